From an optimization exercise on the open Yosys and OpenROAD flow, aimed at small area; shortcuts taken in it are not production practice. The RTL was checked by simulation tests, not by an equivalence proof against the original design. The runs stand in the order in which they began. Some may have run side by side, so a run need not build on the results above it, and the first need not be the original design. Some runs may be left out. An edit can pass the tests and still lose a function that they never use.

==> flow/design.v <==
module reflet_sr_latch #(
    parameter default_value = 1'b0
    )(
    input clk,
    input reset,
    input set,
    output reg out
    );
    always @ (posedge clk)
        if(reset)
            out <= 0;
        else
            if(set)
                out <= 1;
endmodule
module reflet_short (
    input clk,
    input reset,
    input in,
    output out
    );
    reg mem1, mem2;
    always @ (posedge clk)
        if(!reset)
        begin
            mem1 <= 0;
            mem2 <= 0;
        end
        else
        begin
            mem1 <= in;
            mem2 <= mem1;
        end
    assign out = mem1 & !mem2;
endmodule
module reflet_rw_register #(
    parameter addr_size = 16,
    reg_addr = 0,
    default_value = 0
    )(
    input clk,
    input reset,
    input enable,
    input [addr_size-1:0] addr,
    input write_en,
    input [7:0] data_in,
    output [7:0] data_out,
    output reg [7:0] data
    );
    wire wr_en = enable && write_en && reg_addr == addr;
    wire read_en = enable && reg_addr == addr;
    always @ (posedge clk)
        if(!reset)
        begin
            data <= default_value;
        end
        else
        begin
            if(wr_en)
                data <= data_in;
        end
    assign data_out = ( read_en ? data : 0 );
endmodule
module reflet_rwe_register #(
    parameter addr_size = 16,
    reg_addr = 0,
    default_value = 0
    )(
    input clk,
    input reset,
    input enable,
    input [addr_size-1:0] addr,
    input write_en,
    input [7:0] data_in,
    output [7:0] data_out,
    input [7:0] data_override,
    input override,
    output reg [7:0] data
    );
    wire wr_en = enable && write_en && reg_addr == addr;
    wire read_en = enable && reg_addr == addr;
    always @ (posedge clk)
        if(!reset)
        begin
            data <= default_value;
        end
        else
        begin
            if(override)
                data <= data_override;
            else
            begin
                if(wr_en)
                    data <= data_in;
            end
        end
    assign data_out = ( read_en ? data : 0 );
endmodule
module reflet_ro_register #(
    parameter addr_size = 16,
    reg_addr = 0
    )(
    input enable,
    input [addr_size-1:0] addr,
    output [7:0] data_out,
    input [7:0] data
    );
    wire read_en = enable && reg_addr == addr;
    assign data_out = ( read_en ? data : 0 );
endmodule
module reflet_counter #(
    parameter size = 32
    )(
    input clk,
    input reset,
    input enable,
    input [size-1:0] max,
    output out
    );
    reg [size-1:0] counter;
    reg reached_max;
    reg reached_max_ark;
    always @ (posedge clk)
        if(!reset)
        begin
            counter <= 0;
            reached_max <= 0;    
            reached_max_ark <= 0;
        end
        else
        begin 
            if(enable)  
            begin
                if(counter == max - 1)
                begin
                    counter <= 0;
                    reached_max <= 1;
                end
                else
                begin
                    counter <= counter + 1;
                    reached_max <= 0;
                end
            end
            reached_max_ark <= reached_max;
        end
        assign out = ( max == 0 ? 0 :
                        ( max == 1 ? enable :
                           reached_max & !reached_max_ark));
endmodule
module reflet_hardware_info #(
    parameter wordsize = 16,
    base_addr_size = 16,
    base_addr = 16'hFF00,
    enable_interrupt_mux = 1,
    enable_gpio = 1,
    enable_timer = 1,
    enable_timer2 = 1,
    enable_uart = 1,
    enable_pwm = 1,
    enable_segments = 1,
    enable_power_manager = 1,
    enable_synth = 1,
    enable_ext_io = 1,
    clk_freq=1000000
    )(
    input enable,
    input [base_addr_size-1:0] addr,
    output [7:0] data_out
    );
    wire using_hwi = enable && addr >= base_addr && addr < base_addr + 4;
    wire [1:0] offset = addr - base_addr;
    localparam integer clk_freq_MHz = clk_freq/1000000;
    wire [7:0] clk_freq_lsb = clk_freq_MHz & 32'h000000FF;
    wire [7:0] clk_freq_msb = (clk_freq_MHz & 32'h0000FF00) >> 8;
    wire [2:0] wordsize_info = ( wordsize == 8 ? 1 :
                               ( wordsize == 16 ? 2 : 
                               ( wordsize == 32 ? 3 :
                               ( wordsize == 64 ? 4 :
                               ( wordsize == 128 ? 5 :
                               0)))));
    wire [7:0] dout_clk1;
    wire [7:0] dout_clk2;
    wire [7:0] dout_info1;
    wire [7:0] dout_info2;
    assign data_out = dout_clk1 | dout_clk2 | dout_info1 | dout_info2;
    reflet_ro_register #(.addr_size(2), .reg_addr(0)) reg_clk_lsb (
       .enable(using_hwi),
       .addr(offset),
       .data_out(dout_clk1),
       .data(clk_freq_lsb));
   reflet_ro_register #(.addr_size(2), .reg_addr(1)) reg_clk_msb (
       .enable(using_hwi),
       .addr(offset),
       .data_out(dout_clk2),
       .data(clk_freq_msb));
   reflet_ro_register #(.addr_size(2), .reg_addr(2)) reg_info1 (
       .enable(using_hwi),
       .addr(offset),
       .data_out(dout_info1),
       .data({|enable_uart, |enable_timer2, |enable_timer, |enable_gpio, |enable_interrupt_mux, wordsize_info }));
   reflet_ro_register #(.addr_size(2), .reg_addr(3)) reg_info2 (
       .enable(using_hwi),
       .addr(offset),
       .data_out(dout_info2),
       .data({3'h0, |enable_ext_io, |enable_synth, |enable_power_manager, |enable_segments, |enable_pwm}));
endmodule
module reflet_interrupt_mux #(
    parameter base_addr_size = 16,
    base_addr = 16'hFF04
    )(
    input clk,
    input reset,
    input enable,
    input [base_addr_size-1:0] addr,
    input write_en,
    input [7:0] data_in,
    output [7:0] data_out,
    output [3:0] cpu_int,
    input gpio_int_in,
    input uart_int_in,
    input timer_int_in,
    input timer_2_int_in
    );
    wire using_interrupt_mux = enable && addr >= base_addr && addr < base_addr + 4;
    wire [1:0] offset = addr - base_addr;
    wire gpio_int, uart_int, timer_int, timer_2_int;
    wire gpio_int_en;
    wire [1:0] gpio_int_level;
    wire [3:0] gpio_int_interrupt_mux;
    reflet_int_mapper gpio_mapper(.enable(gpio_int_en & gpio_int), .level(gpio_int_level), .out(gpio_int_interrupt_mux));
    wire uart_int_en;
    wire [1:0] uart_int_level;
    wire [3:0] uart_int_interrupt_mux;
    reflet_int_mapper uart_mapper(.enable(uart_int_en & uart_int), .level(uart_int_level), .out(uart_int_interrupt_mux));
    wire timer_int_en;
    wire [1:0] timer_int_level;
    wire [3:0] timer_int_interrupt_mux;
    reflet_int_mapper timer_mapper(.enable(timer_int_en & timer_int), .level(timer_int_level), .out(timer_int_interrupt_mux));
    wire [1:0] timer_2_int_level;
    wire [3:0] timer_2_int_interrupt_mux;
    wire timer_2_int_en;
    reflet_int_mapper timer_2_mapper(.enable(timer_2_int_en & timer_2_int), .level(timer_2_int_level), .out(timer_2_int_interrupt_mux));
    assign cpu_int = gpio_int_interrupt_mux | uart_int_interrupt_mux | timer_int_interrupt_mux | timer_2_int_interrupt_mux;
    wire [7:0] int_list = {4'h0, timer_2_int_in & timer_2_int_en, timer_int_in & timer_int_en, uart_int_in & uart_int_en, gpio_int_in & gpio_int_en};
    wire int_updating = |int_list;
    wire [7:0] status_register;
    assign gpio_int = status_register[0];
    assign uart_int = status_register[1];
    assign timer_int = status_register[2];
    assign timer_2_int = status_register[3];
    wire [7:0] dout_enable;
    wire [7:0] dout_level;
    wire [7:0] dout_reserved;
    wire [7:0] dout_status;
    wire [7:0] int_en;
    wire [7:0] int_level;
    assign data_out = dout_enable | dout_status | dout_reserved | dout_level;
    reflet_rw_register #(.addr_size(2), .reg_addr(0), .default_value(0)) reg_en(
        .clk(clk),
        .reset(reset),
        .enable(using_interrupt_mux),
        .addr(offset),
        .write_en(write_en),
        .data_in(data_in[7:0]),
        .data_out(dout_enable),
        .data(int_en));
    reflet_rw_register #(.addr_size(2), .reg_addr(1), .default_value(0)) reg_level(
        .clk(clk),
        .reset(reset),
        .enable(using_interrupt_mux),
        .addr(offset),
        .write_en(write_en),
        .data_in(data_in[7:0]),
        .data_out(dout_level),
        .data(int_level));
    reflet_ro_register #(.addr_size(2), .reg_addr(2)) reg_reserved (
        .enable(using_interrupt_mux),
        .addr(offset),
        .data_out(dout_reserved),
        .data(8'h0));
    reflet_rwe_register #(.addr_size(2), .reg_addr(3), .default_value(0)) reg_status(
        .clk(clk),
        .reset(reset),
        .enable(using_interrupt_mux),
        .addr(offset),
        .write_en(write_en),
        .data_in(data_in[7:0]),
        .data_out(dout_status),
        .data(status_register),
        .data_override(status_register | int_list),
        .override(int_updating));
    assign gpio_int_en = int_en[0];
    assign gpio_int_level = int_level[1:0];
    assign uart_int_en = int_en[1];
    assign uart_int_level = int_level[3:2];
    assign timer_int_en = int_en[2];
    assign timer_int_level = int_level[5:4];
    assign timer_2_int_en = int_en[3];
    assign timer_2_int_level = int_level[7:6];
endmodule
module reflet_int_mapper(
    input enable,
    input [1:0] level,
    output [3:0] out
    );
    wire [3:0] map = ( level == 0 ? 4'b0001 :
                ( level == 1 ? 4'b0010 :
                 ( level == 2 ? 4'b0100 :
                  4'b1000 )));
    assign out = ( enable ? map : 4'b0000 );
endmodule
module reflet_gpio #(
    parameter base_addr_size = 16,
    base_addr = 16'hFF08
    )(
    input clk,
    input reset,
    input enable,
    output interrupt,
    input [base_addr_size-1:0] addr,
    input write_en,
    input [7:0] data_in,
    output [7:0] data_out,
    input [15:0] gpi,
    output [15:0] gpo
    );
    wire using_gpio = enable && addr >= base_addr && addr < base_addr + 8;
    wire [2:0] offset = addr - base_addr;
    wire [15:0] intmap_rising;
    wire [15:0] intmap_falling;
    reg [15:0] prev_gpi;
    wire [15:0] rising_edge_gpi = gpi & ~prev_gpi;
    wire [15:0] falling_edge_gpi = ~gpi & prev_gpi;
    assign interrupt = |(rising_edge_gpi & intmap_rising) | |(falling_edge_gpi & intmap_falling);
    always @ (posedge clk)
        if(!reset)
            prev_gpi <= 0;
        else
            prev_gpi <= gpi;
    wire [7:0] dout_gpo1;
    wire [7:0] dout_gpo2;
    wire [7:0] dout_gpi1;
    wire [7:0] dout_gpi2;
    wire [7:0] dout_intmap_r1;
    wire [7:0] dout_intmap_r2;
    wire [7:0] dout_intmap_f1;
    wire [7:0] dout_intmap_f2;
    reflet_rw_register #(.addr_size(3), .reg_addr(0), .default_value(0)) reg_pgo1(
        .clk(clk),
        .reset(reset),
        .enable(using_gpio),
        .addr(offset),
        .write_en(write_en),
        .data_in(data_in[7:0]),
        .data_out(dout_gpo1),
        .data(gpo[7:0]));
    reflet_rw_register #(.addr_size(3), .reg_addr(1), .default_value(0)) reg_pgo2(
        .clk(clk),
        .reset(reset),
        .enable(using_gpio),
        .addr(offset),
        .write_en(write_en),
        .data_in(data_in[7:0]),
        .data_out(dout_gpo2),
        .data(gpo[15:8]));
    reflet_ro_register #(.addr_size(3), .reg_addr(2)) reg_pgi1(
        .enable(using_gpio),
        .addr(offset),
        .data_out(dout_gpi1),
        .data(gpi[7:0]));
    reflet_ro_register #(.addr_size(3), .reg_addr(3)) reg_pgi2(
        .enable(using_gpio),
        .addr(offset),
        .data_out(dout_gpi2),
        .data(gpi[15:8]));
    reflet_rw_register #(.addr_size(3), .reg_addr(4), .default_value(0)) reg_intmap_r1(
        .clk(clk),
        .reset(reset),
        .enable(using_gpio),
        .addr(offset),
        .write_en(write_en),
        .data_in(data_in[7:0]),
        .data_out(dout_intmap_r1),
        .data(intmap_rising[7:0]));
    reflet_rw_register #(.addr_size(3), .reg_addr(5), .default_value(0)) reg_intmap_r2(
        .clk(clk),
        .reset(reset),
        .enable(using_gpio),
        .addr(offset),
        .write_en(write_en),
        .data_in(data_in[7:0]),
        .data_out(dout_intmap_r2),
        .data(intmap_rising[15:8]));
    reflet_rw_register #(.addr_size(3), .reg_addr(6), .default_value(0)) reg_intmap_f1(
        .clk(clk),
        .reset(reset),
        .enable(using_gpio),
        .addr(offset),
        .write_en(write_en),
        .data_in(data_in[7:0]),
        .data_out(dout_intmap_f1),
        .data(intmap_falling[7:0]));
    reflet_rw_register #(.addr_size(3), .reg_addr(7), .default_value(0)) reg_intmap_f2(
        .clk(clk),
        .reset(reset),
        .enable(using_gpio),
        .addr(offset),
        .write_en(write_en),
        .data_in(data_in[7:0]),
        .data_out(dout_intmap_f2),
        .data(intmap_falling[15:8]));
    assign data_out = dout_gpi1 | dout_gpi2 | dout_gpo1 | dout_gpo2 | dout_intmap_r1 | dout_intmap_r2 | dout_intmap_f1 | dout_intmap_f2;
endmodule
module reflet_timer #(
    parameter base_addr_size = 16,
    base_addr = 16'hFF10
    )(
    input clk,
    input reset,
    input enable,
    output interrupt,
    input [base_addr_size-1:0] addr,
    input write_en,
    input [7:0] data_in,
    output [7:0] data_out
    );
    wire using_timer = enable && addr >= base_addr && addr < base_addr + 3;
    wire [1:0] offset = addr - base_addr;
    wire [7:0] dout_pre1;
    wire [7:0] dout_pre2;
    wire [7:0] dout_mcnt;
    assign data_out = dout_mcnt | dout_pre1 | dout_pre2;
    wire [7:0] pre1;
    wire [7:0] pre2;
    wire [7:0] mcnt;
    reflet_rw_register #(.addr_size(2), .reg_addr(0), .default_value(0)) reg_pre1(
        .clk(clk),
        .reset(reset),
        .enable(using_timer),
        .addr(offset),
        .write_en(write_en),
        .data_in(data_in),
        .data_out(dout_pre1),
        .data(pre1));
    reflet_rw_register #(.addr_size(2), .reg_addr(1), .default_value(0)) reg_pre2(
        .clk(clk),
        .reset(reset),
        .enable(using_timer),
        .addr(offset),
        .write_en(write_en),
        .data_in(data_in),
        .data_out(dout_pre2),
        .data(pre2));
    reflet_rw_register #(.addr_size(2), .reg_addr(2), .default_value(0)) reg_mcnt(
        .clk(clk),
        .reset(reset),
        .enable(using_timer),
        .addr(offset),
        .write_en(write_en),
        .data_in(data_in),
        .data_out(dout_mcnt),
        .data(mcnt));
    wire timer_active = mcnt != 8'h0;
    wire [8:0] pre1_max = pre1+1;
    wire [8:0] pre2_max = pre2+1;
    wire [7:0] mcnt_max = mcnt;
    wire pre1_out, pre2_out;
    reflet_counter #(.size(9)) pre1_cnt(
        .clk(clk),
        .reset(reset & timer_active),
        .enable(1'b1),
        .max(pre1_max),
        .out(pre1_out));
    reflet_counter #(.size(9)) pre2_cnt(
        .clk(clk),
        .reset(reset & timer_active),
        .enable(pre1_out),
        .max(pre2_max),
        .out(pre2_out));
    reflet_counter #(.size(8)) mcnt_cnt(
        .clk(clk),
        .reset(reset & timer_active),
        .enable(pre2_out),
        .max(mcnt_max),
        .out(interrupt));
endmodule
module reflet_timer_2 #(
    parameter base_addr_size = 16,
    base_addr = 16'hFF13
    )(
    input clk,
    input reset,
    input enable,
    output interrupt,
    input [base_addr_size-1:0] addr,
    input write_en,
    input [7:0] data_in,
    output [7:0] data_out,
    input timer_input
    );
    wire using_timer = enable && addr >= base_addr && addr < base_addr + 3;
    wire [1:0] offset = addr - base_addr;
    wire [7:0] dout_pre1;
    wire [7:0] dout_pre2;
    wire [7:0] dout_mcnt;
    assign data_out = dout_mcnt | dout_pre1 | dout_pre2;
    wire using_external_input;
    wire [6:0] pre1;
    wire [7:0] pre2;
    wire [7:0] mcnt;
    reflet_rw_register #(.addr_size(2), .reg_addr(0), .default_value(0)) reg_pre1(
        .clk(clk),
        .reset(reset),
        .enable(using_timer),
        .addr(offset),
        .write_en(write_en),
        .data_in(data_in),
        .data_out(dout_pre1),
        .data({pre1, using_external_input}));
    reflet_rw_register #(.addr_size(2), .reg_addr(1), .default_value(0)) reg_pre2(
        .clk(clk),
        .reset(reset),
        .enable(using_timer),
        .addr(offset),
        .write_en(write_en),
        .data_in(data_in),
        .data_out(dout_pre2),
        .data(pre2));
    reflet_rw_register #(.addr_size(2), .reg_addr(2), .default_value(0)) reg_mcnt(
        .clk(clk),
        .reset(reset),
        .enable(using_timer),
        .addr(offset),
        .write_en(write_en),
        .data_in(data_in),
        .data_out(dout_mcnt),
        .data(mcnt));
    wire timer_active = mcnt != 8'h0;
    wire [7:0] pre1_max = pre1+1;
    wire [8:0] pre2_max = pre2+1;
    wire [7:0] mcnt_max = mcnt;
    wire pre1_out, pre2_out;
    reflet_counter #(.size(8)) pre1_cnt(
        .clk(clk),
        .reset(reset & timer_active),
        .enable(using_external_input ? timer_input : 1'b1),
        .max(pre1_max),
        .out(pre1_out));
    reflet_counter #(.size(9)) pre2_cnt(
        .clk(clk),
        .reset(reset & timer_active),
        .enable(pre1_out),
        .max(pre2_max),
        .out(pre2_out));
    reflet_counter #(.size(8)) mcnt_cnt(
        .clk(clk),
        .reset(reset & timer_active),
        .enable(pre2_out),
        .max(mcnt_max),
        .out(interrupt));
endmodule
module reflet_uart #(
    parameter base_addr_size = 16,
    base_addr = 16'hFF16,
    clk_freq = 1000000
    )(
    input clk,
    input reset,
    input enable,
    output interrupt,
    input [base_addr_size-1:0] addr,
    input write_en,
    input [7:0] data_in,
    output [7:0] data_out,
    input rx,
    output tx
    );
    wire using_uart = enable && addr >= base_addr && addr < base_addr + 4;
    wire [1:0] offset = addr - base_addr;
    wire receive_done, end_transmit;
    wire [7:0] dout_tx_cmd;
    wire [7:0] dout_tx_data;
    wire [7:0] dout_rx_cmd;
    wire [7:0] dout_rx_data;
    wire [7:0] tx_cmd;
    wire [7:0] tx_data;
    wire [7:0] rx_cmd;
    wire [7:0] rx_data;
    reflet_rw_register #(.addr_size(2), .reg_addr(0), .default_value(1)) reg_tx_cmd(
        .clk(clk),
        .reset(reset & !end_transmit),
        .enable(using_uart),
        .addr(offset),
        .write_en(write_en),
        .data_in(data_in[7:0]),
        .data_out(dout_tx_cmd),
        .data(tx_cmd));
    reflet_rw_register #(.addr_size(2), .reg_addr(1), .default_value(0)) reg_tx_data(
        .clk(clk),
        .reset(reset),
        .enable(using_uart),
        .addr(offset),
        .write_en(write_en),
        .data_in(data_in[7:0]),
        .data_out(dout_tx_data),
        .data(tx_data));
    reflet_rwe_register #(.addr_size(2), .reg_addr(2), .default_value(1)) reg_rx_cmd(
        .clk(clk),
        .reset(reset),
        .enable(using_uart),
        .data_override(8'h0),
        .override(receive_done),
        .addr(offset),
        .write_en(write_en),
        .data_in(data_in[7:0]),
        .data_out(dout_rx_cmd),
        .data(rx_cmd));
    reflet_ro_register #(.addr_size(2), .reg_addr(3)) reg_rx_data(
        .enable(using_uart),
        .addr(offset),
        .data_out(dout_rx_data),
        .data(rx_data));
    assign data_out = dout_rx_cmd | dout_tx_cmd | dout_rx_data | dout_tx_data;
    reflet_uart_uart #(.clk_freq(clk_freq)) uart(
        .clk(clk),
        .reset(reset),
        .rx(rx),
        .tx(tx),
        .data_tx(tx_data),
        .data_rx(rx_data),
        .receive_done(receive_done),
        .start_transmit(!(|tx_cmd)),
        .end_transmit(end_transmit));
    reg save_receive;
    assign interrupt = receive_done & !save_receive;
    always @ (posedge clk)
        if(!reset)
            save_receive <= 0;
        else
            save_receive <= receive_done;
endmodule
module reflet_uart_uart #(
    parameter clk_freq = 1000000,
    baud_rate = 9600 
    )(
    input clk,
    input reset,
    input rx,
    output tx,
    input [7:0] data_tx,           
    output [7:0] data_rx,          
    output receive_done,           
    input start_transmit,          
    output end_transmit            
    );
    localparam integer mult = clk_freq / (baud_rate * 4);
    wire uart_en;
    reflet_counter #(.size(32)) uart_counter (
        .clk(clk), 
        .reset(reset), 
        .enable(1'b1), 
        .max(mult), 
        .out(uart_en));
    wire start_transmit_latched, end_transmit_long, receive_done_long;
    reflet_sr_latch tx_cmd_latch (  
        .clk(clk),
        .reset(!reset | end_transmit),
        .set(start_transmit),
        .out(start_transmit_latched));
    reflet_short end_tx_shortening (  
        .clk(clk),
        .reset(reset),
        .in(end_transmit_long),
        .out(end_transmit));
    reflet_short receive_done_shortening (
        .clk(clk),
        .reset(reset),
        .in(receive_done_long),
        .out(receive_done));
    reflet_uart_tx transmit (
        .clk(clk),
        .enable(uart_en),
        .reset(reset),
        .tx(tx),
        .data_tx(data_tx),
        .start_transmit(start_transmit_latched),
        .end_transmit(end_transmit_long));
    reflet_uart_rx receive (
        .clk(clk),
        .enable(uart_en),
        .reset(reset),
        .rx(rx),
        .data_rx(data_rx),
        .receive_done(receive_done_long));
endmodule
module reflet_uart_tx(
    input clk,
    input enable,  
    input reset,
    output tx,
    input [7:0] data_tx,
    input start_transmit,
    output end_transmit
    );
    reg [4:0] tx_count;
    reg tx_buzy;
    reg tx_r;
    assign tx = tx_r;
    assign end_transmit = tx_count > 7;
    reg [1:0] tx_sync;  
    always @(posedge clk)
        if(!reset)
        begin
            tx_count <= 0;
            tx_buzy <= 0;
            tx_r <= 1;
            tx_sync <= 0;
        end
        else if(enable)
        begin
            if(tx_sync == 0)
            begin
                if(tx_buzy)
                begin
                    if(tx_count > 7)  
                    begin
                        tx_r <= 1;
                        tx_count <= 0;
                        tx_buzy <= 0;
                    end    
                    else  
                    begin
                        tx_r <= data_tx[tx_count];
                        tx_count <= tx_count + 1;
                    end
                end
                else 
                    if(start_transmit)
                    begin
                        tx_buzy <= 1;
                        tx_r <= 0;  
                    end
                    else  
                        tx_r <= 1;
            end
            tx_sync <= tx_sync + 1;
        end
endmodule    
module reflet_uart_rx(
    input clk,
    input enable,  
    input reset,
    input rx,
    output reg [7:0] data_rx,
    output receive_done
    );
    reg [4:0] rx_count;
    reg rx_buzy;
    reg receive_done_r;
    reg [7:0] data_rx_r;
    assign receive_done = receive_done_r;
    reg [1:0] rx_sync;
    reg rx_sync_pass;  
    always @ (posedge clk)
        if(!reset)
        begin
            rx_buzy <= 0;
            rx_count <= 0;
            data_rx_r <= 0;
            receive_done_r <= 0;
            data_rx <= 0;
            rx_sync_pass <= 0;
            rx_sync <= 1;  
        end
        else if(enable)
        begin
            if(rx_buzy)
            begin
                if(rx_sync == 0)
                begin
                    if(rx_count < 8)  
                        data_rx_r[rx_count] <= rx;
                    else
                    begin  
                        receive_done_r <= 1;
                        rx_buzy <= 0;
                        data_rx <= data_rx_r;
                    end    
                    rx_count <= rx_count + 1;
                end
                rx_sync <= rx_sync + 1;
            end
            else
                if(rx)  
                    receive_done_r <= 0;
                else  
                begin
                    if(rx_sync_pass)
                    begin
                        receive_done_r <= 0;
                        rx_count <= 0;
                        rx_buzy <= 1;
                        rx_sync_pass <= 0;
                    end
                    else
                        rx_sync_pass <= 1;
                end
        end
endmodule
module reflet_pwm #(
    parameter base_addr_size = 16,
    base_addr= 16'hFF1A
    )(
    input clk,
    input reset,
    input enable,
    input [base_addr_size-1:0] addr,
    input [7:0] data_in,
    output [7:0] data_out,
    input write_en,
    output out
    );
    wire using_pwm = enable && addr >= base_addr && addr < base_addr + 2;
    wire offset = addr - base_addr;
    wire [7:0] dout_freq;
    wire [7:0] dout_duty;
    wire [7:0] freq;
    wire [7:0] duty;
    assign data_out = dout_duty | dout_freq;
    reflet_rw_register #(.addr_size(1), .reg_addr(0), .default_value(0)) reg_freq (
        .clk(clk),
        .reset(reset),
        .enable(using_pwm),
        .addr(offset),
        .write_en(write_en),
        .data_in(data_in),
        .data_out(dout_freq),
        .data(freq));
    reflet_rw_register #(.addr_size(1), .reg_addr(1), .default_value(0)) reg_duty (
        .clk(clk),
        .reset(reset),
        .enable(using_pwm),
        .addr(offset),
        .write_en(write_en),
        .data_in(data_in),
        .data_out(dout_duty),
        .data(duty));
    reflet_pwm_pwm #(.size(8)) pwm (
        .clk(clk),
        .reset(reset),
        .enable(1'b1),
        .duty_cycle(duty),
        .max(freq),
        .out(out));
endmodule
module reflet_pwm_pwm #(
    parameter size = 8
    )(
    input clk,
    input reset,
    input enable,
    input [size-1:0] duty_cycle,
    input [size-1:0] max,
    output out
    );
    reg out_normal;
    reg enable_later;
    wire update;
    wire using_count_off = duty_cycle > 1 && duty_cycle < max;
    wire using_count_base = using_count_off | duty_cycle == 1;
    wire base_freq, switch_off;
    wire [size-1:0] duty_cycle_late = duty_cycle - 1;  
    reflet_counter #(.size(size)) count_base (
        .clk(clk),
        .reset(reset & !update),
        .enable(using_count_base & enable),
        .max(max),
        .out(base_freq));
    reflet_counter #(.size(size)) count_off (
        .clk(clk),
        .reset(reset & !update & !base_freq),  
        .enable(using_count_off & out_normal & enable),
        .max(duty_cycle_late),  
        .out(switch_off));
    always @ (posedge clk)
        if(!reset)
        begin
            out_normal <= 0;
            enable_later <= 0;
        end
        else
        begin
            enable_later <= enable;
            if (enable_later)
            begin
                if(base_freq | update)
                    out_normal <= 1;
                else if(switch_off)
                    out_normal <= 0;
            end
        end
    reg [2 * size - 1:0] old_values;
    always @ (posedge clk)
        old_values <= {max, duty_cycle};
    assign update = |(old_values ^ {max, duty_cycle});
    assign out = ( duty_cycle == 0 ? 0 :
                    ( duty_cycle == 1 ? base_freq :
                       ( duty_cycle >= max ? 1 :
                          out_normal)));
endmodule
module reflet_seven_segments #(
    parameter base_addr_size = 16,
    base_addr = 16'hFF1C
    )(
    input clk,
    input reset,
    input enable,
    input [base_addr_size-1:0] addr,
    input [7:0] data_in,
    output [7:0] data_out,
    input write_en,
    output [6:0] segments,
    output [3:0] selection,
    output dot,
    output colon
    );
    wire using_segment = enable && addr >= base_addr && addr < base_addr + 3;
    wire [1:0] offset = addr - base_addr;
    wire [7:0] dout_ctrl;
    wire [7:0] dout_num01;
    wire [7:0] dout_num23;
    wire [7:0] ctrl;
    wire [7:0] num01;
    wire [7:0] num23;
    assign data_out = dout_ctrl | dout_num01 | dout_num23;
    reflet_rw_register #(.addr_size(2), .reg_addr(0), .default_value(0)) reg_ctrl(
        .clk(clk),
        .reset(reset),
        .enable(using_segment),
        .addr(offset),
        .write_en(write_en),
        .data_in(data_in[7:0]),
        .data_out(dout_ctrl),
        .data(ctrl));
    reflet_rw_register #(.addr_size(2), .reg_addr(1), .default_value(0)) reg_num01(
        .clk(clk),
        .reset(reset),
        .enable(using_segment),
        .addr(offset),
        .write_en(write_en),
        .data_in(data_in[7:0]),
        .data_out(dout_num01),
        .data(num01));
    reflet_rw_register #(.addr_size(2), .reg_addr(2), .default_value(0)) reg_num23(
        .clk(clk),
        .reset(reset),
        .enable(using_segment),
        .addr(offset),
        .write_en(write_en),
        .data_in(data_in[7:0]),
        .data_out(dout_num23),
        .data(num23));
    reflet_7seg seg7 (
        .clk(clk),
        .reset(reset),
        .enable(ctrl[0]),
        .using_colon(ctrl[1]),
        .dots(ctrl[7:4]),
        .num0(num01[3:0]),
        .num1(num01[7:4]),
        .num2(num23[3:0]),
        .num3(num23[7:4]),
        .segments(segments),
        .selection(selection),
        .dot(dot),
        .colon(colon));
endmodule
module reflet_7seg (
    input clk,
    input reset,
    input enable,
    input using_colon,
    input [3:0] dots,
    input [3:0] num0,
    input [3:0] num1,
    input [3:0] num2,
    input [3:0] num3,
    output [6:0] segments,
    output [3:0] selection,
    output dot,
    output colon
    );
    wire [6:0] num_segments [3:0];
    reflet_number_to_segment seg0(num0, num_segments[0]);
    reflet_number_to_segment seg1(num1, num_segments[1]);
    reflet_number_to_segment seg2(num2, num_segments[2]);
    reflet_number_to_segment seg3(num3, num_segments[3]);
    reg [10:0] cnt_r;
    wire [1:0] cnt = cnt_r[10:9];
    always @ (posedge clk)
        if(!reset)
            cnt_r <= 0;
        else
            cnt_r <= cnt_r + 1;
    assign segments = num_segments[cnt];
    assign selection = 
        ( !enable  ? 4'b0000 :
        ( cnt == 0 ? 4'b0001 :
        ( cnt == 1 ? 4'b0010 :
        ( cnt == 2 ? 4'b0100 :
                 4'b1000))));
    assign colon = !using_colon;
    assign dot = !dots[cnt];
endmodule
module reflet_number_to_segment (
    input [3:0] number,
    output [6:0] segments
    );
    assign segments =
        ( number == 4'h0 ? 7'b1000000 :
        ( number == 4'h1 ? 7'b1111001 :
        ( number == 4'h2 ? 7'b0100100 :
        ( number == 4'h3 ? 7'b0110000 :
        ( number == 4'h4 ? 7'b0011001 :
        ( number == 4'h5 ? 7'b0010010 :
        ( number == 4'h6 ? 7'b0000010 :
        ( number == 4'h7 ? 7'b1111000 :
        ( number == 4'h8 ? 7'b0000000 :
        ( number == 4'h9 ? 7'b0010000 :
        ( number == 4'hA ? 7'b0001000 :
        ( number == 4'hB ? 7'b0000011 :
        ( number == 4'hC ? 7'b1000110 :
        ( number == 4'hD ? 7'b0100001 :
        ( number == 4'hE ? 7'b0000110 :
                   7'b0001110 )))))))))))))));
endmodule
module reflet_power_manager #(
    parameter base_addr_size = 16,
    base_addr = 16'hFF1F
    )(
    input clk,
    input reset,
    input enable,
    input [base_addr_size-1:0] addr,
    input write_en,
    input [7:0] data_in,
    output [7:0] data_out,
    input [3:0] cpu_interrupts,
    output cpu_enable
    );
    wire using_pm = enable && addr >= base_addr && addr < base_addr + 2;
    wire offset = addr - base_addr;
    wire [3:0] awakening_ints;
    wire int_detected = |{awakening_ints & cpu_interrupts};
    wire [7:0] power_value;
    wire pwm_out, using_lowpower, sleeping;
    reflet_pwm_pwm #(.size(9)) power_pwm(
        .clk(clk),
        .reset(reset),
        .enable(1'b1),
        .duty_cycle(power_value + 9'h1),
        .max(9'h100),
        .out(pwm_out));
    assign cpu_enable = (sleeping ? 0 : (using_lowpower ? pwm_out : 1));
    wire [7:0] dout_sleep;
    wire [7:0] dout_lowpower;
    wire [7:0] sleep_value;
    assign data_out = dout_sleep | dout_lowpower;
    reflet_rwe_register #(.addr_size(1), .reg_addr(0), .default_value(0)) sleep_reg (
        .clk(clk),
        .reset(reset),
        .enable(using_pm),
        .addr(offset),
        .write_en(write_en),
        .data_in(data_in),
        .data_out(dout_sleep),
        .data(sleep_value),
        .data_override({sleep_value[7:1], 1'b0}),
        .override(int_detected));
    reflet_rw_register #(.addr_size(1), .reg_addr(1), .default_value(8'hFF)) power_reg (
        .clk(clk),
        .reset(reset),
        .enable(using_pm),
        .addr(offset),
        .write_en(write_en),
        .data_in(data_in),
        .data_out(dout_lowpower),
        .data(power_value));
    assign using_lowpower = sleep_value[1];
    assign sleeping = sleep_value[0];
    assign awakening_ints = sleep_value[7:4];
endmodule    
module reflet_synth #(
    parameter base_addr_size = 16,
    base_addr = 16'hFF21,
    clk_freq = 1000000
    )(
    input clk,
    input reset,
    input enable,
    input [base_addr_size-1:0] addr,
    input write_en,
    input [7:0] data_in,
    output [7:0] data_out,
    output synth_out
    );
    wire using_synth = enable && addr == base_addr;
    wire [1:0] shape;
    wire [5:0] tone;
    reflet_rw_register #(.addr_size(1), .reg_addr(0), .default_value(0)) register (
        .clk(clk),
        .reset(reset),
        .enable(using_synth),
        .addr(1'b0),
        .write_en(write_en),
        .data_in(data_in),
        .data_out(data_out),
        .data({shape, tone}));
    reflet_synth_generator #(.clk_freq(clk_freq)) synth (
        .clk(clk),
        .reset(reset),
        .shape(shape),
        .tone(tone),
        .out(synth_out));
endmodule
module reflet_synth_generator #(
    parameter clk_freq = 1000000
    )(
    input clk,
    input reset,
    input [1:0] shape,
    input [5:0] tone,
    output out
    );
    wire clk_1MHZ;
    localparam clk_freq_MHz = clk_freq / 1000000;
    wire[$clog2(clk_freq_MHz):0] _clk_freq_MHz = clk_freq_MHz;
    reflet_counter #(.size($clog2(clk_freq_MHz)+1)) mhz_gen (
        .clk(clk),
        .reset(reset),
        .enable(1'b1),
        .max(_clk_freq_MHz),
        .out(clk_1MHZ));
    wire [13:0] divisor;
    wire [13:0] duty = (shape == 2'b01 ? {3'b000, divisor[13:3]} :  
                          (shape == 2'b10 ? {2'b00, divisor[13:2]} :  
                              (shape == 2'b11 ? {1'b0, divisor[13:1]} :  
                                 0)));  
    reflet_synth_div_map map(
        .clk(clk),
        .select(tone),
        .out(divisor));
    reflet_pwm_pwm #(.size(14)) pwm (
        .clk(clk),
        .reset(reset),
        .enable(clk_1MHZ),
        .duty_cycle(duty),
        .max(divisor),
        .out(out));
endmodule
module reflet_synth_div_map (
    input clk,
    input [5:0] select,
    output [13:0] out
    );
    reg [13:0] divisor;
    assign out = divisor;
    always @ (posedge clk)
        case(select)
            00 : divisor <= 14431;  
            01 : divisor <= 13621;  
            02 : divisor <= 12856;  
            03 : divisor <= 12135;  
            04 : divisor <= 11454;  
            05 : divisor <= 10811;  
            06 : divisor <= 10204;  
            07 : divisor <= 9631;   
            08 : divisor <= 9091;   
            09 : divisor <= 8581;   
            10 : divisor <= 8099;   
            11 : divisor <= 7645;   
            12 : divisor <= 7215;   
            13 : divisor <= 6810;   
            14 : divisor <= 6428;   
            15 : divisor <= 6067;   
            16 : divisor <= 5727;   
            17 : divisor <= 5405;   
            18 : divisor <= 5102;   
            19 : divisor <= 4816;   
            20 : divisor <= 4545;   
            21 : divisor <= 4290;   
            22 : divisor <= 4050;   
            23 : divisor <= 3822;   
            24 : divisor <= 3608;   
            25 : divisor <= 3405;   
            26 : divisor <= 3214;   
            27 : divisor <= 3034;   
            28 : divisor <= 2863;   
            29 : divisor <= 2703;   
            30 : divisor <= 2551;   
            31 : divisor <= 2408;   
            32 : divisor <= 2273;   
            33 : divisor <= 2145;   
            34 : divisor <= 2025;   
            35 : divisor <= 1911;   
            36 : divisor <= 1804;   
            37 : divisor <= 1703;   
            38 : divisor <= 1607;   
            39 : divisor <= 1517;   
            40 : divisor <= 1432;   
            41 : divisor <= 1351;   
            42 : divisor <= 1276;   
            43 : divisor <= 1204;   
            44 : divisor <= 1136;   
            45 : divisor <= 1073;   
            46 : divisor <= 1012;   
            47 : divisor <= 956;    
            48 : divisor <= 902;    
            49 : divisor <= 851;    
            50 : divisor <= 804;    
            51 : divisor <= 758;    
            52 : divisor <= 716;    
            53 : divisor <= 676;    
            54 : divisor <= 638;    
            55 : divisor <= 602;    
            56 : divisor <= 568;    
            57 : divisor <= 536;    
            58 : divisor <= 506;    
            59 : divisor <= 478;    
            60 : divisor <= 451;    
            61 : divisor <= 426;    
            62 : divisor <= 402;    
            63 : divisor <= 379;    
        endcase
endmodule
module reflet_extended_io #(
    parameter base_addr_size = 16,
    base_addr = 16'hFF22,
    number_of_io = 128
    )(
    input clk,
    input reset,
    input enable,
    input [base_addr_size-1:0] addr,
    input write_en,
    input [7:0] data_in,
    output [7:0] data_out,
    input [number_of_io-1:0] gpi,
    output [number_of_io-1:0] gpo
    );
    wire using_extio = addr >= base_addr && addr < base_addr + 2 && enable;
    wire offset = addr - base_addr;
    wire [7:0] dout_addr;
    wire [7:0] dout_ctrl;
    wire [7:0] io_addr;
    wire [7:0] io_ctrl;
    wire gpi_read, gpo_read, gpo_write, edit_gpo, update_ctrl;
    assign data_out = dout_addr | dout_ctrl;
    reflet_rw_register #(.addr_size(1), .reg_addr(0), .default_value(0)) reg_addr (
        .clk(clk),
        .reset(reset),
        .enable(using_extio),
        .addr(offset),
        .write_en(write_en),
        .data_in(data_in),
        .data_out(dout_addr),
        .data(io_addr));
    reflet_rwe_register #(.addr_size(1), .reg_addr(1), .default_value(0)) reg_ctrl (
        .clk(clk),
        .reset(reset),
        .enable(using_extio),
        .addr(offset),
        .write_en(write_en),
        .data_in(data_in),
        .data_out(dout_ctrl),
        .data(io_ctrl),
        .data_override({5'h0, gpo_write, gpo_read, gpi_read}),
        .override(edit_gpo | update_ctrl));
    assign gpo_write = io_ctrl[2];
    assign edit_gpo = io_ctrl[3];
    reflet_addressable_io #(.number_of_io(number_of_io), .addr_size(8)) io (
        .clk(clk),
        .reset(reset),
        .addr(io_addr),
        .gpi_read(gpi_read),
        .gpo_read(gpo_read),
        .gpo_write(gpo_write),
        .edit_gpo(edit_gpo),
        .gpi(gpi),
        .gpo(gpo));
    reg [7:0] io_addr_old;
    wire update_addr = io_addr_old != io_addr;
    reg update_delay;  
    always @ (posedge clk)
        if(!reset)
        begin
            io_addr_old <= 7'h1;  
            update_delay <= 1;
        end
        else
        begin
            io_addr_old <= io_addr;
            update_delay <= edit_gpo;
        end
    assign update_ctrl = update_addr | update_delay;
endmodule
module reflet_addressable_io #(
    parameter number_of_io = 128,
    addr_size = 8
    )(
    input clk,
    input reset,
    input [addr_size-1:0] addr,
    output gpi_read,
    output gpo_read,
    input gpo_write,
    input edit_gpo,
    input [number_of_io-1:0] gpi,
    output reg [number_of_io-1:0] gpo
    );
    integer i;
    assign gpi_read = gpi[addr];
    assign gpo_read = gpo[addr];
    always @ (posedge clk)
        if(!reset)
            gpo <= 0;
        else
            if(edit_gpo)
                gpo[addr] <= gpo_write;
endmodule
module reflet_peripheral #(
    parameter wordsize = 16,
    base_addr_size = 16,
    base_addr = 16'hFF00,
    clk_freq = 1000000,
    mem_resetable = 0,
    enable_interrupt_mux = 1,
    enable_gpio = 1,
    enable_timer = 1,
    enable_timer2 = 1,
    enable_uart = 1,
    enable_pwm = 1,
    enable_segments = 1,
    enable_power_manager = 1,
    enable_synth = 1,
    enable_ext_io = 1,
    enable_vga = 1,
    ext_io_size = 128
    )(
    input clk,
    input reset,
    input enable,
    output [3:0] interrupt_request,
    output cpu_enable,
    input [base_addr_size-1:0] addr,
    input [7:0] data_in,
    output [7:0] data_out,
    input write_en,
    input [15:0] gpi,
    output [15:0] gpo,
    input rx,
    output tx,
    output pwm,
    output [6:0] segments,
    output [3:0] seg_select,
    output seg_dot,
    output seg_colon,
    output synth_out,
    input [ext_io_size-1:0] ext_io_in,
    output [ext_io_size-1:0] ext_io_out,
    output h_sync,
    output v_sync,
    output [1:0] R_out,
    output [1:0] G_out,
    output [1:0] B_out
    );
    wire [7:0] dout_hwi;
    wire [7:0] dout_interrupt_mux;
    wire [7:0] dout_gpio;
    wire [7:0] dout_timer;
    wire [7:0] dout_timer2;
    wire [7:0] dout_uart;
    wire [7:0] dout_pwm;
    wire [7:0] dout_segments;
    wire [7:0] dout_power;
    wire [7:0] dout_synth;
    wire [7:0] dout_extio;
    wire [7:0] dout_vga;
    assign data_out = dout_hwi | dout_interrupt_mux | dout_gpio | dout_timer | dout_timer2 | dout_uart | dout_pwm | dout_segments | dout_power | dout_synth | dout_extio | dout_vga;
    wire int_gpio, int_timer, int_uart, int_timer2;
    wire using_peripherals = enable && addr >= base_addr && addr < base_addr + (4 + 4 + 8 + 3 + 4 + 2 + 3 + 3 + 2 + 1 + 2 + 5);
    wire [($clog2((4 + 4 + 8 + 3 + 4 + 2 + 3 + 3 + 2 + 1 + 2 + 5)))-1:0] offset = addr - base_addr;
    reflet_hardware_info #(
        .wordsize(wordsize),
        .base_addr_size(($clog2((4 + 4 + 8 + 3 + 4 + 2 + 3 + 3 + 2 + 1 + 2 + 5)))), 
        .base_addr(0), 
        .clk_freq(clk_freq),
        .enable_interrupt_mux(enable_interrupt_mux),
        .enable_gpio(enable_gpio),
        .enable_timer(enable_timer),
        .enable_timer2(enable_timer2),
        .enable_uart(enable_uart),
        .enable_pwm(enable_pwm),
        .enable_segments(enable_segments),
        .enable_power_manager(enable_power_manager),
        .enable_synth(enable_synth),
        .enable_ext_io(enable_ext_io))
    hwi (
        .enable(using_peripherals),
        .addr(offset),
        .data_out(dout_hwi)); 
    generate
        if(enable_interrupt_mux)
            reflet_interrupt_mux #(.base_addr_size(($clog2((4 + 4 + 8 + 3 + 4 + 2 + 3 + 3 + 2 + 1 + 2 + 5)))), .base_addr((0   + 4))) interrupt_mux (
                .clk(clk),
                .reset(reset),
                .enable(using_peripherals),
                .addr(offset),
                .data_in(data_in[7:0]),
                .data_out(dout_interrupt_mux),
                .write_en(write_en),
                .cpu_int(interrupt_request),
                .gpio_int_in(int_gpio),
                .uart_int_in(int_uart),
                .timer_int_in(int_timer),
                .timer_2_int_in(int_timer2));
        else
        begin
            assign dout_interrupt_mux = 0;
            assign interrupt_request = 0;
        end
    endgenerate
    generate
        if(enable_gpio)
            reflet_gpio #(.base_addr_size(($clog2((4 + 4 + 8 + 3 + 4 + 2 + 3 + 3 + 2 + 1 + 2 + 5)))), .base_addr(((0   + 4)  + 4))) gpio (
                .clk(clk),
                .reset(reset),
                .enable(using_peripherals),
                .interrupt(int_gpio),
                .addr(offset),
                .data_in(data_in[7:0]),
                .data_out(dout_gpio),
                .write_en(write_en),
                .gpi(gpi),
                .gpo(gpo));
        else
        begin
            assign dout_gpio = 0;
            assign int_gpio = 0;
            assign gpo = 0;
        end
    endgenerate
    generate
        if(enable_timer)
            reflet_timer #(.base_addr_size(($clog2((4 + 4 + 8 + 3 + 4 + 2 + 3 + 3 + 2 + 1 + 2 + 5)))), .base_addr((((0   + 4)  + 4)  + 8))) timer (
                .clk(clk),
                .reset(reset),
                .enable(using_peripherals),
                .interrupt(int_timer),
                .addr(offset),
                .data_in(data_in[7:0]),
                .data_out(dout_timer),
                .write_en(write_en));
        else
        begin
            assign dout_timer = 0;
            assign int_timer = 0;
        end
    endgenerate
    generate
        if(enable_timer2)
            reflet_timer_2 #(.base_addr_size(($clog2((4 + 4 + 8 + 3 + 4 + 2 + 3 + 3 + 2 + 1 + 2 + 5)))), .base_addr(((((0   + 4)  + 4)  + 8) + 3))) timer2 (
                .clk(clk),
                .reset(reset),
                .enable(using_peripherals),
                .interrupt(int_timer2),
                .addr(offset),
                .data_in(data_in[7:0]),
                .data_out(dout_timer2),
                .write_en(write_en),
                .timer_input(int_timer));
        else
        begin
            assign dout_timer2 = 0;
            assign int_timer2 = 0;
        end
    endgenerate
    generate
        if(enable_uart)
            reflet_uart #(.base_addr_size(($clog2((4 + 4 + 8 + 3 + 4 + 2 + 3 + 3 + 2 + 1 + 2 + 5)))), .base_addr((((((0   + 4)  + 4)  + 8) + 3) + 3)), .clk_freq(clk_freq)) uart (
                .clk(clk),
                .reset(reset),
                .enable(using_peripherals),
                .interrupt(int_uart),
                .addr(offset),
                .data_in(data_in[7:0]),
                .data_out(dout_uart),
                .write_en(write_en),
                .rx(rx),
                .tx(tx));
        else
        begin
            assign dout_uart = 0;
            assign int_uart = 0;
        end
    endgenerate
    generate
        if(enable_pwm)
            reflet_pwm #(.base_addr_size(($clog2((4 + 4 + 8 + 3 + 4 + 2 + 3 + 3 + 2 + 1 + 2 + 5)))), .base_addr(((((((0   + 4)  + 4)  + 8) + 3) + 3)  + 4))) pwm_generator (
                .clk(clk),
                .reset(reset),
                .enable(using_peripherals),
                .addr(offset),
                .data_in(data_in[7:0]),
                .data_out(dout_pwm),
                .write_en(write_en),
                .out(pwm));
        else
        begin
            assign dout_pwm = 0;
            assign pwm = 0;
        end
    endgenerate
    generate
        if(enable_segments)
            reflet_seven_segments #(.base_addr_size(($clog2((4 + 4 + 8 + 3 + 4 + 2 + 3 + 3 + 2 + 1 + 2 + 5)))), .base_addr((((((((0   + 4)  + 4)  + 8) + 3) + 3)  + 4)   + 2))) seg7 (
                .clk(clk),
                .reset(reset),
                .enable(using_peripherals),
                .addr(offset),
                .data_in(data_in[7:0]),
                .data_out(dout_segments),
                .write_en(write_en),
                .segments(segments),
                .selection(seg_select),
                .dot(seg_dot),
                .colon(seg_colon));
        else
        begin
            assign segments = 0;
            assign seg_select = 0;
            assign seg_dot = 0;
            assign seg_colon = 0;
            assign dout_segments = 0;
        end
    endgenerate
    generate
        if(enable_power_manager)
            reflet_power_manager #(.base_addr_size(($clog2((4 + 4 + 8 + 3 + 4 + 2 + 3 + 3 + 2 + 1 + 2 + 5)))), .base_addr(((((((((0   + 4)  + 4)  + 8) + 3) + 3)  + 4)   + 2)   + 3))) power_manager (
                .clk(clk),
                .reset(reset),
                .enable(using_peripherals),
                .addr(offset),
                .data_in(data_in[7:0]),
                .data_out(dout_power),
                .write_en(write_en),
                .cpu_enable(cpu_enable),
                .cpu_interrupts(interrupt_request));
        else
        begin
            assign cpu_enable = 1;
            assign dout_power = 0;
        end
    endgenerate
    generate 
        if(enable_synth)
            reflet_synth #(.base_addr_size(($clog2((4 + 4 + 8 + 3 + 4 + 2 + 3 + 3 + 2 + 1 + 2 + 5)))), .base_addr((((((((((0   + 4)  + 4)  + 8) + 3) + 3)  + 4)   + 2)   + 3) + 2)), .clk_freq(clk_freq)) synth (
                .clk(clk),
                .reset(reset),
                .enable(using_peripherals),
                .addr(offset),
                .write_en(write_en),
                .data_in(data_in[7:0]),
                .data_out(dout_synth),
                .synth_out(synth_out));
        else
        begin
            assign synth_out = 0;
            assign dout_synth = 0;
        end
    endgenerate
    generate
        if(enable_ext_io)
            reflet_extended_io #(.base_addr_size(($clog2((4 + 4 + 8 + 3 + 4 + 2 + 3 + 3 + 2 + 1 + 2 + 5)))), .base_addr(((((((((((0   + 4)  + 4)  + 8) + 3) + 3)  + 4)   + 2)   + 3) + 2) + 1)), .number_of_io(ext_io_size)) ext_io (
                .clk(clk),
                .reset(reset),
                .enable(using_peripherals),
                .addr(offset),
                .data_in(data_in),
                .data_out(dout_extio),
                .write_en(write_en),
                .gpi(ext_io_in),
                .gpo(ext_io_out));
        else
        begin
            assign dout_extio = 0;
            assign ext_io_out = 0;
        end
    endgenerate
    assign h_sync   = 1'b0;
    assign v_sync   = 1'b0;
    assign R_out    = 2'b0;
    assign G_out    = 2'b0;
    assign B_out    = 2'b0;
    assign dout_vga = 8'b0;
endmodule
module reflet_periph16 (
    input clk,
    input reset,
    input enable,
    output [3:0] interrupt_request,
    output cpu_enable,
    input [14:0] addr,
    input [7:0] data_in,
    output [7:0] data_out,
    input write_en,
    input [15:0] gpi,
    output [15:0] gpo,
    input rx,
    output tx,
    output pwm,
    output [6:0] segments,
    output [3:0] seg_select,
    output seg_dot,
    output seg_colon,
    output synth_out,
    input [127:0] ext_io_in,
    output [127:0] ext_io_out
    );
    wire h_sync, v_sync;
    wire [1:0] R_out, G_out, B_out;
    reflet_peripheral #(
        .wordsize(16),
        .base_addr_size(15),
        .base_addr(15'h7F00),
        .clk_freq(1000000),
        .mem_resetable(0),
        .enable_interrupt_mux(1),
        .enable_gpio(1),
        .enable_timer(1),
        .enable_timer2(1),
        .enable_uart(1),
        .enable_pwm(1),
        .enable_segments(1),
        .enable_power_manager(1),
        .enable_synth(1),
        .enable_ext_io(1),
        .enable_vga(0),
        .ext_io_size(128))
    periph (
        .clk(clk),
        .reset(reset),
        .enable(enable),
        .interrupt_request(interrupt_request),
        .cpu_enable(cpu_enable),
        .addr(addr),
        .data_in(data_in),
        .data_out(data_out),
        .write_en(write_en),
        .gpi(gpi),
        .gpo(gpo),
        .rx(rx),
        .tx(tx),
        .pwm(pwm),
        .segments(segments),
        .seg_select(seg_select),
        .seg_dot(seg_dot),
        .seg_colon(seg_colon),
        .synth_out(synth_out),
        .ext_io_in(ext_io_in),
        .ext_io_out(ext_io_out),
        .h_sync(h_sync),
        .v_sync(v_sync),
        .R_out(R_out),
        .G_out(G_out),
        .B_out(B_out));
endmodule
==> flow/run.sh <==
#!/bin/bash
# synth_recipe.tcl (not shown) runs the flow's synth.tcl, then flattens the netlist and writes it again
# the make line also repeats each setting of config.mk as NAME=value (left out here)
make -C /OpenROAD-flow-scripts/flow DESIGN_CONFIG=/design/flow/config.mk WORK_HOME=/design/flow/orfs CLKGATE_MAP_FILE= SYNTH_SCRIPT=/design/flow/synth_recipe.tcl finish
==> flow/config.mk <==
export PLATFORM = sky130hd
export DESIGN_NAME = reflet_periph16
export DESIGN_NICKNAME = reflet_periph16
export VERILOG_FILES = /design/flow/design.v
export SDC_FILE = /design/flow/constraint.sdc
export NUM_CORES = 4
export LEC_CHECK = 0
export CAP_MARGIN = 20
export CORE_MARGIN = 2
export CORE_UTILIZATION = 40
export SLEW_MARGIN = 20
==> flow/constraint.sdc <==
create_clock -name core_clock -period 10.0 [get_ports {clk}]
set_input_delay 2.0000 -clock core_clock [delete_from_list [all_inputs] [get_ports {clk}]]
set_output_delay 2.0000 -clock core_clock [all_outputs]
set_load 0.01 [all_outputs]
==> results of run 1 <==
==> worst reg2reg max path: cells and delay by family (launching register included) <==
kind,cells,cell delay (ps)
simple gates,4,2040
flops,1,710
buf+inv,2,640
compound gates,4,890
mux,2,500
fa+ha+maj,1,350
xor+xnor,1,190
==> per-layer routing <==
metal / up-vias / share of wire, % / global-route usage (%) / wire [um]
li1: 17191 / - / - / -
met1: 17161 / 43 / 34.9 / 56900
met2: 1485 / 45 / 40.9 / 59100
met3: 259 / 8.1 / 5.62 / 10600
met4: 16 / 3.2 / 8.05 / 4170
met5: - / 0.079 / 0 / 104
==> logic make-up after synthesis <==
group / Yosys count
AOI/OAI and AO/OA: 1032
xor gates and xnor gates: 369
adders and majority gates: 91
buffers and inverters: 432
DFF: 670
muxes: 190
and+or+nand+nor: 1972
==> worst paths after layout <==
kind                                                    endpoint                                          start  slack, ps  depth (start not counted)
setup / recovery                                     data_out[6]                                        addr[0]       2060                         10
hold / removal    periph.genblk6.pwm_generator.pwm.old_values[9]  periph.genblk6.pwm_generator.reg_freq.data[1]        400                          0
setup reg to reg                                            flop          periph.genblk9.synth.register.data[6]       4620                         14
hold reg to reg   periph.genblk6.pwm_generator.pwm.old_values[9]  periph.genblk6.pwm_generator.reg_freq.data[1]        400                          0
==> area by class of cell <==
| class | count | area share, % |
|---|---|---|
| Multi-Input combinational cell | 3654 | 51.7 |
| Sequential cell | 670 | 29.9 |
| Timing Repair Buffer | 391 | 8.39 |
| Clock buffer | 115 | 4.96 |
| Tap cell | 1265 | 3.52 |
| Inverter | 115 | 0.977 |
| Clock inverter | 22 | 0.602 |
| Antenna cell | 1 | 0.00557 |
==> synthesized netlist by cell type, types with 10 or more instances <==
library cell / count / area share, %
nand3_1: 314 / 4.1
nand2_1: 660 / 6.5
a21oi_1: 437 / 5.7
nor3_2: 11 / 0.29
mux2_2: 13 / 0.38
a22o_1: 17 / 0.39
xor2_1: 191 / 4.4
or3_1: 21 / 0.34
a22oi_1: 72 / 1.4
or4_1: 19 / 0.37
nor2_1: 416 / 4.1
mux2i_1: 82 / 2.1
and2_1: 55 / 0.90
a211oi_1: 22 / 0.43
nand2b_1: 45 / 0.74
buf_1: 24 / 0.24
or2_2: 17 / 0.28
o21ai_0: 233 / 3.0
nand4_1: 82 / 1.3
and3_1: 64 / 1.0
mux4_2: 94 / 5.5
nor2b_1: 37 / 0.61
nand3b_1: 28 / 0.55
nor4_1: 50 / 0.82
nor3_1: 92 / 1.2
nor3b_1: 14 / 0.27
a222oi_1: 11 / 0.29
clkbuf_1: 274 / 2.7
and4_1: 11 / 0.25
dfxtp_1: 670 / 35
inv_1: 110 / 1.1
a221oi_1: 20 / 0.46
o22ai_1: 21 / 0.34
buf_2: 12 / 0.16
xnor2_1: 178 / 4.1
a31oi_1: 29 / 0.47
o211ai_1: 29 / 0.57
a21o_1: 10 / 0.20
ha_1: 91 / 3.0
==> through the flow <==
step,setup WS (ps),std cells,utilization [%],hold WS [ps]
5_1_grt,1880,6233,47.4,414
6_report,2060,6233,47.4,396
3_3_place_gp,2020,6095,44.7,384
2_1_floorplan,3870,4756,-,326
3_5_place_dp,2040,6095,44.7,388
4_1_cts,2040,6232,47.3,396
==> flow_summary.json, run 1 <==
{
  "synth_compound_area_share_pct": 16.4,
  "final_area_um2": 44900,
  "cp_slowest_stage_delay_ps": 1180,
  "antenna_found_initial": 9,
  "synth_top_flop_cell": "dfxtp_1",
  "min_period_ps": 7940,
  "cts-buffers-inserted": 77,
  "netlist_instances": 4756,
  "cts_hold_buf": 0,
  "grt_pass1_wl_um": 201000,
  "slew_viol_final": 0,
  "fin_crit_sh_pct": 79.4,
  "cp_top_family": "buffers and inverters",
  "path_cells": "clkdlybuf4s50_1, nand2b_1, nand2b_1, nor2_1, buf_4, a222oi_1, nand3_1, nor3_1, nand4_1, clkdlybuf4s50_1",
  "ys_warn_count": 35,
  "ys_async_sr_fraction_pct": 0,
  "via_per_inst": 5.79,
  "avgRoutedWirePerCell_um": 21.0,
  "drive_gt1_share_pct": 7.15,
  "setup_tns_ps": 0,
  "hold_violations": 0,
  "synth_edf_count": 0,
  "io_buffers": 344,
  "drc_errors": 0,
  "clock-skew-final_ps": 33.1,
  "cp_slowest_cell": "clkdlybuf4s50_1",
  "die-width_um": 313,
  "cts-resized-gates": 0,
  "drt_iter0_markers": 3632,
  "final_cell_mix": "dfxtp_1 (666), nand2_1 (660), a21oi_1 (437)",
  "final_nets": 5172,
  "clk_pin_slew_worst_paths_ps": 60,
  "ios": 345,
  "grt_use_total_pct": 25.8,
  "final_common_cell": "dfxtp_1",
  "crit_path_start_kind": "primary input",
  "avgSynthCellArea_um2": 8.04,
  "routed_wl_um": 131000,
  "clock-sinks": 670,
  "dieArea_um2": 98100,
  "cp.required_ps": 8000,
  "grt_max_degree": 189,
  "synth_top_family_by_area": "simple AND/OR/NAND/NOR gates",
  "fill_cells": 9201,
  "seq_area_um2": 13400,
  "first_global_vias": 33418,
  "synth_fa_ha_area_share_pct": 2.98,
  "syn_area_um2": 38300,
  "worstPathMaxFanout": 24,
  "largest_reg_flops": 128,
  "hold_path_class": "reg -> reg",
  "status": "timing/DRC/antenna clean",
  "crit_type": "in -> out",
  "grt_overflow": 0,
  "regMostFlops": "periph.genblk10.ext_io.io.gpo",
  "drt-pass1-iter-count": 9,
  "ant_nets": 0,
  "syn_to_final_growth_pct": 17.4,
  "achievable-frequency_mhz": 126,
  "design.core.area_um2": 94900,
  "worst_pin_slew_ps": 1090,
  "vias": 36112,
  "num_rows": 113,
  "rsz0062_at_grt": "no",
  "synthSimpleGateAreaFrac_pct": 24.6,
  "postCtsSetupRepairBufs": 0,
  "ctsLongestPathBuffers": 3,
  "dp_hpwl_um": 94000,
  "start_util_pct": 40.3,
  "cts_tree": "yes",
  "cp-end-kind": "primary output",
  "reg.largest.list": "periph.genblk10.ext_io.io.gpo x128, periph.genblk5.uart.uart.uart_counter.counter x32, periph.genblk9.synth.synth.pwm.old_values x27",
  "multiInputGateArea_um2": 23200,
  "die_h_um": 313,
  "synth_seq_cells": 670,
  "synth_nets": 5019,
  "synth-seq-area-share_pct": 35.1,
  "synthXorXnorAreaFrac_pct": 8.45,
  "slew_headroom_pct": 27.1,
  "placed_area_um2": 42400,
  "clk_latency_ps": 660,
  "muxShareOfSynthArea_pct": 8.10,
  "gp_congestion": 0.980,
  "crit_buf_inv": 3,
  "clockRootBuffer": "clkbuf_16",
  "arrival_ps": 5940,
  "max-cap-violations": 0,
  "yosysUniqueCellTypes": 99,
  "setup_violations": 0,
  "htree_levels": 3
}
Power of run 1 is not shown: the default activity estimate is doubtful for this run.
==> run 2, diff against run 1 <==
==> flow/design.v (replaced) <==
module reflet_counter #(
    parameter size = 8,
    inc_cmp = 0   
    )(
    input clk,
    input clear,
    input enable,
    input [size-1:0] last,
    output pulse
    );
    reg [size-1:0] counter;
    reg reached_max;
    reg reached_max_ark;
    wire [size:0] counter_inc = {1'b0, counter} + 1'b1;
    wire hit = inc_cmp ? (counter_inc == {1'b0, last}) : (counter == last);
    always @ (posedge clk)
        if(clear)
        begin
            counter <= 0;
            reached_max <= 0;
            reached_max_ark <= 0;
        end
        else
        begin
            if(enable)
            begin
                counter <= hit ? {size{1'b0}} : counter_inc[size-1:0];
                reached_max <= hit;
            end
            reached_max_ark <= reached_max;
        end
    assign pulse = reached_max & !reached_max_ark;
endmodule
module reflet_timer #(
    parameter pre1_size = 8
    )(
    input clk,
    input reset,
    input count_en,             
    input [pre1_size-1:0] pre1,
    input [7:0] pre2,
    input [7:0] mcnt,
    output interrupt
    );
    wire clear = !reset | (mcnt == 8'h0);
    wire p1_pulse, p2_pulse, m_pulse;
    wire pre1_out = (pre1 == 0) ? count_en : p1_pulse;
    wire pre2_out = (pre2 == 0) ? pre1_out : p2_pulse;
    reflet_counter #(.size(pre1_size+1), .inc_cmp(0)) pre1_cnt(
        .clk(clk),
        .clear(clear),
        .enable(count_en),
        .last({1'b0, pre1}),
        .pulse(p1_pulse));
    reflet_counter #(.size(9), .inc_cmp(0)) pre2_cnt(
        .clk(clk),
        .clear(clear),
        .enable(pre1_out),
        .last({1'b0, pre2}),
        .pulse(p2_pulse));
    reflet_counter #(.size(8), .inc_cmp(1)) mcnt_cnt(
        .clk(clk),
        .clear(clear),
        .enable(pre2_out),
        .last(mcnt),
        .pulse(m_pulse));
    assign interrupt = (mcnt == 8'h0) ? 1'b0 :
                       (mcnt == 8'h1) ? pre2_out : m_pulse;
endmodule
module reflet_uart (
    input clk,
    input reset,
    input [7:0] tx_data,
    input start_transmit,       
    output end_transmit,        
    output receive_done,        
    output reg [7:0] rx_data,
    input rx,
    output reg tx
    );
    reg [4:0] div;
    wire uart_en = div == 5'd0;
    always @ (posedge clk)
        if(!reset)
            div <= 5'd26;
        else if(div == 5'd25)
            div <= 5'd0;
        else if(div == 5'd26)
            div <= 5'd1;
        else
            div <= div + 1'b1;
    reg start_latched;
    reg [3:0] tx_state;
    reg [1:0] tx_sync;
    wire tx_end_long = tx_state == 4'd8;
    assign end_transmit = tx_end_long & (tx_sync == 2'd1) & (div == 5'd2);
    always @ (posedge clk)
        if(!reset | end_transmit)
            start_latched <= 0;
        else if(start_transmit)
            start_latched <= 1;
    always @ (posedge clk)
        if(!reset)
        begin
            tx_state <= 4'd9;
            tx <= 1;
            tx_sync <= 0;
        end
        else if(uart_en)
        begin
            if(tx_sync == 0)
            begin
                if(tx_state == 4'd9)
                begin
                    if(start_latched)
                    begin
                        tx_state <= 4'd0;
                        tx <= 0;
                    end
                    else
                        tx <= 1;
                end
                else
                begin
                    tx <= tx_state[3] | tx_data[tx_state[2:0]];
                    tx_state <= tx_state + 1'b1;
                end
            end
            tx_sync <= tx_sync + 1'b1;
        end
    reg [3:0] rx_count;
    reg [1:0] rx_sync;
    reg rx_sync_pass;
    reg [7:0] rx_shift;
    wire rx_busy = !(rx_count[3] & (rx_count[1] | rx_count[0]));
    assign receive_done = (rx_count == 4'd9) & (div == 5'd2);
    always @ (posedge clk)
        if(uart_en & rx_busy & (rx_sync == 0) & !rx_count[3])
            rx_shift <= {rx, rx_shift[7:1]};
    always @ (posedge clk)
        if(!reset)
        begin
            rx_count <= 4'd10;
            rx_data <= 0;
            rx_sync_pass <= 0;
            rx_sync <= 1;
        end
        else if(uart_en)
        begin
            if(rx_busy)
            begin
                if(rx_sync == 0)
                begin
                    if(rx_count[3])
                        rx_data <= rx_shift;
                    rx_count <= rx_count + 1'b1;
                end
                rx_sync <= rx_sync + 1'b1;
            end
            else
            begin
                if(!rx & rx_sync_pass)
                begin
                    rx_count <= 4'd0;
                    rx_sync_pass <= 0;
                end
                else
                begin
                    rx_count <= 4'd10;
                    if(!rx)
                        rx_sync_pass <= 1;
                end
            end
        end
endmodule
module reflet_pwm (
    input clk,
    input reset,
    input update,
    input restart_n,
    input [7:0] duty_cycle,
    input [7:0] max,
    output out
    );
    wire dc_zero = duty_cycle == 8'h0;
    wire dc_one  = duty_cycle == 8'h1;
    wire dc_ge   = duty_cycle >= max;
    wire using_count_off = !dc_zero & !dc_one & !dc_ge;
    wire using_count_base = using_count_off | dc_one;
    reg [7:0] cnt;
    reg reached_max, reached_max_ark;
    wire [8:0] cnt_inc = {1'b0, cnt} + 1'b1;
    wire hit = cnt_inc == {1'b0, max};
    always @ (posedge clk)
    begin
        if(update)
            cnt <= 0;
        else if(using_count_base)
            cnt <= hit ? 8'h0 : cnt_inc[7:0];
        if(!reset | update)
        begin
            reached_max <= 0;
            reached_max_ark <= 0;
        end
        else
        begin
            if(using_count_base)
                reached_max <= hit;
            reached_max_ark <= reached_max;
        end
    end
    wire base_freq = (max == 8'h0) ? 1'b0 :
                     (max == 8'h1) ? using_count_base :
                     reached_max & !reached_max_ark;
    reg out_normal, first;
    wire switch_off = using_count_off & ((duty_cycle == 8'h2) |
        (first ? (cnt_inc[7:0] == duty_cycle) : (cnt == duty_cycle)));
    always @ (posedge clk)
    begin
        if(!reset)
            out_normal <= 0;
        else if(restart_n)
        begin
            if(base_freq | update)
                out_normal <= 1;
            else if(switch_off)
                out_normal <= 0;
        end
        if(update)
            first <= 1;
        else if(base_freq)
            first <= 0;
    end
    assign out = dc_zero ? 1'b0 :
                 (dc_one ? base_freq :
                 (dc_ge ? 1'b1 : out_normal));
endmodule
module reflet_7seg (
    input clk,
    input reset,
    input [7:0] ctrl,
    input [7:0] num01,
    input [7:0] num23,
    output reg [6:0] segments,
    output [3:0] selection,
    output dot,
    output colon
    );
    reg [10:0] cnt_r;
    wire [1:0] cnt = cnt_r[10:9];
    always @ (posedge clk)
        if(!reset)
            cnt_r <= 0;
        else
            cnt_r <= cnt_r + 1'b1;
    wire [3:0] number = cnt[1] ? (cnt[0] ? num23[7:4] : num23[3:0]) :
                                 (cnt[0] ? num01[7:4] : num01[3:0]);
    always @ (*)
        case(number)
            4'h0: segments = 7'b1000000;
            4'h1: segments = 7'b1111001;
            4'h2: segments = 7'b0100100;
            4'h3: segments = 7'b0110000;
            4'h4: segments = 7'b0011001;
            4'h5: segments = 7'b0010010;
            4'h6: segments = 7'b0000010;
            4'h7: segments = 7'b1111000;
            4'h8: segments = 7'b0000000;
            4'h9: segments = 7'b0010000;
            4'hA: segments = 7'b0001000;
            4'hB: segments = 7'b0000011;
            4'hC: segments = 7'b1000110;
            4'hD: segments = 7'b0100001;
            4'hE: segments = 7'b0000110;
            default: segments = 7'b0001110;
        endcase
    assign selection = {4{ctrl[0]}} & (4'b0001 << cnt);
    assign colon = !ctrl[1];
    assign dot = !ctrl[4 + cnt];
endmodule
module reflet_power_pwm (
    input clk,
    input reset,
    input update,
    input restart_n,
    input [7:0] power,
    output out
    );
    wire p_zero = power == 8'h00;
    wire p_full = power == 8'hFF;
    wire using_count_off = !p_zero & !p_full;
    wire using_count_base = !p_full;
    reg [7:0] cnt;
    reg reached_max, reached_max_ark;
    wire hit = cnt == 8'hFF;
    always @ (posedge clk)
    begin
        if(update)
            cnt <= 0;
        else if(using_count_base)
            cnt <= cnt + 1'b1;
        if(!reset | update)
        begin
            reached_max <= 0;
            reached_max_ark <= 0;
        end
        else
        begin
            if(using_count_base)
                reached_max <= hit;
            reached_max_ark <= reached_max;
        end
    end
    wire base_freq = reached_max & !reached_max_ark;
    reg out_normal, first;
    wire switch_off = using_count_off & ((power == 8'h1) |
        (first ? (cnt == power) : (cnt == power + 1'b1)));
    always @ (posedge clk)
    begin
        if(!reset)
            out_normal <= 0;
        else if(restart_n)
        begin
            if(base_freq | update)
                out_normal <= 1;
            else if(switch_off)
                out_normal <= 0;
        end
        if(update)
            first <= 1;
        else if(base_freq)
            first <= 0;
    end
    assign out = p_zero ? base_freq : (p_full ? 1'b1 : out_normal);
endmodule
module reflet_synth (
    input clk,
    input reset,
    input restart_n,
    input [1:0] shape,
    input [5:0] tone,
    input shape_changed,    
    output synth_out
    );
    reg [5:0] tone_late;
    reg tone_changed;
    always @ (posedge clk)
    begin
        tone_late <= tone;
        tone_changed <= tone != tone_late;
    end
    wire update = tone_changed | shape_changed;
    reg [13:0] divisor;
    always @ (*)
        case(tone_late)
            6'd0: divisor = 14'd14431;
            6'd1: divisor = 14'd13621;
            6'd2: divisor = 14'd12856;
            6'd3: divisor = 14'd12135;
            6'd4: divisor = 14'd11454;
            6'd5: divisor = 14'd10811;
            6'd6: divisor = 14'd10204;
            6'd7: divisor = 14'd9631;
            6'd8: divisor = 14'd9091;
            6'd9: divisor = 14'd8581;
            6'd10: divisor = 14'd8099;
            6'd11: divisor = 14'd7645;
            6'd12: divisor = 14'd7215;
            6'd13: divisor = 14'd6810;
            6'd14: divisor = 14'd6428;
            6'd15: divisor = 14'd6067;
            6'd16: divisor = 14'd5727;
            6'd17: divisor = 14'd5405;
            6'd18: divisor = 14'd5102;
            6'd19: divisor = 14'd4816;
            6'd20: divisor = 14'd4545;
            6'd21: divisor = 14'd4290;
            6'd22: divisor = 14'd4050;
            6'd23: divisor = 14'd3822;
            6'd24: divisor = 14'd3608;
            6'd25: divisor = 14'd3405;
            6'd26: divisor = 14'd3214;
            6'd27: divisor = 14'd3034;
            6'd28: divisor = 14'd2863;
            6'd29: divisor = 14'd2703;
            6'd30: divisor = 14'd2551;
            6'd31: divisor = 14'd2408;
            6'd32: divisor = 14'd2273;
            6'd33: divisor = 14'd2145;
            6'd34: divisor = 14'd2025;
            6'd35: divisor = 14'd1911;
            6'd36: divisor = 14'd1804;
            6'd37: divisor = 14'd1703;
            6'd38: divisor = 14'd1607;
            6'd39: divisor = 14'd1517;
            6'd40: divisor = 14'd1432;
            6'd41: divisor = 14'd1351;
            6'd42: divisor = 14'd1276;
            6'd43: divisor = 14'd1204;
            6'd44: divisor = 14'd1136;
            6'd45: divisor = 14'd1073;
            6'd46: divisor = 14'd1012;
            6'd47: divisor = 14'd956;
            6'd48: divisor = 14'd902;
            6'd49: divisor = 14'd851;
            6'd50: divisor = 14'd804;
            6'd51: divisor = 14'd758;
            6'd52: divisor = 14'd716;
            6'd53: divisor = 14'd676;
            6'd54: divisor = 14'd638;
            6'd55: divisor = 14'd602;
            6'd56: divisor = 14'd568;
            6'd57: divisor = 14'd536;
            6'd58: divisor = 14'd506;
            6'd59: divisor = 14'd478;
            6'd60: divisor = 14'd451;
            6'd61: divisor = 14'd426;
            6'd62: divisor = 14'd402;
            default: divisor = 14'd379;  
        endcase
    wire [13:0] duty = (shape == 2'b01 ? {3'b000, divisor[13:3]} :
                       (shape == 2'b10 ? {2'b00, divisor[13:2]} :
                                         {1'b0, divisor[13:1]}));
    wire running = shape != 2'b00;
    reg [13:0] cnt;
    reg reached_max;
    wire [13:0] cnt_inc = cnt + 1'b1;
    wire hit = cnt_inc == divisor;
    always @ (posedge clk)
    begin
        if(update)
            cnt <= 0;
        else if(running)
            cnt <= hit ? 14'h0 : cnt_inc;
        if(!reset | update)
            reached_max <= 0;
        else if(running)
            reached_max <= hit;
    end
    wire base_freq = reached_max;
    reg out_normal, first;
    wire switch_off = running & (first ? (cnt_inc == duty) : (cnt == duty));
    always @ (posedge clk)
    begin
        if(!reset)
            out_normal <= 0;
        else if(restart_n)
        begin
            if(base_freq | update)
                out_normal <= 1;
            else if(switch_off)
                out_normal <= 0;
        end
        if(update)
            first <= 1;
        else if(base_freq)
            first <= 0;
    end
    assign synth_out = running & out_normal;
endmodule
module reflet_extended_io (
    input clk,
    input reset,
    input [6:0] io_addr,
    input edit_gpo,
    input gpo_write,
    output gpi_read,
    output gpo_read,
    input [127:0] gpi,
    output reg [127:0] gpo
    );
    assign gpi_read = gpi[io_addr];
    assign gpo_read = gpo[io_addr];
    wire [7:0] sel_hi;
    wire [15:0] sel_lo;
    genvar i;
    generate
        for(i=0; i<8; i=i+1) begin : g_hi
            assign sel_hi[i] = (edit_gpo & (io_addr[6:4] == i)) | !reset;
        end
        for(i=0; i<16; i=i+1) begin : g_lo
            assign sel_lo[i] = (io_addr[3:0] == i) | !reset;
        end
    endgenerate
    wire wdata = gpo_write & reset;
    generate
        for(i=0; i<128; i=i+1) begin : g_bit
            always @ (posedge clk)
                if(sel_hi[i/16] & sel_lo[i%16])
                    gpo[i] <= wdata;
        end
    endgenerate
endmodule
module reflet_periph16 (
    input clk,
    input reset,
    input enable,
    output [3:0] interrupt_request,
    output cpu_enable,
    input [14:0] addr,
    input [7:0] data_in,
    output [7:0] data_out,
    input write_en,
    input [15:0] gpi,
    output [15:0] gpo,
    input rx,
    output tx,
    output pwm,
    output [6:0] segments,
    output [3:0] seg_select,
    output seg_dot,
    output seg_colon,
    output synth_out,
    input [127:0] ext_io_in,
    output [127:0] ext_io_out
    );
    wire rst = !reset;
    wire bus_sel = enable & (addr[14:6] == 9'b111111100);
    wire [5:0] offset = addr[5:0];
    wire bus_wr = bus_sel & write_en;
    wire [63:0] we = {63'h0, bus_wr} << offset;
    wire [7:0] din0 = data_in & {8{reset}};
    wire [7:0] din1 = {data_in[7:1] & {7{reset}}, data_in[0] | rst};
    reg [7:0] int_en, int_level;
    reg [15:0] gpo_r, rise_mask, fall_mask;
    reg [7:0] t1_pre1, t1_pre2, t1_mcnt;
    reg [7:0] t2_pre1, t2_pre2, t2_mcnt;
    reg [7:0] tx_data;
    reg [7:0] pwm_freq, pwm_duty;
    reg [7:0] seg_ctrl, seg_num01, seg_num23;
    reg [7:0] power;
    reg [7:0] synth_reg;
    reg [6:0] io_addr;
    always @ (posedge clk)
    begin
        if(we[4]  | rst) int_en <= din0;
        if(we[5]  | rst) int_level <= din0;
        if(we[8]  | rst) gpo_r[7:0] <= din0;
        if(we[9]  | rst) gpo_r[15:8] <= din0;
        if(we[12] | rst) rise_mask[7:0] <= din0;
        if(we[13] | rst) rise_mask[15:8] <= din0;
        if(we[14] | rst) fall_mask[7:0] <= din0;
        if(we[15] | rst) fall_mask[15:8] <= din0;
        if(we[16] | rst) t1_pre1 <= din0;
        if(we[17] | rst) t1_pre2 <= din0;
        if(we[18] | rst) t1_mcnt <= din0;
        if(we[19] | rst) t2_pre1 <= din0;
        if(we[20] | rst) t2_pre2 <= din0;
        if(we[21] | rst) t2_mcnt <= din0;
        if(we[23] | rst) tx_data <= din0;
        if(we[26] | rst) pwm_freq <= din0;
        if(we[27] | rst) pwm_duty <= din0;
        if(we[28] | rst) seg_ctrl <= din0;
        if(we[29] | rst) seg_num01 <= din0;
        if(we[30] | rst) seg_num23 <= din0;
        if(we[32] | rst) power <= data_in | {8{rst}};
        if(we[33] | rst) synth_reg <= din0;
        if(we[34] | rst) io_addr <= din0[6:0];
    end
    assign gpo = gpo_r;
    reg restart_n;
    always @ (posedge clk)
        restart_n <= reset;
    reg pwm_update, power_update, shape_changed;
    always @ (posedge clk)
    begin
        pwm_update <= rst ? ((pwm_freq != 8'h0) | (pwm_duty != 8'h0)) :
                      ((we[26] & (data_in != pwm_freq)) | (we[27] & (data_in != pwm_duty)));
        power_update <= rst ? (power != 8'hFF) : (we[32] & (data_in != power));
        shape_changed <= rst ? (synth_reg[7:6] != 2'b00) : (we[33] & (data_in[7:6] != synth_reg[7:6]));
    end
    reg [15:0] prev_gpi;
    always @ (posedge clk)
        prev_gpi <= gpi;
    wire int_gpio = |((gpi & ~prev_gpi & rise_mask) | (~gpi & prev_gpi & fall_mask));
    wire int_timer, int_timer2;
    reflet_timer #(.pre1_size(8)) timer (
        .clk(clk),
        .reset(reset),
        .count_en(1'b1),
        .pre1(t1_pre1),
        .pre2(t1_pre2),
        .mcnt(t1_mcnt),
        .interrupt(int_timer));
    reflet_timer #(.pre1_size(7)) timer2 (
        .clk(clk),
        .reset(reset),
        .count_en(t2_pre1[0] ? int_timer : 1'b1),
        .pre1(t2_pre1[7:1]),
        .pre2(t2_pre2),
        .mcnt(t2_mcnt),
        .interrupt(int_timer2));
    reg [7:0] tx_cmd, rx_cmd;
    wire end_transmit, receive_done;
    wire [7:0] rx_data;
    always @ (posedge clk)
    begin
        if(rst | end_transmit)
            tx_cmd <= 8'h1;
        else if(we[22])
            tx_cmd <= data_in;
        if(rst)
            rx_cmd <= 8'h1;
        else if(receive_done)
            rx_cmd <= 8'h0;
        else if(we[24])
            rx_cmd <= data_in;
    end
    reflet_uart uart (
        .clk(clk),
        .reset(reset),
        .tx_data(tx_data),
        .start_transmit(tx_cmd == 8'h0),
        .end_transmit(end_transmit),
        .receive_done(receive_done),
        .rx_data(rx_data),
        .rx(rx),
        .tx(tx));
    wire int_uart = receive_done;
    reg [7:0] status;
    wire [3:0] int_list = {int_timer2, int_timer, int_uart, int_gpio} & int_en[3:0];
    wire int_updating = |int_list;
    always @ (posedge clk)
        if(rst)
            status <= 0;
        else if(int_updating)
            status <= {status[7:4], status[3:0] | int_list};
        else if(we[7])
            status <= data_in;
    wire [3:0] int_active = status[3:0] & int_en[3:0];
    reg [3:0] cpu_int;
    integer k;
    always @ (*)
    begin
        cpu_int = 4'h0;
        for(k=0; k<4; k=k+1)
            cpu_int = cpu_int | ({3'h0, int_active[k]} << int_level[2*k +: 2]);
    end
    assign interrupt_request = cpu_int;
    reflet_pwm pwm_generator (
        .clk(clk),
        .reset(reset),
        .update(pwm_update),
        .restart_n(restart_n),
        .duty_cycle(pwm_duty),
        .max(pwm_freq),
        .out(pwm));
    reflet_7seg seg7 (
        .clk(clk),
        .reset(reset),
        .ctrl(seg_ctrl),
        .num01(seg_num01),
        .num23(seg_num23),
        .segments(segments),
        .selection(seg_select),
        .dot(seg_dot),
        .colon(seg_colon));
    reg [7:0] sleep;
    wire int_detected = |(sleep[7:4] & cpu_int);
    always @ (posedge clk)
        if(rst)
            sleep <= 0;
        else if(int_detected)
            sleep[0] <= 0;
        else if(we[31])
            sleep <= data_in;
    wire power_pwm_out;
    reflet_power_pwm power_pwm (
        .clk(clk),
        .reset(reset),
        .update(power_update),
        .restart_n(restart_n),
        .power(power),
        .out(power_pwm_out));
    assign cpu_enable = sleep[0] ? 1'b0 : (sleep[1] ? power_pwm_out : 1'b1);
    reflet_synth synth (
        .clk(clk),
        .reset(reset),
        .restart_n(restart_n),
        .shape(synth_reg[7:6]),
        .tone(synth_reg[5:0]),
        .shape_changed(shape_changed),
        .synth_out(synth_out));
    reg [7:0] io_ctrl;
    reg io_update;
    wire gpi_read, gpo_read;
    always @ (posedge clk)
    begin
        if(rst)
            io_ctrl <= 0;
        else if(io_ctrl[3] | io_update)
            io_ctrl <= {5'h0, io_ctrl[2], gpo_read, gpi_read};
        else if(we[35])
            io_ctrl <= data_in;
        io_update <= rst | (we[34] & (data_in[6:0] != io_addr)) | io_ctrl[3];
    end
    reflet_extended_io ext_io (
        .clk(clk),
        .reset(reset),
        .io_addr(io_addr),
        .edit_gpo(io_ctrl[3]),
        .gpo_write(io_ctrl[2]),
        .gpi_read(gpi_read),
        .gpo_read(gpo_read),
        .gpi(ext_io_in),
        .gpo(ext_io_out));
    reg [7:0] rdata;
    always @ (*)
        case(offset)
            6'd0:  rdata = 8'h01;
            6'd2:  rdata = 8'hFA;
            6'd3:  rdata = 8'h1F;
            6'd4:  rdata = int_en;
            6'd5:  rdata = int_level;
            6'd7:  rdata = status;
            6'd8:  rdata = gpo_r[7:0];
            6'd9:  rdata = gpo_r[15:8];
            6'd10: rdata = gpi[7:0];
            6'd11: rdata = gpi[15:8];
            6'd12: rdata = rise_mask[7:0];
            6'd13: rdata = rise_mask[15:8];
            6'd14: rdata = fall_mask[7:0];
            6'd15: rdata = fall_mask[15:8];
            6'd16: rdata = t1_pre1;
            6'd17: rdata = t1_pre2;
            6'd18: rdata = t1_mcnt;
            6'd19: rdata = t2_pre1;
            6'd20: rdata = t2_pre2;
            6'd21: rdata = t2_mcnt;
            6'd22: rdata = tx_cmd;
            6'd23: rdata = tx_data;
            6'd24: rdata = rx_cmd;
            6'd25: rdata = rx_data;
            6'd26: rdata = pwm_freq;
            6'd27: rdata = pwm_duty;
            6'd28: rdata = seg_ctrl;
            6'd29: rdata = seg_num01;
            6'd30: rdata = seg_num23;
            6'd31: rdata = sleep;
            6'd32: rdata = power;
            6'd33: rdata = synth_reg;
            6'd34: rdata = {1'b0, io_addr};
            6'd35: rdata = io_ctrl;
            default: rdata = 8'h00;
        endcase
    assign data_out = rdata & {8{bus_sel}};
endmodule
==> run 2 against run 1 <==
Still clean on timing, DRC and antenna. Worst hold slack improved by 51 ps. Area after synthesis decreased by 25%. Global-route usage rose by 4.8 points. Critical path type unchanged.
==> flow_summary.json, run 2 <==
{
  "status": "timing/DRC/antenna clean",
  "synth_seq_cells": 544,
  "hold_violations": 0,
  "clockRootBuffer": "clkbuf_16",
  "cts_hold_buf": 0,
  "max-cap-violations": 0,
  "htree_levels": 2,
  "critical_path_depth": 9,
  "ant_nets": 0,
  "largest_reg_flops": 128,
  "drt_iter0_markers": 2634,
  "worstPathMaxFanout": 9,
  "avgSynthCellArea_um2": 10.6,
  "ys_async_sr_fraction_pct": 0,
  "path_cells": "clkdlybuf4s50_1, nor2b_1, nand2_1, nor2_1, a22o_1, a221oi_1, and4_1, a21oi_1, clkdlybuf4s50_1",
  "hold_slack_ps": 447,
  "drt-pass1-iter-count": 6,
  "r2r-start": "t1_pre1[0]",
  "cp_slowest_cell": "nor2_1",
  "crit_buf_inv": 2,
  "worst_pin_slew_ps": 1220,
  "cp_slowest_stage_delay_ps": 890,
  "via_per_inst": 6.05,
  "slew_viol_final": 0,
  "antenna_found_initial": 7,
  "synth_nets": 2916,
  "dpl.cell_count": 3896,
  "dieArea_um2": 73600,
  "ios": 345,
  "yosysUniqueCellTypes": 87,
  "cp.required_ps": 8000,
  "avgRoutedWirePerCell_um": 28.8,
  "crit_path_start_kind": "primary input",
  "drive_gt1_share_pct": 9.77,
  "post-synth-top-area-cell": "edfxtp_1",
  "cts-resized-gates": 0,
  "worstHoldStart": "uart.rx_shift[3]",
  "crit_type": "in -> out",
  "cp_top_family": "simple AND/OR/NAND/NOR gates",
  "routed_wl_um": 115000,
  "grt_use_total_pct": 30.5,
  "syn_to_final_growth_pct": 23.5,
  "gp_congestion": 0.972,
  "yosys-top-cells-area": "edfxtp_1 (34%), dfxtp_1 (16%), mux4_2 (7.2%)",
  "yosysTopAreaCellShare_pct": 33.5,
  "reg2reg_slack_ps": 5530,
  "die-width_um": 271,
  "syn_area_um2": 28600,
  "dp_hpwl_um": 87300,
  "min_period_ps": 7580,
  "design.core.area_um2": 71100,
  "cts_tree": "yes",
  "ctsLongestPathBuffers": 3,
  "hold_depth": 0,
  "achievable-frequency_mhz": 132,
  "synth-seq-area-share_pct": 49.3,
  "start_util_pct": 40.2,
  "cp-end-kind": "primary output",
  "clk_latency_ps": 660,
  "setup_tns_ps": 0,
  "clk_pin_slew_worst_paths_ps": 60,
  "ys_warn_count": 10,
  "rsz0062_at_grt": "no",
  "postCtsSetupRepairBufs": 0,
  "hold_end": "uart.rx_shift[2]",
  "first_global_vias": 23601,
  "grt_overflow": 0,
  "r2r-end": "timer2.pre2_cnt.counter[3]",
  "fin_crit_sh_pct": 75.8,
  "regMostFlops": "ext_io.gpo",
  "synth_commonest_cells": "nor2_1 (347), edfxtp_1 (319), nand2_1 (228)",
  "vias": 24271,
  "grt_pass1_wl_um": 165000,
  "io_buffers": 344,
  "hold_path_class": "reg -> reg",
  "synth_edf_count": 319,
  "grt_max_degree": 129,
  "die_h_um": 271,
  "drc_errors": 0,
  "clock-skew-final_ps": 36.0,
  "final_util_pct": 49.6,
  "netlist_instances": 2695,
  "arrival_ps": 5580,
  "final_nets": 3230,
  "stdcell_count": 4012,
  "yosysMostFrequentCell": "nor2_1",
  "slew_headroom_pct": 18.6,
  "num_rows": 98,
  "cts-buffers-inserted": 60,
  "setup_violations": 0,
  "final_cell_mix": "nor2_1 (343), clkdlybuf4s50_1 (343), edfxtp_1 (319)",
  "clock-sinks": 544,
  "synth_top_flop_cell": "edfxtp_1",
  "cp_common_cell": "clkdlybuf4s50_1",
  "reg2regPathDepth": 8
}
run 2: cell types whose count changed after synthesis, sizes merged, moves of 153 or more:
cell    change
nand2     -432
clkbuf    -169
nand3     -228
a21oi     -339
o21ai     -153
dfxtp     -445
edfxtp    +319
run 2: metal layers:
metal,vias to the layer above,track usage (%),part of all wire (%)
met4,4,11.9,4.0
met2,1174,50.8,48
met5,-,0,0.021
met3,204,5.10,7.9
li1,10724,-,-
met1,12165,39.7,40
run 2: how the worst max path moves through the flow:
stage | slack, ps | endpoint | start
CTS | 2410 | data_out[4] | addr[4]
detailed placement | 2400 | data_out[4] | addr[4]
finish | 2420 | data_out[4] | addr[4]
floorplan | 4250 | data_out[5] | addr[1]
global route | 2330 | data_out[0] | addr[4]
global placement | 2410 | data_out[0] | addr[4]
run 2: area by class of cell:
class / count / area, um^2
Timing Repair Buffer: 402 / 3880
Clock buffer: 72 / 1640
Antenna cell: 1 / 2.50
Clock inverter: 42 / 548
Fill cell: 6359 / 35800
Multi-Input combinational cell: 1944 / 13800
Tap cell: 950 / 1190
Sequential cell: 544 / 14100
Inverter: 57 / 214
run 2: through the flow:
| step | area, um^2 | setup slack, ps |
|---|---|---|
| floorplan | 28600 | 4250 |
| global placement | 33100 | 2410 |
| detailed placement | 33100 | 2400 |
| CTS | 35300 | 2410 |
| global route | 35300 | 2330 |
| finish | 35300 | 2420 |
run 2: logic make-up after synthesis:
kind of cell | after synthesis | share of synthesized area (%)
buffers and inverters | 207 | 2.90
xor gates and xnor gates | 209 | 6.46
muxes | 173 | 10.1
and+or+nand+nor | 1023 | 17.4
AOI/OAI and AO/OA | 490 | 11.8
DFF | 544 | 49.3
adders and majority gates | 49 | 2.14
Power of run 2 is not shown: the default activity estimate is doubtful for this run.
==> run 3, diff against run 2 <==
==> flow/flow/run.sh (new file) <==
#!/bin/bash
set -o pipefail
export BUFFER_PORTS_ARGS="-buffer_cell sky130_fd_sc_hd__buf_1"
export CTS_ARGS="-sink_clustering_enable -repair_clock_nets -dont_use_dummy_load"
bash standard.sh > standard.log 2>&1
==> flow/standard.sh (new file) <==
#!/bin/bash
# synth_recipe.tcl (not shown) runs the flow's synth.tcl, then flattens the netlist and writes it again
# the make line also repeats each setting of config.mk as NAME=value (left out here)
make -C /OpenROAD-flow-scripts/flow DESIGN_CONFIG=/design/flow/config.mk WORK_HOME=/design/flow/orfs CLKGATE_MAP_FILE= SYNTH_SCRIPT=/design/flow/synth_recipe.tcl "${@:-finish}"
removed: flow/run.sh
==> run 3 against run 2 <==
Area after synthesis did not move. Maximum frequency rose by 11%. Utilization fell by 4.0 points. Register-to-register slack improved by 630 ps. Wire length fell by 0.98%. First-iteration DRC count fell by 2.2%. Count of clock-buffer cells in the layout fell by 13. Worst hold slack got worse by 11 ps. Critical endpoint is now data_out[7]. Highest routed layer unchanged.
==> flow_summary.json, run 3 <==
{
  "status": "timing/DRC/antenna clean",
  "antenna_found_initial": 5,
  "cp_slowest_cell": "a2111oi_0",
  "final_nets": 3232,
  "final_util_pct": 45.7,
  "netlist_instances": 2695,
  "postCtsSetupRepairBufs": 0,
  "die_h_um": 271,
  "synth_nets": 2916,
  "placed_area_um2": 31000,
  "fin_crit_sh_pct": 68.2,
  "dieArea_um2": 73600,
  "avgRoutedWirePerCell_um": 28.9,
  "hold_violations": 0,
  "start_util_pct": 40.2,
  "die-width_um": 271,
  "cts-resized-gates": 0,
  "crit_type": "in -> out",
  "clockRootBuffer": "clkbuf_16",
  "num_rows": 98,
  "dp_hpwl_um": 85800,
  "io_buffers": 344,
  "clk_pin_slew_worst_paths_ps": 60,
  "cp_slowest_stage_delay_ps": 780,
  "crit_path_start_kind": "primary input",
  "first_global_vias": 23903,
  "largest_reg_flops": 128,
  "path_cells": "buf_1, inv_1, nand2_1, nor2_1, buf_4, a22oi_1, nand4_1, a2111oi_0, a31oi_1, buf_1",
  "slew_viol_final": 0,
  "grt_pass1_wl_um": 164000,
  "slew_headroom_pct": 19.6,
  "grt_max_degree": 100,
  "setup_violations": 0,
  "yosys-top-cells-area": "edfxtp_1 (34%), dfxtp_1 (16%), mux4_2 (7.2%)",
  "regMostFlops": "ext_io.gpo",
  "cts_hold_buf": 0,
  "htree_levels": 2,
  "gp_congestion": 0.995,
  "yosysTopAreaCellShare_pct": 33.5,
  "cts_tree": "yes",
  "synth_commonest_cells": "nor2_1 (347), edfxtp_1 (319), nand2_1 (228)",
  "design.core.area_um2": 71100,
  "clock-sinks": 544,
  "setup_tns_ps": 0,
  "rsz0062_at_grt": "no",
  "grt_overflow": 0,
  "max-cap-violations": 0,
  "avgSynthCellArea_um2": 10.6,
  "worstPathMaxFanout": 10,
  "drc_errors": 0,
  "final_area_um2": 32500,
  "grt_use_total_pct": 30.2,
  "synth_edf_count": 319,
  "clk_latency_ps": 650,
  "yosysMostFrequentCell": "nor2_1",
  "synth-seq-area-share_pct": 49.3,
  "cp.required_ps": 8000,
  "yosysUniqueCellTypes": 87,
  "ios": 345,
  "cp_top_family": "compound AO/OA/AOI/OAI gates",
  "drt_iter0_markers": 2577,
  "worst_pin_slew_ps": 1200,
  "crit_buf_inv": 4,
  "syn_area_um2": 28600,
  "clock-skew-final_ps": 62.1,
  "drt-pass1-iter-count": 8,
  "hold_path_class": "reg -> reg",
  "synth_top_flop_cell": "edfxtp_1",
  "syn_to_final_growth_pct": 13.6,
  "ys_warn_count": 10,
  "ant_nets": 0,
  "drive_gt1_share_pct": 8.67,
  "synth_seq_cells": 544,
  "via_per_inst": 6.18,
  "final_cell_mix": "nor2_1 (343), buf_1 (343), edfxtp_1 (319)",
  "cts-buffers-inserted": 59,
  "min_period_ps": 6820,
  "ys_async_sr_fraction_pct": 0,
  "post-synth-top-area-cell": "edfxtp_1",
  "vias": 24476,
  "achievable-frequency_mhz": 147,
  "arrival_ps": 4820,
  "cp-end-kind": "primary output",
  "cp_common_cell": "buf_1",
  "ctsLongestPathBuffers": 3,
  "routed_wl_um": 114000
}
run 3: cell counts after synthesis:
Identical to the previous run, type by type.
run 3: cell families after synthesis:
| kind of cell | count (synthesis) | synth area share (%) |
|---|---|---|
| compound gates | 490 | 11.8 |
| xor+xnor | 209 | 6.46 |
| mux | 173 | 10.1 |
| buf+inv | 207 | 2.90 |
| simple gates | 1023 | 17.4 |
| fa+ha+maj | 49 | 2.14 |
| flops | 544 | 49.3 |
run 3: stage by stage:
stage	cells	hold WS (ps)	setup slack (ps)
final	3960	435	3180
after global routing	3960	450	3050
after CTS	3959	436	3260
after detailed placement	3900	428	3280
after global placement	3899	427	3180
after floorplan	2695	346	4250
run 3: worst register-to-register path, delay by kind of cell (launching register included):
kind | cells | cell delay [ps]
and+or+nand+nor | 4 | 1360
buffers and inverters | 1 | 220
AOI/OAI and AO/OA | 3 | 1560
DFF | 1 | 540
run 3: area by class of cell:
class,instances,area [um^2]
multi-input combinational,1944,13800
clock buffer,59,1480
inverter,57,214
timing repair buffer,405,1750
tap,950,1190
fill,6718,38600
sequential,544,14100
antenna,1,2.50
run 3: final timing paths:
kind	startpoint	endpoint	slack (ps)	cells past startpoint
worst max-delay path	addr[0]	data_out[7]	3180	10
worst min-delay path	timer.pre1_cnt.reached_max	timer.pre1_cnt.reached_max_ark	440	2
worst max register to register	t1_pre1[4]	timer2.pre2_cnt.counter[2]	6160	8
worst min register to register	timer.pre1_cnt.reached_max	timer.pre1_cnt.reached_max_ark	440	2
run 3: routing by layer:
metal | wire length, um | track usage, % | vias up
li1 | - | - | 10657
met1 | 46000 | 39.3 | 12292
met2 | 54300 | 50.0 | 1306
met3 | 9120 | 5.25 | 215
met4 | 4890 | 12.5 | 6
met5 | 30 | 0 | -
Power of run 3 is not shown: the default activity estimate is doubtful for this run.
==> run 4, diff against run 3 <==
==> flow/flow/run.sh (replaced) <==
#!/bin/bash
set -o pipefail
export BUFFER_PORTS_ARGS="-buffer_cell sky130_fd_sc_hd__buf_1"
export CTS_ARGS="-sink_clustering_enable -repair_clock_nets -dont_use_dummy_load -buf_list sky130_fd_sc_hd__clkbuf_4"
bash standard.sh > standard.log 2>&1
--- a/flow/config.mk
+++ b/flow/config.mk
@@ -6,4 +6,5 @@
 export NUM_CORES = 4
 export LEC_CHECK = 0
+export ABC_AREA = 1
 export CAP_MARGIN = 20
 export CORE_MARGIN = 2
==> run 4 against run 3 <==
Cell area shrank 2.0%. Via count grew 8.8%. Largest cell class unchanged. Still clean. Register-to-register slack gained 710 ps. Non-clock buffer count shrank 19. Critical path depth grew 1.
==> flow_summary.json, run 4 <==
{
  "crit_type": "in -> out",
  "routed_wl_um": 102000,
  "clk_pin_slew_worst_paths_ps": 60,
  "hold_end": "uart.rx_shift[6]",
  "die-width_um": 270,
  "first_global_vias": 24850,
  "slew_headroom_pct": 21.5,
  "synth_seq_cells": 544,
  "worst_pin_slew_ps": 1180,
  "use_met1_pct": 39.0,
  "reg2regPathDepth": 11,
  "path_cells": "buf_1, nor2_1, inv_1, nor3_1, a21oi_1, o2111ai_1, nor4_1, nand2_1, o21ai_0, inv_1, buf_1",
  "vias": 26625,
  "hold_depth": 0,
  "grt_overflow": 0,
  "synth_edf_count": 319,
  "largest_reg_flops": 128,
  "crit_path_start_kind": "primary input",
  "cp_slowest_stage_delay_ps": 620,
  "regMostFlops": "ext_io.gpo",
  "final_nets": 4066,
  "hold_violations": 0,
  "r2r-start": "io_addr[1]",
  "reg2reg_slack_ps": 6870,
  "clk_latency_ps": 1010,
  "yosysTopAreaCellShare_pct": 33.9,
  "drc_errors": 0,
  "avgRoutedWirePerCell_um": 21.2,
  "final_cell_mix": "nand2_1 (648), nor2_1 (461), inv_1 (428)",
  "worstPathMaxFanout": 5,
  "use_met2_pct": 39.5,
  "fin_crit_sh_pct": 66.0,
  "min_period_ps": 6600,
  "drt_iter0_markers": 2699,
  "r2r-end": "io_ctrl[0]",
  "synth_commonest_cells": "nand2_1 (648), nor2_1 (467), inv_1 (431)",
  "io_buffers": 344,
  "synth_nets": 3626,
  "cts_hold_buf": 0,
  "hold_path_class": "reg -> reg",
  "final_common_cell": "nand2_1",
  "fill_cells": 7062,
  "postCtsSetupRepairBufs": 0,
  "htree_levels": 4,
  "avgSynthCellArea_um2": 8.30,
  "clock-sinks": 544,
  "gp_congestion": 0.938,
  "design.core.area_um2": 70000,
  "num_rows": 97,
  "post-synth-top-area-cell": "edfxtp_1",
  "met3_usage_pct": 7.09,
  "yosys-top-cells-area": "edfxtp_1 (34%), dfxtp_1 (16%), nand2_1 (8.6%)",
  "via_per_inst": 5.56,
  "cp.required_ps": 8000,
  "grt_pass1_wl_um": 151000,
  "drt-pass1-iter-count": 6,
  "multiInputGateArea_um2": 12200,
  "ys_warn_count": 10,
  "ant_nets": 0,
  "yosysMostFrequentCell": "nand2_1",
  "dp_hpwl_um": 75100,
  "start_util_pct": 40.3,
  "ys_async_sr_fraction_pct": 0,
  "antenna_found_initial": 5,
  "die_h_um": 270,
  "ios": 345,
  "setup_tns_ps": 0,
  "status": "timing/DRC/antenna clean",
  "syn_to_final_growth_pct": 12.7,
  "cts-resized-gates": 0,
  "rsz0062_at_grt": "no",
  "slew_viol_final": 0,
  "cts-buffers-inserted": 152,
  "seq_area_um2": 14100,
  "worstHoldStart": "uart.rx_shift[7]",
  "setup_violations": 0,
  "top_usage_layer": "met2",
  "grt_use_total_pct": 27.1,
  "yosysUniqueCellTypes": 59,
  "max-cap-violations": 0,
  "grt_max_degree": 129,
  "syn_area_um2": 28300,
  "cp-end-kind": "primary output",
  "achievable-frequency_mhz": 152,
  "clockRootBuffer": "clkbuf_4",
  "synth-seq-area-share_pct": 49.8,
  "arrival_ps": 4600,
  "cts_tree": "yes",
  "dieArea_um2": 72800,
  "netlist_instances": 3405,
  "cp_slowest_cell": "o21ai_0",
  "clock-skew-final_ps": 116,
  "ctsLongestPathBuffers": 3,
  "synth_top_flop_cell": "edfxtp_1",
  "drive_gt1_share_pct": 6.19
}
## run 4: cell types whose count changed after synthesis, moves of 32 or more
cell      delta
a21oi_1     +97
xnor2_1     -84
mux4_2      -91
nand3_1     +61
nor2b_1     -35
nand2b_1    -32
a22oi_1     +82
o22ai_1     +37
o21ai_0     +96
xor2_1      -35
nand2_1    +420
nor2_1     +120
mux2i_1     -71
inv_1      +376
## run 4: worst max path at each step
| stage | from | endpoint | slack (ps) |
|---|---|---|---|
| global route | addr[1] | data_out[4] | 3260 |
| finish | addr[3] | data_out[4] | 3400 |
| detailed placement | addr[3] | data_out[4] | 3560 |
| global placement | addr[1] | data_out[4] | 3600 |
| floorplan | addr[5] | data_out[2] | 4730 |
| CTS | addr[5] | data_out[4] | 3560 |
## run 4: cell families after synthesis
group                    after synthesis  synth area share (%)
adder cells (fa/ha/maj)               49                  2.17
buffers and inverters                539                  7.30
XOR/XNOR                              90                  2.82
AND/OR/NAND/NOR                     1444                  21.5
multiplexers                           1                0.0354
flip-flops                           544                  49.8
AO/OA/AOI/OAI                        738                  16.3
## run 4: area by class of cell
class                           count  area share (%)
Timing Repair Buffer              386            5.06
Multi-Input combinational cell   2322            38.2
Tap cell                          940            3.69
Clock buffer                      152            3.58
Antenna cell                        7          0.0550
Sequential cell                   544            44.2
Inverter                          439            5.17
## run 4: critical path, delay by kind of cell
| family | cells | cell delay (ps) |
|---|---|---|
| and+or+nand+nor | 4 | 720 |
| buffers and inverters | 4 | 640 |
| AOI/OAI and AO/OA | 3 | 1230 |
## run 4: stage by stage
stage | cells | worst slack, ps | hold WS [ps] | utilization, % | area [um^2]
after floorplan | 3405 | 4730 | 346 | - | 28300
after global placement | 4629 | 3600 | 410 | 43.8 | 30600
after detailed placement | 4630 | 3560 | 420 | 43.8 | 30700
after CTS | 4782 | 3560 | 389 | 45.4 | 31800
after global routing | 4789 | 3260 | 395 | 45.5 | 31800
final | 4790 | 3400 | 406 | 45.5 | 31800
## run 4: metal layers
metal / routed length, um / part of all wire [%]
met3: 10800 / 11
met5: 0 / 0
met2: 43400 / 43
met4: 2570 / 2.5
met1: 45000 / 44
Power of run 4 is not shown: the default activity estimate is doubtful for this run.
==> run 5, diff against run 4 <==
==> flow/flow/run.sh (replaced) <==
#!/bin/bash
set -o pipefail
export BUFFER_PORTS_ARGS="-buffer_cell sky130_fd_sc_hd__buf_1"
export CTS_ARGS="-sink_clustering_enable -repair_clock_nets -dont_use_dummy_load -buf_list sky130_fd_sc_hd__clkbuf_2"
bash standard.sh > standard.log 2>&1
==> run 5 against run 4 <==
Critical path type unchanged. Die area did not move. Clock skew increased by 41 ps. Flip-flop and latch count did not move. Still clean. Synthesized cell count is the same.
==> flow_summary.json, run 5 <==
{
  "drc_errors": 0,
  "grt_max_degree": 129,
  "largest_reg_flops": 128,
  "fin_crit_sh_pct": 65.5,
  "syn_area_um2": 28300,
  "synthXorXnorAreaFrac_pct": 2.82,
  "first_global_vias": 24886,
  "dieArea_um2": 72800,
  "fill_cells": 7111,
  "clk_latency_ps": 1340,
  "synth_fa_ha_area_share_pct": 2.17,
  "crit_path_start_kind": "primary input",
  "muxShareOfSynthArea_pct": 0.0354,
  "gp_congestion": 0.938,
  "cp_slowest_cell": "o21ai_0",
  "grt_pass1_wl_um": 152000,
  "netlist_instances": 3405,
  "routed_wl_um": 102000,
  "yosysMostFrequentCell": "nand2_1",
  "io_buffers": 344,
  "worstPathMaxFanout": 8,
  "cts_tree": "yes",
  "ios": 345,
  "synth_nets": 3626,
  "synth_compound_area_share_pct": 16.3,
  "final_cell_mix": "nand2_1 (648), nor2_1 (461), inv_1 (428)",
  "htree_levels": 4,
  "num_rows": 97,
  "clock-sinks": 544,
  "synth_edf_count": 319,
  "design.core.area_um2": 70000,
  "grt_use_total_pct": 27.1,
  "synth_top_family_by_area": "simple AND/OR/NAND/NOR gates",
  "hold_depth": 2,
  "setup_violations": 0,
  "synth-seq-area-share_pct": 49.8,
  "synthSimpleGateAreaFrac_pct": 21.5,
  "arrival_ps": 4550,
  "drt-pass1-iter-count": 6,
  "cts_hold_buf": 0,
  "drt_iter0_markers": 2904,
  "hold_violations": 0,
  "avgRoutedWirePerCell_um": 21.3,
  "crit_type": "in -> out",
  "setup_tns_ps": 0,
  "ys_async_sr_fraction_pct": 0,
  "die-width_um": 270,
  "cp_slowest_stage_delay_ps": 570,
  "ys_warn_count": 10,
  "yosysTopAreaCellShare_pct": 33.9,
  "grt_overflow": 0,
  "final_common_cell": "nand2_1",
  "synth_top_flop_cell": "edfxtp_1",
  "clock-skew-final_ps": 158,
  "slew_headroom_pct": 22.8,
  "yosys-top-cells-area": "edfxtp_1 (34%), dfxtp_1 (16%), nand2_1 (8.6%)",
  "antenna_found_initial": 5,
  "cts-resized-gates": 0,
  "cp.required_ps": 8000,
  "dp_hpwl_um": 75100,
  "post-synth-top-area-cell": "edfxtp_1",
  "min_period_ps": 6550,
  "synth_seq_cells": 544,
  "status": "timing/DRC/antenna clean",
  "postCtsSetupRepairBufs": 0,
  "via_per_inst": 5.55,
  "regMostFlops": "ext_io.gpo",
  "syn_to_final_growth_pct": 11.3,
  "max-cap-violations": 0,
  "synth_commonest_cells": "nand2_1 (648), nor2_1 (467), inv_1 (431)",
  "avgSynthCellArea_um2": 8.30,
  "start_util_pct": 40.3,
  "clockRootBuffer": "clkbuf_2",
  "drive_gt1_share_pct": 6.14,
  "die_h_um": 270,
  "cts-buffers-inserted": 150,
  "vias": 26597,
  "hold_path_class": "reg -> reg",
  "ctsLongestPathBuffers": 3,
  "path_cells": "buf_1, inv_1, nand2_1, inv_1, nand2_1, nor2_1, a22oi_1, o221ai_1, nor4_1, nand2_1, o21ai_0, inv_1, buf_1",
  "ant_nets": 0,
  "achievable-frequency_mhz": 153,
  "final_nets": 4064,
  "clk_pin_slew_worst_paths_ps": 80,
  "cp-end-kind": "primary output",
  "worst_pin_slew_ps": 1160,
  "yosysUniqueCellTypes": 59,
  "reg2regPathDepth": 11,
  "slew_viol_final": 0,
  "rsz0062_at_grt": "no"
}
run 5: cell counts after synthesis:
Identical to the previous run, type by type.
run 5: metrics by stage:
stage	setup WS (ps)	hold slack, ps	area (um^2)	util [%]	instances
2_1_floorplan	4730	346	28300	-	3405
3_3_place_gp	3600	410	30600	43.8	4629
3_5_place_dp	3560	420	30700	43.8	4630
4_1_cts	3560	382	31400	44.9	4780
5_1_grt	3260	401	31500	44.9	4791
6_report	3450	379	31500	44.9	4791
run 5: kinds of logic after synthesis:
kind of cell               after synthesis
adders and majority gates               49
and+or+nand+nor                       1444
buffers and inverters                  539
DFF                                    544
AOI/OAI and AO/OA                      738
muxes                                    1
xor gates and xnor gates                90
run 5: area by class of cell:
cell class                 instances  area, um^2  share of cell area [%]
clock buffer                     150         751                    2.39
inverter                         439        1650                    5.24
timing repair buffer             386        1610                    5.12
sequential                       544       14100                    44.8
multi-input combinational       2322       12200                    38.7
tap                              940        1180                    3.74
antenna                           10        25.0                  0.0795
run 5: path summary, 6_finish.rpt:
path,start,endpoint,slack (ps)
worst max-delay path,addr[2],data_out[4],3450
worst min-delay path,timer.pre2_cnt.reached_max,timer.pre2_cnt.reached_max_ark,380
worst max register to register,io_addr[1],io_ctrl[0],6850
worst min register to register,timer.pre2_cnt.reached_max,timer.pre2_cnt.reached_max_ark,380
run 5: critical path, delay by kind of cell:
family,cells,cell delay [ps]
buffers and inverters,5,600
AOI/OAI and AO/OA,3,1110
and+or+nand+nor,5,840
run 5: routing by layer:
| metal | global-route usage, % | wire [um] | up-vias |
|---|---|---|---|
| li1 | - | - | 12581 |
| met3 | 7.06 | 10800 | 155 |
| met4 | 9.06 | 2490 | 0 |
| met1 | 39.0 | 45000 | 12543 |
| met5 | 0 | 0 | - |
| met2 | 39.5 | 43500 | 1318 |
Power of run 5 is not shown: the default activity estimate is doubtful for this run.
==> run 6, diff against run 5 <==
--- a/flow/design.v
+++ b/flow/design.v
@@ -521,5 +521,5 @@
     wire [63:0] we = {63'h0, bus_wr} << offset;
     wire [7:0] din0 = data_in & {8{reset}};
-    wire [7:0] din1 = {data_in[7:1] & {7{reset}}, data_in[0] | rst};
+    reg [7:0] rdata;
     reg [7:0] int_en, int_level;
     reg [15:0] gpo_r, rise_mask, fall_mask;
@@ -563,10 +563,11 @@
         restart_n <= reset;
     reg pwm_update, power_update, shape_changed;
+    wire [7:0] wr_diff = data_in ^ rdata;
+    wire wr_changes = |wr_diff;
     always @ (posedge clk)
     begin
-        pwm_update <= rst ? ((pwm_freq != 8'h0) | (pwm_duty != 8'h0)) :
-                      ((we[26] & (data_in != pwm_freq)) | (we[27] & (data_in != pwm_duty)));
-        power_update <= rst ? (power != 8'hFF) : (we[32] & (data_in != power));
-        shape_changed <= rst ? (synth_reg[7:6] != 2'b00) : (we[33] & (data_in[7:6] != synth_reg[7:6]));
+        pwm_update <= rst | ((we[26] | we[27]) & wr_changes);
+        power_update <= rst | (we[32] & wr_changes);
+        shape_changed <= rst | (we[33] & (|wr_diff[7:6]));
     end
     reg [15:0] prev_gpi;
@@ -693,5 +694,5 @@
         else if(we[35])
             io_ctrl <= data_in;
-        io_update <= rst | (we[34] & (data_in[6:0] != io_addr)) | io_ctrl[3];
+        io_update <= rst | (we[34] & (|wr_diff[6:0])) | io_ctrl[3];
     end
     reflet_extended_io ext_io (
@@ -705,43 +706,41 @@
         .gpi(ext_io_in),
         .gpo(ext_io_out));
-    reg [7:0] rdata;
+    wire [63:0] rsel = 64'h1 << offset;
     always @ (*)
-        case(offset)
-            6'd0:  rdata = 8'h01;
-            6'd2:  rdata = 8'hFA;
-            6'd3:  rdata = 8'h1F;
-            6'd4:  rdata = int_en;
-            6'd5:  rdata = int_level;
-            6'd7:  rdata = status;
-            6'd8:  rdata = gpo_r[7:0];
-            6'd9:  rdata = gpo_r[15:8];
-            6'd10: rdata = gpi[7:0];
-            6'd11: rdata = gpi[15:8];
-            6'd12: rdata = rise_mask[7:0];
-            6'd13: rdata = rise_mask[15:8];
-            6'd14: rdata = fall_mask[7:0];
-            6'd15: rdata = fall_mask[15:8];
-            6'd16: rdata = t1_pre1;
-            6'd17: rdata = t1_pre2;
-            6'd18: rdata = t1_mcnt;
-            6'd19: rdata = t2_pre1;
-            6'd20: rdata = t2_pre2;
-            6'd21: rdata = t2_mcnt;
-            6'd22: rdata = tx_cmd;
-            6'd23: rdata = tx_data;
-            6'd24: rdata = rx_cmd;
-            6'd25: rdata = rx_data;
-            6'd26: rdata = pwm_freq;
-            6'd27: rdata = pwm_duty;
-            6'd28: rdata = seg_ctrl;
-            6'd29: rdata = seg_num01;
-            6'd30: rdata = seg_num23;
-            6'd31: rdata = sleep;
-            6'd32: rdata = power;
-            6'd33: rdata = synth_reg;
-            6'd34: rdata = {1'b0, io_addr};
-            6'd35: rdata = io_ctrl;
-            default: rdata = 8'h00;
-        endcase
+        rdata =
+            ({8{rsel[0]}} & 8'h01) |
+            ({8{rsel[2]}} & 8'hFA) |
+            ({8{rsel[3]}} & 8'h1F) |
+            ({8{rsel[4]}} & int_en) |
+            ({8{rsel[5]}} & int_level) |
+            ({8{rsel[7]}} & status) |
+            ({8{rsel[8]}} & gpo_r[7:0]) |
+            ({8{rsel[9]}} & gpo_r[15:8]) |
+            ({8{rsel[10]}} & gpi[7:0]) |
+            ({8{rsel[11]}} & gpi[15:8]) |
+            ({8{rsel[12]}} & rise_mask[7:0]) |
+            ({8{rsel[13]}} & rise_mask[15:8]) |
+            ({8{rsel[14]}} & fall_mask[7:0]) |
+            ({8{rsel[15]}} & fall_mask[15:8]) |
+            ({8{rsel[16]}} & t1_pre1) |
+            ({8{rsel[17]}} & t1_pre2) |
+            ({8{rsel[18]}} & t1_mcnt) |
+            ({8{rsel[19]}} & t2_pre1) |
+            ({8{rsel[20]}} & t2_pre2) |
+            ({8{rsel[21]}} & t2_mcnt) |
+            ({8{rsel[22]}} & tx_cmd) |
+            ({8{rsel[23]}} & tx_data) |
+            ({8{rsel[24]}} & rx_cmd) |
+            ({8{rsel[25]}} & rx_data) |
+            ({8{rsel[26]}} & pwm_freq) |
+            ({8{rsel[27]}} & pwm_duty) |
+            ({8{rsel[28]}} & seg_ctrl) |
+            ({8{rsel[29]}} & seg_num01) |
+            ({8{rsel[30]}} & seg_num23) |
+            ({8{rsel[31]}} & sleep) |
+            ({8{rsel[32]}} & power) |
+            ({8{rsel[33]}} & synth_reg) |
+            ({8{rsel[34]}} & {1'b0, io_addr}) |
+            ({8{rsel[35]}} & io_ctrl);
     assign data_out = rdata & {8{bus_sel}};
 endmodule
==> flow/flow/run.sh (replaced) <==
#!/bin/bash
set -o pipefail
export BUFFER_PORTS_ARGS="-buffer_cell sky130_fd_sc_hd__buf_1"
export CTS_ARGS="-sink_clustering_enable -repair_clock_nets -dont_use_dummy_load -buf_list sky130_fd_sc_hd__clkbuf_8 -sink_clustering_size 14 -sink_clustering_max_diameter 70"
bash standard.sh > standard.log 2>&1
==> run 6 against run 5 <==
Still clean on timing, DRC and antenna. Synthesized cell count grew 3.7%. Cell area shrank 0.29%. First-iteration DRC count increased by 8.2%. Global-route usage is 1.2 points higher. Critical path depth is 3 lower. Non-clock buffer count fell by 5. Flip-flop and latch count unchanged. Worst hold slack improved by 46 ps. Wire length up 4.5%.
==> flow_summary.json, run 6 <==
{
  "status": "timing/DRC/antenna clean",
  "synth-seq-area-share_pct": 49.9,
  "worstPathMaxFanout": 13,
  "crit_buf_inv": 2,
  "crit_path_start_kind": "primary input",
  "postCtsSetupRepairBufs": 0,
  "design.core.area_um2": 70000,
  "drt-pass1-iter-count": 6,
  "min_period_ps": 6580,
  "yosysUniqueCellTypes": 54,
  "slew_headroom_pct": 20.4,
  "r2r-end": "status[6]",
  "achievable-frequency_mhz": 152,
  "syn_area_um2": 28200,
  "gp_congestion": 1.01,
  "synth_nets": 3753,
  "post-synth-top-area-cell": "edfxtp_1",
  "setup_ws_ps": 3420,
  "arrival_ps": 4580,
  "dp_hpwl_um": 80200,
  "worst_pin_slew_ps": 1190,
  "cts-resized-gates": 0,
  "htree_levels": 2,
  "clock-sinks": 544,
  "cp.required_ps": 8000,
  "synth_top_flop_cell": "edfxtp_1",
  "synth_seq_cells": 544,
  "r2r-start": "t1_pre1[1]",
  "ctsLongestPathBuffers": 3,
  "regMostFlops": "ext_io.gpo",
  "syn_to_final_growth_pct": 11.1,
  "dieArea_um2": 72800,
  "grt_overflow": 0,
  "cp_slowest_cell": "nor2_1",
  "post-place-ws_ps": 3500,
  "die-width_um": 270,
  "synth_commonest_cells": "nand2_1 (912), nor2_1 (487), inv_1 (368)",
  "cp_top_family": "simple AND/OR/NAND/NOR gates",
  "avgRoutedWirePerCell_um": 22.1,
  "ys_async_sr_fraction_pct": 0,
  "ant_nets": 0,
  "grt_max_degree": 129,
  "hold_end": "timer.pre1_cnt.reached_max_ark",
  "final_nets": 4096,
  "synth_edf_count": 319,
  "reg2regPathDepth": 13,
  "largest_reg_flops": 128,
  "cp_slowest_stage_delay_ps": 760,
  "cp_common_cell": "nor2_1",
  "cts-buffers-inserted": 50,
  "yosysTopAreaCellShare_pct": 33.9,
  "grt_use_total_pct": 28.3,
  "clk_latency_ps": 730,
  "hold_depth": 2,
  "path_cells": "buf_1, nand3_1, nor2_1, nand2_1, o21ai_0, nor2_1, nand2_1, nor2_1, a21oi_1, buf_1",
  "clock-skew-final_ps": 155,
  "rsz0062_at_grt": "no",
  "avgSynthCellArea_um2": 8.00,
  "cts_hold_buf": 0,
  "max-cap-violations": 0,
  "yosys-top-cells-area": "edfxtp_1 (34%), dfxtp_1 (16%), nand2_1 (12%)",
  "io_buffers": 344,
  "netlist_instances": 3532,
  "final_common_cell": "nand2_1",
  "fill_cells": 7209,
  "vias": 26513,
  "ios": 345,
  "setup_violations": 0,
  "setup_tns_ps": 0,
  "drive_gt1_share_pct": 3.38,
  "num_rows": 97,
  "drc_errors": 0,
  "final_cell_mix": "nand2_1 (912), nor2_1 (482), inv_1 (364)",
  "via_per_inst": 5.51,
  "grt_pass1_wl_um": 157000,
  "start_util_pct": 40.3,
  "reg2reg_slack_ps": 6680,
  "worstHoldStart": "timer.pre1_cnt.reached_max",
  "cp-end-kind": "primary output",
  "clk_pin_slew_worst_paths_ps": 90,
  "antenna_found_initial": 2,
  "clockRootBuffer": "clkbuf_8",
  "crit_type": "in -> out",
  "yosysMostFrequentCell": "nand2_1",
  "hold_violations": 0,
  "slew_viol_final": 0,
  "die_h_um": 270,
  "cts_tree": "yes",
  "first_global_vias": 24680,
  "hold_path_class": "reg -> reg",
  "routed_wl_um": 106000,
  "ys_warn_count": 10,
  "drt_iter0_markers": 3142,
  "fin_crit_sh_pct": 65.8
}
-- run 6: worst reg2reg max path: cells and delay by family (launching register included) --
family | cells | cell delay (ps)
and+or+nand+nor | 10 | 1730
DFF | 1 | 540
AOI/OAI and AO/OA | 2 | 850
buffers and inverters | 1 | 150
-- run 6: worst max-delay path by stage --
stage | slack [ps] | depth (start not counted) | end | start
after CTS | 3510 | 10 | data_out[2] | addr[4]
after global placement | 3540 | 10 | data_out[2] | addr[4]
final | 3420 | 10 | data_out[6] | addr[4]
after global routing | 3300 | 10 | data_out[2] | addr[4]
after detailed placement | 3500 | 10 | data_out[2] | addr[4]
after floorplan | 4710 | 10 | data_out[0] | addr[4]
-- run 6: final cells by class --
type / count / area (um^2) / share of cell area (%)
diodes: 1 / 2.50 / 0.00798
repair buffers: 381 / 1590 / 5.07
inverters: 372 / 1400 / 4.45
flip-flops and latches: 544 / 14100 / 44.9
clock buffers: 50 / 688 / 2.19
multi-input cells: 2526 / 12400 / 39.6
well taps: 940 / 1180 / 3.75
-- run 6: per-layer routing --
layer	track usage, %	up-vias	part of all wire, %
met5	0	-	0
met4	8.67	0	3.1
met3	4.36	199	7.9
met2	44.4	1191	44
met1	40.3	12576	44
li1	-	12547	-
-- run 6: metrics by stage --
step | instances | utilization [%] | hold slack (ps) | cell area [um^2]
after floorplan | 3532 | - | 346 | 28200
after detailed placement | 4763 | 43.8 | 414 | 30700
after global placement | 4763 | 43.8 | 413 | 30700
after global routing | 4814 | 44.8 | 435 | 31400
final | 4814 | 44.8 | 425 | 31400
after CTS | 4813 | 44.8 | 427 | 31400
-- run 6: kinds of logic (layout without fill, tap and decap cells) --
group                    Yosys count  after routing  synth area share, %
buffers and inverters            462            803                 6.23
adder cells (fa/ha/maj)           49             49                 2.17
AND/OR/NAND/NOR                 1767           1767                 26.1
flip-flops                       544            544                 49.9
AO/OA/AOI/OAI                    638            638                 13.5
other                              0              1                    0
XOR/XNOR                          72             72                 2.23
Power of run 6 is not shown: the default activity estimate is doubtful for this run.
==> run 7, diff against run 6 <==
==> flow/flow/run.sh (replaced) <==
#!/bin/bash
set -o pipefail
export BUFFER_PORTS_ARGS="-buffer_cell sky130_fd_sc_hd__buf_1"
export CTS_ARGS="-sink_clustering_enable -repair_clock_nets -dont_use_dummy_load -buf_list sky130_fd_sc_hd__clkbuf_4 -sink_clustering_size 8 -sink_clustering_max_diameter 50"
bash standard.sh > standard.log 2>&1
==> run 7 against run 6 <==
Still clean. Die area did not move. Area after synthesis is the same. Worst hold slack about the same. Count of clock-buffer cells in the layout grew 38. Worst setup slack improved by 42 ps. Via count rose by 1.3%. Critical path type unchanged. Critical endpoint is now data_out[2].
==> flow_summary.json, run 7 <==
{
  "grt_use_total_pct": 28.6,
  "cp_slowest_stage_delay_ps": 550,
  "achievable-frequency_mhz": 153,
  "min_period_ps": 6540,
  "cp.required_ps": 8000,
  "r2r-end": "status[5]",
  "hold_path_class": "reg -> reg",
  "fill_cells": 7245,
  "seq_area_um2": 14100,
  "synth_top_flop_cell": "edfxtp_1",
  "grt_max_degree": 129,
  "ys_async_sr_fraction_pct": 0,
  "num_rows": 97,
  "ant_nets": 0,
  "arrival_ps": 4540,
  "final_nets": 4134,
  "fin_crit_sh_pct": 65.4,
  "postCtsSetupRepairBufs": 0,
  "slew_viol_final": 0,
  "multiInputGateArea_um2": 12400,
  "synth_seq_cells": 544,
  "first_global_vias": 25100,
  "reg2reg_slack_ps": 6630,
  "worstPathMaxFanout": 13,
  "cp_slowest_cell": "nand3_1",
  "ios": 345,
  "cp-end-kind": "primary output",
  "cts_tree": "yes",
  "worst_pin_slew_ps": 1150,
  "yosys-top-cells-area": "edfxtp_1 (34%), dfxtp_1 (16%), nand2_1 (12%)",
  "syn_area_um2": 28200,
  "reg2regPathDepth": 13,
  "drt_iter0_markers": 3019,
  "rsz0062_at_grt": "no",
  "final_cell_mix": "nand2_1 (912), nor2_1 (482), inv_1 (364)",
  "design.core.area_um2": 70000,
  "grt_pass1_wl_um": 158000,
  "start_util_pct": 40.3,
  "cts_hold_buf": 0,
  "slew_headroom_pct": 23.2,
  "yosysTopAreaCellShare_pct": 33.9,
  "hold_end": "timer.pre1_cnt.reached_max_ark",
  "synth_commonest_cells": "nand2_1 (912), nor2_1 (487), inv_1 (368)",
  "cp_common_cell": "nor2_1",
  "synth_edf_count": 319,
  "hold_slack_ps": 425,
  "post-synth-top-area-cell": "edfxtp_1",
  "ctsLongestPathBuffers": 3,
  "drc_errors": 0,
  "r2r-start": "t1_pre1[0]",
  "via_per_inst": 5.53,
  "htree_levels": 3,
  "dieArea_um2": 72800,
  "setup_tns_ps": 0,
  "status": "timing/DRC/antenna clean",
  "worstHoldStart": "timer.pre1_cnt.reached_max",
  "largest_reg_flops": 128,
  "synth-seq-area-share_pct": 49.9,
  "grt_overflow": 0,
  "avgRoutedWirePerCell_um": 22.0,
  "cts-buffers-inserted": 88,
  "clockRootBuffer": "clkbuf_4",
  "dp_hpwl_um": 80200,
  "yosysMostFrequentCell": "nand2_1",
  "gp_congestion": 1.01,
  "clock-sinks": 544,
  "clk_pin_slew_worst_paths_ps": 80,
  "die_h_um": 270,
  "netlist_instances": 3532,
  "drt-pass1-iter-count": 6,
  "final_common_cell": "nand2_1",
  "syn_to_final_growth_pct": 11.0,
  "ys_warn_count": 10,
  "vias": 26852,
  "hold_violations": 0,
  "path_cells": "buf_1, nand3_1, nor2_1, inv_1, o21ai_0, nor2_1, nand2_1, nor2_1, a21oi_1, buf_1",
  "clock-skew-final_ps": 174,
  "clk_latency_ps": 960,
  "crit_path_start_kind": "primary input",
  "crit_type": "in -> out",
  "routed_wl_um": 107000,
  "cts-resized-gates": 0,
  "setup_violations": 0,
  "yosysUniqueCellTypes": 54,
  "hold_depth": 2,
  "regMostFlops": "ext_io.gpo",
  "die-width_um": 270,
  "avgSynthCellArea_um2": 8.00,
  "io_buffers": 344,
  "max-cap-violations": 0,
  "synth_nets": 3753,
  "drive_gt1_share_pct": 4.32,
  "antenna_found_initial": 4
}
run 7: cell count changes in the layout (fill, tap and decap cells not counted), sizes merged:
cell	previous run	this run
diode	1	4
clkbuf	51	89
run 7: worst max path at each step:
stage | cells after the start | startpoint | to | slack [ps]
finish | 10 | addr[4] | data_out[2] | 3460
global route | 10 | addr[4] | data_out[2] | 3340
CTS | 10 | addr[4] | data_out[2] | 3510
detailed placement | 10 | addr[4] | data_out[2] | 3500
global placement | 10 | addr[4] | data_out[2] | 3540
floorplan | 10 | addr[4] | data_out[0] | 4710
run 7: cell families after synthesis:
logic type / Yosys count / synth area share (%)
flip-flops: 544 / 49.9
buffers and inverters: 462 / 6.23
AND/OR/NAND/NOR: 1767 / 26.1
AO/OA/AOI/OAI: 638 / 13.5
XOR/XNOR: 72 / 2.23
adder cells (fa/ha/maj): 49 / 2.17
run 7: final cells by class:
type                    count  area share (%)
flip-flops and latches    544            44.9
multi-input cells        2526            39.7
repair buffers            381            5.07
inverters                 372            4.45
well taps                 940            3.75
clock buffers              88            2.11
diodes                      4          0.0319
run 7: routing by layer:
metal  vias up  share of wire, %  GRT usage [%]
met5         -                 0              0
met4         0               3.2           9.36
met3       195               8.5           5.66
met2      1228                44           44.2
met1     12755                44           40.0
li1      12674                 -              -
run 7: through the flow:
| step | utilization [%] | setup slack [ps] | instances | area [um^2] |
|---|---|---|---|---|
| after floorplan | - | 4710 | 3532 | 28200 |
| after global placement | 43.8 | 3540 | 4763 | 30700 |
| after detailed placement | 43.8 | 3500 | 4763 | 30700 |
| after CTS | 44.7 | 3510 | 4851 | 31300 |
| after global routing | 44.8 | 3340 | 4855 | 31400 |
| final | 44.8 | 3460 | 4855 | 31400 |
run 7: critical path: cells and delay by family:
kind,cells,cell delay [ps]
buffers and inverters,3,590
AO/OA/AOI/OAI,2,660
AND/OR/NAND/NOR,5,1270
Power of run 7 is not shown: the default activity estimate is doubtful for this run.
==> run 8, diff against run 7 <==
--- a/flow/config.mk
+++ b/flow/config.mk
@@ -7,6 +7,6 @@
 export LEC_CHECK = 0
 export ABC_AREA = 1
-export CAP_MARGIN = 20
+export CAP_MARGIN = 0
 export CORE_MARGIN = 2
 export CORE_UTILIZATION = 40
-export SLEW_MARGIN = 20
+export SLEW_MARGIN = 0
==> run 8 against run 7 <==
Still clean. Maximum frequency decreased by 0.92%. Synthesized cell count did not move. Die area stayed put. Global-route usage barely moved. Sequential share of layout area about the same. Clock skew fell by 39 ps. Flip-flop and latch count stayed put. Critical path type unchanged. Highest routed layer unchanged.
==> flow_summary.json, run 8 <==
{
  "worstPathMaxFanout": 13,
  "ys_async_sr_fraction_pct": 0,
  "antenna_found_initial": 3,
  "clockRootBuffer": "clkbuf_4",
  "htree_levels": 3,
  "crit_type": "in -> out",
  "io_buffers": 344,
  "rsz0062_at_grt": "no",
  "path_cells": "buf_1, nand3_1, nor2_1, nand2_1, o21ai_0, nor2_1, nand2_1, nor2_1, a21oi_1, buf_1",
  "die_h_um": 270,
  "crit_path_start_kind": "primary input",
  "yosysTopAreaCellShare_pct": 33.9,
  "cts-resized-gates": 0,
  "dp_hpwl_um": 80200,
  "clk_latency_ps": 930,
  "synth_edf_count": 319,
  "syn_to_final_growth_pct": 11.0,
  "syn_area_um2": 28200,
  "arrival_ps": 4600,
  "r2r-start": "t1_pre1[0]",
  "yosys-top-cells-area": "edfxtp_1 (34%), dfxtp_1 (16%), nand2_1 (12%)",
  "drt-pass1-iter-count": 8,
  "yosysMostFrequentCell": "nand2_1",
  "synth_top_flop_cell": "edfxtp_1",
  "synth-seq-area-share_pct": 49.9,
  "max-cap-violations": 0,
  "grt_max_degree": 129,
  "grt_use_total_pct": 28.5,
  "ios": 345,
  "slew_headroom_pct": 14.5,
  "status": "timing/DRC/antenna clean",
  "ant_nets": 0,
  "postCtsSetupRepairBufs": 0,
  "design.core.area_um2": 70000,
  "cp_slowest_cell": "nor2_1",
  "worstHoldStart": "timer.pre1_cnt.reached_max",
  "netlist_instances": 3532,
  "start_util_pct": 40.3,
  "final_nets": 4134,
  "cts_tree": "yes",
  "hold_path_class": "reg -> reg",
  "vias": 26930,
  "worst_pin_slew_ps": 1280,
  "ys_warn_count": 10,
  "fin_crit_sh_pct": 66.0,
  "setup_tns_ps": 0,
  "ctsLongestPathBuffers": 3,
  "hold_depth": 2,
  "hold_violations": 0,
  "clk_pin_slew_worst_paths_ps": 80,
  "drt_iter0_markers": 3283,
  "hold_end": "timer.pre1_cnt.reached_max_ark",
  "cp.required_ps": 8000,
  "crit_start": "addr[4]",
  "reg2regPathDepth": 13,
  "avgSynthCellArea_um2": 8.00,
  "r2r-end": "status[6]",
  "yosysUniqueCellTypes": 54,
  "regMostFlops": "ext_io.gpo",
  "cp-end-kind": "primary output",
  "first_global_vias": 25061,
  "fill_cells": 7205,
  "gp_congestion": 1.01,
  "grt_overflow": 0,
  "final_common_cell": "nand2_1",
  "synth_commonest_cells": "nand2_1 (912), nor2_1 (487), inv_1 (368)",
  "drc_errors": 0,
  "num_rows": 97,
  "achievable-frequency_mhz": 152,
  "avgRoutedWirePerCell_um": 22.0,
  "clock-sinks": 544,
  "largest_reg_flops": 128,
  "setup_violations": 0,
  "cts_hold_buf": 0,
  "post-synth-top-area-cell": "edfxtp_1",
  "drive_gt1_share_pct": 4.22,
  "cp_slowest_stage_delay_ps": 740,
  "grt_pass1_wl_um": 158000,
  "seq_area_um2": 14100,
  "dieArea_um2": 72800,
  "synth_seq_cells": 544,
  "cts-buffers-inserted": 88,
  "clock-skew-final_ps": 134,
  "via_per_inst": 5.55,
  "slew_viol_final": 0,
  "die-width_um": 270,
  "cp_common_cell": "nor2_1",
  "reg2reg_slack_ps": 6650,
  "min_period_ps": 6600,
  "final_cell_mix": "nand2_1 (912), nor2_1 (482), inv_1 (367)",
  "routed_wl_um": 107000,
  "synth_nets": 3753,
  "multiInputGateArea_um2": 12400
}
==> run 8: area by class of cell <==
cell class,instances,share of cell area [%]
sequential,544,44.9
antenna,4,0.0319
tap,940,3.75
inverter,372,4.45
multi-input combinational,2526,39.7
clock buffer,88,2.11
timing repair buffer,381,5.06
==> run 8: routing by layer <==
layer	up-vias	wire length (um)	part of all wire, %	track usage (%)
li1	12675	-	-	-
met1	12722	46900	44	40.4
met2	1326	46700	44	43.7
met3	207	9420	8.8	5.46
met4	0	3730	3.5	9.75
met5	-	0	0	0
==> run 8: worst max-delay path by stage <==
stage,to,slack [ps],depth (start not counted)
2_1_floorplan,data_out[0],4710,10
3_3_place_gp,data_out[2],3540,10
3_5_place_dp,data_out[2],3490,10
4_1_cts,data_out[2],3490,10
5_1_grt,data_out[2],3330,10
6_report,data_out[6],3400,10
==> run 8: logic make-up after synthesis <==
logic type,after synthesis,synth area share [%]
flops,544,49.9
compound gates,638,13.5
buf+inv,462,6.23
simple gates,1767,26.1
fa+ha+maj,49,2.17
xor+xnor,72,2.23
==> run 8: stage by stage <==
stage	worst slack, ps	util, %	hold slack, ps	cell area [um^2]	std cells
after floorplan	4710	-	346	28200	3532
after global placement	3540	43.8	413	30700	4763
after detailed placement	3490	43.8	414	30700	4763
after CTS	3490	44.7	426	31300	4851
after global routing	3330	44.8	435	31300	4855
final	3400	44.8	425	31300	4855
==> run 8: worst max-delay path: cells and delay by family <==
family,cells,cell delay (ps)
and+or+nand+nor,6,1740
AOI/OAI and AO/OA,2,410
buffers and inverters,2,420
Power of run 8 is not shown: the default activity estimate is doubtful for this run.
==> run 9, diff against run 8 <==
==> flow/flow/run.sh (replaced) <==
#!/bin/bash
set -euo pipefail
HERE=$(pwd)
FDIR=$HERE/flow
PLAT=${FLOW_PLATFORM:-sky130hd}
R=$HERE/orfs/results/$PLAT/reflet_periph16/base
LIB=$FLOW_HOME/platforms/$PLAT/lib/sky130_fd_sc_hd__tt_025C_1v80.lib
YOSYS=$FLOW_HOME/../tools/install/yosys/bin/yosys
[ -x "$YOSYS" ] || YOSYS=yosys

export BUFFER_PORTS_ARGS="-buffer_cell sky130_fd_sc_hd__buf_1"
export CTS_ARGS="-sink_clustering_enable -repair_clock_nets -dont_use_dummy_load -buf_list sky130_fd_sc_hd__clkbuf_4 -sink_clustering_size 8 -sink_clustering_max_diameter 50"

# 1. standard synthesis
bash standard.sh synth > standard_synth.log 2>&1
cp "$R/1_2_yosys.v" "$HERE/synth_standard.v"

# 2. area re-mapping of the combinational logic
DU=""
for c in $(cat "$FDIR/dont_use.txt"); do DU="$DU -dont_use $c"; done
"$YOSYS" -l "$HERE/remap.log" -p "
read_liberty -overwrite -ignore_miss_func $LIB
read_verilog $HERE/synth_standard.v
hierarchy -top $FLOW_TOP
blackbox sky130_fd_sc_hd__dfxtp_1 sky130_fd_sc_hd__edfxtp_1
flatten
rename -hide w:_*_.*
opt_clean -purge
opt -purge
abc -liberty $LIB $DU -script $FDIR/remap.abc
opt_clean -purge
hilomap -singleton -hicell sky130_fd_sc_hd__conb_1 HI -locell sky130_fd_sc_hd__conb_1 LO
splitnets
opt_clean -purge
insbuf -buf sky130_fd_sc_hd__buf_4 A X
read_liberty -lib -overwrite $LIB
tee -o $HERE/remap_stat.txt stat -liberty $LIB
check -assert
write_verilog -noattr -nohex -nodec $HERE/remap_raw.v
" > /dev/null
python3 "$FDIR/fixnames.py" "$HERE/synth_standard.v" "$HERE/remap_raw.v" "$HERE/remap.v" > "$HERE/fixnames.log" 2>&1
cp "$HERE/remap.v" "$R/1_2_yosys.v"
rm -f "$R/1_synth.odb" "$R/1_synth.sdc"

# 3. standard layout steps on the re-mapped netlist
bash standard.sh > standard.log 2>&1
==> flow/flow/dont_use.txt (new file) <==
sky130_fd_sc_hd__lpflow_bleeder_1
sky130_fd_sc_hd__lpflow_clkbufkapwr_1
sky130_fd_sc_hd__lpflow_clkbufkapwr_16
sky130_fd_sc_hd__lpflow_clkbufkapwr_2
sky130_fd_sc_hd__lpflow_clkbufkapwr_4
sky130_fd_sc_hd__lpflow_clkbufkapwr_8
sky130_fd_sc_hd__lpflow_clkinvkapwr_1
sky130_fd_sc_hd__lpflow_clkinvkapwr_16
sky130_fd_sc_hd__lpflow_clkinvkapwr_2
sky130_fd_sc_hd__lpflow_clkinvkapwr_4
sky130_fd_sc_hd__lpflow_clkinvkapwr_8
sky130_fd_sc_hd__lpflow_decapkapwr_12
sky130_fd_sc_hd__lpflow_decapkapwr_3
sky130_fd_sc_hd__lpflow_decapkapwr_4
sky130_fd_sc_hd__lpflow_decapkapwr_6
sky130_fd_sc_hd__lpflow_decapkapwr_8
sky130_fd_sc_hd__lpflow_inputiso0n_1
sky130_fd_sc_hd__lpflow_inputiso0p_1
sky130_fd_sc_hd__lpflow_inputiso1n_1
sky130_fd_sc_hd__lpflow_inputiso1p_1
sky130_fd_sc_hd__lpflow_inputisolatch_1
sky130_fd_sc_hd__lpflow_isobufsrc_1
sky130_fd_sc_hd__lpflow_isobufsrc_16
sky130_fd_sc_hd__lpflow_isobufsrc_2
sky130_fd_sc_hd__lpflow_isobufsrc_4
sky130_fd_sc_hd__lpflow_isobufsrc_8
sky130_fd_sc_hd__lpflow_isobufsrckapwr_16
sky130_fd_sc_hd__lpflow_lsbuf_lh_hl_isowell_tap_1
sky130_fd_sc_hd__lpflow_lsbuf_lh_hl_isowell_tap_2
sky130_fd_sc_hd__lpflow_lsbuf_lh_hl_isowell_tap_4
sky130_fd_sc_hd__lpflow_lsbuf_lh_isowell_4
sky130_fd_sc_hd__lpflow_lsbuf_lh_isowell_tap_1
sky130_fd_sc_hd__lpflow_lsbuf_lh_isowell_tap_2
sky130_fd_sc_hd__lpflow_lsbuf_lh_isowell_tap_4
sky130_fd_sc_hd__probe_p_8
sky130_fd_sc_hd__probec_p_8
==> flow/flow/fixnames.py (new file) <==
#!/usr/bin/env python3
# fixnames.py STANDARD.v REMAPPED.v OUT.v
# Gives each flip-flop's Q net in REMAPPED.v the name that net has in STANDARD.v
# (the standard synthesis), when that name is free. Instance names are untouched.
import re, sys
std, rem, out = sys.argv[1:4]
cellre = re.compile(r'(sky130_fd_sc_hd__\w+)\s+(\S+)\s*\((.*?)\);', re.S)
def flop_q(text):
    d = {}
    for t, n, body in cellre.findall(text):
        if 'dfxtp' in t or 'dfrtp' in t or 'dfstp' in t:
            m = re.search(r'\.Q\(([^()]*)\)', body)
            if m:
                d[n] = m.group(1).strip()
    return d
s_std = open(std).read()
s_rem = open(rem).read()
q_std = flop_q(s_std)
q_rem = flop_q(s_rem)
def tok(name):
    # verilog identifier as written: escaped names end with a space
    return name
def pattern(name):
    if name.startswith('\\'):
        return re.escape(name) + r'(?=\s)'
    return r'(?<![\w$\\])' + re.escape(name) + r'(?![\w$])'
renamed = 0
for inst, qs in q_std.items():
    qr = q_rem.get(inst)
    if qr is None or qr == qs:
        continue
    # only plain (non-bus-slice, non-port) nets are renamed
    if '[' in qr.replace('\\', '') and not qr.startswith('\\'):
        continue
    if re.search(pattern(qs), s_rem):
        continue  # name already used in the remapped netlist
    base_qs = qs
    if qs.startswith('\\'):
        new = qs + ' '
    else:
        new = qs
    s_rem = re.sub(pattern(qr) + (r'\s?' if qr.startswith('\\') else ''), lambda m: new, s_rem)
    renamed += 1
open(out, 'w').write(s_rem)
print('renamed', renamed, 'flip-flop output nets')
==> flow/flow/remap.abc (new file) <==
strash
&get -n
&fraig -x
&put
scorr
dc2
strash
&get -n
&dch -f
&nf -R 1000
&put
strash
dc2
&get -n
&dch -f
&nf -R 1000
&put
--- a/flow/config.mk
+++ b/flow/config.mk
@@ -7,6 +7,6 @@
 export LEC_CHECK = 0
 export ABC_AREA = 1
-export CAP_MARGIN = 0
+export CAP_MARGIN = 20
 export CORE_MARGIN = 2
 export CORE_UTILIZATION = 40
-export SLEW_MARGIN = 0
+export SLEW_MARGIN = 20
==> run 9 against run 8 <==
Clock skew decreased by 30 ps. Critical path depth fell by 2. Maximum frequency shrank 6.8%. Wire length up 0.30%. Global-route usage is 3.9 points higher. Critical endpoint is now data_out[3]. Utilization rose by 1.1 points. Non-clock buffer count fell by 7. Still clean on timing, DRC and antenna.
==> flow_summary.json, run 9 <==
{
  "status": "timing/DRC/antenna clean",
  "min_period_ps": 7080,
  "cts-resized-gates": 0,
  "num_rows": 91,
  "drive_gt1_share_pct": 4.37,
  "ant_nets": 0,
  "achievable-frequency_mhz": 141,
  "grt_use_total_pct": 32.4,
  "setup_violations": 0,
  "avgSynthCellArea_um2": 10.1,
  "hold_violations": 0,
  "die_h_um": 254,
  "ctsLongestPathBuffers": 3,
  "antenna_found_initial": 7,
  "clockRootBuffer": "clkbuf_4",
  "syn_to_final_growth_pct": 13.1,
  "worstPathMaxFanout": 10,
  "final_common_cell": "nor2_1",
  "via_per_inst": 6.13,
  "crit_buf_inv": 2,
  "worst_pin_slew_ps": 1230,
  "clock-sinks": 544,
  "final_cell_mix": "nor2_1 (377), buf_1 (343), edfxtp_1 (319)",
  "hold_path_class": "reg -> reg",
  "seq_area_um2": 14100,
  "ys_warn_count": 10,
  "cp-end-kind": "primary output",
  "slew_headroom_pct": 17.4,
  "cp_common_cell": "buf_1",
  "crit_type": "in -> out",
  "arrival_ps": 5080,
  "dp_hpwl_um": 80400,
  "postCtsSetupRepairBufs": 0,
  "syn_area_um2": 25000,
  "htree_levels": 3,
  "multiInputGateArea_um2": 10700,
  "cp.required_ps": 8000,
  "avgRoutedWirePerCell_um": 28.4,
  "cp_slowest_cell": "nor2_1",
  "crit_path_start_kind": "primary input",
  "die-width_um": 254,
  "vias": 23105,
  "largest_reg_flops": 128,
  "fill_cells": 6076,
  "routed_wl_um": 107000,
  "dieArea_um2": 64500,
  "cp_slowest_stage_delay_ps": 980,
  "design.core.area_um2": 61700,
  "first_global_vias": 21732,
  "start_util_pct": 40.5,
  "rsz0062_at_grt": "no",
  "regMostFlops": "ext_io.gpo",
  "max-cap-violations": 0,
  "drc_errors": 0,
  "slew_viol_final": 0,
  "cp_top_family": "simple AND/OR/NAND/NOR gates",
  "netlist_instances": 2469,
  "grt_max_degree": 129,
  "grt_pass1_wl_um": 151000,
  "drt-pass1-iter-count": 9,
  "drt_iter0_markers": 2970,
  "clk_pin_slew_worst_paths_ps": 80,
  "cts_tree": "yes",
  "clk_latency_ps": 890,
  "synth_nets": 2641,
  "cts_hold_buf": 0,
  "final_nets": 3100,
  "cts-buffers-inserted": 83,
  "clock-skew-final_ps": 105,
  "gp_congestion": 0.964,
  "grt_overflow": 0,
  "io_buffers": 344,
  "path_cells": "buf_1, or3b_1, nor2_1, a222oi_1, nand4_1, or3_1, and2_0, buf_1",
  "ios": 345,
  "setup_tns_ps": 0,
  "fin_crit_sh_pct": 70.8
}
-- run 9: worst paths after layout --
kind	from	endpoint	slack, ps	cells after the start
max	addr[3]	data_out[3]	2920	8
min	timer.pre1_cnt.reached_max	timer.pre1_cnt.reached_max_ark	420	2
max reg2reg	t1_pre1[1]	status[1]	4390	16
min reg2reg	timer.pre1_cnt.reached_max	timer.pre1_cnt.reached_max_ark	420	2
-- run 9: through the flow --
step | util [%] | setup WS [ps] | hold WS (ps) | std cells | cell area [um^2]
CTS | 45.8 | 3010 | 425 | 3762 | 28300
detailed placement | 44.8 | 3030 | 414 | 3679 | 27600
floorplan | - | 4350 | 400 | 2469 | 25000
global placement | 44.8 | 3000 | 405 | 3679 | 27600
finish | 45.9 | 2920 | 422 | 3767 | 28300
global route | 45.9 | 2900 | 427 | 3767 | 28300
-- run 9: per-layer routing --
layer | GRT usage [%] | vias up | wire [um]
met5 | 0 | - | 45
met4 | 12.7 | 6 | 4030
met3 | 5.03 | 204 | 7940
met2 | 53.4 | 1195 | 50000
met1 | 42.9 | 11372 | 45100
li1 | - | 10328 | -
-- run 9: layout make-up --
cell class,instances,area share [%]
sequential,544,49.8
tap,837,3.70
antenna,4,0.0354
clock buffer,83,2.20
multi-input combinational,1857,37.9
timing repair buffer,374,5.49
inverter,68,0.902
-- run 9: tightest hold or removal path, cell delays in order, from the launching register on --
cell and delay (ps):
dfxtp_1 310, clkinv_1 40, nor2_1 30
Power of run 9 is not shown: the default activity estimate is doubtful for this run.
==> run 10, diff against run 9 <==
==> flow/flow/remap.abc (replaced) <==
strash
&get -n
&fraig -x
&put
scorr
dc2
strash
&get -n
&deepsyn -T 20
&put
strash
&get -n
&dch -f
&nf -R 1000 -C 32
&put
strash
&get -n
&deepsyn -T 20
&put
strash
&get -n
&dch -f
&nf -R 1000 -C 32
&put
==> run 10 against run 9 <==
Maximum frequency shrank 2.4%. Area after synthesis shrank 1.9%. Register-to-register slack gained 960 ps. Critical endpoint is now data_out[0]. Flip-flop and latch count is the same. Utilization grew 0.29 points. Non-clock buffer count grew 16. Global-route usage shrank 0.56 points. Cell count shrank 4.8%. Worst setup slack lost 170 ps. Die area shrank 1.9%. Highest routed layer unchanged. Critical path depth grew 3. Still clean on timing, DRC and antenna.
==> flow_summary.json, run 10 <==
{
  "status": "timing/DRC/antenna clean",
  "hold_path_class": "reg -> reg",
  "final_common_cell": "buf_1",
  "synth_nets": 2495,
  "clk_pin_slew_worst_paths_ps": 70,
  "drt_iter0_markers": 2779,
  "dieArea_um2": 63400,
  "clockRootBuffer": "clkbuf_4",
  "drive_gt1_share_pct": 5.19,
  "via_per_inst": 6.32,
  "cts_tree": "yes",
  "vias": 22669,
  "setup_tns_ps": 0,
  "ant_nets": 0,
  "min_period_ps": 7250,
  "fill_cells": 5728,
  "ios": 345,
  "first_global_vias": 21073,
  "regMostFlops": "ext_io.gpo",
  "ctsLongestPathBuffers": 3,
  "worst_pin_slew_ps": 1140,
  "drt-pass1-iter-count": 9,
  "final_nets": 2968,
  "cts-buffers-inserted": 81,
  "slew_viol_final": 0,
  "r2r-start": "t1_pre1[6]",
  "largest_reg_flops": 128,
  "gp_congestion": 0.996,
  "rsz0062_at_grt": "no",
  "r2r-end": "status[0]",
  "worstHoldStart": "timer.pre1_cnt.reached_max",
  "num_rows": 90,
  "routed_wl_um": 104000,
  "postCtsSetupRepairBufs": 0,
  "worstPathMaxFanout": 9,
  "clock-skew-final_ps": 61.7,
  "cts-resized-gates": 0,
  "htree_levels": 3,
  "hold_depth": 2,
  "setup_violations": 0,
  "hold_end": "timer.pre1_cnt.reached_max_ark",
  "path_cells": "buf_1, or2_0, nor2_1, buf_4, a222oi_1, a21boi_0, nand4_1, a2111oi_0, nand4_1, and2_0, buf_1",
  "grt_use_total_pct": 31.9,
  "reg2reg_slack_ps": 5350,
  "grt_pass1_wl_um": 147000,
  "grt_overflow": 0,
  "achievable-frequency_mhz": 138,
  "ys_warn_count": 10,
  "arrival_ps": 5250,
  "start_util_pct": 40.6,
  "cp-end-kind": "primary output",
  "cp_slowest_stage_delay_ps": 510,
  "crit_path_start_kind": "primary input",
  "cts_hold_buf": 0,
  "cp.required_ps": 8000,
  "fin_crit_sh_pct": 72.5,
  "netlist_instances": 2323,
  "design.core.area_um2": 60500,
  "avgSynthCellArea_um2": 10.6,
  "antenna_found_initial": 14,
  "max-cap-violations": 0,
  "grt_max_degree": 130,
  "drc_errors": 0,
  "clock-sinks": 544,
  "reg2regPathDepth": 14,
  "die_h_um": 252,
  "dp_hpwl_um": 78400,
  "slew_headroom_pct": 23.8,
  "hold_violations": 0,
  "final_cell_mix": "buf_1 (343), edfxtp_1 (319), nor2_1 (281)",
  "clk_latency_ps": 840,
  "cp_slowest_cell": "nand4_1",
  "syn_area_um2": 24500,
  "io_buffers": 344,
  "avgRoutedWirePerCell_um": 29.0,
  "syn_to_final_growth_pct": 13.7,
  "die-width_um": 252,
  "crit_type": "in -> out"
}
==> run 10: changes by cell type in the layout (fill, tap and decap cells not counted), moves of 17 or more <==
cell / delta
a21oi_1: -41
a22o_1: +53
a221oi_1: +20
nor2_1: -96
nor3_1: -19
buf_4: +17
a22oi_1: -64
==> run 10: worst max-delay path by stage <==
| stage | slack [ps] | cells past startpoint | to | from |
|---|---|---|---|---|
| 3_5_place_dp | 2920 | 10 | data_out[5] | addr[1] |
| 2_1_floorplan | 4250 | 7 | data_out[4] | addr[0] |
| 3_3_place_gp | 2890 | 11 | data_out[0] | addr[0] |
| 6_report | 2750 | 11 | data_out[0] | addr[0] |
| 5_1_grt | 2540 | 11 | data_out[0] | addr[0] |
| 4_1_cts | 2930 | 10 | data_out[5] | addr[1] |
==> run 10: final cells by class <==
class                      instances  area (um^2)  area share, %
timing repair buffer             390         1660           5.94
clock buffer                      81          608           2.18
antenna                           12         30.0          0.108
sequential                       544        14100           50.5
tap                              782          978           3.51
inverter                          69          259          0.928
multi-input combinational       1710        10300           36.9
==> run 10: metrics by stage <==
| stage | util, % | instances | worst slack (ps) | hold slack (ps) | cell area, um^2 |
|---|---|---|---|---|---|
| 3_3_place_gp | 45.0 | 3494 | 2890 | 403 | 27200 |
| 5_1_grt | 46.1 | 3585 | 2540 | 440 | 27900 |
| 3_5_place_dp | 45.0 | 3494 | 2920 | 408 | 27200 |
| 6_report | 46.1 | 3588 | 2750 | 417 | 27900 |
| 4_1_cts | 46.0 | 3575 | 2930 | 418 | 27800 |
| 2_1_floorplan | - | 2323 | 4250 | 400 | 24500 |
==> run 10: routing by layer <==
layer	wire length, um	GRT usage, %	up-vias
li1	-	-	9993
met1	41800	41.0	11079
met2	48700	52.5	1375
met3	9120	6.07	216
met4	4420	13.9	6
met5	37	0	-
==> run 10: worst max-delay path, delay by kind of cell <==
kind	cells	cell delay (ps)
AND/OR/NAND/NOR	5	1700
AO/OA/AOI/OAI	3	990
buffers and inverters	3	540
Power of run 10 is not shown: the default activity estimate is doubtful for this run.
==> run 11, diff against run 10 <==
--- a/flow/flow/run.sh
+++ b/flow/flow/run.sh
@@ -10,5 +10,5 @@
 
 export BUFFER_PORTS_ARGS="-buffer_cell sky130_fd_sc_hd__buf_1"
-export CTS_ARGS="-sink_clustering_enable -repair_clock_nets -dont_use_dummy_load -buf_list sky130_fd_sc_hd__clkbuf_4 -sink_clustering_size 8 -sink_clustering_max_diameter 50"
+export CTS_ARGS="-sink_clustering_enable -repair_clock_nets -dont_use_dummy_load -buf_list {sky130_fd_sc_hd__clkbuf_2 sky130_fd_sc_hd__clkbuf_4} -sink_clustering_size 8 -sink_clustering_max_diameter 50"
 
 # 1. standard synthesis
==> run 11 against run 10 <==
Still clean. Die area stayed put. Area after synthesis stayed put. Cell area stayed put. Count of clock-buffer cells in the layout stayed put. Via count stayed put. Non-clock buffer count stayed put. Flip-flop and latch count stayed put. Worst setup slack stayed put. First-iteration DRC count stayed put. Worst hold slack stayed put. Register-to-register slack hardly changed. Utilization stayed put. Critical path type unchanged. Largest cell class unchanged.
==> flow_summary.json, run 11 <==
{
  "ctsLongestPathBuffers": 3,
  "grt_overflow": 0,
  "die_h_um": 252,
  "hold_violations": 0,
  "netlist_instances": 2323,
  "ant_nets": 0,
  "postCtsSetupRepairBufs": 0,
  "avgRoutedWirePerCell_um": 29.0,
  "final_nets": 2968,
  "hold_depth": 2,
  "drive_gt1_share_pct": 5.19,
  "syn_to_final_growth_pct": 13.7,
  "clk_pin_slew_worst_paths_ps": 70,
  "design.core.area_um2": 60500,
  "cts_tree": "yes",
  "clockRootBuffer": "clkbuf_4",
  "crit_path_start_kind": "primary input",
  "start_util_pct": 40.6,
  "achievable-frequency_mhz": 138,
  "arrival_ps": 5250,
  "crit_buf_inv": 3,
  "setup_tns_ps": 0,
  "reg2reg_slack_ps": 5350,
  "cp.required_ps": 8000,
  "drt-pass1-iter-count": 9,
  "dieArea_um2": 63400,
  "vias": 22669,
  "worstPathMaxFanout": 9,
  "grt_use_total_pct": 31.9,
  "avgSynthCellArea_um2": 10.6,
  "crit_type": "in -> out",
  "slew_headroom_pct": 23.8,
  "cp_top_family": "simple AND/OR/NAND/NOR gates",
  "hold_end": "timer.pre1_cnt.reached_max_ark",
  "final_common_cell": "buf_1",
  "worstHoldStart": "timer.pre1_cnt.reached_max",
  "clock-sinks": 544,
  "hold_path_class": "reg -> reg",
  "ios": 345,
  "syn_area_um2": 24500,
  "rsz0062_at_grt": "no",
  "die-width_um": 252,
  "fin_crit_sh_pct": 72.5,
  "dp_hpwl_um": 78400,
  "r2r-end": "status[0]",
  "status": "timing/DRC/antenna clean",
  "setup_violations": 0,
  "min_period_ps": 7250,
  "first_global_vias": 21073,
  "htree_levels": 3,
  "worst_pin_slew_ps": 1140,
  "regMostFlops": "ext_io.gpo",
  "synth_nets": 2495,
  "num_rows": 90,
  "cp-end-kind": "primary output",
  "cp_slowest_stage_delay_ps": 510,
  "cts_hold_buf": 0,
  "slew_viol_final": 0,
  "final_cell_mix": "buf_1 (343), edfxtp_1 (319), nor2_1 (281)",
  "max-cap-violations": 0,
  "largest_reg_flops": 128,
  "drt_iter0_markers": 2779,
  "clock-skew-final_ps": 61.7,
  "via_per_inst": 6.32,
  "clk_latency_ps": 840,
  "io_buffers": 344,
  "grt_max_degree": 130,
  "grt_pass1_wl_um": 147000,
  "ys_warn_count": 10,
  "reg2regPathDepth": 14,
  "drc_errors": 0,
  "r2r-start": "t1_pre1[6]",
  "cp_slowest_cell": "nand4_1",
  "path_cells": "buf_1, or2_0, nor2_1, buf_4, a222oi_1, a21boi_0, nand4_1, a2111oi_0, nand4_1, and2_0, buf_1",
  "cts-buffers-inserted": 81,
  "cts-resized-gates": 0,
  "antenna_found_initial": 14,
  "gp_congestion": 0.996,
  "routed_wl_um": 104000
}
## run 11: tightest hold or removal path: stages, from the launching register on
cell,delay [ps]
dfxtp_1,300
clkinv_1,40
nor2_1,40
## run 11: cell type report
class	instances	area, um^2
Sequential cell	544	14100
Inverter	69	259
Fill cell	5728	32600
Clock buffer	81	608
Multi-Input combinational cell	1710	10300
Antenna cell	12	30.0
Timing Repair Buffer	390	1660
Tap cell	782	978
## run 11: stage by stage
| stage | util, % | std cells | setup slack [ps] | cell area [um^2] | hold WS, ps |
|---|---|---|---|---|---|
| floorplan | - | 2323 | 4250 | 24500 | 400 |
| global placement | 45.0 | 3494 | 2890 | 27200 | 403 |
| detailed placement | 45.0 | 3494 | 2920 | 27200 | 408 |
| CTS | 46.0 | 3575 | 2930 | 27800 | 418 |
| global route | 46.1 | 3585 | 2540 | 27900 | 440 |
| finish | 46.1 | 3588 | 2750 | 27900 | 417 |
## run 11: per-layer routing
metal  up-vias  track usage [%]  wire length, um
met5         -                0               37
met4         6             13.9             4420
met3       216             6.07             9120
met2      1375             52.5            48700
met1     11079             41.0            41800
li1       9993                -                -
## run 11: worst max-delay path by stage
stage,start,to,slack (ps),cells after the start
final,addr[0],data_out[0],2750,11
after global routing,addr[0],data_out[0],2540,11
after CTS,addr[1],data_out[5],2930,10
after detailed placement,addr[1],data_out[5],2920,10
after global placement,addr[0],data_out[0],2890,11
after floorplan,addr[0],data_out[4],4250,7
Power of run 11 is not shown: the default activity estimate is doubtful for this run.
==> run 12, diff against run 11 <==
--- a/flow/flow/run.sh
+++ b/flow/flow/run.sh
@@ -10,5 +10,5 @@
 
 export BUFFER_PORTS_ARGS="-buffer_cell sky130_fd_sc_hd__buf_1"
-export CTS_ARGS="-sink_clustering_enable -repair_clock_nets -dont_use_dummy_load -buf_list {sky130_fd_sc_hd__clkbuf_2 sky130_fd_sc_hd__clkbuf_4} -sink_clustering_size 8 -sink_clustering_max_diameter 50"
+export CTS_ARGS="-sink_clustering_enable -repair_clock_nets -dont_use_dummy_load -buf_list sky130_fd_sc_hd__clkbuf_4 -sink_clustering_size 8 -sink_clustering_max_diameter 50"
 
 # 1. standard synthesis
--- a/flow/config.mk
+++ b/flow/config.mk
@@ -9,4 +9,4 @@
 export CAP_MARGIN = 20
 export CORE_MARGIN = 2
-export CORE_UTILIZATION = 40
+export CORE_UTILIZATION = 55
 export SLEW_MARGIN = 20
==> run 12 against run 11 <==
Worst setup slack worse by 6.2 ps. Area after synthesis stayed put. Via count up 1.0%.
==> flow_summary.json, run 12 <==
{
  "netlist_instances": 2323,
  "setup_tns_ps": 0,
  "clockRootBuffer": "clkbuf_4",
  "multiInputGateArea_um2": 10200,
  "achievable-frequency_mhz": 138,
  "drt_iter0_markers": 3156,
  "crit_type": "in -> out",
  "final_cell_mix": "buf_1 (343), edfxtp_1 (319), nor2_1 (283)",
  "avgSynthCellArea_um2": 10.6,
  "largest_reg_flops": 128,
  "htree_levels": 3,
  "path_cells": "buf_1, or2_0, nor2_1, a222oi_1, a21boi_0, nand4_1, a2111oi_0, nand4_1, and2_0, buf_1",
  "die-width_um": 215,
  "fill_cells": 3630,
  "clk_latency_ps": 890,
  "cp_slowest_stage_delay_ps": 600,
  "cp_slowest_cell": "a2111oi_0",
  "drt-pass1-iter-count": 7,
  "slew_viol_final": 0,
  "io_buffers": 344,
  "grt_pass1_wl_um": 138000,
  "ios": 345,
  "dieArea_um2": 46300,
  "vias": 22895,
  "reg2reg_slack_ps": 5380,
  "final_common_cell": "buf_1",
  "grt_max_degree": 130,
  "min_period_ps": 7260,
  "drc_errors": 0,
  "first_global_vias": 21368,
  "seq_area_um2": 14100,
  "num_rows": 77,
  "avgRoutedWirePerCell_um": 28.2,
  "via_per_inst": 6.77,
  "start_util_pct": 55.6,
  "worstPathMaxFanout": 9,
  "final_nets": 2959,
  "syn_area_um2": 24500,
  "status": "timing/DRC/antenna clean",
  "gp_congestion": 1.06,
  "synth_nets": 2495,
  "syn_to_final_growth_pct": 12.2,
  "cts-buffers-inserted": 79,
  "setup_violations": 0,
  "clock-sinks": 544,
  "ys_warn_count": 10,
  "cts-resized-gates": 0,
  "max-cap-violations": 0,
  "ctsLongestPathBuffers": 3,
  "cp_top_family": "simple AND/OR/NAND/NOR gates",
  "drive_gt1_share_pct": 4.67,
  "crit_path_start_kind": "primary input",
  "fin_crit_sh_pct": 72.6,
  "hold_path_class": "reg -> reg",
  "clock-skew-final_ps": 84.0,
  "rsz0062_at_grt": "no",
  "ant_nets": 0,
  "grt_overflow": 0,
  "design.core.area_um2": 44100,
  "hold_violations": 0,
  "cts_tree": "yes",
  "slew_headroom_pct": 17.0,
  "clk_pin_slew_worst_paths_ps": 80,
  "grt_use_total_pct": 40.3,
  "crit_buf_inv": 2,
  "cp.required_ps": 8000,
  "postCtsSetupRepairBufs": 0,
  "cts_hold_buf": 0,
  "regMostFlops": "ext_io.gpo",
  "arrival_ps": 5260,
  "die_h_um": 215,
  "dp_hpwl_um": 71000,
  "cp-end-kind": "primary output",
  "worst_pin_slew_ps": 1240,
  "antenna_found_initial": 5,
  "routed_wl_um": 95400
}
## run 12: worst paths after layout
check	startpoint	end	depth (start not counted)
max	addr[0]	data_out[0]	10
min	timer.pre1_cnt.reached_max	timer.pre1_cnt.reached_max_ark	2
max reg2reg	t1_pre1[2]	status[4]	14
min reg2reg	timer.pre1_cnt.reached_max	timer.pre1_cnt.reached_max_ark	2
## run 12: area by class of cell
cell class / count / share of cell area [%]
inverters: 69 / 0.941
clock buffers: 79 / 2.15
diodes: 4 / 0.0364
multi-input cells: 1710 / 37.2
repair buffers: 383 / 5.83
well taps: 592 / 2.69
flip-flops and latches: 544 / 51.1
## run 12: worst register-to-register path: stages (launching register included)
cell and delay, ps:
edfxtp_1 560, nor4_1 360, nand2_1 80, o21ai_0 270
o21ai_0 370, o221ai_1 840, nand2_1 100, o21ai_0 120
buf_4 200, o21ai_0 180, o32ai_1 560, nand2_1 170
and2_0 210, nor2_1 300, a22o_1 210
## run 12: through the flow
stage | hold slack, ps | util [%] | setup slack (ps) | area (um^2) | cells
3_3_place_gp | 404 | 60.9 | 2940 | 26900 | 3296
3_5_place_dp | 415 | 61.0 | 2880 | 26900 | 3297
5_1_grt | 449 | 62.4 | 2640 | 27500 | 3381
6_report | 424 | 62.4 | 2740 | 27500 | 3381
2_1_floorplan | 400 | - | 4250 | 24500 | 2323
4_1_cts | 431 | 62.3 | 2860 | 27500 | 3376
## run 12: layer usage
| metal | share of wire, % | vias to the layer above | global-route usage [%] |
|---|---|---|---|
| met3 | 9.3 | 308 | 6.44 |
| li1 | - | 9957 | - |
| met5 | 0.014 | - | 0 |
| met2 | 46 | 1602 | 64.9 |
| met4 | 6.9 | 2 | 25.4 |
| met1 | 37 | 11026 | 50.9 |
Power of run 12 is not shown: the default activity estimate is doubtful for this run.

-- port drivers added, routing unchanged --
Ports are ideal in the flow. The routed layouts listed here were re-timed in OpenROAD. Step 1: set_driving_cell puts a clkbuf_16 on clk and a buf_2 on each other input, an assumption about the parent block. Step 2 also shifts input and output timing later by t, the mid clock arrival at the registers, as if the neighbouring blocks saw the same clock. Slacks: no drivers / after step 1 / after step 2; pairs: no drivers / after step 1.
run | shift t [ns] | slack for setup (ns) | slew at the worst register clock pin (ns)
run 1 | 0.720 | 2.064 / 2.037 / 2.037 | 0.07 / 0.07
run 2 | 0.711 | 2.416 / 2.383 / 2.383 | 0.08 / 0.08
run 3 | 0.682 | 3.185 / 3.151 / 3.151 | 0.07 / 0.07
run 4 | 1.010 | 3.402 / 3.350 / 3.350 | 0.07 / 0.07
run 5 | 1.297 | 3.451 / 3.402 / 3.402 | 0.11 / 0.11
run 6 | 0.722 | 3.421 / 3.388 / 3.388 | 0.10 / 0.10
run 7 | 0.916 | 3.463 / 3.427 / 3.427 | 0.10 / 0.10
run 8 | 0.911 | 3.402 / 3.367 / 3.367 | 0.10 / 0.10
run 9 | 0.905 | 2.921 / 2.884 / 2.884 | 0.10 / 0.10
run 10 | 0.883 | 2.750 / 2.708 / 2.708 | 0.10 / 0.10
run 11 | 0.883 | 2.750 / 2.708 / 2.708 | 0.10 / 0.10
run 12 | 0.904 | 2.744 / 2.710 / 2.710 | 0.10 / 0.10
After both steps every run listed still meets setup and hold. The setup slack of run 4, which loses most, moves by -0.052 ns with the drivers and by -0.052 ns with both steps.
